From an optimization exercise on the open Yosys and OpenROAD flow, aimed at small area; shortcuts taken in it are not production practice.
Only simulation tests tie the RTL to the original design; equivalence was not proved.
The runs stand in the order in which they began. Some may have run side by side, so a run need not build on the results above it, and the first need not be the original design.
Not every run is shown, and edits may drop behaviour that the tests do not exercise.
Power figures rest on the tool's default switching activity, not on a simulated workload.

--- flow/design.v ---
module ALU (
    input logic  [4:0]  alu_op,
    input logic  [31:0] SrcA,SrcB,
    output logic [31:0] ALUResult
);
 always_comb begin
    case(alu_op)
    5'b00000: ALUResult = SrcA + SrcB ;                              
    5'b00001: ALUResult = SrcA - SrcB ;                              
    5'b00010: ALUResult = SrcA << SrcB[4:0];                         
    5'b00011: ALUResult = ($signed(SrcA) < $signed(SrcB)) ? 1 : 0;   
    5'b00100: ALUResult = (SrcA < SrcB) ? 1 : 0;                     
    5'b00101: ALUResult = SrcA ^ SrcB;                               
    5'b00110: ALUResult = SrcA >> SrcB[4:0];                            
    5'b00111: ALUResult = $signed(SrcA) >>> SrcB[4:0];                       
    5'b01000: ALUResult = SrcA | SrcB;                               
    5'b01001: ALUResult = SrcA & SrcB;                               
    5'b01010: ALUResult = SrcB;                                       
    default:  ALUResult = SrcA + SrcB;
    endcase
  end
endmodule
module AddrPlus4 (
  input  logic [31:0] Addr_MW,
  output logic [31:0] AddrPlus4
);
  assign AddrPlus4 = Addr_MW + 32'd4;
endmodule
module BranchCond (
    input logic [2:0]  funct3,
    input logic [6:0]  instr_opcode,
    input logic [31:0] SrcAE,SrcBE,
    output logic br_taken
);
parameter [2:0] BEQ  = 3'b000;
parameter [2:0] BNE  = 3'b001;
parameter [2:0] BLT  = 3'b100;
parameter [2:0] BGE  = 3'b101;
parameter [2:0] BLTU = 3'b110;
parameter [2:0] BGEU = 3'b111;
logic [32:0] cmp_output;
logic [31:0] cmp_operand_1,cmp_operand_2;
logic        cmp_not_zero,cmp_neg,cmp_overflow;
assign cmp_operand_1 = SrcAE;
assign cmp_operand_2 = SrcBE;
assign cmp_output    = {1'b0, cmp_operand_1} - {1'b0, cmp_operand_2};
assign cmp_not_zero  = |cmp_output [31:0];
assign cmp_neg       = cmp_output [31];
assign cmp_overflow  = (cmp_neg & ~cmp_operand_1[31] & cmp_operand_2 [31] ) | ( ~cmp_neg & cmp_operand_1[31] & ~cmp_operand_2[31] );
always_comb begin
    case (instr_opcode)
        7'b1100011 :begin   
            case(funct3) 
                BEQ    : br_taken = ~cmp_not_zero;
                BNE    : br_taken = cmp_not_zero; 
                BLT    : br_taken = (cmp_neg ^ cmp_overflow);
                BLTU   : br_taken = cmp_output[32];
                BGE    : br_taken = ~( cmp_neg ^ cmp_overflow); 
                BGEU   : br_taken = ~cmp_output[32];
                default: br_taken = 1'b0;
            endcase
        end
        7'b1101111 , 7'b1100111: br_taken = 1'b1;  
        default   : br_taken = 1'b0;
    endcase
end
endmodule
module First_Register (
    input               clk ,rst,Stall,Flush,csr_Flush,is_mret,
    input  logic [31:0] Addr,Inst,
    output logic        is_mretF,
    output logic [31:0] AddrF,InstF
);
    always_ff @( posedge clk ) begin 
        if(rst) begin
            AddrF <= 32'b0;
            InstF <= 32'b0;
            is_mretF <= 1'b0;
        end
        else if(Stall) begin
            AddrF <= AddrF;
            InstF <= InstF;
            is_mretF <= is_mretF;
        end
        else if (Flush || csr_Flush) begin
            InstF <= 32'h00000013;
        end
        else begin
            AddrF <= Addr;
            InstF <= Inst;
            is_mretF <= is_mret;
        end
    end
endmodule
module Hazard_Controller (
input  logic        clk,rst,reg_wr,Stall_MW,csr_reg_rd,csr_reg_wr,is_mret,csr_kill,
input  logic [1:0]  wb_sel,
input  logic [31:0] InstF,
output logic        reg_wrMW,csr_reg_rdMW,csr_reg_wrMW,is_mretMW,valid_DM,
output logic [1:0]  wb_selMW,
output logic [2:0]  InstF_MW_funct3,
output logic [4:0]  InstF_MW_rs1,
output logic [6:0]  InstF_MW_opcode
);
always_ff @ ( posedge clk ) begin 
    if ( rst ) begin
        InstF_MW_funct3 <= 3'b0;
        InstF_MW_rs1    <= 5'b0;
        InstF_MW_opcode <= 7'b0;
        wb_selMW        <= 2'b0;
        reg_wrMW        <= 1'b0;  
        csr_reg_wrMW    <= 1'b0;
        csr_reg_rdMW    <= 1'b0;
        is_mretMW       <= 1'b0;
    end
     else if ( Stall_MW ) begin
        InstF_MW_funct3 <= InstF_MW_funct3;
        InstF_MW_rs1    <= InstF_MW_rs1;
        InstF_MW_opcode <= InstF_MW_opcode;
        wb_selMW        <= wb_selMW; 
        reg_wrMW        <= reg_wrMW;    
        csr_reg_wrMW    <= csr_reg_wrMW;
        csr_reg_rdMW    <= csr_reg_rdMW;  
        is_mretMW       <= is_mretMW;   
    end
    else if ( csr_kill ) begin    
        InstF_MW_funct3 <= 3'b0;
        InstF_MW_rs1    <= 5'b0;
        InstF_MW_opcode <= 7'b0;
        wb_selMW        <= 2'b0;
        reg_wrMW        <= 1'b0;
        csr_reg_wrMW    <= 1'b0;
        csr_reg_rdMW    <= 1'b0;
        is_mretMW       <= 1'b0;
    end
    else begin
        InstF_MW_funct3 <= InstF [14:12];
        InstF_MW_rs1    <= InstF [19:15];
        InstF_MW_opcode <= InstF [6:0];
        wb_selMW        <= wb_sel;
        reg_wrMW        <= reg_wr;
        csr_reg_wrMW    <= csr_reg_wr;
        csr_reg_rdMW    <= csr_reg_rd; 
        is_mretMW       <= is_mret;
    end
end
always_ff @(posedge clk) begin
    if ( rst )
        valid_DM <= 1'b0;
    else if ( Stall_MW )
        valid_DM <= 1'b1;
    else
        valid_DM <= 1'b0;
end
endmodule
module Hazard_Unit (
    input  logic       reg_wrMW,br_taken,valid,          
    input  logic [1:0] wb_selMW,                 
    input  logic [4:0] raddr1,raddr2,waddr_MW,  
    output logic       For_A, For_B,Stall,Stall_MW,Flush
);
  logic rs1_valid;
  logic rs2_valid;
  assign rs1_valid = |raddr1;
  assign rs2_valid = |raddr2;
  always_comb begin
    if (((raddr1 == waddr_MW) & (reg_wrMW)) & (rs1_valid)  & (valid==0)) begin
      For_A = 1'b0;
    end
    else begin
      For_A = 1'b1;
    end
  end
  always_comb begin
    if (((raddr2 == waddr_MW) & (reg_wrMW)) & (rs2_valid) & ( valid == 0) ) begin
      For_B = 1'b0;
    end
    else begin
      For_B = 1'b1;
    end
  end
  logic lwStall;
  assign  lwStall  = ( wb_selMW[1] & (( raddr1 == waddr_MW ) | ( raddr2 == waddr_MW )) & ( valid == 0) & (reg_wrMW));
  assign  Stall    = lwStall;
  assign  Stall_MW = lwStall;  
always_comb begin
  if (br_taken)
      Flush  = 1'b1;
  else Flush = 1'b0;
end
endmodule
module immediate_gen (
  input  logic [31:0] InstF,
  input  logic [2:0]  ImmSrcD,
  output logic [31:0] ImmExtD
);
logic [24:0] Imm;
assign Imm = InstF [31:7];
  always_comb begin
    casex(ImmSrcD)
    3'b000:   ImmExtD = {{20{Imm[24]}}, Imm[24:13]};
    3'b001:   ImmExtD = {{20{Imm[24]}}, Imm[24:18], Imm[4:0]};
    3'b010:   ImmExtD = {{20{Imm[24]}}, Imm[0],  Imm[23:18], Imm[4:1], 1'b0};
    3'b011:   ImmExtD = {{12{Imm[24]}}, Imm[12:5],  Imm[13], Imm[23:14], 1'b0};
    3'b100:   ImmExtD = {Imm[24:5],12'b000000000000};
    default: 	ImmExtD = 32'd0;  
    endcase
  end
endmodule
module Instruction_Fetch (
    input logic [31:0] InstF,
    output logic [4:0] raddr1,raddr2,waddr
);
always_comb begin
        raddr1 = InstF [19:15];
        raddr2 = InstF [24:20];
        waddr  = InstF [11:7];  
end
endmodule
module LoadStore_Unit (
    input  logic        Stall_MW,valid_DM,
    input  logic [2:0]  InstF_MW_funct3,
    input  logic [6:0]  InstF_MW_opcode,
    input  logic [31:0] data_rd,       
	input  logic [31:0] rdata2_MW,        
    input  logic [31:0] ALUResult_MW,    
    output logic        cs,wr,Stall_MW_DM,valid, 
    output logic [3:0]  mask,
    output logic [31:0] addr,data_wr,   
	output logic [31:0] rdata           
);
parameter Byte              = 3'b000; 
parameter HalfWord          = 3'b001;
parameter Word              = 3'b010;
parameter Byte_Unsigned     = 3'b100;
parameter HalfWord_Unsigned = 3'b101;
assign addr                 = ALUResult_MW;
assign Stall_MW_DM          = Stall_MW;
assign valid                = valid_DM;
always_comb begin
    wr = 1;
    cs = 1;
	case (InstF_MW_opcode)
	7'b0000011: begin 
		wr = 1;
	    cs = 0;   
	end
	7'b0100011: begin 
		wr = 0; 
	    cs = 0;   
	end
	endcase
end
logic [7:0]  rdata_byte;
logic [15:0] rdata_hword;
logic [31:0] rdata_word;
    always_comb begin
        rdata_byte  = '0;
        rdata_hword = '0;
        rdata_word  = '0;
        case(InstF_MW_opcode) 
            7'b0000011: begin  
                case (InstF_MW_funct3)
                    Byte , Byte_Unsigned: case( addr[1:0] )
                            2'b00 : rdata_byte = data_rd [7:0];
                            2'b01 : rdata_byte = data_rd [15:8];     
                            2'b10 : rdata_byte = data_rd [23:16];
                            2'b11 : rdata_byte = data_rd [31:24]; 
                        endcase     
                    HalfWord , HalfWord_Unsigned: case( addr[1] )
                            1'b0 : rdata_hword = data_rd [15:0];       
                            1'b1 : rdata_hword = data_rd [31:16];
                        endcase
                    Word: rdata_word = data_rd; 
                endcase
            end
        endcase
    end
 always_comb
   begin 
        case (InstF_MW_funct3)
            Byte              : rdata = {{24{rdata_byte[7]}},   rdata_byte}; 
            Byte_Unsigned     : rdata = {24'b0,                 rdata_byte};
            HalfWord          : rdata = {{16{rdata_hword[15]}}, rdata_hword}; 
            HalfWord_Unsigned : rdata = {16'b0,                 rdata_hword};
            Word              : rdata = {                       rdata_word};
            default           : rdata = '0;        
        endcase 
  end
always_comb begin
    data_wr = '0;
    mask    = '0;
    case (InstF_MW_opcode)
       7'b0100011 : begin  
            case (InstF_MW_funct3)
            	Byte :  begin
            		case (addr[1:0])
                    2'b00 : begin
                        data_wr[7:0] = rdata2_MW[7:0];
                        mask         = 4'b0001;
                    end 
                    2'b01: begin
                        data_wr [15:8] = rdata2_MW[7:0];
                        mask           = 4'b0010;
                    end
                    2'b10: begin
                       data_wr[23:16]  = rdata2_MW [7:0];
                        mask           = 4'b0100;
                    end
                    2'b11:begin
                        data_wr[31:24] = rdata2_MW[7:0];
                        mask           = 4'b1000;
                    end
                    default: begin
                    end
                    endcase
            	end
                HalfWord: begin
                    case(addr[1]) 
                        1'b0 : begin data_wr [15:0]  = rdata2_MW[15:0];
                        mask                         = 4'b0011;
						end
                        1'b1 : begin data_wr [31:16] = rdata2_MW [15:0];
                        mask                         = 4'b1100;
						end
                    endcase
                end
				Word: begin 
					data_wr = rdata2_MW;
					mask 	= 4'b1111;
				end 		
            endcase
       end 
    endcase
end
endmodule
module Mux_PC (
    input logic         PCsrc, csr_epc_taken,               
    input logic  [31:0] PCF,ALUResult, csr_evec,
    output logic [31:0] PC
);
logic [31:0] PCnew;
 always_comb 
 begin 
    case (PCsrc)
        1'b0 :   PCnew = PCF;
        1'b1 :   PCnew = {ALUResult[31:1], 1'b0}; 
    endcase
 end 
assign PC = (csr_epc_taken) ? csr_evec : PCnew;
endmodule
module MuxResult (
    input logic  [1:0]  wb_selMW,  
    input logic  [31:0] ALUResult_MW,rdata,AddrPlus4, csr_rdata,
    output logic [31:0] wdata
);
always_comb begin 
    case (wb_selMW)
       2'b00 : wdata = AddrPlus4;
       2'b01 : wdata = ALUResult_MW;
       2'b10 : wdata = rdata;
       2'b11 : wdata = csr_rdata;
    endcase
    end
endmodule
module PCPlus4 (
  input  logic [31:0] Addr,
  output logic [31:0] PCF
);
  assign PCF = Addr + 32'd4;
endmodule
module Register_file (
     input logic         clk,rst,reg_wrMW,
     input logic  [4:0]  raddr1,raddr2,waddr_MW,
     input logic  [31:0] wdata,
     output logic [31:0] rdata1,rdata2
);
    logic [31:0] register_file[31:0];
    always_comb begin
        rdata1 = (|raddr1) ? register_file[raddr1] : '0 ;
        rdata2 = (|raddr2) ? register_file[raddr2] : '0 ;
    end
  always_ff @(negedge clk) begin
    if (rst)
				for (int i = 0; i < 32; i++) register_file[i] <= '0;
    if (reg_wrMW && (|waddr_MW)) begin
        register_file[waddr_MW] <= wdata;
    end 
  end
endmodule
module Second_Register (
    input  logic         clk,rst,Stall_MW,  
    input  logic  [4:0]  waddr,
    input  logic  [31:0] AddrF,ALUResult,SrcBE, SrcAE, ImmExtD,
    output logic  [4:0]  waddr_MW,
    output logic  [31:0] Addr_MW,ALUResult_MW,rdata2_MW, SrcA_MW, ImmExt_MW
);
always_ff @( posedge clk ) begin
    if (rst) begin
        Addr_MW      <= 32'b0;
        ALUResult_MW <= 32'b0;
        rdata2_MW    <= 32'b0;
        waddr_MW     <= 5'b0;
        SrcA_MW      <= 32'b0;
        ImmExt_MW    <= 32'b0;
    end 
    else if (Stall_MW) begin
        Addr_MW      <= Addr_MW;
        ALUResult_MW <= ALUResult_MW;
        rdata2_MW    <= rdata2_MW;
        waddr_MW     <= waddr_MW; 
        SrcA_MW      <= SrcA_MW;  
        ImmExt_MW    <= ImmExt_MW;   
    end 
    else begin
        Addr_MW      <= AddrF;
        ALUResult_MW <= ALUResult;
        rdata2_MW    <= SrcBE;
        waddr_MW     <= waddr; 
        SrcA_MW      <= SrcAE; 
        ImmExt_MW    <= ImmExtD;
    end
end
endmodule
module controller (
    input  logic        br_taken,
    input  logic [31:0] InstF,
    output logic        PCsrc,reg_wr,sel_A,sel_B, csr_reg_wr, csr_reg_rd,is_mret,
    output logic [1:0]  wb_sel,
    output logic [2:0]  ImmSrcD,funct3,
    output logic [4:0]  alu_op,
    output logic [6:0]  instr_opcode
);
logic       Btype;
logic [6:0] funct7;
parameter [4:0] ADD  = 5'b00000;
parameter [4:0] SUB  = 5'b00001;
parameter [4:0] SLL  = 5'b00010;
parameter [4:0] SLT  = 5'b00011;
parameter [4:0] SLTU = 5'b00100;
parameter [4:0] XOR  = 5'b00101;
parameter [4:0] SRL  = 5'b00110;
parameter [4:0] SRA  = 5'b00111;
parameter [4:0] OR   = 5'b01000;
parameter [4:0] AND  = 5'b01001;
parameter [4:0] LUI  = 5'b01010;
assign instr_opcode = InstF[6:0];
assign funct7       = InstF[31:25];
assign funct3       = InstF[14:12];
always_comb
begin
       csr_reg_wr = 1'b0;
       csr_reg_rd = 1'b0;
       reg_wr     = 1'b0;
       sel_A      = 1'b1;
       sel_B      = 1'b0;
       wb_sel     = 2'b01;
       Btype      = 1'b0;
       ImmSrcD    = 3'b000;
       alu_op     = ADD;
    case(instr_opcode)
        7'b0110011:  
        begin 
            reg_wr   = 1'b1;
            sel_A    = 1'b1;
            sel_B    = 1'b0;
            wb_sel   = 2'b01;
            Btype    = 1'b0;
            ImmSrcD  = 3'b000;
            case (funct3)
                3'b000: begin
                    case (funct7) 
                        7'b0000000 : alu_op = ADD; 
                        7'b0100000 : alu_op = SUB; 
                    endcase
                    end
                3'b001: alu_op = SLL;
                3'b010: alu_op = SLT;
                3'b011: alu_op = SLTU;
                3'b100: alu_op = XOR;
                3'b101: begin
                    case (funct7)
                        7'b0000000 : alu_op = SRL;
                        7'b0100000 : alu_op = SRA; 
                    endcase          
                    end
                3'b110: alu_op = OR;
                3'b111: alu_op = AND;   
            endcase
            end
        7'b0010011: begin  
        reg_wr   = 1'b1;
        sel_A    = 1'b1;
        sel_B    = 1'b1;
        wb_sel   = 2'b01;
        Btype    = 1'b0;
        ImmSrcD  = 3'b000;
        case (funct3)
            3'b000: alu_op = ADD;
            3'b001: alu_op = SLL;
            3'b010: alu_op = SLT;
            3'b011: alu_op = SLTU;
            3'b100: alu_op = XOR;
            3'b101: begin
                    case (funct7)
                        7'b0000000: alu_op = SRL;
                        7'b0100000: alu_op = SRA; 
                    endcase
                    end
            3'b110: alu_op = OR;
            3'b111: alu_op = AND; 
        endcase
        end
        7'b0000011: begin  
            reg_wr  = 1'b1;
            sel_A   = 1'b1;
            sel_B   = 1'b1;
            wb_sel  = 2'b10;
            Btype   = 1'b0;
            ImmSrcD = 3'b000;
            alu_op  = ADD;
            end
        7'b0100011: begin  
            reg_wr  = 1'b0;
            sel_A   = 1'b1;
            sel_B   = 1'b1;
            wb_sel  = 2'b01;
            Btype   = 1'b0;
            ImmSrcD = 3'b001;
            alu_op  = ADD;
        end
        7'b0110111: begin  
            reg_wr  = 1'b1;
            sel_B   = 1'b1;
            sel_A   = 1'b1;
            wb_sel  = 2'b01;
            Btype    = 1'b0;
            ImmSrcD = 3'b100;
            alu_op  = LUI;
        end
        7'b0010111: begin  
            reg_wr  = 1'b1;
            sel_B   = 1'b1;
            sel_A   = 1'b0; 
            wb_sel  = 2'b01;
            Btype   = 1'b0;
            ImmSrcD = 3'b100;
            alu_op  = ADD;
        end
        7'b1100011: begin  
            Btype   = 1'b1;
            reg_wr  = 1'b0;
            sel_A   = 1'b0; 
            sel_B   = 1'b1; 
            wb_sel  = 2'b01;
            ImmSrcD = 3'b010;
            alu_op  = ADD;
        end
        7'b1101111: begin  
            Btype   = 1'b1;
            reg_wr  = 1'b1;
            sel_A   = 1'b0; 
            sel_B   = 1'b1; 
            wb_sel  = 2'b00;
            ImmSrcD = 3'b011;
            alu_op  = ADD;
            end
        7'b1100111: begin  
            Btype   = 1'b1;
            reg_wr  = 1'b1;
            sel_A   = 1'b1; 
            sel_B   = 1'b1; 
            wb_sel  = 2'b00;
            ImmSrcD = 3'b000;
            alu_op  = ADD;
        end
        7'b1110011: begin  
            if (funct3 != 3'b000) begin
                csr_reg_wr = 1'b1;
                csr_reg_rd = 1'b1;
                ImmSrcD    = 3'b000;
                wb_sel     = 2'b11;
                reg_wr     = 1'b1;
                Btype      = 1'b0;
            end
        end
        default: begin
        end
    endcase
    PCsrc = Btype && br_taken;
end
    always_comb begin
        is_mret = 1'b0;
        case ( InstF )
        32'h30200073: is_mret = 1'b1;  
        endcase
    end
endmodule
module csr (
    input  logic        clk,rst,csr_reg_wrpin,csr_reg_rdpin,csr_is_mret,interrupt,
    input  logic        csr_stall,csr_ex_sys,
    input  logic [2:0]  csr_funct3,
    input  logic [4:0]  csr_zimm,
    input  logic [31:0] csr_pc ,
    input  logic [31:0] csr_addr32,
    input  logic [31:0] csr_wdata,
    output logic        csr_epc_taken,csr_Flush,csr_kill,
    output logic [31:0] csr_rdata, csr_evec
    );
logic [11:0] csr_addr;
assign csr_addr = csr_addr32[11:0];
localparam logic [11:0] csr_addr_MIP     = 12'h344;
localparam logic [11:0] csr_addr_MIE     = 12'h304;
localparam logic [11:0] csr_addr_MSTATUS = 12'h300;
localparam logic [11:0] csr_addr_MCAUSE  = 12'h342;
localparam logic [11:0] csr_addr_MTVEC   = 12'h305;
localparam logic [11:0] csr_addr_MEPC    = 12'h341;
logic [31:0] csr_mip_ff;
logic [31:0] csr_mie_ff;
logic [31:0] csr_mstatus_ff;
logic [31:0] csr_mcause_ff;
logic [31:0] csr_mtvec_ff;
logic [31:0] csr_mepc_ff;
logic        mstatus_mie, mstatus_mpie, mie_mtie, mtvec_mode;
logic [31:2] mtvec_base, mepc_q;
logic [31:0] mcause_q;
logic csr_mip_wr_flag;
logic csr_mie_wr_flag;
logic csr_mstatus_wr_flag;
logic csr_mcause_wr_flag;
logic csr_mtvec_wr_flag;
logic csr_mepc_wr_flag;
logic csr_interrupt;
logic [31:0] csr_pre_evec;
logic [31:0] csr_wval, csr_new;
logic        csr_we;
always_comb begin
    csr_mip_ff     = '0;
    csr_mip_ff [7] = interrupt;
    csr_mie_ff     = '0;
    csr_mie_ff [7] = mie_mtie;
    csr_mstatus_ff = '0;
    csr_mstatus_ff [3] = mstatus_mie;
    csr_mstatus_ff [7] = mstatus_mpie;
    csr_mcause_ff  = mcause_q;
    csr_mtvec_ff   = {mtvec_base, 1'b0, mtvec_mode};
    csr_mepc_ff    = {mepc_q, 2'b00};
end
logic MTIP,MTIE,MIE;
assign MTIP = csr_mip_ff [7];
assign MTIE = csr_mie_ff [7];
assign MIE  = csr_mstatus_ff [3];
assign csr_interrupt = MTIP & MTIE & MIE & ~csr_stall & ~csr_ex_sys &
                       ~csr_reg_rdpin & ~csr_is_mret;
always_comb begin
    if ( csr_mtvec_ff[0] )
        csr_pre_evec = {csr_mtvec_ff[31:2], 2'b00} + 32'd28;    
    else
        csr_pre_evec = {csr_mtvec_ff[31:2], 2'b00};             
    csr_evec      = csr_is_mret ? csr_mepc_ff : csr_pre_evec;
    csr_epc_taken = csr_interrupt | csr_is_mret;
    csr_Flush     = csr_interrupt | csr_is_mret;
    csr_kill      = csr_is_mret;
end
always_comb begin
    csr_rdata = '0;
    if ( csr_reg_rdpin ) begin
        case (csr_addr)
            csr_addr_MIP     : csr_rdata = csr_mip_ff;
            csr_addr_MIE     : csr_rdata = csr_mie_ff;
            csr_addr_MSTATUS : csr_rdata = csr_mstatus_ff;
            csr_addr_MCAUSE  : csr_rdata = csr_mcause_ff;
            csr_addr_MTVEC   : csr_rdata = csr_mtvec_ff;
            csr_addr_MEPC    : csr_rdata = csr_mepc_ff;
            default          : csr_rdata = '0;
        endcase
    end
end
always_comb begin
    csr_wval = csr_funct3[2] ? {27'b0, csr_zimm} : csr_wdata;
    case (csr_funct3[1:0])
        2'b01:   csr_new = csr_wval;
        2'b10:   csr_new = csr_rdata | csr_wval;
        default: csr_new = csr_rdata & ~csr_wval;
    endcase
    csr_we = csr_reg_wrpin & ~csr_stall & ((csr_funct3[1:0] == 2'b01) | (|csr_zimm));
end
always_comb begin
    csr_mip_wr_flag      = 1'b0;
    csr_mie_wr_flag      = 1'b0;
    csr_mstatus_wr_flag  = 1'b0;
    csr_mcause_wr_flag   = 1'b0;
    csr_mtvec_wr_flag    = 1'b0;
    csr_mepc_wr_flag     = 1'b0;
    if ( csr_we ) begin
        case(csr_addr)
            csr_addr_MIP     : csr_mip_wr_flag     = 1'b1;
            csr_addr_MIE     : csr_mie_wr_flag     = 1'b1;
            csr_addr_MSTATUS : csr_mstatus_wr_flag = 1'b1;
            csr_addr_MCAUSE  : csr_mcause_wr_flag  = 1'b1;
            csr_addr_MTVEC   : csr_mtvec_wr_flag   = 1'b1;
            csr_addr_MEPC    : csr_mepc_wr_flag    = 1'b1;
            default          : ;
        endcase
    end
end
always_ff @( posedge clk) begin
    if( rst ) begin
        mie_mtie <= 1'b0 ;
    end
    else if ( csr_mie_wr_flag ) begin
        mie_mtie <= csr_new[7];
    end
end
always_ff @( posedge clk ) begin
    if( rst ) begin
        mstatus_mie  <= 1'b0;
        mstatus_mpie <= 1'b0;
    end
    else if ( csr_interrupt ) begin
        mstatus_mpie <= mstatus_mie;
        mstatus_mie  <= 1'b0;
    end
    else if ( csr_is_mret ) begin
        mstatus_mie  <= mstatus_mpie;
        mstatus_mpie <= 1'b1;
    end
    else if ( csr_mstatus_wr_flag ) begin
        mstatus_mie  <= csr_new[3];
        mstatus_mpie <= csr_new[7];
    end
end
always_ff @( posedge clk ) begin
    if( rst ) begin
        mcause_q <= 32'b0;
    end
    else if ( csr_interrupt ) begin
        mcause_q <= 32'h80000007;    
    end
    else if ( csr_mcause_wr_flag ) begin
        mcause_q <= csr_new;
    end
end
always_ff @( posedge clk ) begin
    if( rst ) begin
        mtvec_base <= 30'b0;
        mtvec_mode <= 1'b0;
    end
    else if ( csr_mtvec_wr_flag ) begin
        mtvec_base <= csr_new[31:2];
        mtvec_mode <= csr_new[0];
    end
end
always_ff @( posedge clk ) begin
    if( rst ) begin
        mepc_q <= 30'b0;
    end
    else if ( csr_interrupt ) begin
        mepc_q <= csr_pc[31:2];
    end
    else if ( csr_mepc_wr_flag ) begin
        mepc_q <= csr_new[31:2];
    end
end
endmodule
module forward_mux1(
  input  logic [31:0] rdata1, ALUResult_MW,
  input  logic For_A,
  output logic [31:0] SrcAE
);
always_comb begin
    case (For_A)
        1'b0 : SrcAE = ALUResult_MW;
        1'b1 : SrcAE = rdata1;
    default  : SrcAE = rdata1;
    endcase
end
endmodule
module forward_mux2(
  input  logic [31:0] rdata2, ALUResult_MW,
  input  logic For_B,
  output logic [31:0] SrcBE
);
always_comb begin
    case (For_B)
        1'b0 : SrcBE = ALUResult_MW;
        1'b1 : SrcBE = rdata2;
    default  : SrcBE = rdata2;
    endcase
end
endmodule
module mux_selA (
    input logic         sel_A,  
    input logic  [31:0] SrcAE,AddrF,
    output logic [31:0] SrcA
);
always_comb begin 
    case (sel_A)
       1'b0 : SrcA = AddrF;
       1'b1 : SrcA = SrcAE;
    endcase  
end
endmodule
module mux_selB (
    input logic         sel_B,  
    input logic  [31:0] ImmExtD,SrcBE,
    output logic [31:0] SrcB
);
always_comb begin 
    case (sel_B)
       1'b0 : SrcB = SrcBE;
       1'b1 : SrcB = ImmExtD;
    endcase
end
endmodule
module program_counter (
	input  logic 		clk,rst,Stall,
	input  logic [31:0] PC,
	output logic [31:0] Addr
);
	 always_ff @ (posedge clk) begin
	 	if (rst) 
	   		Addr <= 32'd0;
	 	else if( ~Stall )
			Addr <= PC;
	end	
endmodule
module TopLevel (
    input  logic        clk,rst,interrupt,
    output logic [31:0] imem_addr,
    input  logic [31:0] imem_rdata,
    output logic [31:0] dmem_addr,
    output logic [31:0] dmem_wdata,
    output logic [3:0]  dmem_wmask,
    output logic        dmem_we,
    input  logic [31:0] dmem_rdata);
    logic        PCsrc,reg_wr,sel_A,sel_B,cs,wr,br_taken,reg_wrMW,For_A,For_B,Stall,Flush,
                 Stall_MW,valid,valid_DM,Stall_MW_DM, csr_reg_wr, csr_reg_rd, csr_reg_wrMW, csr_reg_rdMW,is_mret,is_mretMW,csr_Flush,
                 csr_epc_taken,csr_kill,is_mretF;
    logic [1:0]  wb_sel,wb_selMW;
    logic [2:0]  ImmSrcD,funct3,InstF_MW_funct3;
    logic [3:0]  mask;
    logic [4:0]  raddr1,raddr2,waddr,alu_op,waddr_MW,InstF_MW_rs1;
    logic [6:0]  instr_opcode,InstF_MW_opcode;
    logic [31:0] Addr,PC,Inst,PCF,wdata,rdata1,SrcAE,rdata2,SrcBE,ImmExtD,SrcA,SrcB,ALUResult,
                 rdata,data_rd,addr,data_wr,AddrPlus4,AddrF,InstF,Addr_MW,ALUResult_MW,rdata2_MW, 
                 SrcA_MW, ImmExt_MW, csr_rdata, csr_evec, csr_pc;
Mux_PC MuxPC(
    .PCF(PCF),
    .ALUResult(ALUResult),
    .PCsrc(PCsrc),
    .PC(PC),
    .csr_epc_taken(csr_epc_taken),
    .csr_evec(csr_evec));
program_counter ProgCounter (
    .clk(clk),
    .rst(rst),
    .Stall(Stall),
    .PC(PC),
    .Addr(Addr));
assign imem_addr = Addr;
assign Inst      = imem_rdata;
Instruction_Fetch Fetch(
    .InstF(InstF),
    .raddr1(raddr1),
    .raddr2(raddr2),
    .waddr(waddr));
PCPlus4 PCplus4 (
    .Addr(Addr),
    .PCF(PCF));
Register_file RegsiterFile(
    .clk(clk),
    .rst(rst),
    .reg_wrMW(reg_wrMW),
    .raddr1(raddr1),
    .raddr2(raddr2),
    .waddr_MW(waddr_MW),
    .wdata(wdata),
    .rdata1(rdata1),
    .rdata2(rdata2));
ALU Alu(
    .alu_op(alu_op),
    .SrcA(SrcA),
    .SrcB(SrcB),
    .ALUResult(ALUResult));
controller Controller(
    .br_taken(br_taken),
    .InstF(InstF),
    .PCsrc(PCsrc),
    .reg_wr(reg_wr),
    .sel_A(sel_A),
    .sel_B(sel_B),
    .wb_sel(wb_sel),
    .ImmSrcD(ImmSrcD),
    .funct3(funct3),
    .alu_op(alu_op),
    .instr_opcode(instr_opcode),
    .csr_reg_wr(csr_reg_wr), 
    .csr_reg_rd(csr_reg_rd),
    .is_mret(is_mret));
LoadStore_Unit loadstore(
    .Stall_MW(Stall_MW),
    .valid_DM(valid_DM),
    .InstF_MW_funct3(InstF_MW_funct3),
    .InstF_MW_opcode(InstF_MW_opcode),
    .data_rd(data_rd),
    .rdata2_MW(rdata2_MW),
    .ALUResult_MW(ALUResult_MW),
    .cs(cs),
    .wr(wr),
    .Stall_MW_DM(Stall_MW_DM),
    .valid(valid),
    .mask(mask),
    .addr(addr),
    .data_wr(data_wr),
    .rdata(rdata));
assign dmem_addr  = addr;
assign dmem_wdata = data_wr;
assign dmem_wmask = mask;
assign dmem_we    = (~cs) & (~wr);
assign data_rd    = dmem_rdata;
immediate_gen Immediate(
    .InstF(InstF),
    .ImmSrcD(ImmSrcD),
    .ImmExtD(ImmExtD));
mux_selA MuxselA(
    .sel_A(sel_A),
    .SrcAE(SrcAE),
    .AddrF(AddrF),
    .SrcA(SrcA));
mux_selB MuxselB(
    .sel_B(sel_B),
    .ImmExtD(ImmExtD),
    .SrcBE(SrcBE),
    .SrcB(SrcB));
MuxResult Muxresult(
    .wb_selMW(wb_selMW),
    .ALUResult_MW(ALUResult_MW),
    .rdata(rdata),
    .AddrPlus4(AddrPlus4),
    .wdata(wdata),
    .csr_rdata(csr_rdata));
BranchCond Branchcond(
    .funct3(funct3),
    .instr_opcode(instr_opcode),
    .SrcAE(SrcAE),
    .SrcBE(SrcBE),
    .br_taken(br_taken));
AddrPlus4 addrplus4(
    .Addr_MW(Addr_MW),
    .AddrPlus4(AddrPlus4));
First_Register firs_register (
    .clk(clk),
    .rst(rst),
    .Stall(Stall),
    .Flush(Flush),
    .csr_Flush(csr_Flush),
    .is_mret(is_mret),
    .Addr(Addr),
    .Inst(Inst),
    .is_mretF(is_mretF),
    .AddrF(AddrF),
    .InstF(InstF));
Second_Register second_register(
    .clk(clk),
    .rst(rst),
    .Stall_MW(Stall_MW),
    .waddr(waddr),
    .AddrF(AddrF),
    .ALUResult(ALUResult),
    .SrcBE(SrcBE),
    .SrcAE(SrcAE),
    .ImmExtD(ImmExtD),
    .waddr_MW(waddr_MW),
    .Addr_MW(Addr_MW),
    .ALUResult_MW(ALUResult_MW),
    .rdata2_MW(rdata2_MW),
    .SrcA_MW(SrcA_MW),
    .ImmExt_MW(ImmExt_MW)
    );
forward_mux1 ForwardMux1(
    .rdata1(rdata1),
    .ALUResult_MW(ALUResult_MW),
    .For_A(For_A),
    .SrcAE(SrcAE));
forward_mux2 ForwardMux2(
    .rdata2(rdata2),
    .ALUResult_MW(ALUResult_MW),
    .For_B(For_B),
    .SrcBE(SrcBE));
Hazard_Unit hazardunit (
    .reg_wrMW(reg_wrMW),
    .br_taken(br_taken),
    .valid(valid),
    .wb_selMW(wb_selMW),
    .raddr1(raddr1),
    .raddr2(raddr2),
    .waddr_MW(waddr_MW),
    .For_A(For_A),
    .For_B(For_B),
    .Stall(Stall),
    .Stall_MW(Stall_MW),
    .Flush(Flush));
Hazard_Controller hazardcontroller(
    .clk(clk),
    .rst(rst),
    .reg_wr(reg_wr),
    .Stall_MW(Stall_MW),
    .csr_reg_rd(csr_reg_rd),
    .csr_reg_wr(csr_reg_wr),
    .is_mret(is_mret),
    .csr_kill(csr_kill),
    .valid_DM(valid_DM),
    .wb_sel(wb_sel),
    .InstF(InstF),
    .reg_wrMW(reg_wrMW),
    .csr_reg_rdMW(csr_reg_rdMW),
    .csr_reg_wrMW(csr_reg_wrMW),
    .is_mretMW(is_mretMW),
    .wb_selMW(wb_selMW),
    .InstF_MW_funct3(InstF_MW_funct3),
    .InstF_MW_rs1(InstF_MW_rs1),
    .InstF_MW_opcode(InstF_MW_opcode));
assign csr_pc = PCsrc ? {ALUResult[31:1], 1'b0} : Addr;
csr csr (
    .clk(clk), 
    .rst(rst), 
    .csr_reg_wrpin(csr_reg_wrMW), 
    .csr_reg_rdpin(csr_reg_rdMW), 
    .csr_is_mret(is_mretMW),
    .interrupt(interrupt),
    .csr_stall(Stall_MW),
    .csr_ex_sys(csr_reg_rd | is_mret),
    .csr_funct3(InstF_MW_funct3),
    .csr_zimm(InstF_MW_rs1),
    .csr_pc(csr_pc),
    .csr_addr32(ImmExt_MW), 
    .csr_wdata(SrcA_MW), 
    .csr_epc_taken(csr_epc_taken),
    .csr_Flush(csr_Flush),
    .csr_kill(csr_kill),
    .csr_rdata(csr_rdata), 
    .csr_evec(csr_evec));
endmodule
--- flow/run.sh ---
#!/bin/bash
# synth_recipe.tcl (not shown) runs the flow's synth.tcl, then flattens the netlist and writes it again
# the make line also repeats each setting of config.mk as NAME=value (left out here)
make -C /OpenROAD-flow-scripts/flow DESIGN_CONFIG=/design/flow/config.mk WORK_HOME=/design/flow/orfs CLKGATE_MAP_FILE= SYNTH_SCRIPT=/design/flow/synth_recipe.tcl finish
--- flow/config.mk ---
export PLATFORM = sky130hd
export DESIGN_NAME = TopLevel
export DESIGN_NICKNAME = TopLevel
export VERILOG_FILES = /design/flow/design.v
export SDC_FILE = /design/flow/constraint.sdc
export NUM_CORES = 8
export LEC_CHECK = 0
export CAP_MARGIN = 20
export CORE_MARGIN = 2
export CORE_UTILIZATION = 40
export SLEW_MARGIN = 20
--- flow/constraint.sdc ---
create_clock -name core_clock -period 20.0 [get_ports {clk}]
set_input_delay 4.0000 -clock core_clock [delete_from_list [all_inputs] [get_ports {clk}]]
set_output_delay 4.0000 -clock core_clock [all_outputs]
set_load 0.01 [all_outputs]
==> results.yml, run 1 <==
synthesis:
  synth_cell_types: 107
  synth_top_area_share_pct: 36.9
  ys_warn_count: 19
  synth_top_cell_by_area: "edfxtp_1"
  synth_area_sq_mm: 0.0832
  synthCells: 7942
  ys_async_sr_fraction_pct: 0
  synth_area_leaders: "edfxtp_1 37%, mux4_2 13%, dfxtp_1 8.5%, nor2_1 6.9%, mux2i_1 5.0%"
  avgSynthCellArea_sq_um: 10.5
  synth-edff-count: 1024
  seq_area_frac_synth_pct: 45.5
  ys.flop_type: "edfxtp_1"
  synth_seq_cells: 1379
timing:
  slew_violations: 0
  whs_ns: 0.453
  hold_viol: 0
  tightest_slew_ns: 1.32
  rsz0062_at_grt: "false"
  relSlewSlack_pct: 12.0
  setup_viol: 0
  final.setup_skew_ns: 0.0798
  tns_ns: 0
cells_and_area:
  final_common_cell: "nor2_1"
  fin_nets: 9051
  final_layout_size_suffix_gt1_share_pct: 13.5
  design_area_sq_mm: 0.0970
  final_cell_count_no_fill: 11667
  fill_cells: 19294
  synthToLayoutAreaGrowth_pct: 16.6
  mostFrequentLayoutCells: "1523 x nor2_1, 1188 x inv_1, 1024 x edfxtp_1"
power_and_ir_drop:
  total_power_w: 0.00934
  pwr-share-comb_pct: 23.8
  p_sw_share_pct: 37.7
  seq_power_share_pct: 35.4
  p_leak_nw: 37.2
  netSwitchingPower_w: 0.00352
  p_int_w: 0.00582
  clkPwrFrac_pct: 40.7
  ir_drop_uv: 94.0
  p_per_area_mw_per_mm2: 96.3
floorplan:
  initial_utilization_pct: 40.2
  boundaryPins: 168
  die-area_sq_mm: 0.212
  row_count: 167
  coreArea_sq_mm: 0.207
  chipWidth_um: 460
  die_y_um: 460
placement:
  dp_cells: 10364
  dp_hpwl_mm: 268
  placed_area_sq_mm: 0.0880
  globalplace.congestion: 1.05
  port_buffers: 166
setup_path:
  worstReg2RegEnd: "csr.mepc_q[6]$_SDFFE_PP0P_"
  crit_type: "flop to flop"
  crit_path_end_kind: "flop"
  crit_start: "RegsiterFile.register_file[31][6]$_SDFFCE_NN0P_"
  cp_data_arrival_time_ns: 19.90
  cp_num_buf_inv: 1
  worst-path-stages: 31
  cpMaxStageDelayCell: "mux2i_1"
  critPathTopFamily: "simple AND/OR/NAND/NOR gates"
  r2r-start: "RegsiterFile.register_file[31][6]$_SDFFCE_NN0P_"
  crit_end: "csr.mepc_q[6]$_SDFFE_PP0P_"
  rr_worst_depth: 31
  regToRegSetupSlack_ns: 0.82
  crit_fanout: 31
  worstPathRequired_ns: 20.73
  slowest_delay_ns: 0.86
  worstSetupStartpointType: "flop"
grt:
  first_global_vias: 75880
  grt_max_degree: 147
  grt.overflow.total: 0
  grt_pass1_wl_mm: 566
  antenna_found_initial: 14
  track_usage_pct: 37.8
cts:
  clockBufferDepth: 3
  post_cts_resized: 0
  path_clk_slew_ns: 0.06
  numCtsBuffers: 158
  cts_hold_buf: 0
  cts_max_level: 4
  clk_latency_ns: 0.84
  cts_tree: "yes"
  cts_sinks: 1379
  clockRootBuffer: "clkbuf_16"
  postCtsSetupRepairBufs: 0
route:
  num_vias: 77463
  ant_nets: 0
  drt-initial-drc-count: 12450
  vias_per_cell: 6.64
  drt_wl_total_mm: 410
  drc: 0
  detail_route.wl_per_cell_um: 35.2
  drt-pass1-iter-count: 8
min_path:
  hp-class: "flop to flop"
run_status:
  outcome: "finished clean"
job:
  drv_cap: 0
## registers in the layout, summed over array words and instances, names as in the netlist, 2 cells and up
register and count:
second_register.Addr_MW 31, RegsiterFile.register_file 1024, second_register.rdata2_MW 32, hazardcontroller.InstF_MW_opcode 7, csr.mepc_q 30, hazardcontroller.wb_selMW 2, hazardcontroller.InstF_MW_rs1 5, second_register.ImmExt_MW 12
second_register.ALUResult_MW 32, ProgCounter.Addr 31, second_register.waddr_MW 5, csr.mcause_q 32, hazardcontroller.InstF_MW_funct3 3, firs_register.InstF 32, second_register.SrcA_MW 32, csr.mtvec_base 30
firs_register.AddrF 31
## cells by family after synthesis
group                      count (synthesis)  synth area share, %
DFF                                     1379                 45.5
other                                      1              0.00451
muxes                                    926                 18.3
xor gates and xnor gates                 122                 1.28
and+or+nand+nor                         2766                 14.2
buffers and inverters                    876                 4.49
AOI/OAI and AO/OA                       1733                 14.1
adders and majority gates                139                 2.13
## power by group through the flow
stage               registers (W)  logic, W  clock network [W]
finish                    0.00331   0.00223            0.00380
global route              0.00331   0.00226            0.00409
CTS                       0.00331   0.00213            0.00383
detailed placement        0.00335   0.00212           0.000303
global placement          0.00334   0.00213           0.000303
floorplan                 0.00330   0.00119           0.000303
## routing by layer
layer / GRT usage [%] / wire length (um) / share of wire, % / vias to the layer above
li1: - / - / - / 31558
met1: 45.7 / 142000 / 35 / 37984
met2: 56.8 / 180000 / 44 / 6374
met3: 11.3 / 52400 / 13 / 1537
met4: 28.8 / 35500 / 8.6 / 10
met5: 0 / 71 / 0.017 / -
## cell type report
| type | instances | area, sq um | area share, % |
|---|---|---|---|
| Multi-Input combinational cell | 5719 | 42500 | 43.8 |
| Sequential cell | 1379 | 37900 | 39.1 |
| Clock inverter | 1122 | 4850 | 5.00 |
| Tap cell | 2704 | 3380 | 3.49 |
| Inverter | 135 | 508 | 0.524 |
| Clock buffer | 175 | 4120 | 4.25 |
| Antenna cell | 5 | 12.5 | 0.0129 |
| Timing Repair Buffer | 428 | 3720 | 3.83 |
## per-stage QoR
step / worst slack, ns / utilization (%)
floorplan: 3.24 / -
global placement: 1.18 / 42.5
detailed placement: 1.11 / 42.5
CTS: 1.12 / 46.9
global route: 0.476 / 46.9
finish: 0.825 / 46.9
## cells in the mapped netlist (29+ instances only)
master	n
nor2_1	1531
edfxtp_1	1024
nand2_1	626
clkbuf_1	543
a21oi_1	496
mux4_2	470
mux2i_1	412
dfxtp_1	355
o21ai_0	201
a22oi_1	158
a211oi_1	143
ha_1	135
inv_1	129
nand3_1	124
nor3_1	103
a31oi_1	92
buf_2	89
o22ai_1	86
xnor2_1	77
o211ai_1	70
and2_1	63
nand2b_1	56
o221ai_1	55
a22o_1	51
buf_1	46
xor2_1	45
mux2_2	44
nand4_1	38
a21o_1	37
a222oi_1	37
a221o_1	34
or3_1	33
buf_4	32
and3_1	30
buf_6	29
## worst min path at each step
stage                                                                start  slack [ns]                                                to  cells after the start
after CTS                 hazardcontroller.InstF_MW_opcode[1]$_SDFFE_PP0N_        0.45  hazardcontroller.InstF_MW_opcode[1]$_SDFFE_PP0N_                      2
final                     hazardcontroller.InstF_MW_opcode[1]$_SDFFE_PP0N_        0.45  hazardcontroller.InstF_MW_opcode[1]$_SDFFE_PP0N_                      2
after global routing               second_register.Addr_MW[1]$_SDFFE_PP0N_        0.47           second_register.Addr_MW[1]$_SDFFE_PP0N_                      2
after global placement    hazardcontroller.InstF_MW_opcode[1]$_SDFFE_PP0N_        0.43  hazardcontroller.InstF_MW_opcode[1]$_SDFFE_PP0N_                      2
after detailed placement  hazardcontroller.InstF_MW_opcode[6]$_SDFFE_PP0N_        0.45  hazardcontroller.InstF_MW_opcode[6]$_SDFFE_PP0N_                      2
after floorplan           hazardcontroller.InstF_MW_opcode[0]$_SDFFE_PP0N_        0.43  hazardcontroller.InstF_MW_opcode[0]$_SDFFE_PP0N_                      2
## worst min-delay path: stages (launching register included)
cell and delay (ns):
dfxtp_1 0.30, nand2_1 0.05, a21oi_1 0.05
==> run 2: changes to the inputs <==
==> flow/design.v (replaced) <==
module TopLevel (
    input  logic        clk, rst, interrupt,
    output logic [31:0] imem_addr,
    input  logic [31:0] imem_rdata,
    output logic [31:0] dmem_addr,
    output logic [31:0] dmem_wdata,
    output logic [3:0]  dmem_wmask,
    output logic        dmem_we,
    input  logic [31:0] dmem_rdata);
  localparam logic [2:0] INIT = 3'd0, EX0 = 3'd1, EX1 = 3'd2,
                         TR0 = 3'd3, TR1 = 3'd4, TR2 = 3'd5;
  localparam int E_MTVEC = 32, E_MEPC = 33, E_MCAUSE = 34;
  logic [2:0]  ph;         
  logic [2:0]  st;
  logic [29:0] pc;
  logic [31:0] a;          
  logic [31:0] t;          
  logic        mie_q, mpie_q, mtie_q;
  logic        carry_q, z_q, aux_q;
  logic [3:0]  prev_q;
  wire ex0  = st == EX0;
  wire ex1  = st == EX1;
  wire tr0  = st == TR0;
  wire tr1  = st == TR1;
  wire tr2  = st == TR2;
  wire init = st == INIT;
  wire ph0  = ph == 3'd0;
  wire ph7  = ph == 3'd7;
  wire [31:0] ir  = imem_rdata;
  wire [4:0]  opc = ir[6:2];
  wire [2:0]  f3  = ir[14:12];
  wire [4:0]  rd  = ir[11:7];
  wire [4:0]  rs1 = ir[19:15];
  wire [4:0]  rs2 = ir[24:20];
  wire is_load  = opc == 5'b00000;
  wire is_opimm = opc == 5'b00100;
  wire is_auipc = opc == 5'b00101;
  wire is_store = opc == 5'b01000;
  wire is_op    = opc == 5'b01100;
  wire is_lui   = opc == 5'b01101;
  wire is_br    = opc == 5'b11000;
  wire is_jalr  = opc == 5'b11001;
  wire is_jal   = opc == 5'b11011;
  wire is_sys   = opc == 5'b11100;
  wire is_csr   = is_sys & (f3 != 3'b000);
  wire is_mret  = is_sys & (f3 == 3'b000) & ir[29];
  wire is_alu   = is_op | is_opimm;
  wire is_shift = is_alu & (f3[1:0] == 2'b01);
  wire is_slt   = is_alu & (f3[2:1] == 2'b01);
  wire is_logic = is_alu & f3[2] & (f3[1:0] != 2'b01);
  wire is_sub   = is_op & ir[30] & (f3 == 3'b000);
  wire [11:0] csra = ir[31:20];
  wire c_mstatus = csra == 12'h300;
  wire c_mie     = csra == 12'h304;
  wire c_mip     = csra == 12'h344;
  wire c_mtvec   = csra == 12'h305;
  wire c_mepc    = csra == 12'h341;
  wire c_mcause  = csra == 12'h342;
  wire csr_wr    = is_csr & ((f3[1:0] == 2'b01) | (rs1 != 5'd0));
  logic [31:0] imm;
  always_comb begin
    if (is_store)                imm = {{20{ir[31]}}, ir[31:25], ir[11:7]};
    else if (is_br)              imm = {{19{ir[31]}}, ir[31], ir[7], ir[30:25], ir[11:8], 1'b0};
    else if (is_lui | is_auipc)  imm = {ir[31:12], 12'b0};
    else if (is_jal)             imm = {{11{ir[31]}}, ir[31], ir[19:12], ir[20], ir[30:21], 1'b0};
    else                         imm = {{20{ir[31]}}, ir[31:20]};
  end
  wire [3:0] immnib = imm[{ph, 2'b00} +: 4];
  wire [31:0] pcw = {pc, 2'b00};
  wire [3:0] pcnib = pcw[{ph, 2'b00} +: 4];
  logic [5:0]  ra2;
  logic [34:0] wen;
  logic [3:0]  wdat;
  logic [139:0] onib;       
  assign onib[3:0] = 4'd0;
  genvar e;
  for (e = 1; e <= 34; e++) begin : g_rf
    logic [31:0] r;
    always_ff @(posedge clk) r <= {wen[e] ? wdat : r[3:0], r[31:4]};
    assign onib[4*e +: 4] = r[3:0];
  end
  always_comb begin
    ra2 = {1'b0, rs2};
    if (tr2) ra2 = 6'd32;
    else if (is_mret) ra2 = 6'd33;
    else if (is_csr) begin
      ra2 = 6'd0;
      if (c_mtvec)  ra2 = 6'd32;
      if (c_mepc)   ra2 = 6'd33;
      if (c_mcause) ra2 = 6'd34;
    end
  end
  wire [3:0] p1 = onib[{rs1, 2'b00} +: 4];
  wire [3:0] p2 = onib[{ra2, 2'b00} +: 4];
  logic [3:0] csyn;
  always_comb begin
    csyn = 4'd0;
    if (is_csr) begin
      if (c_mstatus & ph == 3'd0) csyn = {mie_q, 3'b0};
      if (c_mstatus & ph == 3'd1) csyn = {mpie_q, 3'b0};
      if (c_mie     & ph == 3'd1) csyn = {mtie_q, 3'b0};
      if (c_mip     & ph == 3'd1) csyn = {interrupt, 3'b0};
    end
  end
  wire [3:0] p2x = p2 | csyn;
  logic [3:0] xo, yo;
  logic       sub;
  always_comb begin
    xo = 4'd0;
    yo = immnib;
    sub = 1'b0;
    case (st)
      EX0: begin
        if (is_alu | is_load | is_store | is_jalr | is_br) xo = p1;
        if (is_auipc | is_jal) xo = pcw[{ph, 2'b00} +: 4];
        if (is_shift) xo = 4'd0;
        if (is_csr) xo = f3[2] ? ((ph == 3'd0) ? rs1[3:0] : (ph == 3'd1) ? {3'b0, rs1[4]} : 4'd0) : p1;
        if (is_op | is_br | is_csr | is_mret) yo = p2x;
        sub = is_sub | is_slt | is_br;
      end
      EX1: begin
        if (is_jal | is_jalr | is_br) xo = pcnib;
        if (is_jal | is_jalr) yo = (ph == 3'd0) ? 4'd4 : 4'd0;
        if (is_slt) yo = (ph == 3'd0) ? {3'b0, aux_q} : 4'd0;
      end
      TR0: begin xo = pcnib; yo = 4'd0; end
      TR1: begin yo = (ph == 3'd0) ? 4'h7 : (ph == 3'd7) ? 4'h8 : 4'h0; end
      TR2: begin
        yo = p2;
        xo = (ph == 3'd0) ? {p2[0], p2[0], 2'b00} : (ph == 3'd1) ? {3'b0, aux_q} : 4'd0;
      end
      default: ;
    endcase
  end
  wire [3:0] yv  = yo ^ {4{sub}};
  wire       cin = ph0 ? sub : carry_q;
  wire [4:0] sum5 = {1'b0, xo} + {1'b0, yv} + {4'd0, cin};
  wire [3:0] sum = sum5[3:0];
  wire       cout = sum5[4];
  logic [3:0] lut;
  always_comb begin
    if (is_csr) lut = (f3[1:0] == 2'b01) ? 4'b1100 : (f3[1:0] == 2'b10) ? 4'b1110 : 4'b0010;
    else        lut = (f3[1:0] == 2'b00) ? 4'b0110 : (f3[1:0] == 2'b10) ? 4'b1110 : 4'b1000;
  end
  logic [3:0] lres;
  always_comb for (int i = 0; i < 4; i++) lres[i] = lut[{xo[i], yo[i]}];
  wire use_logic = ex0 & (is_logic | is_csr);
  wire [3:0] res = use_logic ? lres : sum;
  wire uns   = is_br ? f3[1] : f3[0];
  wire lt    = uns ? ~cout : ((xo[3] ^ yo[3]) ? xo[3] : sum[3]);
  wire eq    = z_q & (sum == 4'd0);
  wire taken = f3[2] ? (lt ^ f3[0]) : (eq ^ f3[0]);
  wire [4:0] shamt = is_csr ? 5'd0 : a[4:0];
  wire [2:0] q = shamt[4:2];
  wire [1:0] r = shamt[1:0];
  wire left = is_csr | ~f3[2];
  logic [3:0] depth;
  always_comb begin
    if (left) depth = (q == 3'd0) ? 4'd8 : {1'b0, q};
    else      depth = {1'b0, 3'd7 - q};
  end
  logic [3:0] tap;
  always_comb begin
    case (depth)
      4'd0: tap = p1;
      4'd1: tap = t[31:28];
      4'd2: tap = t[27:24];
      4'd3: tap = t[23:20];
      4'd4: tap = t[19:16];
      4'd5: tap = t[15:12];
      4'd6: tap = t[11:8];
      4'd7: tap = t[7:4];
      default: tap = t[3:0];
    endcase
  end
  wire [3:0] phq = {1'b0, ph} + {1'b0, q};
  logic [3:0] tapv;
  always_comb begin
    if (left) tapv = (ex1 & (ph >= q)) ? tap : 4'd0;
    else      tapv = (ex0 | (phq <= 4'd6)) ? tap : {4{aux_q}};
  end
  wire [2:0] shr = left ? (3'd4 - {1'b0, r}) : {1'b0, r};
  wire [7:0] win = {tapv, prev_q} >> shr;
  wire [3:0] shout = win[3:0];
  wire [1:0] off = a[1:0];
  wire [2:0] lidx = ph + {off, 1'b0};
  wire [3:0] lraw = dmem_rdata[{lidx, 2'b00} +: 4];
  wire lsgn = ~f3[2] & ((f3[1:0] == 2'b00) ? dmem_rdata[{off, 3'b111}] : dmem_rdata[{off[1], 4'b1111}]);
  wire lfill = ((f3[1:0] == 2'b00) & (ph >= 3'd2)) | ((f3[1:0] == 2'b01) & (ph >= 3'd4));
  wire [3:0] ldnib = lfill ? {4{lsgn}} : lraw;
  wire single = ~(is_load | is_jal | is_jalr | is_shift | is_slt | is_csr |
                  (is_store & (off != 2'd0)) | (is_br & taken));
  wire done = ph7 & ((ex0 & single) | ex1 | tr2);
  wire jump = (ex1 & (is_jal | is_jalr | is_br)) | (ex0 & is_mret) | tr2;
  wire irq  = interrupt & mie_q & mtie_q;
  wire a_we = (ex0 & (is_load | is_store | is_jal | is_jalr | is_shift | is_mret)) |
              (ex1 & is_br) | tr2;
  wire [31:0] a_eff = {(a_we & ph7) ? res : a[31:28], a[27:0]};
  wire gwe = (ex0 & ((is_alu & ~is_shift & ~is_slt) | is_lui | is_auipc)) |
             (ex1 & (is_jal | is_jalr | is_slt | is_shift | is_load | is_csr));
  wire cwe = ex0 & csr_wr;
  always_comb begin
    wdat = res;
    if (ex1 & is_load) wdat = ldnib;
    if (ex1 & (is_shift | is_csr)) wdat = shout;
    if (ph0 & cwe & c_mtvec) wdat[1] = 1'b0;
    if (ph0 & cwe & c_mepc)  wdat[1:0] = 2'b00;
    if (init) wdat = 4'd0;
  end
  always_comb begin
    wen = '0;
    for (int i = 1; i < 32; i++) wen[i] = gwe & (rd == i);
    wen[E_MTVEC]  = init | (cwe & c_mtvec);
    wen[E_MEPC]   = init | (cwe & c_mepc) | tr0;
    wen[E_MCAUSE] = init | (cwe & c_mcause) | tr1;
  end
  assign imem_addr = pcw;
  assign dmem_addr = a_eff;
  assign dmem_wdata = {(is_store | is_csr) ? p2x : p1, t[31:4]};
  assign dmem_we = is_store & (ph == {~off, 1'b1}) & ((ex0 & (off == 2'd0)) | (ex1 & (off != 2'd0)));
  always_comb begin
    case (f3[1:0])
      2'b00:   dmem_wmask = 4'b0001 << off;
      2'b01:   dmem_wmask = off[1] ? 4'b1100 : 4'b0011;
      default: dmem_wmask = 4'b1111;
    endcase
  end
  always_ff @(posedge clk) begin
    t <= {(is_store | is_csr) ? p2x : p1, t[31:4]};
    carry_q <= cout;
    z_q <= (ph0 | z_q) & (sum == 4'd0);
    prev_q <= tapv;
    if (a_we) a[{ph, 2'b00} +: 4] <= res;
    if (tr2 & ph0) aux_q <= p2[0];
    else if (ex0 & ph7) aux_q <= is_slt ? lt : (p1[3] & ir[30]);
  end
  always_ff @(posedge clk) begin
    if (rst) begin
      ph <= 3'd0;
      st <= INIT;
      pc <= 30'd0;
      mie_q <= 1'b0;
      mpie_q <= 1'b0;
      mtie_q <= 1'b0;
    end else begin
      ph <= ph + 3'd1;
      if (done) pc <= jump ? a_eff[31:2] : pc + 30'd1;
      if (ph7) begin
        case (st)
          INIT: st <= irq ? TR0 : EX0;
          EX0:  st <= single ? (irq ? TR0 : EX0) : EX1;
          EX1:  st <= irq ? TR0 : EX0;
          TR0:  st <= TR1;
          TR1:  st <= TR2;
          default: st <= EX0;
        endcase
      end
      if (cwe & c_mstatus & (ph == 3'd0)) mie_q <= res[3];
      if (cwe & c_mstatus & (ph == 3'd1)) mpie_q <= res[3];
      if (cwe & c_mie & (ph == 3'd1)) mtie_q <= res[3];
      if (ex0 & is_mret & ph7) begin
        mie_q <= mpie_q;
        mpie_q <= 1'b1;
      end
      if (tr0 & ph0) begin
        mpie_q <= mie_q;
        mie_q <= 1'b0;
      end
    end
  end
endmodule
==> run 2 against run 1 <==
  * Still clean
  * Core utilization up 0.49 points
  * Clock-buffer cell count shrank 26
  * Critical path depth fell by 14
  * Combinational power down 91%
  * Total power fell by 49%
  * Setup slack improved by 3.7 ns
  * First-iteration DRC count decreased by 83%
  * Non-clock buffer count is 234 lower
  * Clock skew decreased by 0.031 ns
  * Critical path type is now input port to output pin
  * Critical endpoint is now dmem_addr[30]
==> results.yml, run 2 <==
synthesis:
  synth_area_sq_mm: 0.0355
  avgSynthCellArea_sq_um: 12.1
  ys.flop_type: "dfxtp_1"
  yosys-top-cells-count: "1165 x dfxtp_1, 345 x nand2_1, 179 x o21ai_0"
  synth_top_cell_by_area: "dfxtp_1"
  synth_top_area_share_pct: 65.8
  synthCells: 2926
  synth_cell_types: 94
  ys_async_sr_fraction_pct: 0
  ys_warn_count: 1
  synth_area_leaders: "dfxtp_1 66%, nand2_1 3.7%, mux4_2 3.0%, edfxtp_1 2.8%, o21ai_0 2.5%"
  synth-edff-count: 33
  seq_area_frac_synth_pct: 68.6
  yosysMostFrequentCell: "dfxtp_1"
  synth_seq_cells: 1198
power_and_ir_drop:
  clkPwrFrac_pct: 45.9
  netSwitchingPower_w: 0.00103
  p_per_area_mw_per_mm2: 115
  seq_power_share_pct: 50.1
  p_int_w: 0.00378
  p_sw_share_pct: 21.5
  pwr-share-comb_pct: 4.0
  p_leak_nw: 15.7
  ir_drop_uv: 101
cts:
  clk_latency_ns: 0.70
  clockRootBuffer: "clkbuf_16"
  cts_sinks: 1198
  clockBufferDepth: 3
  cts_tree: "yes"
  cts_hold_buf: 0
  post_cts_resized: 0
  postCtsSetupRepairBufs: 0
  cts_max_level: 3
  numCtsBuffers: 111
  path_clk_slew_ns: 0.06
setup_path:
  cp_data_arrival_time_ns: 11.48
  worstSetupStartpointType: "input port"
  crit_type: "input port to output pin"
  crit_path_end_kind: "output pin"
  worstPathRequired_ns: 16.00
  crit_fanout: 22
route:
  drt_wl_total_mm: 95.9
  num_vias: 22685
  detail_route.wl_per_cell_um: 22.3
  highest_layer: "met5"
  vias_per_cell: 5.27
  drt-initial-drc-count: 2060
  wl_met2_mm: 41.7
  dr_wl_met3_mm: 6.61
  drc: 0
  met1_length_mm: 44.9
  drt-pass1-iter-count: 5
  ant_nets: 0
placement:
  globalplace.congestion: 0.926
  port_buffers: 163
  pre_cts_slack_ns: 4.62
  dp_hpwl_mm: 66.0
  dp_cells: 4095
timing:
  tns_ns: 0
  final.setup_skew_ns: 0.0485
  slew_violations: 0
  max_freq_mhz: 64.6
  whs_ns: 0.296
  relSlewSlack_pct: 24.3
  finalCriticalPeriod_ns: 15.48
  rsz0062_at_grt: "false"
  hold_viol: 0
  setup_viol: 0
  tightest_slew_ns: 1.12
  layout_setup_ws_ns: 4.52
  finalCritPeriodShare_pct: 77.4
grt:
  grt_pass1_wl_mm: 141
  track_usage_pct: 20.7
  grt.overflow.total: 0
  first_global_vias: 22044
  antenna_found_initial: 4
  grt_max_degree: 71
floorplan:
  initial_utilization_pct: 40.2
  boundaryPins: 168
  die_y_um: 302
  chipWidth_um: 302
  row_count: 109
  coreArea_sq_mm: 0.0881
  die-area_sq_mm: 0.0910
run_status:
  outcome: "finished clean"
min_path:
  hp-class: "flop to flop"
cells_and_area:
  fin_nets: 3138
  max_flop_register: "g_rf.r"
  largest_reg_flops: 1088
  final_layout_size_suffix_gt1_share_pct: 10.5
  mostFrequentLayoutCells: "1164 x dfxtp_1, 345 x nand2_1, 177 x o21ai_0"
  synthToLayoutAreaGrowth_pct: 17.8
  final_common_cell: "dfxtp_1"
  final_cell_count_no_fill: 4301
  reg_top3: "g_rf.r: 1088 flops, a: 32 flops, t: 32 flops"
  utilization_pct: 47.4
job:
  drv_cap: 0
## run 2: cell types whose count changed in the layout (fill, tap and decap cells not counted), moves of 72 or more
cell,change
nand2_1,-218
buf_4,-225
edfxtp_1,-991
inv_1,-1158
ha_1,-110
a21oi_1,-401
xnor2_1,-72
mux4_2,-422
nor2_1,-1424
dfxtp_1,+822
a22oi_1,-144
mux2i_1,-340
a211oi_1,-131
## run 2: worst paths after layout
kind,start,slack (ns),end,cells after the start
setup / recovery,imem_rdata[2],4.52,dmem_addr[30],17
hold / removal,g_rf[33].r[9]$_DFF_P_,0.30,g_rf[33].r[5]$_DFF_P_,0
setup reg to reg,ph[0]$_SDFF_PP0_,10.95,pc[29]$_SDFFE_PP0P_,23
hold reg to reg,g_rf[33].r[9]$_DFF_P_,0.30,g_rf[33].r[5]$_DFF_P_,0
## run 2: worst max-delay path, stage by stage
cell and delay, ns:
clkdlybuf4s50_1 0.79, nand4bb_1 0.72, or3_1 0.68, or4_1 0.73, nand2_2 0.57, mux2i_1 0.29
a211oi_1 0.10, or4_1 0.57, a41oi_1 0.41, nor2_1 0.13, xor2_1 0.18, fa_1 0.47
fa_1 0.42, xor2_1 0.23, nor2_1 0.09, o21ai_0 0.43, clkdlybuf4s50_1 0.66
## run 2: cell type report
cell class	instances	area [sq um]
fillers	7881	46300
well taps	1165	1460
flip-flops and latches	1198	24300
inverters	34	128
clock buffers	149	3140
multi-input cells	1504	10100
diodes	1	2.50
clock inverters	56	801
repair buffers	194	1850
## run 2: per-layer routing
layer | global-route usage (%) | vias up
li1 | - | 10507
met1 | 29.6 | 11093
met2 | 31.8 | 903
met3 | 3.81 | 176
met4 | 6.67 | 6
met5 | 0 | -
## run 2: logic make-up after synthesis
family                     after synthesis  synth area share (%)
buffers and inverters                  225                  3.27
xor gates and xnor gates                11                 0.272
and+or+nand+nor                        730                  9.74
AOI/OAI and AO/OA                      588                  11.2
other                                    1                0.0106
muxes                                  144                  5.85
adders and majority gates               29                  1.08
DFF                                   1198                  68.6
## run 2: metrics by stage
stage                     cell area, sq um  power (W)
final                                41800    0.00481
after global routing                 41800    0.00496
after CTS                            41800    0.00486
after detailed placement             37800    0.00265
after global placement               37800    0.00265
after floorplan                      35500    0.00258
## run 2: power by group through the flow
stage | clock network [W] | registers (W) | logic, W
floorplan | 0 | 0.00246 | 0.000117
global placement | 0 | 0.00246 | 0.000190
detailed placement | 0 | 0.00246 | 0.000191
CTS | 0.00225 | 0.00241 | 0.000192
global route | 0.00235 | 0.00241 | 0.000206
finish | 0.00221 | 0.00241 | 0.000194
==> run 3: changes to the inputs <==
--- a/flow/config.mk
+++ b/flow/config.mk
@@ -9,3 +9,4 @@
 export CORE_MARGIN = 2
 export CORE_UTILIZATION = 40
+export CTS_BUF_LIST = sky130_fd_sc_hd__clkbuf_2 sky130_fd_sc_hd__clkbuf_4 sky130_fd_sc_hd__clkbuf_8
 export SLEW_MARGIN = 20
==> run 3 against run 2 <==
  * Still clean on timing, DRC and antenna
  * Design area is 0.28% higher
  * Total power is 1.0% lower
  * Routed wire length is 0.52% higher
  * Maximum frequency is 0.24% higher
  * Sequential power hardly changed
  * Synthesized area stayed put
  * Critical endpoint unchanged
==> results.yml, run 3 <==
timing:
  tightest_slew_ns: 1.12
  max_freq_mhz: 64.8
  hold_viol: 0
  final.setup_skew_ns: 0.0428
  finalCritPeriodShare_pct: 77.2
  setup_viol: 0
  relSlewSlack_pct: 24.5
  rsz0062_at_grt: "false"
  slew_violations: 0
  finalCriticalPeriod_ns: 15.44
  tns_ns: 0
floorplan:
  row_count: 109
  die_y_um: 302
  coreArea_sq_mm: 0.0881
  initial_utilization_pct: 40.2
  boundaryPins: 168
  die-area_sq_mm: 0.0910
  chipWidth_um: 302
synthesis:
  synth-edff-count: 33
  yosys.area_share.adder_pct: 1.08
  synth_xor_area_share_pct: 0.272
  yosys-top-cells-count: "1165 x dfxtp_1, 345 x nand2_1, 179 x o21ai_0"
  synth_area_sq_mm: 0.0355
  synth_cell_types: 94
  ys_async_sr_fraction_pct: 0
  yosysMostFrequentCell: "dfxtp_1"
  synth_seq_cells: 1198
  synth_top_area_share_pct: 65.8
  synthSimpleGateAreaFrac_pct: 9.74
  synth-compound-area-share_pct: 11.2
  synthCells: 2926
  synth_top_family_by_area: "compound AO/OA/AOI/OAI gates"
  synth_area_leaders: "dfxtp_1 66%, nand2_1 3.7%, mux4_2 3.0%, edfxtp_1 2.8%, o21ai_0 2.5%"
  avgSynthCellArea_sq_um: 12.1
  ys.flop_type: "dfxtp_1"
  synth_top_cell_by_area: "dfxtp_1"
  muxShareOfSynthArea_pct: 5.85
  ys_warn_count: 1
  seq_area_frac_synth_pct: 68.6
setup_path:
  crit_chain: "clkdlybuf4s50_1, nand4bb_1, or3_1, or4_1, nand2_2, mux2i_1, a211oi_1, or4_1, a41oi_1, nor2_1, xor2_1, fa_1, fa_1, xor2_1, nor2_1, o21ai_0, clkdlybuf4s50_1"
  worstReg2RegEnd: "pc[29]$_SDFFE_PP0P_"
  crit_type: "input port to output pin"
  worstPathRequired_ns: 16.00
  regToRegSetupSlack_ns: 10.98
  r2r-start: "ph[0]$_SDFF_PP0_"
  crit_fanout: 22
  worstSetupStartpointType: "input port"
  critPathTopFamily: "simple AND/OR/NAND/NOR gates"
  cp_num_buf_inv: 2
  crit_path_end_kind: "output pin"
  cpMaxStageDelayCell: "clkdlybuf4s50_1"
  cp_data_arrival_time_ns: 11.44
  slowest_delay_ns: 0.78
  rr_worst_depth: 23
power_and_ir_drop:
  pwr-share-comb_pct: 4.1
  p_per_area_mw_per_mm2: 114
  clkPwrFrac_pct: 45.3
  seq_power_share_pct: 50.6
  p_leak_nw: 16.0
  p_int_w: 0.00370
  netSwitchingPower_w: 0.00107
  ir_drop_uv: 85.0
  p_sw_share_pct: 22.4
placement:
  globalplace.congestion: 0.926
  dp_hpwl_mm: 66.0
  port_buffers: 163
  placed_area_sq_mm: 0.0378
route:
  drt-initial-drc-count: 1891
  drt-pass1-iter-count: 7
  drt_wl_total_mm: 96.4
  detail_route.wl_per_cell_um: 21.8
  num_vias: 22977
  drc: 0
  ant_nets: 0
  vias_per_cell: 5.20
cts:
  cts_hold_buf: 0
  clockRootBuffer: "clkbuf_8"
  clockBufferDepth: 3
  cts_tree: "yes"
  clk_latency_ns: 0.85
  postCtsSetupRepairBufs: 0
  cts_sinks: 1198
  numCtsBuffers: 177
  cts_max_level: 4
  post_cts_resized: 0
  path_clk_slew_ns: 0.07
cells_and_area:
  mostFrequentLayoutCells: "1164 x dfxtp_1, 345 x nand2_1, 214 x clkbuf_8"
  max_flop_register: "g_rf.r"
  fill_cells: 7920
  largest_reg_flops: 1088
  reg_top3: "g_rf.r: 1088 flops, a: 32 flops, t: 32 flops"
  design_area_sq_mm: 0.0419
  utilization_pct: 47.5
  final_layout_size_suffix_gt1_share_pct: 14.2
  fin_nets: 3204
  final_common_cell: "dfxtp_1"
  synthToLayoutAreaGrowth_pct: 18.1
min_path:
  hp-class: "flop to flop"
  min_to: "g_rf[10].r[26]$_DFF_P_"
  hold_start: "g_rf[10].r[30]$_DFF_P_"
  whs_path_depth: 0
job:
  drv_cap: 0
grt:
  grt.overflow.total: 0
  antenna_found_initial: 6
  grt_pass1_wl_mm: 143
  track_usage_pct: 21.0
  first_global_vias: 22702
  grt_max_degree: 71
run_status:
  outcome: "finished clean"
run 3: cell counts after synthesis:
No cell type changed its count.
run 3: worst max-delay path by stage:
stage / start / depth (start not counted) / endpoint / slack [ns]
6_report: imem_rdata[2] / 17 / dmem_addr[30] / 4.56
5_1_grt: imem_rdata[2] / 17 / dmem_addr[30] / 4.27
4_1_cts: imem_rdata[2] / 17 / dmem_addr[30] / 4.62
3_5_place_dp: imem_rdata[2] / 17 / dmem_addr[30] / 4.62
3_3_place_gp: imem_rdata[2] / 17 / dmem_addr[30] / 4.69
2_1_floorplan: imem_rdata[12] / 20 / dmem_addr[29] / 7.25
run 3: logic make-up after synthesis:
logic type | count (synthesis)
flip-flops | 1198
AND/OR/NAND/NOR | 730
AO/OA/AOI/OAI | 588
buffers and inverters | 225
multiplexers | 144
adder cells (fa/ha/maj) | 29
XOR/XNOR | 11
other | 1
run 3: through the flow:
step	instances	setup slack (ns)	total power (W)	hold WS [ns]
floorplan	2927	7.25	0.00258	0.310
global placement	4095	4.69	0.00265	0.310
detailed placement	4095	4.62	0.00265	0.312
CTS	4417	4.62	0.00481	0.291
global route	4418	4.27	0.00493	0.291
finish	4420	4.56	0.00476	0.298
run 3: cell type report:
class	count	area (sq um)	share of cell area, %
inverter	34	128	0.305
tap	1165	1460	3.48
clock buffer	276	3410	8.15
sequential	1198	24300	58.1
clock inverter	46	642	1.53
timing repair buffer	194	1850	4.43
antenna	3	7.51	0.0179
multi-input combinational	1504	10100	24.0
run 3: power by group through the flow:
stage          combinational, W  sequential, W  clock [W]
2_1_floorplan          0.000117        0.00246          0
3_3_place_gp           0.000190        0.00246          0
5_1_grt                0.000206        0.00241    0.00231
3_5_place_dp           0.000191        0.00246          0
4_1_cts                0.000192        0.00241    0.00221
6_report               0.000194        0.00241    0.00216
run 3: metal layers:
layer  up-vias  track usage [%]  share of wire [%]
li1      10694                -                  -
met1     11151             29.5                 47
met2       948             31.8                 43
met3       178             4.40                7.2
met4         6             8.13                2.8
met5         -                0              0.036
==> run 4: changes to the inputs <==
--- a/flow/config.mk
+++ b/flow/config.mk
@@ -9,4 +9,4 @@
 export CORE_MARGIN = 2
 export CORE_UTILIZATION = 40
-export CTS_BUF_LIST = sky130_fd_sc_hd__clkbuf_2 sky130_fd_sc_hd__clkbuf_4 sky130_fd_sc_hd__clkbuf_8
+export CTS_BUF_LIST = sky130_fd_sc_hd__clkbuf_4
 export SLEW_MARGIN = 20
==> run 4 against run 3 <==
  * Register-to-register slack improved by 0.29 ns
  * Clock skew rose by 0.056 ns
  * Maximum frequency decreased by 0.39%
  * Non-clock buffer count increased by 1
  * Synthesized cell count unchanged
  * Total power shrank 5.4%
  * Synthesized area did not move
==> results.yml, run 4 <==
floorplan:
  initial_utilization_pct: 40.2
  die-area_sq_mm: 0.0910
  boundaryPins: 168
  die_y_um: 302
  chipWidth_um: 302
  row_count: 109
  coreArea_sq_mm: 0.0881
cells_and_area:
  mostFrequentLayoutCells: "1164 x dfxtp_1, 416 x clkbuf_4, 345 x nand2_1"
  synthToLayoutAreaGrowth_pct: 16.7
  final_layout_size_suffix_gt1_share_pct: 16.9
  max_flop_register: "g_rf.r"
  final_common_cell: "dfxtp_1"
  fin_nets: 3333
  utilization_pct: 47.0
  final_cell_count_no_fill: 4589
  reg_top3: "g_rf.r: 1088 flops, a: 32 flops, t: 32 flops"
  largest_reg_flops: 1088
timing:
  slew_violations: 0
  final.setup_skew_ns: 0.0985
  hold_viol: 0
  setup_viol: 0
  max_freq_mhz: 64.5
  finalCritPeriodShare_pct: 77.5
  finalCriticalPeriod_ns: 15.50
  tightest_slew_ns: 1.11
  whs_ns: 0.241
  tns_ns: 0
  relSlewSlack_pct: 25.3
  rsz0062_at_grt: "false"
power_and_ir_drop:
  p_per_area_mw_per_mm2: 109
  total_power_w: 0.00451
  ir_drop_uv: 80.9
  p_leak_nw: 15.9
setup_path:
  regToRegSetupSlack_ns: 11.27
  rr_worst_depth: 24
  crit_path_end_kind: "output pin"
  cp_data_arrival_time_ns: 11.50
  worstReg2RegEnd: "pc[24]$_SDFFE_PP0P_"
  r2r-start: "ph[0]$_SDFF_PP0_"
  crit_fanout: 22
  crit_type: "input port to output pin"
  worstSetupStartpointType: "input port"
  worstPathRequired_ns: 16.00
synthesis:
  synthCells: 2926
  synth_cell_types: 94
  synth_area_sq_mm: 0.0355
  synth-edff-count: 33
  synth_top_family_by_area: "compound AO/OA/AOI/OAI gates"
  synthSimpleGateAreaFrac_pct: 9.74
  muxShareOfSynthArea_pct: 5.85
  ys.flop_type: "dfxtp_1"
  synth_xor_area_share_pct: 0.272
  seq_area_frac_synth_pct: 68.6
  ys_warn_count: 1
  yosysMostFrequentCell: "dfxtp_1"
  synth_top_area_share_pct: 65.8
  yosys-top-cells-count: "1165 x dfxtp_1, 345 x nand2_1, 179 x o21ai_0"
  ys_async_sr_fraction_pct: 0
  synth-compound-area-share_pct: 11.2
  synth_area_leaders: "dfxtp_1 66%, nand2_1 3.7%, mux4_2 3.0%, edfxtp_1 2.8%, o21ai_0 2.5%"
  avgSynthCellArea_sq_um: 12.1
  synth_top_cell_by_area: "dfxtp_1"
  synth_seq_cells: 1198
  yosys.area_share.adder_pct: 1.08
route:
  met1_length_mm: 44.4
  wl_met2_mm: 42.3
  highest_layer: "met5"
  drt-initial-drc-count: 2017
  drt_wl_total_mm: 97.2
  dr_wl_met3_mm: 7.78
  detail_route.wl_per_cell_um: 21.2
  ant_nets: 0
  drc: 0
  vias_per_cell: 5.17
  num_vias: 23709
  drt-pass1-iter-count: 6
min_path:
  hold_start: "g_rf[22].r[17]$_DFF_P_"
  min_to: "g_rf[22].r[13]$_DFF_P_"
  whs_path_depth: 0
  hp-class: "flop to flop"
cts:
  cts_sinks: 1198
  postCtsSetupRepairBufs: 0
  cts_hold_buf: 0
  path_clk_slew_ns: 0.06
  clockRootBuffer: "clkbuf_4"
  cts_max_level: 5
  clk_latency_ns: 1.12
  clockBufferDepth: 4
  numCtsBuffers: 305
  post_cts_resized: 0
  cts_tree: "yes"
job:
  drv_cap: 0
placement:
  globalplace.congestion: 0.926
  port_buffers: 163
  dp_cells: 4095
  dp_hpwl_mm: 66.0
grt:
  first_global_vias: 23709
  grt_max_degree: 71
  antenna_found_initial: 8
  track_usage_pct: 21.2
  grt.overflow.total: 0
  grt_pass1_wl_mm: 145
run_status:
  outcome: "finished clean"
==> run 4: cell type report <==
class                           instances  area, sq um
Fill cell                            8109        46700
Sequential cell                      1198        24300
Multi-Input combinational cell       1504        10100
Clock buffer                          416         3120
Timing Repair Buffer                  195         1880
Tap cell                             1165         1460
Clock inverter                         74          405
Inverter                               34          128
Antenna cell                            3         7.51
==> run 4: how the worst max path moves through the flow <==
stage                         startpoint             to  slack (ns)  cells after the start
after floorplan           imem_rdata[12]  dmem_addr[29]        7.25                     20
after global placement     imem_rdata[2]  dmem_addr[30]        4.69                     17
after detailed placement   imem_rdata[2]  dmem_addr[30]        4.62                     17
after CTS                  imem_rdata[2]  dmem_addr[30]        4.62                     17
after global routing       imem_rdata[2]  dmem_addr[30]        4.26                     18
final                      imem_rdata[2]  dmem_addr[30]        4.50                     17
==> run 4: layer usage <==
layer	vias to the layer above	track usage, %
met4	8	8.25
met1	11463	29.2
li1	11074	-
met3	186	5.97
met2	978	31.7
met5	-	0
==> run 4: cells by family after synthesis <==
logic type	after synthesis
multiplexers	144
AO/OA/AOI/OAI	588
flip-flops	1198
XOR/XNOR	11
other	1
adder cells (fa/ha/maj)	29
buffers and inverters	225
AND/OR/NAND/NOR	730
==> run 4: worst max-delay path, cell delays in order <==
cell	delay, ns
clkdlybuf4s50_1	0.80
nand4bb_1	0.72
or3_1	0.67
or4_1	0.72
nand2_2	0.57
mux2i_1	0.29
a211oi_1	0.10
or4_1	0.57
a41oi_1	0.42
nor2_1	0.13
xor2_1	0.18
fa_1	0.47
fa_1	0.42
xor2_1	0.23
nor2_1	0.09
o21ai_0	0.44
clkdlybuf4s50_1	0.66
==> run 4: stage by stage <==
stage	cell area (sq um)	worst slack [ns]
floorplan	35500	7.25
finish	41400	4.50
CTS	41300	4.62
global placement	37800	4.69
global route	41400	4.26
detailed placement	37800	4.62
==> run 4: where the power goes <==
group	total (W)	switching [W]	internal (W)
clock network	0.00190	0.000896	0.00101
registers	0.00241	0.00000543	0.00240
logic	0.000194	0.000125	0.0000687
total	0.00451	0.00103	0.00348
==> run 5: changes to the inputs <==
--- a/flow/config.mk
+++ b/flow/config.mk
@@ -8,5 +8,7 @@
 export CAP_MARGIN = 20
 export CORE_MARGIN = 2
-export CORE_UTILIZATION = 40
+export CORE_UTILIZATION = 60
 export CTS_BUF_LIST = sky130_fd_sc_hd__clkbuf_4
+export CTS_CLUSTER_DIAMETER = 40
+export CTS_CLUSTER_SIZE = 10
 export SLEW_MARGIN = 20
==> run 5 against run 4 <==
  * Sequential power hardly changed
  * Clock-buffer cell count down 264
  * Total power down 17%
  * Sequential cell count unchanged
  * Clock skew shrank 0.030 ns
  * Sequential share of layout area grew 3.8 points
  * Core utilization increased by 19 points
  * Setup slack worse by 0.093 ns
  * Clock power shrank about 40%
  * Die area shrank 33%
  * Non-clock buffer count increased by 3
  * Critical path depth increased by 1
==> results.yml, run 5 <==
run_status:
  outcome: "finished clean"
setup_path:
  cp_data_arrival_time_ns: 11.60
  slowest_delay_ns: 0.96
  crit_start: "imem_rdata[6]"
  crit_type: "input port to output pin"
  crit_chain: "clkdlybuf4s50_1, nand4bb_1, or3_1, or4_1, nand2_2, mux2_2, a221oi_1, o2111ai_1, a41oi_1, nor2_1, xor2_1, fa_1, fa_1, xor2_1, nor2_1, buf_4, o21ai_0, clkdlybuf4s50_1"
  regToRegSetupSlack_ns: 11.70
  worstSetupStartpointType: "input port"
  r2r-start: "st[2]$_SDFFE_PP0P_"
  cpMaxStageDelayCell: "clkdlybuf4s50_1"
  crit_fanout: 21
  crit_path_end_kind: "output pin"
  worstPathRequired_ns: 16.00
route:
  vias_per_cell: 5.82
  drt-initial-drc-count: 2437
  num_vias: 22668
  drc: 0
  detail_route.wl_per_cell_um: 23.3
  drt_wl_total_mm: 90.8
  drt-pass1-iter-count: 8
  ant_nets: 0
synthesis:
  ys_warn_count: 1
  yosysMostFrequentCell: "dfxtp_1"
  synth_seq_cells: 1198
  synthCells: 2926
  avgSynthCellArea_sq_um: 12.1
  synth_area_sq_mm: 0.0355
  synth_area_leaders: "dfxtp_1 66%, nand2_1 3.7%, mux4_2 3.0%, edfxtp_1 2.8%, o21ai_0 2.5%"
  ys_async_sr_fraction_pct: 0
  yosys-top-cells-count: "1165 x dfxtp_1, 345 x nand2_1, 179 x o21ai_0"
  synth_cell_types: 94
  seq_area_frac_synth_pct: 68.6
  synth-edff-count: 33
  synth_top_cell_by_area: "dfxtp_1"
  synth_top_area_share_pct: 65.8
  ys.flop_type: "dfxtp_1"
timing:
  slew_violations: 0
  tightest_slew_ns: 1.15
  rsz0062_at_grt: "false"
  layout_setup_ws_ns: 4.40
  whs_ns: 0.299
  final.setup_skew_ns: 0.0688
  finalCriticalPeriod_ns: 15.60
  setup_viol: 0
  tns_ns: 0
  relSlewSlack_pct: 23.3
  hold_viol: 0
  max_freq_mhz: 64.1
  finalCritPeriodShare_pct: 78.0
floorplan:
  initial_utilization_pct: 60.4
  boundaryPins: 168
  chipWidth_um: 247
  die_y_um: 247
  die-area_sq_mm: 0.0611
  coreArea_sq_mm: 0.0587
  row_count: 89
cells_and_area:
  fin_nets: 3178
  max_flop_register: "g_rf.r"
  largest_reg_flops: 1088
  final_common_cell: "dfxtp_1"
  mostFrequentLayoutCells: "1164 x dfxtp_1, 345 x nand2_1, 177 x o21ai_0"
  final_cell_count_no_fill: 3896
  design_area_sq_mm: 0.0388
  synthToLayoutAreaGrowth_pct: 9.52
  final_layout_size_suffix_gt1_share_pct: 10.5
  reg_top3: "g_rf.r: 1088 flops, a: 32 flops, t: 32 flops"
power_and_ir_drop:
  p_per_area_mw_per_mm2: 96.4
  p_leak_nw: 14.6
  ir_drop_uv: 85.2
cts:
  cts_max_level: 4
  path_clk_slew_ns: 0.10
  cts_hold_buf: 0
  post_cts_resized: 0
  cts_sinks: 1198
  cts_tree: "yes"
  numCtsBuffers: 147
  clockBufferDepth: 3
  postCtsSetupRepairBufs: 0
  clk_latency_ns: 1.03
  clockRootBuffer: "clkbuf_4"
job:
  drv_cap: 0
grt:
  track_usage_pct: 29.9
  grt_max_degree: 71
  grt_pass1_wl_mm: 135
  first_global_vias: 22060
  antenna_found_initial: 11
  grt.overflow.total: 0
placement:
  pre_cts_slack_ns: 4.62
  placed_area_sq_mm: 0.0373
  globalplace.congestion: 0.959
  port_buffers: 163
  dp_hpwl_mm: 64.1
  dp_cells: 3706
min_path:
  hp-class: "flop to flop"
  hold_start: "g_rf[22].r[19]$_DFF_P_"
run 5: cell counts after synthesis:
Identical to the previous run, type by type.
run 5: kinds of logic (layout without fill, tap and decap cells):
group	count (synthesis)	after routing	synth area share, %
and+or+nand+nor	730	730	9.74
adders and majority gates	29	29	1.08
buffers and inverters	225	416	3.27
AOI/OAI and AO/OA	588	588	11.2
muxes	144	144	5.85
DFF	1198	1198	68.6
xor gates and xnor gates	11	11	0.272
other	1	7	0.0106
run 5: cell type report:
class | count | area (sq um)
Clock inverter | 32 | 297
Tap cell | 773 | 967
Multi-Input combinational cell | 1504 | 10100
Antenna cell | 5 | 12.5
Inverter | 34 | 128
Timing Repair Buffer | 198 | 1900
Clock buffer | 152 | 1140
Sequential cell | 1198 | 24300
Fill cell | 4350 | 19800
run 5: final timing paths:
kind,cells after the start,end
min,0,g_rf[22].r[15]$_DFF_P_
max reg2reg,21,pc[29]$_SDFFE_PP0P_
min reg2reg,0,g_rf[22].r[15]$_DFF_P_
max,18,dmem_addr[30]
run 5: metal layers:
layer | up-vias | GRT usage [%] | wire length [um]
li1 | 10575 | - | -
met1 | 10839 | 41.2 | 39800
met2 | 1032 | 45.5 | 40400
met3 | 208 | 7.31 | 7220
met4 | 14 | 12.0 | 3220
met5 | - | 0 | 92
run 5: per-stage QoR:
step,util (%),power (W)
after floorplan,-,0.00258
after global placement,63.6,0.00265
after detailed placement,63.6,0.00265
after CTS,66.1,0.00378
after global routing,66.2,0.00389
final,66.2,0.00375
run 5: worst max-delay path, delay by kind of cell:
kind / cells / cell delay [ns]
simple gates: 6 / 2.65
fa+ha+maj: 2 / 0.90
xor+xnor: 2 / 0.40
buf+inv: 3 / 1.79
mux: 1 / 0.41
compound gates: 4 / 1.42
run 5: power by group:
group          internal, W  switching [W]
clock             0.000409       0.000735
sequential         0.00240     0.00000504
combinational    0.0000699       0.000124
==> run 6: changes to the inputs <==
--- a/flow/config.mk
+++ b/flow/config.mk
@@ -8,7 +8,7 @@
 export CAP_MARGIN = 20
 export CORE_MARGIN = 2
-export CORE_UTILIZATION = 60
-export CTS_BUF_LIST = sky130_fd_sc_hd__clkbuf_4
-export CTS_CLUSTER_DIAMETER = 40
-export CTS_CLUSTER_SIZE = 10
+export CORE_UTILIZATION = 40
+export CTS_BUF_LIST = sky130_fd_sc_hd__clkbuf_8
+export CTS_CLUSTER_DIAMETER = 50
+export CTS_CLUSTER_SIZE = 16
 export SLEW_MARGIN = 20
==> run 6 against run 5 <==
  * Largest cell class unchanged
  * Synthesized area unchanged
  * Critical endpoint unchanged
  * Global-route usage down 9.5 points
  * Total power rose by 5.4%
  * Critical path depth decreased by 1
  * Final cell count is 8.9% higher
  * Synthesized cell count did not move
  * Routed wire length grew 4.2%
  * Register-to-register slack got worse by 0.77 ns
  * Core utilization shrank 21 points
  * Maximum frequency increased by 0.67%
  * Sequential cell count is the same
  * Worst hold slack got worse by 0.0015 ns
==> results.yml, run 6 <==
synthesis:
  ys_async_sr_fraction_pct: 0
  synth_seq_cells: 1198
  yosysMostFrequentCell: "dfxtp_1"
  synth_top_area_share_pct: 65.8
  avgSynthCellArea_sq_um: 12.1
  seq_area_frac_synth_pct: 68.6
  ys_warn_count: 1
  synth-edff-count: 33
  synth_top_cell_by_area: "dfxtp_1"
  synth_area_leaders: "dfxtp_1 66%, nand2_1 3.7%, mux4_2 3.0%, edfxtp_1 2.8%, o21ai_0 2.5%"
  ys.flop_type: "dfxtp_1"
  synthCells: 2926
  synth_area_sq_mm: 0.0355
  synth_cell_types: 94
  yosys-top-cells-count: "1165 x dfxtp_1, 345 x nand2_1, 179 x o21ai_0"
route:
  drt_wl_total_mm: 94.6
  drc: 0
  ant_nets: 0
  num_vias: 22459
  vias_per_cell: 5.29
  drt-pass1-iter-count: 6
  drt-initial-drc-count: 2058
  detail_route.wl_per_cell_um: 22.3
cts:
  post_cts_resized: 0
  postCtsSetupRepairBufs: 0
  cts_max_level: 3
  numCtsBuffers: 101
  cts_hold_buf: 0
  path_clk_slew_ns: 0.09
  cts_sinks: 1198
  clockRootBuffer: "clkbuf_8"
  clk_latency_ns: 0.75
  cts_tree: "yes"
  clockBufferDepth: 3
floorplan:
  row_count: 109
  die_y_um: 302
  coreArea_sq_mm: 0.0881
  die-area_sq_mm: 0.0910
  chipWidth_um: 302
  initial_utilization_pct: 40.2
  boundaryPins: 168
power_and_ir_drop:
  ir_drop_uv: 66.2
  p_leak_nw: 14.8
  total_power_w: 0.00395
  p_per_area_mw_per_mm2: 99.4
grt:
  antenna_found_initial: 6
  track_usage_pct: 20.4
  first_global_vias: 21818
  grt.overflow.total: 0
  grt_max_degree: 71
  grt_pass1_wl_mm: 140
min_path:
  whs_path_depth: 0
  hp-class: "flop to flop"
cells_and_area:
  mostFrequentLayoutCells: "1164 x dfxtp_1, 345 x nand2_1, 177 x o21ai_0"
  reg_top3: "g_rf.r: 1088 flops, a: 32 flops, t: 32 flops"
  final_common_cell: "dfxtp_1"
  final_layout_size_suffix_gt1_share_pct: 9.23
  max_flop_register: "g_rf.r"
  fin_nets: 3128
  fill_cells: 8119
  synthToLayoutAreaGrowth_pct: 12.0
  largest_reg_flops: 1088
setup_path:
  rr_worst_depth: 23
  cp_data_arrival_time_ns: 11.49
  worstPathRequired_ns: 16.00
  crit_type: "input port to output pin"
  worstSetupStartpointType: "input port"
  crit_fanout: 22
  regToRegSetupSlack_ns: 10.93
  crit_path_end_kind: "output pin"
placement:
  dp_hpwl_mm: 66.0
  globalplace.congestion: 0.926
  port_buffers: 163
timing:
  tns_ns: 0
  final.setup_skew_ns: 0.0533
  rsz0062_at_grt: "false"
  setup_viol: 0
  max_freq_mhz: 64.6
  finalCriticalPeriod_ns: 15.49
  hold_viol: 0
  relSlewSlack_pct: 25.8
  slew_violations: 0
  finalCritPeriodShare_pct: 77.5
  tightest_slew_ns: 1.10
run_status:
  outcome: "finished clean"
job:
  drv_cap: 0
## run 6: cell types whose count changed in the layout (fill, tap and decap cells not counted), moves of 2 or more
cell,change
clkinvlp_4,-3
inv_6,+2
inv_1,+4
clkinv_2,+10
inv_2,-3
clkinv_4,-3
diode_2,-4
clkbuf_4,-152
buf_4,-3
clkinv_1,-5
bufinv_16,+3
clkinv_8,+3
inv_8,+3
clkbuf_8,+103
## run 6: kinds of logic after synthesis
logic type	synth area share (%)
AO/OA/AOI/OAI	11.2
XOR/XNOR	0.272
adder cells (fa/ha/maj)	1.08
buffers and inverters	3.27
flip-flops	68.6
multiplexers	5.85
other	0.0106
AND/OR/NAND/NOR	9.74
## run 6: worst paths after layout
| check | end | start |
|---|---|---|
| worst max register to register | pc[24]$_SDFFE_PP0P_ | ph[0]$_SDFF_PP0_ |
| worst max-delay path | dmem_addr[30] | imem_rdata[2] |
| worst min register to register | g_rf[3].r[21]$_DFF_P_ | g_rf[3].r[25]$_DFF_P_ |
| worst min-delay path | g_rf[3].r[21]$_DFF_P_ | g_rf[3].r[25]$_DFF_P_ |
## run 6: per-stage QoR
step	setup WS (ns)	std cells	hold WS [ns]	utilization, %	area (sq um)
2_1_floorplan	7.25	2927	0.310	-	35500
3_3_place_gp	4.69	4095	0.310	42.9	37800
3_5_place_dp	4.62	4095	0.312	42.9	37800
4_1_cts	4.63	4242	0.287	45.1	39700
5_1_grt	4.21	4243	0.304	45.1	39700
6_report	4.51	4243	0.297	45.1	39700
## run 6: cell type report
class / count / area [sq um] / area share [%]
Antenna cell: 1 / 2.50 / 0.00630
Clock buffer: 103 / 1420 / 3.57
Clock inverter: 44 / 489 / 1.23
Inverter: 34 / 128 / 0.321
Multi-Input combinational cell: 1504 / 10100 / 25.3
Sequential cell: 1198 / 24300 / 61.2
Tap cell: 1165 / 1460 / 3.67
Timing Repair Buffer: 194 / 1850 / 4.67
## run 6: worst max-delay path, stage by stage
cell and delay, ns:
clkdlybuf4s50_1 0.79, nand4bb_1 0.71, or3_1 0.67, or4_1 0.73, nand2_2 0.55, mux2i_1 0.30, a211oi_1 0.10, or4_1 0.57
a41oi_1 0.45, nor2_1 0.13, xor2_1 0.18, fa_1 0.47, fa_1 0.42, xor2_1 0.23, nor2_1 0.09, o21ai_0 0.44
clkdlybuf4s50_1 0.65
## run 6: metal layers
layer  share of wire [%]  track usage, %  wire length (um)  vias up
met3                 6.7            3.57              6360      175
li1                    -               -                 -    10442
met2                  43            31.3             40800      881
met5               0.044               0                42        -
met4                 3.0            6.40              2810        8
met1                  47            29.5             44600    10953
## run 6: power by group
| part | switching (W) | internal, W | leakage [nW] |
|---|---|---|---|
| sequential | 0.00000549 | 0.00240 | 9.68 |
| combinational | 0.000126 | 0.0000686 | 4.12 |
| clock | 0.000777 | 0.000571 | 0.988 |
| total | 0.000908 | 0.00304 | 14.8 |
==> run 7: changes to the inputs <==
==> flow/design.v (replaced) <==
module TopLevel (
    input  logic        clk, rst, interrupt,
    output logic [31:0] imem_addr,
    input  logic [31:0] imem_rdata,
    output logic [31:0] dmem_addr,
    output logic [31:0] dmem_wdata,
    output logic [3:0]  dmem_wmask,
    output logic        dmem_we,
    input  logic [31:0] dmem_rdata);
  localparam logic [2:0] INIT = 3'd0, S0 = 3'd1, S1 = 3'd2, S2 = 3'd3,
                         T0 = 3'd4, T1 = 3'd5, T2 = 3'd6;
  logic [2:0]  ph;         
  logic [2:0]  st;
  logic [29:0] pc;
  logic [31:0] a;          
  logic [31:0] t;          
  logic        mie_q, mpie_q, mtie_q;
  logic        carry_q, z_q, aux_q;
  logic [3:0]  prev_q;
  wire s0   = st == S0;
  wire s1   = st == S1;
  wire s2   = st == S2;
  wire t0   = st == T0;
  wire t1   = st == T1;
  wire t2   = st == T2;
  wire init = st == INIT;
  wire trap = t0 | t1 | t2;
  wire ph0  = ph == 3'd0;
  wire ph7  = ph == 3'd7;
  wire [31:0] ir  = imem_rdata;
  wire [4:0]  opc = ir[6:2];
  wire [2:0]  f3  = ir[14:12];
  wire [4:0]  rd  = ir[11:7];
  wire [4:0]  rs1 = ir[19:15];
  wire [4:0]  rs2 = ir[24:20];
  wire is_load  = opc == 5'b00000;
  wire is_opimm = opc == 5'b00100;
  wire is_auipc = opc == 5'b00101;
  wire is_store = opc == 5'b01000;
  wire is_op    = opc == 5'b01100;
  wire is_lui   = opc == 5'b01101;
  wire is_br    = opc == 5'b11000;
  wire is_jalr  = opc == 5'b11001;
  wire is_jal   = opc == 5'b11011;
  wire is_sys   = opc == 5'b11100;
  wire is_csr   = is_sys & (f3 != 3'b000);
  wire is_mret  = is_sys & (f3 == 3'b000) & ir[29];
  wire is_alu   = is_op | is_opimm;
  wire is_shift = is_alu & (f3[1:0] == 2'b01);
  wire is_slt   = is_alu & (f3[2:1] == 2'b01);
  wire is_logic = is_alu & f3[2] & (f3[1:0] != 2'b01);
  wire is_sub   = is_op & ir[30] & (f3 == 3'b000);
  wire csr_imm  = is_csr & f3[2];
  wire csr_reg  = is_csr & ~f3[2];
  wire len3 = (is_op & (is_shift | is_slt)) | csr_reg;
  wire len2 = is_jal | is_jalr | is_br | is_load | is_store | is_mret |
              (is_opimm & (is_shift | is_slt)) | (is_op & ~is_shift & ~is_slt) | csr_imm;
  wire last = (s0 & ~len2 & ~len3) | (s1 & ~len3) | s2 | t2;
  wire [11:0] csra = ir[31:20];
  wire c_mstatus = csra == 12'h300;
  wire c_mie     = csra == 12'h304;
  wire c_mip     = csra == 12'h344;
  wire c_mtvec   = csra == 12'h305;
  wire c_mepc    = csra == 12'h341;
  wire c_mcause  = csra == 12'h342;
  wire csr_wr    = (f3[1:0] == 2'b01) | (rs1 != 5'd0);
  wire cstep     = (csr_imm & s0) | (csr_reg & s1);    
  wire cwe       = cstep & csr_wr;
  wire sh_pre = is_shift & ((is_opimm & s0) | (is_op & s1));
  wire sh_wr  = is_shift & ((is_opimm & s1) | (is_op & s2));
  logic [5:0]   pa;
  logic [34:0]  wen;
  logic [3:0]   wdat;
  logic [139:0] onib;       
  assign onib[3:0] = 4'd0;
  genvar e;
  for (e = 1; e <= 34; e++) begin : g_rf
    logic [31:0] r;
    always_ff @(posedge clk) r <= {wen[e] ? wdat : r[3:0], r[31:4]};
    assign onib[4*e +: 4] = r[3:0];
  end
  always_comb begin
    pa = {1'b0, rs1};
    if (trap) pa = 6'd32;
    else if (is_mret) pa = 6'd33;
    else if (cstep) begin
      pa = 6'd0;
      if (c_mtvec)  pa = 6'd32;
      if (c_mepc)   pa = 6'd33;
      if (c_mcause) pa = 6'd34;
    end
    else if (((is_br | is_op) & s0) | (is_store & s1)) pa = {1'b0, rs2};
  end
  wire [3:0] p = onib[{pa, 2'b00} +: 4];
  logic [3:0] csyn;
  always_comb begin
    csyn = 4'd0;
    if (cstep) begin
      if (c_mstatus & ph == 3'd0) csyn = {mie_q, 3'b0};
      if (c_mstatus & ph == 3'd1) csyn = {mpie_q, 3'b0};
      if (c_mie     & ph == 3'd1) csyn = {mtie_q, 3'b0};
      if (c_mip     & ph == 3'd1) csyn = {interrupt, 3'b0};
    end
  end
  wire [3:0] pb = p | csyn;
  logic [31:0] imm;
  always_comb begin
    if (t1)                      imm = {27'd0, aux_q, aux_q, aux_q, 2'b00};
    else if (t2)                 imm = 32'h80000007;
    else if (t0)                 imm = 32'd0;
    else if (~s0)                imm = (is_jal | is_jalr) ? 32'd4 : {31'd0, aux_q};
    else if (is_store)           imm = {{20{ir[31]}}, ir[31:25], ir[11:7]};
    else if (is_br)              imm = {{19{ir[31]}}, ir[31], ir[7], ir[30:25], ir[11:8], 1'b0};
    else if (is_lui | is_auipc)  imm = {ir[31:12], 12'b0};
    else if (is_jal)             imm = {{11{ir[31]}}, ir[31], ir[19:12], ir[20], ir[30:21], 1'b0};
    else if (is_csr)             imm = {27'd0, rs1};
    else if (is_op | is_mret)     imm = 32'd0;
    else                         imm = {{20{ir[31]}}, ir[31:20]};
  end
  wire [3:0] immnib = imm[{ph, 2'b00} +: 4];
  wire [31:0] pcw = {pc, 2'b00};
  wire [3:0] pcnib = pcw[{ph, 2'b00} +: 4];
  wire xsel_pc = (s0 & (is_auipc | is_jal | is_br)) | (s1 & (is_jal | is_jalr)) | t0;
  wire xsel_p  = (s0 & (is_jalr | is_load | is_store | (is_opimm & ~is_shift) | csr_imm | is_mret | is_op)) |
                 (s1 & (is_br | is_op | csr_reg)) | t1;
  wire ysel_t  = (s1 & (is_op | is_br | is_csr)) | (s2 & csr_reg);
  wire [3:0] xo = xsel_pc ? pcnib : xsel_p ? pb : 4'd0;
  wire [3:0] yo = ysel_t ? t[3:0] : immnib;
  wire sub = (s0 & is_opimm & is_slt) | (s1 & (is_br | (is_op & (is_slt | is_sub))));
  wire [3:0] yv  = yo ^ {4{sub}};
  wire       cin = ph0 ? sub : carry_q;
  wire [4:0] sum5 = {1'b0, xo} + {1'b0, yv} + {4'd0, cin};
  wire [3:0] sum = sum5[3:0];
  wire       cout = sum5[4];
  logic [3:0] lut;
  always_comb begin
    if (is_csr) lut = (f3[1:0] == 2'b01) ? 4'b1010 : (f3[1:0] == 2'b10) ? 4'b1110 : 4'b0100;
    else        lut = (f3[1:0] == 2'b00) ? 4'b0110 : (f3[1:0] == 2'b10) ? 4'b1110 : 4'b1000;
  end
  logic [3:0] lres;
  always_comb for (int i = 0; i < 4; i++) lres[i] = lut[{xo[i], yo[i]}];
  wire use_logic = (s0 & is_opimm & is_logic) | (s1 & is_op & is_logic) | cstep;
  wire [3:0] res = use_logic ? lres : sum;
  wire uns   = is_br ? f3[1] : f3[0];
  wire lt    = uns ? ~cout : ((xo[3] ^ yo[3]) ? xo[3] : sum[3]);
  wire eq    = z_q & (sum == 4'd0);
  wire taken = f3[2] ? (lt ^ f3[0]) : (eq ^ f3[0]);
  wire [2:0] q = a[4:2];
  wire [1:0] r = a[1:0];
  wire left = ~f3[2];
  wire [2:0] depth = left ? q : 3'd7 - q;
  logic [3:0] tap;
  always_comb begin
    case (depth)
      3'd0: tap = pb;
      3'd1: tap = t[31:28];
      3'd2: tap = t[27:24];
      3'd3: tap = t[23:20];
      3'd4: tap = t[19:16];
      3'd5: tap = t[15:12];
      3'd6: tap = t[11:8];
      default: tap = t[7:4];
    endcase
  end
  wire [3:0] phq = {1'b0, ph} + {1'b0, q};
  logic [3:0] tapv;
  always_comb begin
    if (left) tapv = (sh_wr & (ph >= q)) ? tap : 4'd0;
    else      tapv = (sh_pre | (phq <= 4'd6)) ? tap : {4{aux_q}};
  end
  wire [2:0] shr = left ? (3'd4 - {1'b0, r}) : {1'b0, r};
  wire [7:0] win = {tapv, prev_q} >> shr;
  wire [3:0] shout = win[3:0];
  wire [1:0] off = a[1:0];
  wire [2:0] lidx = ph + {off, 1'b0};
  wire [3:0] lraw = dmem_rdata[{lidx, 2'b00} +: 4];
  wire lsgn = ~f3[2] & ((f3[1:0] == 2'b00) ? dmem_rdata[{off, 3'b111}] : dmem_rdata[{off[1], 4'b1111}]);
  wire lfill = ((f3[1:0] == 2'b00) & (ph >= 3'd2)) | ((f3[1:0] == 2'b01) & (ph >= 3'd4));
  wire [3:0] ldnib = lfill ? {4{lsgn}} : lraw;
  wire done = ph7 & last;
  wire jump = (s1 & (is_jal | is_jalr | (is_br & taken) | is_mret)) | t2;
  wire irq  = interrupt & mie_q & mtie_q;
  logic [29:0] pc_base, pc_next;
  logic [30:0] pc_c;
  always_comb begin
    pc_base = jump ? a[31:2] : pc;
    pc_c[0] = ~jump;
    for (int i = 0; i < 30; i++) begin
      pc_next[i] = pc_base[i] ^ pc_c[i];
      pc_c[i+1] = pc_base[i] & pc_c[i];
    end
  end
  wire a_we = (s0 & (is_load | is_store | is_jal | is_jalr | is_br | is_shift | is_mret)) | t1;
  wire gwe = (s0 & (is_lui | is_auipc | (is_opimm & ~is_shift & ~is_slt))) |
             (s1 & (is_jal | is_jalr | (is_opimm & (is_shift | is_slt)) |
                    (is_op & ~is_shift & ~is_slt) | is_load | csr_imm)) |
             (s2 & len3);
  always_comb begin
    wdat = res;
    if (s1 & is_load) wdat = ldnib;
    if (sh_wr) wdat = shout;
    if (ph0 & cwe & c_mtvec) wdat[1] = 1'b0;
    if (ph0 & cwe & c_mepc)  wdat[1:0] = 2'b00;
    if (init) wdat = 4'd0;
  end
  always_comb begin
    wen = '0;
    for (int i = 1; i < 32; i++) wen[i] = gwe & (rd == i);
    wen[32] = init | (cwe & c_mtvec);
    wen[33] = init | (cwe & c_mepc) | t0;
    wen[34] = init | (cwe & c_mcause) | t2;
  end
  assign imem_addr = pcw;
  assign dmem_addr = a;
  assign dmem_wdata = {pb, t[31:4]};
  assign dmem_we = is_store & s1 & (ph == {~off, 1'b1});
  always_comb begin
    case (f3[1:0])
      2'b00:   dmem_wmask = 4'b0001 << off;
      2'b01:   dmem_wmask = off[1] ? 4'b1100 : 4'b0011;
      default: dmem_wmask = 4'b1111;
    endcase
  end
  always_ff @(posedge clk) begin
    t <= {pb, t[31:4]};
    carry_q <= cout;
    z_q <= (ph0 | z_q) & (sum == 4'd0);
    prev_q <= tapv;
    for (int j = 0; j < 8; j++) if (a_we && ph == j) a[4*j +: 4] <= res;
    if (t0 & ph0) aux_q <= p[0];
    else if (ph7 & ((s0 & is_opimm & is_slt) | (s1 & is_op & is_slt))) aux_q <= lt;
    else if (ph7 & sh_pre) aux_q <= pb[3] & ir[30];
  end
  always_ff @(posedge clk) begin
    if (rst) begin
      ph <= 3'd0;
      st <= INIT;
      pc <= 30'd0;
      mie_q <= 1'b0;
      mpie_q <= 1'b0;
      mtie_q <= 1'b0;
    end else begin
      ph <= ph + 3'd1;
      if (done) pc <= pc_next;
      if (ph7) begin
        case (st)
          INIT:    st <= irq ? T0 : S0;
          S0:      st <= last ? (irq ? T0 : S0) : S1;
          S1:      st <= last ? (irq ? T0 : S0) : S2;
          S2:      st <= irq ? T0 : S0;
          T0:      st <= T1;
          T1:      st <= T2;
          default: st <= S0;
        endcase
      end
      if (cwe & c_mstatus & (ph == 3'd0)) mie_q <= res[3];
      if (cwe & c_mstatus & (ph == 3'd1)) mpie_q <= res[3];
      if (cwe & c_mie & (ph == 3'd1)) mtie_q <= res[3];
      if (s1 & is_mret & ph7) begin
        mie_q <= mpie_q;
        mpie_q <= 1'b1;
      end
      if (t0 & ph0) begin
        mpie_q <= mie_q;
        mie_q <= 1'b0;
      end
    end
  end
endmodule
--- a/flow/config.mk
+++ b/flow/config.mk
@@ -8,7 +8,7 @@
 export CAP_MARGIN = 20
 export CORE_MARGIN = 2
-export CORE_UTILIZATION = 40
+export CORE_UTILIZATION = 60
 export CTS_BUF_LIST = sky130_fd_sc_hd__clkbuf_8
 export CTS_CLUSTER_DIAMETER = 50
-export CTS_CLUSTER_SIZE = 16
+export CTS_CLUSTER_SIZE = 20
 export SLEW_MARGIN = 20
==> run 7 against run 6 <==
  * Global-route usage up 6.1 points
  * Worst hold slack worse by 0.013 ns
  * Core utilization grew 23 points
  * Critical path type is now input port to flop
  * Design area decreased by 5.4%
  * Final cell count is 18% lower
  * Non-clock buffer count decreased by 1
  * Critical path depth increased by 40
  * Die area down 36%
  * Critical endpoint is now pc[29]$_SDFFE_PP0P_
  * Clock-buffer cell count fell by 11
==> results.yml, run 7 <==
run_status:
  outcome: "finished clean"
setup_path:
  cp_num_buf_inv: 5
  path_common_cell: "ha_1"
  crit_fanout: 16
  cpMaxStageDelayCell: "o31a_1"
  crit_type: "input port to flop"
  worstPathRequired_ns: 20.53
  slowest_delay_ns: 0.69
  cp_data_arrival_time_ns: 18.37
  worstSetupStartpointType: "input port"
  critPathTopFamily: "adder cells"
  crit_path_end_kind: "flop"
synthesis:
  synth_cell_types: 95
  avgSynthCellArea_sq_um: 13.3
  yosysMostFrequentCell: "dfxtp_1"
  ys.flop_type: "dfxtp_1"
  seq_area_frac_synth_pct: 72.1
  ys_async_sr_fraction_pct: 0
  synth_top_cell_by_area: "dfxtp_1"
  yosys-top-cells-count: "1165 x dfxtp_1, 187 x nand2_1, 158 x mux2_2"
  synth_seq_cells: 1198
  synth-edff-count: 33
  synth_area_leaders: "dfxtp_1 69%, mux2_2 5.3%, edfxtp_1 2.9%, nand2_1 2.1%, ha_1 1.9%"
  synth_area_sq_mm: 0.0337
  synthCells: 2538
  ys_warn_count: 1
  synth_top_area_share_pct: 69.2
timing:
  setup_viol: 0
  tns_ns: 0
  tightest_slew_ns: 1.14
  finalCritPeriodShare_pct: 89.2
  finalCriticalPeriod_ns: 17.84
  hold_viol: 0
  max_freq_mhz: 56.1
  rsz0062_at_grt: "false"
  final.setup_skew_ns: 0.0804
  relSlewSlack_pct: 24.1
  slew_violations: 0
cells_and_area:
  reg_top3: "g_rf.r: 1088 flops, a: 32 flops, t: 32 flops"
  max_flop_register: "g_rf.r"
  utilization_pct: 67.9
  final_layout_size_suffix_gt1_share_pct: 13.3
  mostFrequentLayoutCells: "1164 x dfxtp_1, 186 x nand2_1, 163 x clkdlybuf4s50_1"
  largest_reg_flops: 1088
  synthToLayoutAreaGrowth_pct: 11.5
  design_area_sq_mm: 0.0376
  fin_nets: 2813
  fill_cells: 4007
  final_common_cell: "dfxtp_1"
cts:
  clk_latency_ns: 0.73
  cts_sinks: 1198
  clockRootBuffer: "clkbuf_8"
  cts_hold_buf: 0
  numCtsBuffers: 84
  path_clk_slew_ns: 0.10
  post_cts_resized: 0
  cts_max_level: 3
  cts_tree: "yes"
  clockBufferDepth: 3
  postCtsSetupRepairBufs: 0
route:
  drt_wl_total_mm: 77.5
  drc: 0
  ant_nets: 0
  vias_per_cell: 5.53
  drt-initial-drc-count: 1389
  drt-pass1-iter-count: 5
  detail_route.wl_per_cell_um: 22.2
  num_vias: 19286
floorplan:
  die-area_sq_mm: 0.0581
  chipWidth_um: 241
  initial_utilization_pct: 61.0
  coreArea_sq_mm: 0.0553
  die_y_um: 241
  boundaryPins: 168
  row_count: 86
grt:
  grt.overflow.total: 0
  antenna_found_initial: 2
  grt_pass1_wl_mm: 115
  first_global_vias: 18843
  grt_max_degree: 41
  track_usage_pct: 26.5
power_and_ir_drop:
  p_per_area_mw_per_mm2: 102
  ir_drop_uv: 120
  p_leak_nw: 14.8
min_path:
  hp-class: "flop to flop"
placement:
  globalplace.congestion: 0.959
  dp_hpwl_mm: 54.8
  port_buffers: 163
  placed_area_sq_mm: 0.0358
job:
  drv_cap: 0
==> run 7: changes by cell type in the layout (fill, tap and decap cells not counted), moves of 11 or more <==
| cell | before | now |
|---|---|---|
| a22o_1 | 26 | 5 |
| a32o_1 | 13 | 0 |
| clkbuf_8 | 103 | 92 |
| ha_1 | 25 | 51 |
| mux2_2 | 23 | 158 |
| mux2i_1 | 72 | 47 |
| mux4_2 | 48 | 21 |
| nand2_1 | 345 | 186 |
| nand3_1 | 71 | 57 |
| nor3_1 | 46 | 29 |
| nor4_1 | 17 | 4 |
| o21ai_0 | 177 | 55 |
| o311ai_0 | 21 | 1 |
| o31ai_1 | 71 | 5 |
==> run 7: final timing paths <==
check / startpoint / endpoint / slack [ns] / cells past startpoint
worst max-delay path: imem_rdata[12] / pc[29]$_SDFFE_PP0P_ / 2.16 / 57
worst min-delay path: g_rf[30].r[14]$_DFF_P_ / g_rf[30].r[10]$_DFF_P_ / 0.28 / 0
worst max register to register: st[2]$_SDFFE_PP0N_ / pc[29]$_SDFFE_PP0P_ / 6.08 / 54
worst min register to register: g_rf[30].r[14]$_DFF_P_ / g_rf[30].r[10]$_DFF_P_ / 0.28 / 0
==> run 7: metrics by stage <==
| stage | instances | hold slack, ns | power [W] | setup slack [ns] |
|---|---|---|---|---|
| after detailed placement | 3354 | 0.312 | 0.00263 | 1.64 |
| after global routing | 3485 | 0.283 | 0.00396 | 1.41 |
| after floorplan | 2539 | 0.310 | 0.00256 | 4.93 |
| after global placement | 3354 | 0.310 | 0.00263 | 1.81 |
| after CTS | 3484 | 0.279 | 0.00386 | 2.35 |
| final | 3487 | 0.284 | 0.00384 | 2.16 |
==> run 7: layout make-up <==
class	instances	area, sq um	share of cell area (%)
Sequential cell	1198	24300	64.7
Tap cell	748	936	2.49
Multi-Input combinational cell	1179	8600	22.9
Clock buffer	92	1270	3.37
Timing Repair Buffer	193	1860	4.94
Inverter	36	135	0.360
Clock inverter	38	462	1.23
Antenna cell	3	7.51	0.0200
==> run 7: worst reg2reg max path: cells and delay by family (launching register included) <==
family                   cells  cell delay, ns
adder cells (fa/ha/maj)     29            5.63
AO/OA/AOI/OAI               13            3.57
multiplexers                 3            0.74
XOR/XNOR                     1            0.16
buffers and inverters        2            0.45
AND/OR/NAND/NOR              6            2.20
flip-flops                   1            0.96
==> run 7: cells by family (layout without fill, tap and decap cells) <==
group	count (synthesis)	count (layout)	synth area share, %
compound gates	361	361	7.30
xor+xnor	14	14	0.364
fa+ha+maj	54	54	2.07
buf+inv	162	359	2.43
flops	1198	1198	72.1
mux	234	234	8.34
other cells	1	5	0.0111
simple gates	514	514	7.37
==> run 7: where the power goes <==
group | internal, W | switching (W) | total [W]
sequential | 0.00241 | 0.00000977 | 0.00242
combinational | 0.0000644 | 0.0000995 | 0.000164
clock | 0.000492 | 0.000766 | 0.00126
==> run 7: metal layers <==
layer | routed length [um] | up-vias | global-route usage (%)
met3 | 4760 | 169 | 4.27
met4 | 2550 | 0 | 8.89
met1 | 35100 | 9374 | 36.9
met5 | 0 | - | 0
li1 | - | 9028 | -
met2 | 35100 | 715 | 42.6
==> run 8: changes to the inputs <==
--- a/flow/config.mk
+++ b/flow/config.mk
@@ -9,6 +9,6 @@
 export CORE_MARGIN = 2
 export CORE_UTILIZATION = 60
-export CTS_BUF_LIST = sky130_fd_sc_hd__clkbuf_8
-export CTS_CLUSTER_DIAMETER = 50
-export CTS_CLUSTER_SIZE = 20
+export CTS_BUF_LIST = sky130_fd_sc_hd__clkbuf_4
+export CTS_CLUSTER_DIAMETER = 40
+export CTS_CLUSTER_SIZE = 8
 export SLEW_MARGIN = 20
==> run 8 against run 7 <==
  * Total power barely moved
  * Final cell count up 2.5%
  * Combinational power barely moved
  * Via count up 2.6%
  * Routed wire length increased by 0.50%
  * Die area did not move
  * Global-route usage rose by 0.43 points
  * Setup slack improved by 0.40 ns
  * Critical path type unchanged
  * Critical endpoint unchanged
  * Largest cell class unchanged
  * Largest power group unchanged
==> results.yml, run 8 <==
cts:
  cts_sinks: 1198
  cts_tree: "yes"
  clockBufferDepth: 3
  clockRootBuffer: "clkbuf_4"
  cts_max_level: 4
  numCtsBuffers: 177
  cts_hold_buf: 0
  postCtsSetupRepairBufs: 0
  clk_latency_ns: 1.01
  path_clk_slew_ns: 0.10
  post_cts_resized: 0
synthesis:
  synth_top_area_share_pct: 69.2
  synth_area_leaders: "dfxtp_1 69%, mux2_2 5.3%, edfxtp_1 2.9%, nand2_1 2.1%, ha_1 1.9%"
  seq_area_frac_synth_pct: 72.1
  synth_top_cell_by_area: "dfxtp_1"
  synth-edff-count: 33
  synth_seq_cells: 1198
  yosys-top-cells-count: "1165 x dfxtp_1, 187 x nand2_1, 158 x mux2_2"
  synth_area_sq_mm: 0.0337
  synthCells: 2538
  synth_cell_types: 95
  yosysMostFrequentCell: "dfxtp_1"
  ys_warn_count: 1
  ys_async_sr_fraction_pct: 0
  ys.flop_type: "dfxtp_1"
  avgSynthCellArea_sq_um: 13.3
cells_and_area:
  final_common_cell: "dfxtp_1"
  multiInputGateArea_sq_mm: 0.00860
  regArea_sq_mm: 0.0243
  fin_nets: 2906
  largest_reg_flops: 1088
  final_layout_size_suffix_gt1_share_pct: 15.8
  final_cell_count_no_fill: 3573
  design_area_sq_mm: 0.0376
  synthToLayoutAreaGrowth_pct: 11.5
  reg_top3: "g_rf.r: 1088 flops, a: 32 flops, t: 32 flops"
  fill_cells: 4055
  mostFrequentLayoutCells: "1164 x dfxtp_1, 186 x nand2_1, 182 x clkbuf_4"
  max_flop_register: "g_rf.r"
route:
  vias_per_cell: 5.54
  drc: 0
  detail_route.wl_per_cell_um: 21.8
  drt-initial-drc-count: 1366
  num_vias: 19792
  drt_wl_total_mm: 77.9
  drt-pass1-iter-count: 6
  ant_nets: 0
floorplan:
  die-area_sq_mm: 0.0581
  initial_utilization_pct: 61.0
  boundaryPins: 168
  coreArea_sq_mm: 0.0553
  chipWidth_um: 241
  row_count: 86
  die_y_um: 241
grt:
  grt_pass1_wl_mm: 116
  first_global_vias: 19630
  met3_usage_pct: 5.90
  track_usage_pct: 27.0
  grtUsageMet1_pct: 36.3
  busiest_layer: "met2"
  grt_max_degree: 41
  grt.overflow.total: 0
  antenna_found_initial: 3
  met2_usage_pct: 42.7
timing:
  finalCriticalPeriod_ns: 17.44
  whs_ns: 0.283
  rsz0062_at_grt: "false"
  finalCritPeriodShare_pct: 87.2
  max_freq_mhz: 57.3
  tightest_slew_ns: 1.08
  tns_ns: 0
  setup_viol: 0
  relSlewSlack_pct: 28.3
  slew_violations: 0
  hold_viol: 0
  final.setup_skew_ns: 0.0648
setup_path:
  cp_data_arrival_time_ns: 18.32
  crit_fanout: 16
  slowest_delay_ns: 0.70
  path_common_cell: "ha_1"
  crit_type: "input port to flop"
  crit_path_end_kind: "flop"
  worstSetupStartpointType: "input port"
  cpMaxStageDelayCell: "o31a_1"
  worstPathRequired_ns: 20.88
job:
  drv_cap: 0
power_and_ir_drop:
  ir_drop_uv: 88.5
  p_int_w: 0.00297
  netSwitchingPower_w: 0.000865
  p_leak_nw: 14.9
  p_sw_share_pct: 22.5
  seq_power_share_pct: 62.9
  p_per_area_mw_per_mm2: 102
  clkPwrFrac_pct: 32.8
  pwr-share-comb_pct: 4.3
placement:
  placed_area_sq_mm: 0.0358
  dp_cells: 3354
  port_buffers: 163
  dp_hpwl_mm: 54.8
  globalplace.congestion: 0.959
run_status:
  outcome: "finished clean"
min_path:
  hp-class: "flop to flop"
[run 8: cell types whose count changed in the layout (fill, tap and decap cells not counted), moves of 3 or more]
cell	before	now
inv_16	3	0
inv_6	2	5
clkbuf_8	92	0
inv_8	6	2
clkinv_8	4	1
clkinv_1	3	9
inv_1	36	33
clkbuf_4	0	182
clkinvlp_4	8	4
[run 8: worst paths after layout]
kind / from / endpoint / slack (ns) / cells past startpoint
max reg2reg: st[2]$_SDFFE_PP0N_ / pc[29]$_SDFFE_PP0P_ / 6.14 / 54
max: imem_rdata[12] / pc[29]$_SDFFE_PP0P_ / 2.56 / 57
min reg2reg: g_rf[2].r[27]$_DFF_P_ / g_rf[2].r[23]$_DFF_P_ / 0.28 / 0
min: g_rf[2].r[27]$_DFF_P_ / g_rf[2].r[23]$_DFF_P_ / 0.28 / 0
[run 8: cell families (layout without fill, tap and decap cells)]
family / after synthesis / after routing / synth area share, %
XOR/XNOR: 14 / 14 / 0.364
AND/OR/NAND/NOR: 514 / 514 / 7.37
AO/OA/AOI/OAI: 361 / 361 / 7.30
buffers and inverters: 162 / 443 / 2.43
other: 1 / 7 / 0.0111
adder cells (fa/ha/maj): 54 / 54 / 2.07
multiplexers: 234 / 234 / 8.34
flip-flops: 1198 / 1198 / 72.1
[run 8: metrics by stage]
stage / util (%) / setup WS (ns) / total power, W
final: 68.0 / 2.56 / 0.00384
after global routing: 67.9 / 1.78 / 0.00399
after CTS: 67.9 / 2.76 / 0.00387
after detailed placement: 64.8 / 1.64 / 0.00263
after global placement: 64.8 / 1.81 / 0.00263
after floorplan: - / 4.93 / 0.00256
[run 8: layer usage]
layer  up-vias  wire [um]
li1       9271          -
met1      9602      34400
met2       766      35600
met3       153       5500
met4         0       2410
met5         -          0
[run 8: worst max-delay path, delay by kind of cell]
| family | cells | cell delay [ns] |
|---|---|---|
| AOI/OAI and AO/OA | 11 | 3.25 |
| xor gates and xnor gates | 1 | 0.16 |
| adders and majority gates | 30 | 6.09 |
| buffers and inverters | 4 | 1.20 |
| muxes | 3 | 0.96 |
| and+or+nand+nor | 8 | 2.59 |
[run 8: power by group through the flow]
stage | sequential (W) | combinational, W | clock, W
after global routing | 0.00242 | 0.000173 | 0.00140
after detailed placement | 0.00247 | 0.000161 | 0
after global placement | 0.00247 | 0.000160 | 0
final | 0.00241 | 0.000164 | 0.00126
after CTS | 0.00241 | 0.000162 | 0.00130
after floorplan | 0.00247 | 0.0000956 | 0
[run 8: area by class of cell]
cell class,count,share of cell area (%)
inverter,36,0.360
clock buffer,182,3.64
timing repair buffer,193,4.94
sequential,1198,64.7
antenna,5,0.0333
multi-input combinational,1179,22.9
tap,748,2.49
clock inverter,32,0.959
==> run 9: changes to the inputs <==
==> flow/flow/run.sh (new file) <==
#!/bin/bash
# The standard layout, with the smallest buffer on every port.
set -euo pipefail
bash standard.sh BUFFER_PORTS_ARGS="-buffer_cell sky130_fd_sc_hd__buf_1" finish > standard.log 2>&1
==> flow/standard.sh (new file) <==
#!/bin/bash
# synth_recipe.tcl (not shown) runs the flow's synth.tcl, then flattens the netlist and writes it again
# the make line also repeats each setting of config.mk as NAME=value (left out here)
make -C /OpenROAD-flow-scripts/flow DESIGN_CONFIG=/design/flow/config.mk WORK_HOME=/design/flow/orfs CLKGATE_MAP_FILE= SYNTH_SCRIPT=/design/flow/synth_recipe.tcl "${@:-finish}"
removed: flow/run.sh
==> run 9 against run 8 <==
  * Still clean on timing, DRC and antenna
  * Worst hold slack improved by 0.0024 ns
  * Sequential power about the same
  * Synthesized area unchanged
  * First-iteration DRC count decreased by 0.15%
  * Sequential share of layout area increased by 1.8 points
  * Clock-buffer cell count is 2 higher
  * Setup slack improved by 0.67 ns
  * Total power shrank 0.98%
  * Global-route usage shrank 0.32 points
  * Maximum frequency rose by 4.0%
  * Clock power hardly changed
  * Core utilization shrank 1.9 points
==> results.yml, run 9 <==
grt:
  grt_pass1_wl_mm: 114
  track_usage_pct: 26.7
  antenna_found_initial: 7
  first_global_vias: 19360
  grt_max_degree: 41
  grt.overflow.total: 0
synthesis:
  synth_top_cell_by_area: "dfxtp_1"
  ys.flop_type: "dfxtp_1"
  avgSynthCellArea_sq_um: 13.3
  synth_area_leaders: "dfxtp_1 69%, mux2_2 5.3%, edfxtp_1 2.9%, nand2_1 2.1%, ha_1 1.9%"
  yosysMostFrequentCell: "dfxtp_1"
  ys_warn_count: 1
  seq_area_frac_synth_pct: 72.1
  synth_seq_cells: 1198
  synth-edff-count: 33
  synth_cell_types: 95
  yosys-top-cells-count: "1165 x dfxtp_1, 187 x nand2_1, 158 x mux2_2"
  ys_async_sr_fraction_pct: 0
  synth_top_area_share_pct: 69.2
  synthCells: 2538
  synth_area_sq_mm: 0.0337
cts:
  cts_hold_buf: 0
  clk_latency_ns: 1.05
  cts_max_level: 4
  post_cts_resized: 0
  path_clk_slew_ns: 0.09
  cts_tree: "yes"
  clockRootBuffer: "clkbuf_4"
  postCtsSetupRepairBufs: 0
  clockBufferDepth: 3
  numCtsBuffers: 175
  cts_sinks: 1198
route:
  ant_nets: 0
  drt-initial-drc-count: 1364
  num_vias: 19591
  detail_route.wl_per_cell_um: 21.3
  drt_wl_total_mm: 76.2
  drc: 0
  vias_per_cell: 5.48
  drt-pass1-iter-count: 6
setup_path:
  cpMaxStageDelayCell: "a311oi_1"
  crit_fanout: 33
  worstSetupStartpointType: "input port"
  crit_path_end_kind: "flop"
  rr_worst_depth: 53
  worstPathRequired_ns: 20.91
  crit_type: "input port to flop"
  path_common_cell: "ha_1"
  slowest_delay_ns: 0.76
  cp_data_arrival_time_ns: 17.68
cells_and_area:
  final_common_cell: "dfxtp_1"
  reg_top3: "g_rf.r: 1088 flops, a: 32 flops, t: 32 flops"
  fill_cells: 4191
  final_layout_size_suffix_gt1_share_pct: 15.8
  fin_nets: 2906
  synthToLayoutAreaGrowth_pct: 8.45
  multiInputGateArea_sq_mm: 0.00860
  mostFrequentLayoutCells: "1164 x dfxtp_1, 187 x nand2_1, 184 x clkbuf_4"
  regArea_sq_mm: 0.0243
  max_flop_register: "g_rf.r"
  largest_reg_flops: 1088
floorplan:
  die_y_um: 241
  row_count: 86
  chipWidth_um: 241
  coreArea_sq_mm: 0.0553
  initial_utilization_pct: 61.0
  boundaryPins: 168
  die-area_sq_mm: 0.0581
timing:
  setup_viol: 0
  finalCritPeriodShare_pct: 83.8
  rsz0062_at_grt: "false"
  tightest_slew_ns: 1.01
  slew_violations: 0
  hold_viol: 0
  finalCriticalPeriod_ns: 16.77
  tns_ns: 0
  whs_ns: 0.285
  max_freq_mhz: 59.6
  relSlewSlack_pct: 30.7
  layout_setup_ws_ns: 3.23
  final.setup_skew_ns: 0.0848
power_and_ir_drop:
  clkPwrFrac_pct: 32.7
  p_leak_nw: 14.5
  netSwitchingPower_w: 0.000856
  ir_drop_uv: 108
  seq_power_share_pct: 63.6
  pwr-share-comb_pct: 3.7
  p_sw_share_pct: 22.5
  p_int_w: 0.00294
  p_per_area_mw_per_mm2: 104
placement:
  pre_cts_slack_ns: 2.32
  dp_hpwl_mm: 53.2
  port_buffers: 163
  globalplace.congestion: 0.929
min_path:
  whs_path_depth: 0
  hp-class: "flop to flop"
run_status:
  outcome: "finished clean"
job:
  drv_cap: 0
-- run 9: final timing paths --
check	from	to	slack (ns)
setup / recovery	imem_rdata[12]	pc[29]$_SDFFE_PP0P_	3.23
hold / removal	g_rf[4].r[22]$_DFF_P_	g_rf[4].r[18]$_DFF_P_	0.29
setup reg to reg	st[0]$_SDFFE_PP0N_	pc[29]$_SDFFE_PP0P_	6.52
hold reg to reg	g_rf[4].r[22]$_DFF_P_	g_rf[4].r[18]$_DFF_P_	0.29
-- run 9: power groups by stage --
stage	registers, W	clock network [W]	logic, W
after floorplan	0.00247	0	0.0000956
after global placement	0.00247	0	0.000138
after CTS	0.00241	0.00129	0.000140
after detailed placement	0.00247	0	0.000139
final	0.00241	0.00124	0.000142
after global routing	0.00242	0.00139	0.000152
-- run 9: cells by family (layout without fill, tap and decap cells) --
| kind of cell | Yosys count | count (layout) | synth area share, % |
|---|---|---|---|
| flip-flops | 1198 | 1198 | 72.1 |
| AND/OR/NAND/NOR | 514 | 514 | 7.37 |
| AO/OA/AOI/OAI | 361 | 361 | 7.30 |
| multiplexers | 234 | 234 | 8.34 |
| buffers and inverters | 162 | 443 | 2.43 |
| adder cells (fa/ha/maj) | 54 | 54 | 2.07 |
| XOR/XNOR | 14 | 14 | 0.364 |
| other | 1 | 11 | 0.0111 |
-- run 9: layer usage --
metal  global-route usage [%]  vias up  share of wire (%)
li1                         -     9287                  -
met1                     35.8     9372                 45
met4                     12.4        4                3.9
met3                     6.42      183                6.7
met2                     41.0      745                 45
met5                        0        -              0.034
-- run 9: cell type report --
type | count | area share, %
inverter | 36 | 0.370
timing repair buffer | 195 | 2.33
clock inverter | 28 | 0.862
antenna | 9 | 0.0616
clock buffer | 184 | 3.78
tap | 748 | 2.56
multi-input combinational | 1179 | 23.5
sequential | 1198 | 66.5
-- run 9: critical path: cells and delay by family --
family                     cells  cell delay (ns)
and+or+nand+nor                8             3.12
adders and majority gates     29             5.85
xor gates and xnor gates       1             0.15
buffers and inverters          5             1.32
muxes                          2             0.56
AOI/OAI and AO/OA             10             2.64
-- run 9: stage by stage --
step	total power, W	utilization [%]	instance area (sq um)	std cells
final	0.00380	66.1	36600	3577
after global routing	0.00396	66.1	36600	3573
after CTS	0.00384	66.1	36500	3568
after detailed placement	0.00261	63.0	34800	3356
after global placement	0.00261	63.0	34800	3356
after floorplan	0.00256	-	33700	2539
==> run 10: changes to the inputs <==
--- a/flow/design.v
+++ b/flow/design.v
@@ -212,5 +212,5 @@
   end
   assign imem_addr = pcw;
-  assign dmem_addr = a;
+  assign dmem_addr = {a[31:2], 2'b00};
   assign dmem_wdata = {pb, t[31:4]};
   assign dmem_we = is_store & s1 & (ph == {~off, 1'b1});
==> flow/flow/run.sh (replaced) <==
#!/bin/bash
# The standard layout, with two changes:
#  - after the standard synthesis, its combinational logic is mapped again by
#    ABC for area; flip-flops keep their instances, names and cell types;
#  - every port gets the smallest buffer.
# Each tool's output goes to a log file of its own in this folder.
set -euo pipefail
RES="$PWD/orfs/results/$FLOW_PLATFORM/TopLevel/base"
BP="BUFFER_PORTS_ARGS=-buffer_cell sky130_fd_sc_hd__buf_1"
YOSYS="${FLOW_HOME}/../tools/install/yosys/bin/yosys"
command -v yosys >/dev/null 2>&1 && YOSYS="$(command -v yosys)"
LIB="${FLOW_HOME}/platforms/${FLOW_PLATFORM}/lib/sky130_fd_sc_hd__tt_025C_1v80.lib"

# standard synthesis
bash standard.sh "$BP" "$RES/1_2_yosys.v" > standard_synth.log 2>&1
cp "$RES/1_2_yosys.v" "$RES/1_2_yosys_std.v"

# area remap of the combinational cells
DU=""
for c in $(cat flow/dont_use.txt); do DU="$DU -dont_use $c"; done
cat > remap.ys <<EOT
read_liberty -ignore_miss_func $LIB
delete sky130_fd_sc_hd__*df* sky130_fd_sc_hd__*dl* sky130_fd_sc_hd__conb_*
write_verilog -noattr remap_models.v
design -reset
read_liberty -lib $LIB
read_verilog -sv $RES/1_2_yosys_std.v
hierarchy -top $FLOW_TOP
techmap -map remap_models.v
techmap
rename -hide w:*.*
opt -fast -purge
abc -liberty $LIB $DU -script $PWD/flow/area.abc
opt_clean -purge
hilomap -singleton -hicell sky130_fd_sc_hd__conb_1 HI -locell sky130_fd_sc_hd__conb_1 LO
rename -hide w:*.*
splitnets
opt_clean -purge
insbuf -buf sky130_fd_sc_hd__buf_4 A X
check -assert
stat -liberty $LIB
write_verilog -noattr -nohex -nodec $RES/1_2_yosys.v
EOT
"$YOSYS" -s remap.ys > remap.log 2>&1

# the rest of the standard flow
bash standard.sh "$BP" finish > standard.log 2>&1
==> flow/flow/area.abc (new file) <==
strash
dch -f
map -a
topo
==> flow/flow/dont_use.txt (new file) <==
sky130_fd_sc_hd__probe_p_8
sky130_fd_sc_hd__probec_p_8
sky130_fd_sc_hd__lpflow_bleeder_1
sky130_fd_sc_hd__lpflow_clkbufkapwr_1
sky130_fd_sc_hd__lpflow_clkbufkapwr_16
sky130_fd_sc_hd__lpflow_clkbufkapwr_2
sky130_fd_sc_hd__lpflow_clkbufkapwr_4
sky130_fd_sc_hd__lpflow_clkbufkapwr_8
sky130_fd_sc_hd__lpflow_clkinvkapwr_1
sky130_fd_sc_hd__lpflow_clkinvkapwr_16
sky130_fd_sc_hd__lpflow_clkinvkapwr_2
sky130_fd_sc_hd__lpflow_clkinvkapwr_4
sky130_fd_sc_hd__lpflow_clkinvkapwr_8
sky130_fd_sc_hd__lpflow_decapkapwr_12
sky130_fd_sc_hd__lpflow_decapkapwr_3
sky130_fd_sc_hd__lpflow_decapkapwr_4
sky130_fd_sc_hd__lpflow_decapkapwr_6
sky130_fd_sc_hd__lpflow_decapkapwr_8
sky130_fd_sc_hd__lpflow_inputiso0n_1
sky130_fd_sc_hd__lpflow_inputiso0p_1
sky130_fd_sc_hd__lpflow_inputiso1n_1
sky130_fd_sc_hd__lpflow_inputiso1p_1
sky130_fd_sc_hd__lpflow_inputisolatch_1
sky130_fd_sc_hd__lpflow_isobufsrc_1
sky130_fd_sc_hd__lpflow_isobufsrc_16
sky130_fd_sc_hd__lpflow_isobufsrc_2
sky130_fd_sc_hd__lpflow_isobufsrc_4
sky130_fd_sc_hd__lpflow_isobufsrc_8
sky130_fd_sc_hd__lpflow_isobufsrckapwr_16
sky130_fd_sc_hd__lpflow_lsbuf_lh_hl_isowell_tap_1
sky130_fd_sc_hd__lpflow_lsbuf_lh_hl_isowell_tap_2
sky130_fd_sc_hd__lpflow_lsbuf_lh_hl_isowell_tap_4
sky130_fd_sc_hd__lpflow_lsbuf_lh_isowell_4
sky130_fd_sc_hd__lpflow_lsbuf_lh_isowell_tap_1
sky130_fd_sc_hd__lpflow_lsbuf_lh_isowell_tap_2
sky130_fd_sc_hd__lpflow_lsbuf_lh_isowell_tap_4
==> run 10 against run 9 <==
  * Synthesized area fell by 4.8%
  * Register-to-register slack better by 0.06 ns
  * Routed wire length increased by 2.5%
  * Sequential cell count is the same
  * Critical path depth rose by 20
  * Die area fell by 4.7%
  * Setup slack got worse by 0.36 ns
  * Clock power is essentially flat
  * Via count increased by 7.2%
  * Sequential power is essentially flat
  * Largest cell class unchanged
  * Largest power group unchanged
==> results.yml, run 10 <==
cells_and_area:
  final_common_cell: "dfxtp_1"
  fill_cells: 4044
  largest_reg_flops: 1088
  reg_top3: "g_rf.r: 1088 flops, a: 32 flops, t: 32 flops"
  max_flop_register: "g_rf.r"
  final_layout_size_suffix_gt1_share_pct: 8.05
  mostFrequentLayoutCells: "1165 x dfxtp_1, 341 x nand2_1, 244 x o21ai_0"
  synthToLayoutAreaGrowth_pct: 9.13
  fin_nets: 3159
  design_area_sq_mm: 0.0350
grt:
  met3_usage_pct: 5.95
  grt_max_degree: 46
  antenna_found_initial: 6
  grt_pass1_wl_mm: 117
  grt.overflow.total: 0
  first_global_vias: 19970
  busiest_layer: "met2"
  track_usage_pct: 28.1
  met2_usage_pct: 41.4
  grtUsageMet1_pct: 40.8
job:
  drv_cap: 0
placement:
  placed_area_sq_mm: 0.0333
  dp_hpwl_mm: 55.4
  port_buffers: 161
  globalplace.congestion: 0.963
cts:
  clk_latency_ns: 1.02
  numCtsBuffers: 176
  cts_tree: "yes"
  post_cts_resized: 0
  postCtsSetupRepairBufs: 0
  cts_sinks: 1198
  path_clk_slew_ns: 0.09
  cts_max_level: 4
  clockRootBuffer: "clkbuf_4"
  cts_hold_buf: 0
  clockBufferDepth: 3
floorplan:
  boundaryPins: 168
  initial_utilization_pct: 60.8
  die-area_sq_mm: 0.0554
  coreArea_sq_mm: 0.0528
  die_y_um: 235
  row_count: 84
  chipWidth_um: 235
power_and_ir_drop:
  p_per_area_mw_per_mm2: 109
  p_leak_nw: 13.2
  p_int_w: 0.00293
  seq_power_share_pct: 63.5
  pwr-share-comb_pct: 3.6
  netSwitchingPower_w: 0.000873
  p_sw_share_pct: 22.9
  ir_drop_uv: 83.1
  clkPwrFrac_pct: 32.9
  total_power_w: 0.00381
min_path:
  min_to: "g_rf[34].r[14]$_DFF_P_"
  hp-class: "flop to flop"
  hold_start: "g_rf[34].r[18]$_DFF_P_"
  whs_path_depth: 0
route:
  drt-initial-drc-count: 2148
  drt_wl_total_mm: 78.1
  detail_route.wl_per_cell_um: 20.4
  ant_nets: 0
  drt-pass1-iter-count: 6
  drc: 0
  num_vias: 21008
  vias_per_cell: 5.50
setup_path:
  slowest_delay_ns: 0.82
  critPathTopFamily: "simple AND/OR/NAND/NOR gates"
  crit_fanout: 45
  r2r-start: "st[0]$_SDFFE_PP0N_"
  worstReg2RegEnd: "pc[29]$_SDFFE_PP0P_"
  worstSetupStartpointType: "input port"
  path_common_cell: "nor2_1"
  crit_type: "input port to flop"
  cp_data_arrival_time_ns: 18.03
  worstPathRequired_ns: 20.91
  cpMaxStageDelayCell: "clkinv_1"
  regToRegSetupSlack_ns: 6.58
  rr_worst_depth: 73
  cp_num_buf_inv: 20
  crit_path_end_kind: "flop"
timing:
  tightest_slew_ns: 1.24
  relSlewSlack_pct: 16.7
  slew_violations: 0
  final.setup_skew_ns: 0.0684
  max_freq_mhz: 58.4
  setup_viol: 0
  finalCriticalPeriod_ns: 17.13
  tns_ns: 0
  rsz0062_at_grt: "false"
  finalCritPeriodShare_pct: 85.6
  hold_viol: 0
synthesis:
  synth_area_sq_mm: 0.0321
  ys_warn_count: 1
  avgSynthCellArea_sq_um: 11.5
  synthCells: 2787
run_status:
  outcome: "finished clean"
==> run 10: cell types whose count changed in the layout (fill, tap and decap cells not counted), sizes merged, moves of 27 or more <==
cell,delta
a21oi,+29
o21ai,+182
mux2,-164
nand2,+154
clkinv,+211
ha,-51
inv,-31
mux2i,-44
nor2,+133
o22ai,+27
==> run 10: worst max-delay path by stage <==
stage	start	end	slack [ns]	cells after the start
final	imem_rdata[2]	pc[29]$_SDFFE_PP0P_	2.87	75
after global routing	imem_rdata[5]	pc[29]$_SDFFE_PP0P_	1.36	75
after CTS	imem_rdata[2]	pc[29]$_SDFFE_PP0P_	3.29	75
after detailed placement	imem_rdata[5]	pc[29]$_SDFFE_PP0P_	2.18	74
after global placement	imem_rdata[5]	pc[29]$_SDFFE_PP0P_	2.58	74
after floorplan	imem_rdata[2]	pc[29]$_SDFFE_PP0P_	4.87	74
==> run 10: final cells by class <==
class	instances	area [sq um]	share of cell area [%]
well taps	688	861	2.46
multi-input cells	1320	6550	18.7
clock inverters	32	335	0.957
flip-flops and latches	1198	24300	69.4
diodes	6	15.0	0.0429
repair buffers	186	790	2.25
clock buffers	183	1370	3.92
inverters	210	788	2.25
==> run 10: routing by layer <==
layer / vias up / routed length, um / part of all wire (%)
li1: 9930 / - / -
met4: 2 / 2090 / 2.7
met3: 160 / 5740 / 7.3
met2: 929 / 33800 / 43
met1: 9987 / 36500 / 47
met5: - / 11 / 0.014
==> run 10: through the flow <==
step	hold WS [ns]	util [%]	worst slack (ns)	std cells
after floorplan	0.310	-	4.87	2790
after global placement	0.309	63.1	2.58	3601
after detailed placement	0.312	63.1	2.18	3601
after CTS	0.297	66.3	3.29	3816
after global routing	0.301	66.4	1.36	3822
final	0.311	66.4	2.87	3823
==> run 10: power by group through the flow <==
stage | Clock, W | Combinational, W | Sequential [W]
floorplan | 0 | 0.0000797 | 0.00247
global placement | 0 | 0.000133 | 0.00247
detailed placement | 0 | 0.000133 | 0.00248
CTS | 0.00129 | 0.000134 | 0.00242
global route | 0.00138 | 0.000146 | 0.00242
finish | 0.00125 | 0.000137 | 0.00242
==> run 11: changes to the inputs <==
--- a/flow/config.mk
+++ b/flow/config.mk
@@ -9,6 +9,6 @@
 export CORE_MARGIN = 2
 export CORE_UTILIZATION = 60
-export CTS_BUF_LIST = sky130_fd_sc_hd__clkbuf_4
-export CTS_CLUSTER_DIAMETER = 40
-export CTS_CLUSTER_SIZE = 8
+export CTS_BUF_LIST = sky130_fd_sc_hd__clkbuf_16
+export CTS_CLUSTER_DIAMETER = 60
+export CTS_CLUSTER_SIZE = 30
 export SLEW_MARGIN = 20
==> run 11 against run 10 <==
  * Still clean on timing, DRC and antenna
  * Design area about the same
  * Die area unchanged
  * Non-clock buffer count did not move
  * Final cell count shrank 3.7%
  * Routed wire length grew 1.4%
  * Synthesized cell count did not move
  * Via count down 2.9%
  * First-iteration DRC count barely moved
  * Largest power group unchanged
==> results.yml, run 11 <==
cts:
  cts_hold_buf: 0
  clockBufferDepth: 3
  clk_latency_ns: 0.66
  postCtsSetupRepairBufs: 0
  clockRootBuffer: "clkbuf_16"
  cts_tree: "yes"
  post_cts_resized: 0
  path_clk_slew_ns: 0.11
  cts_max_level: 2
  cts_sinks: 1198
  numCtsBuffers: 55
timing:
  max_freq_mhz: 56.9
  tns_ns: 0
  slew_violations: 0
  final.setup_skew_ns: 0.0487
  relSlewSlack_pct: 9.01
  layout_setup_ws_ns: 2.43
  finalCritPeriodShare_pct: 87.9
  finalCriticalPeriod_ns: 17.57
  setup_viol: 0
  hold_viol: 0
  tightest_slew_ns: 1.35
  rsz0062_at_grt: "false"
route:
  drt-pass1-iter-count: 7
  num_vias: 20406
  drt_wl_total_mm: 79.2
  drt-initial-drc-count: 2150
  detail_route.wl_per_cell_um: 21.5
  ant_nets: 0
  drc: 0
  vias_per_cell: 5.54
cells_and_area:
  regArea_sq_mm: 0.0243
  final_common_cell: "dfxtp_1"
  fill_cells: 3952
  final_cell_count_no_fill: 3682
  max_flop_register: "g_rf.r"
  fin_nets: 3038
  utilization_pct: 66.3
  multiInputGateArea_sq_mm: 0.00655
  mostFrequentLayoutCells: "1165 x dfxtp_1, 341 x nand2_1, 244 x o21ai_0"
  largest_reg_flops: 1088
  reg_top3: "g_rf.r: 1088 flops, a: 32 flops, t: 32 flops"
  synthToLayoutAreaGrowth_pct: 9.07
  final_layout_size_suffix_gt1_share_pct: 3.71
placement:
  dp_hpwl_mm: 55.4
  pre_cts_slack_ns: 2.18
  dp_cells: 3601
  port_buffers: 161
  globalplace.congestion: 0.963
grt:
  antenna_found_initial: 4
  grt_pass1_wl_mm: 118
  grt.overflow.total: 0
  grt_max_degree: 46
  track_usage_pct: 28.2
  first_global_vias: 19145
min_path:
  hp-class: "flop to flop"
  hold_start: "g_rf[29].r[19]$_DFF_P_"
  whs_path_depth: 0
  min_to: "g_rf[29].r[15]$_DFF_P_"
setup_path:
  path_common_cell: "nor2_1"
  worstPathRequired_ns: 20.51
  critPathTopFamily: "simple AND/OR/NAND/NOR gates"
  crit_fanout: 45
  worstReg2RegEnd: "pc[29]$_SDFFE_PP0P_"
  r2r-start: "st[0]$_SDFFE_PP0N_"
  cpMaxStageDelayCell: "nor2_1"
  rr_worst_depth: 73
  slowest_delay_ns: 0.83
  crit_type: "input port to flop"
  crit_path_end_kind: "flop"
  cp_data_arrival_time_ns: 18.08
  cp_num_buf_inv: 20
  regToRegSetupSlack_ns: 6.47
  worstSetupStartpointType: "input port"
power_and_ir_drop:
  pwr-share-comb_pct: 3.6
  clkPwrFrac_pct: 33.6
  ir_drop_uv: 103
  p_leak_nw: 13.0
  netSwitchingPower_w: 0.000859
  p_sw_share_pct: 22.3
  p_per_area_mw_per_mm2: 110
  seq_power_share_pct: 62.8
  p_int_w: 0.00299
floorplan:
  row_count: 84
  coreArea_sq_mm: 0.0528
  boundaryPins: 168
  die-area_sq_mm: 0.0554
  chipWidth_um: 235
  initial_utilization_pct: 60.8
  die_y_um: 235
synthesis:
  synthCells: 2787
  avgSynthCellArea_sq_um: 11.5
  synth_area_sq_mm: 0.0321
  ys_warn_count: 1
run_status:
  outcome: "finished clean"
job:
  drv_cap: 0
-- run 11: changes by cell type in the layout (fill, tap and decap cells not counted), sizes merged --
| cell | delta |
|---|---|
| clkbuf | -126 |
| inv | +4 |
| clkinv | -12 |
| clkinvlp | -2 |
| diode | -2 |
| bufinv | -3 |
-- run 11: layout make-up --
class,instances,share of cell area (%)
Antenna cell,4,0.0286
Clock buffer,57,4.07
Clock inverter,19,0.772
Inverter,210,2.25
Multi-Input combinational cell,1320,18.7
Sequential cell,1198,69.5
Tap cell,688,2.46
Timing Repair Buffer,186,2.26
-- run 11: metrics by stage --
step / area (sq um) / hold slack [ns] / power (W)
6_report: 35000 / 0.298 / 0.00385
5_1_grt: 35000 / 0.295 / 0.00396
4_1_cts: 35000 / 0.296 / 0.00386
3_5_place_dp: 33300 / 0.312 / 0.00261
3_3_place_gp: 33300 / 0.309 / 0.00261
2_1_floorplan: 32100 / 0.310 / 0.00255
-- run 11: worst reg2reg max path, delay by kind of cell, from the launching register on --
family / cells / cell delay [ns]
and+or+nand+nor: 42 / 7.04
buffers and inverters: 20 / 3.83
AOI/OAI and AO/OA: 11 / 1.91
DFF: 1 / 0.62
-- run 11: routing by layer --
layer / track usage [%] / vias up / part of all wire [%]
met4: 7.99 / 2 / 2.5
met2: 43.1 / 819 / 44
li1: - / 9629 / -
met5: 0 / - / 0.019
met1: 42.0 / 9827 / 47
met3: 4.20 / 129 / 7.0
-- run 11: how the worst max path moves through the flow --
| stage | from | endpoint | cells after the start |
|---|---|---|---|
| 2_1_floorplan | imem_rdata[2] | pc[29]$_SDFFE_PP0P_ | 74 |
| 3_3_place_gp | imem_rdata[5] | pc[29]$_SDFFE_PP0P_ | 74 |
| 3_5_place_dp | imem_rdata[5] | pc[29]$_SDFFE_PP0P_ | 74 |
| 4_1_cts | imem_rdata[2] | pc[29]$_SDFFE_PP0P_ | 75 |
| 5_1_grt | imem_rdata[5] | pc[29]$_SDFFE_PP0P_ | 75 |
| 6_report | imem_rdata[5] | pc[29]$_SDFFE_PP0P_ | 74 |
-- run 11: power by group through the flow --
stage	Combinational (W)	Sequential, W	Clock (W)
global placement	0.000133	0.00247	0
global route	0.000146	0.00242	0.00139
CTS	0.000134	0.00242	0.00131
detailed placement	0.000133	0.00248	0
finish	0.000137	0.00242	0.00130
floorplan	0.0000797	0.00247	0
==> run 12: changes to the inputs <==
--- a/flow/config.mk
+++ b/flow/config.mk
@@ -9,6 +9,6 @@
 export CORE_MARGIN = 2
 export CORE_UTILIZATION = 60
-export CTS_BUF_LIST = sky130_fd_sc_hd__clkbuf_16
-export CTS_CLUSTER_DIAMETER = 60
-export CTS_CLUSTER_SIZE = 30
+export CTS_BUF_LIST = sky130_fd_sc_hd__clkbuf_8
+export CTS_CLUSTER_DIAMETER = 40
+export CTS_CLUSTER_SIZE = 20
 export SLEW_MARGIN = 20
==> run 12 against run 11 <==
  * Clock-buffer cell count is 56 higher
  * Still clean
  * Largest power group unchanged
  * Synthesized cell count stayed put
  * Combinational power hardly changed
  * Critical path type unchanged
  * Highest routed layer unchanged
  * Clock power is 24% higher
  * Total power is 8.1% higher
  * Largest cell class unchanged
  * Sequential cell count stayed put
  * Sequential share of layout area is 1.7 points lower
  * Maximum frequency is 1.0% higher
  * Design area is 2.6% higher
  * Register-to-register slack better by 0.06 ns
==> results.yml, run 12 <==
run_status:
  outcome: "finished clean"
cts:
  clockRootBuffer: "clkbuf_8"
  cts_max_level: 3
  numCtsBuffers: 107
  cts_sinks: 1198
  cts_tree: "yes"
  clk_latency_ns: 0.75
  path_clk_slew_ns: 0.10
  postCtsSetupRepairBufs: 0
  clockBufferDepth: 3
  cts_hold_buf: 0
  post_cts_resized: 0
placement:
  dp_hpwl_mm: 55.4
  pre_cts_slack_ns: 2.18
  globalplace.congestion: 0.963
  placed_area_sq_mm: 0.0333
  port_buffers: 161
synthesis:
  synth_area_sq_mm: 0.0321
  ys_warn_count: 1
  synthCells: 2787
  avgSynthCellArea_sq_um: 11.5
cells_and_area:
  synthToLayoutAreaGrowth_pct: 11.9
  fin_nets: 3090
  utilization_pct: 68.0
  max_flop_register: "g_rf.r"
  design_area_sq_mm: 0.0359
  final_common_cell: "dfxtp_1"
  fill_cells: 3887
  reg_top3: "g_rf.r: 1088 flops, a: 32 flops, t: 32 flops"
  final_layout_size_suffix_gt1_share_pct: 7.51
  largest_reg_flops: 1088
  mostFrequentLayoutCells: "1165 x dfxtp_1, 341 x nand2_1, 244 x o21ai_0"
setup_path:
  crit_type: "input port to flop"
  path_common_cell: "nor2_1"
  worstPathRequired_ns: 20.64
  crit_path_end_kind: "flop"
  r2r-start: "st[0]$_SDFFE_PP0N_"
  cpMaxStageDelayCell: "nor2_1"
  critPathTopFamily: "simple AND/OR/NAND/NOR gates"
  worstReg2RegEnd: "pc[29]$_SDFFE_PP0P_"
  regToRegSetupSlack_ns: 6.53
  slowest_delay_ns: 0.79
  crit_fanout: 45
  worstSetupStartpointType: "input port"
  rr_worst_depth: 69
  cp_num_buf_inv: 20
  cp_data_arrival_time_ns: 18.04
timing:
  final.setup_skew_ns: 0.0554
  hold_viol: 0
  max_freq_mhz: 57.5
  layout_setup_ws_ns: 2.60
  tns_ns: 0
  finalCriticalPeriod_ns: 17.40
  rsz0062_at_grt: "false"
  slew_violations: 0
  whs_ns: 0.299
  finalCritPeriodShare_pct: 87.0
  setup_viol: 0
  tightest_slew_ns: 1.26
  relSlewSlack_pct: 15.5
route:
  num_vias: 20687
  ant_nets: 0
  drc: 0
  drt-pass1-iter-count: 6
  detail_route.wl_per_cell_um: 20.7
  drt_wl_total_mm: 78.7
  vias_per_cell: 5.43
  drt-initial-drc-count: 2204
floorplan:
  initial_utilization_pct: 60.8
  chipWidth_um: 235
  row_count: 84
  coreArea_sq_mm: 0.0528
  die_y_um: 235
  boundaryPins: 168
  die-area_sq_mm: 0.0554
grt:
  track_usage_pct: 28.1
  antenna_found_initial: 4
  grt_pass1_wl_mm: 117
  grt_max_degree: 46
  first_global_vias: 19645
  grt.overflow.total: 0
min_path:
  hold_start: "g_rf[1].r[9]$_DFF_P_"
  whs_path_depth: 0
  hp-class: "flop to flop"
  min_to: "g_rf[1].r[5]$_DFF_P_"
power_and_ir_drop:
  p_per_area_mw_per_mm2: 116
  p_leak_nw: 13.5
  ir_drop_uv: 125
job:
  drv_cap: 0
[run 12: worst max path at each step]
| stage | start | to | slack [ns] | cells past startpoint |
|---|---|---|---|---|
| final | imem_rdata[5] | pc[29]$_SDFFE_PP0P_ | 2.60 | 74 |
| after global routing | imem_rdata[5] | pc[29]$_SDFFE_PP0P_ | 1.11 | 75 |
| after CTS | imem_rdata[5] | pc[29]$_SDFFE_PP0P_ | 2.96 | 74 |
| after detailed placement | imem_rdata[5] | pc[29]$_SDFFE_PP0P_ | 2.18 | 74 |
| after global placement | imem_rdata[5] | pc[29]$_SDFFE_PP0P_ | 2.58 | 74 |
| after floorplan | imem_rdata[2] | pc[29]$_SDFFE_PP0P_ | 4.87 | 74 |
[run 12: routing by layer]
layer	global-route usage [%]	wire length, um	vias up
met2	42.2	34300	818
li1	-	-	9801
met1	41.7	36900	9933
met5	0	15	-
met3	5.41	5680	133
met4	8.40	1760	2
[run 12: through the flow]
stage	cells	total power, W
after floorplan	2790	0.00255
after global placement	3601	0.00261
after detailed placement	3601	0.00261
after CTS	3803	0.00419
after global routing	3807	0.00429
final	3807	0.00416
[run 12: where the power goes]
group          switching [W]  leakage [nW]  total [W]  internal, W
registers          0.0000113          9.69    0.00242      0.00241
logic               0.000103          2.48   0.000137    0.0000342
clock network       0.000889          1.33    0.00161     0.000717
total                0.00100          13.5    0.00416      0.00316
[run 12: final cells by class]
| type | instances | area, sq um | share of cell area, % |
|---|---|---|---|
| well taps | 688 | 861 | 2.40 |
| diodes | 3 | 7.51 | 0.0209 |
| flip-flops and latches | 1198 | 24300 | 67.7 |
| clock inverters | 89 | 1040 | 2.89 |
| clock buffers | 113 | 1560 | 4.33 |
| inverters | 210 | 788 | 2.20 |
| repair buffers | 186 | 790 | 2.20 |
| multi-input cells | 1320 | 6550 | 18.2 |
==> run 13: changes to the inputs <==
--- a/flow/flow/run.sh
+++ b/flow/flow/run.sh
@@ -45,3 +45,4 @@
 
 # the rest of the standard flow
-bash standard.sh "$BP" finish > standard.log 2>&1
+CTS="CTS_ARGS=-sink_clustering_enable -repair_clock_nets -sink_clustering_size 30 -sink_clustering_max_diameter 60 -buf_list sky130_fd_sc_hd__clkbuf_16 -tree_buf sky130_fd_sc_hd__clkbuf_4 -dont_use_dummy_load"
+bash standard.sh "$BP" "$CTS" finish > standard.log 2>&1
--- a/flow/config.mk
+++ b/flow/config.mk
@@ -9,6 +9,6 @@
 export CORE_MARGIN = 2
 export CORE_UTILIZATION = 60
-export CTS_BUF_LIST = sky130_fd_sc_hd__clkbuf_8
+export CTS_BUF_LIST = sky130_fd_sc_hd__clkbuf_4
 export CTS_CLUSTER_DIAMETER = 40
-export CTS_CLUSTER_SIZE = 20
+export CTS_CLUSTER_SIZE = 8
 export SLEW_MARGIN = 20
==> run 13 against run 12 <==
  * Routed wire length about the same
  * Sequential cell count unchanged
  * Highest routed layer is now met4
  * Global-route usage decreased by 0.19 points
  * Critical path type unchanged
  * Still clean
==> results.yml, run 13 <==
route:
  drt-initial-drc-count: 2223
  drc: 0
  detail_route.wl_per_cell_um: 21.5
  vias_per_cell: 5.55
  drt-pass1-iter-count: 6
  ant_nets: 0
  num_vias: 20309
  drt_wl_total_mm: 78.6
grt:
  grtUsageMet1_pct: 41.5
  first_global_vias: 19118
  grt_pass1_wl_mm: 117
  met2_usage_pct: 42.6
  antenna_found_initial: 4
  track_usage_pct: 27.9
  grt_max_degree: 46
  grt.overflow.total: 0
  met3_usage_pct: 4.24
  busiest_layer: "met2"
job:
  drv_cap: 0
timing:
  tightest_slew_ns: 1.21
  relSlewSlack_pct: 18.1
  tns_ns: 0
  rsz0062_at_grt: "false"
  finalCritPeriodShare_pct: 87.9
  finalCriticalPeriod_ns: 17.57
  hold_viol: 0
  final.setup_skew_ns: 0.0942
  slew_violations: 0
  max_freq_mhz: 56.9
  setup_viol: 0
setup_path:
  r2r-start: "st[0]$_SDFFE_PP0N_"
  crit_fanout: 45
  slowest_delay_ns: 0.79
  path_common_cell: "nor2_1"
  worstSetupStartpointType: "input port"
  crit_path_end_kind: "flop"
  cp_data_arrival_time_ns: 18.05
  worstPathRequired_ns: 20.48
  cpMaxStageDelayCell: "nor2_1"
  crit_start: "imem_rdata[2]"
  crit_type: "input port to flop"
cells_and_area:
  final_common_cell: "dfxtp_1"
  reg_top3: "g_rf.r: 1088 flops, a: 32 flops, t: 32 flops"
  design_area_sq_mm: 0.0347
  final_layout_size_suffix_gt1_share_pct: 3.20
  max_flop_register: "g_rf.r"
  largest_reg_flops: 1088
  regArea_sq_mm: 0.0243
  utilization_pct: 65.7
  final_cell_count_no_fill: 3662
  mostFrequentLayoutCells: "1165 x dfxtp_1, 341 x nand2_1, 244 x o21ai_0"
  multiInputGateArea_sq_mm: 0.00655
  fill_cells: 3991
  fin_nets: 3038
  synthToLayoutAreaGrowth_pct: 8.08
cts:
  postCtsSetupRepairBufs: 0
  cts_max_level: 2
  clockBufferDepth: 3
  clockRootBuffer: "clkbuf_16"
  numCtsBuffers: 55
  post_cts_resized: 0
  clk_latency_ns: 0.65
  cts_sinks: 1198
  cts_hold_buf: 0
  cts_tree: "yes"
  path_clk_slew_ns: 0.10
placement:
  placed_area_sq_mm: 0.0333
  dp_hpwl_mm: 55.4
  globalplace.congestion: 0.963
  dp_cells: 3601
  port_buffers: 161
synthesis:
  synthCells: 2787
  avgSynthCellArea_sq_um: 11.5
  synth_area_sq_mm: 0.0321
  ys_warn_count: 1
floorplan:
  coreArea_sq_mm: 0.0528
  die_y_um: 235
  chipWidth_um: 235
  row_count: 84
  initial_utilization_pct: 60.8
  die-area_sq_mm: 0.0554
  boundaryPins: 168
run_status:
  outcome: "finished clean"
power_and_ir_drop:
  p_per_area_mw_per_mm2: 107
  pwr-share-comb_pct: 3.7
  ir_drop_uv: 104
  p_int_w: 0.00293
  clkPwrFrac_pct: 31.3
  p_sw_share_pct: 21.2
  netSwitchingPower_w: 0.000789
  p_leak_nw: 12.8
  seq_power_share_pct: 65.0
min_path:
  hp-class: "flop to flop"
  hold_start: "g_rf[29].r[19]$_DFF_P_"
## run 13: cell type report
class                      count  share of cell area (%)
sequential                  1198                    70.1
multi-input combinational   1320                    18.9
clock buffer                  55                    3.97
tap                          688                    2.48
timing repair buffer         186                    2.28
inverter                     210                    2.27
antenna                        5                  0.0361
## run 13: worst paths after layout
check	slack, ns	end	cells past startpoint
worst max-delay path	2.43	pc[29]$_SDFFE_PP0P_	75
worst min-delay path	0.26	g_rf[29].r[15]$_DFF_P_	0
worst max register to register	6.58	pc[29]$_SDFFE_PP0P_	73
worst min register to register	0.26	g_rf[29].r[15]$_DFF_P_	0
## run 13: worst max-delay path: cells and delay by family
| family | cells | cell delay [ns] |
|---|---|---|
| buf+inv | 20 | 4.00 |
| compound gates | 11 | 1.91 |
| simple gates | 44 | 8.11 |
## run 13: metrics by stage
stage / power, W / worst slack (ns) / hold WS [ns]
finish: 0.00372 / 2.43 / 0.263
CTS: 0.00374 / 2.76 / 0.256
detailed placement: 0.00261 / 2.18 / 0.312
floorplan: 0.00255 / 4.87 / 0.310
global route: 0.00383 / 0.899 / 0.248
global placement: 0.00261 / 2.58 / 0.309
## run 13: per-layer routing
layer,up-vias,part of all wire (%)
li1,9613,-
met1,9733,47
met2,823,44
met3,140,7.1
met4,0,2.6
met5,-,0
## run 13: power groups by stage
stage	logic, W	registers (W)	clock network, W
floorplan	0.0000797	0.00247	0
global placement	0.000133	0.00247	0
detailed placement	0.000133	0.00248	0
CTS	0.000134	0.00242	0.00118
global route	0.000146	0.00242	0.00126
finish	0.000137	0.00242	0.00117
==> run 14: changes to the inputs <==
--- a/flow/flow/run.sh
+++ b/flow/flow/run.sh
@@ -45,4 +45,4 @@
 
 # the rest of the standard flow
-CTS="CTS_ARGS=-sink_clustering_enable -repair_clock_nets -sink_clustering_size 30 -sink_clustering_max_diameter 60 -buf_list sky130_fd_sc_hd__clkbuf_16 -tree_buf sky130_fd_sc_hd__clkbuf_4 -dont_use_dummy_load"
+CTS="CTS_ARGS=-sink_clustering_enable -repair_clock_nets -sink_clustering_size 36 -sink_clustering_max_diameter 60 -buf_list sky130_fd_sc_hd__clkbuf_16 -tree_buf sky130_fd_sc_hd__clkbuf_4 -root_buf sky130_fd_sc_hd__clkbuf_4 -dont_use_dummy_load"
 bash standard.sh "$BP" "$CTS" finish > standard.log 2>&1
==> run 14 against run 13 <==
  * Sequential share of layout area rose by 0.43 points
  * Setup slack improved by 0.29 ns
  * Die area unchanged
  * Core utilization is 0.40 points lower
  * Critical endpoint unchanged
  * Register-to-register slack got worse by 0.12 ns
  * Combinational power hardly changed
  * Clock power fell by 9%
  * Sequential power about the same
==> results.yml, run 14 <==
power_and_ir_drop:
  netSwitchingPower_w: 0.000773
  p_int_w: 0.00285
  p_leak_nw: 12.7
  seq_power_share_pct: 66.8
  pwr-share-comb_pct: 3.8
  ir_drop_uv: 104
  clkPwrFrac_pct: 29.4
  p_per_area_mw_per_mm2: 105
  p_sw_share_pct: 21.3
floorplan:
  row_count: 84
  die-area_sq_mm: 0.0554
  boundaryPins: 168
  chipWidth_um: 235
  initial_utilization_pct: 60.8
  coreArea_sq_mm: 0.0528
  die_y_um: 235
grt:
  first_global_vias: 18985
  grt_pass1_wl_mm: 116
  track_usage_pct: 27.6
  grt.overflow.total: 0
  grt_max_degree: 46
  antenna_found_initial: 5
setup_path:
  worstPathRequired_ns: 20.76
  r2r-start: "st[0]$_SDFFE_PP0N_"
  path_common_cell: "nor2_1"
  rr_worst_depth: 73
  regToRegSetupSlack_ns: 6.46
  worstSetupStartpointType: "input port"
  cp_data_arrival_time_ns: 18.04
  slowest_delay_ns: 0.79
  cpMaxStageDelayCell: "nor2_1"
  crit_end: "pc[29]$_SDFFE_PP0P_"
  worstReg2RegEnd: "pc[29]$_SDFFE_PP0P_"
  crit_start: "imem_rdata[2]"
  crit_type: "input port to flop"
  crit_path_end_kind: "flop"
  crit_fanout: 45
cts:
  clockRootBuffer: "clkbuf_4"
  post_cts_resized: 0
  cts_sinks: 1198
  cts_max_level: 2
  cts_hold_buf: 0
  cts_tree: "yes"
  clockBufferDepth: 3
  numCtsBuffers: 50
  postCtsSetupRepairBufs: 0
  clk_latency_ns: 1.03
  path_clk_slew_ns: 0.12
timing:
  hold_viol: 0
  tightest_slew_ns: 1.21
  layout_setup_ws_ns: 2.72
  whs_ns: 0.213
  max_freq_mhz: 57.9
  finalCriticalPeriod_ns: 17.28
  relSlewSlack_pct: 18.3
  finalCritPeriodShare_pct: 86.4
  rsz0062_at_grt: "false"
  final.setup_skew_ns: 0.191
  slew_violations: 0
  tns_ns: 0
  setup_viol: 0
min_path:
  hold_start: "g_rf[29].r[23]$_DFF_P_"
  hp-class: "flop to flop"
placement:
  port_buffers: 161
  dp_hpwl_mm: 55.4
  globalplace.congestion: 0.963
  dp_cells: 3601
  pre_cts_slack_ns: 2.18
  placed_area_sq_mm: 0.0333
route:
  drc: 0
  num_vias: 20323
  ant_nets: 0
  drt-pass1-iter-count: 6
  detail_route.wl_per_cell_um: 21.3
  drt-initial-drc-count: 2192
  drt_wl_total_mm: 77.8
  vias_per_cell: 5.56
cells_and_area:
  max_flop_register: "g_rf.r"
  largest_reg_flops: 1088
  fin_nets: 3033
  final_cell_count_no_fill: 3657
  mostFrequentLayoutCells: "1165 x dfxtp_1, 341 x nand2_1, 244 x o21ai_0"
  final_layout_size_suffix_gt1_share_pct: 3.04
  fill_cells: 4026
  final_common_cell: "dfxtp_1"
  reg_top3: "g_rf.r: 1088 flops, a: 32 flops, t: 32 flops"
  design_area_sq_mm: 0.0345
  synthToLayoutAreaGrowth_pct: 7.42
run_status:
  outcome: "finished clean"
synthesis:
  avgSynthCellArea_sq_um: 11.5
  ys_warn_count: 1
  synth_area_sq_mm: 0.0321
  synthCells: 2787
job:
  drv_cap: 0
## run 14: layout make-up
type	instances	area (sq um)	area share [%]
multi-input cells	1320	6550	19.0
inverters	210	788	2.29
repair buffers	186	790	2.29
clock buffers	50	1160	3.38
flip-flops and latches	1198	24300	70.5
well taps	688	861	2.50
diodes	5	12.5	0.0363
## run 14: through the flow
| stage | total power, W | utilization, % |
|---|---|---|
| global placement | 0.00261 | 63.1 |
| finish | 0.00362 | 65.3 |
| detailed placement | 0.00261 | 63.1 |
| CTS | 0.00364 | 65.3 |
| floorplan | 0.00255 | - |
| global route | 0.00373 | 65.3 |
## run 14: how the worst min path moves through the flow
stage / end / slack (ns) / depth (start not counted)
2_1_floorplan: g_rf[10].r[0]$_DFF_P_ / 0.31 / 0
3_3_place_gp: g_rf[12].r[8]$_DFF_P_ / 0.31 / 0
3_5_place_dp: g_rf[12].r[0]$_DFF_P_ / 0.31 / 0
4_1_cts: g_rf[27].r[7]$_DFF_P_ / 0.19 / 0
5_1_grt: g_rf[26].r[15]$_DFF_P_ / 0.20 / 0
6_report: g_rf[29].r[19]$_DFF_P_ / 0.21 / 0
## run 14: critical path, delay by kind of cell
family,cells,cell delay (ns)
buffers and inverters,20,4.04
and+or+nand+nor,44,8.07
AOI/OAI and AO/OA,11,1.91
## run 14: power groups by stage
| stage | logic [W] | registers [W] | clock network (W) |
|---|---|---|---|
| after floorplan | 0.0000797 | 0.00247 | 0 |
| after global placement | 0.000133 | 0.00247 | 0 |
| after detailed placement | 0.000133 | 0.00248 | 0 |
| after CTS | 0.000134 | 0.00242 | 0.00108 |
| after global routing | 0.000146 | 0.00242 | 0.00116 |
| final | 0.000137 | 0.00242 | 0.00106 |
## run 14: metal layers
metal	vias up	part of all wire, %	track usage, %
met2	807	44	41.6
met4	0	2.5	8.15
met3	122	6.9	4.01
met1	9802	47	41.4
li1	9592	-	-
met5	-	0	0
==> run 15: changes to the inputs <==
--- a/flow/flow/run.sh
+++ b/flow/flow/run.sh
@@ -45,4 +45,4 @@
 
 # the rest of the standard flow
-CTS="CTS_ARGS=-sink_clustering_enable -repair_clock_nets -sink_clustering_size 36 -sink_clustering_max_diameter 60 -buf_list sky130_fd_sc_hd__clkbuf_16 -tree_buf sky130_fd_sc_hd__clkbuf_4 -root_buf sky130_fd_sc_hd__clkbuf_4 -dont_use_dummy_load"
+CTS="CTS_ARGS=-sink_clustering_enable -repair_clock_nets -sink_clustering_size 18 -sink_clustering_max_diameter 40 -buf_list sky130_fd_sc_hd__clkbuf_8 -dont_use_dummy_load"
 bash standard.sh "$BP" "$CTS" finish > standard.log 2>&1
==> run 15 against run 14 <==
  * Highest routed layer is now met5
  * Maximum frequency shrank 1.5%
  * Routed wire length shrank 0.85%
  * Final cell count grew 1.6%
  * Register-to-register slack gained 0.02 ns
  * Combinational power is essentially flat
==> results.yml, run 15 <==
floorplan:
  boundaryPins: 168
  die_y_um: 235
  coreArea_sq_mm: 0.0528
  initial_utilization_pct: 60.8
  die-area_sq_mm: 0.0554
  chipWidth_um: 235
  row_count: 84
setup_path:
  slowest_delay_ns: 0.80
  cpMaxStageDelayCell: "nor2_1"
  cp_data_arrival_time_ns: 18.09
  worstPathRequired_ns: 20.55
  crit_type: "input port to flop"
  worstSetupStartpointType: "input port"
  crit_start: "imem_rdata[5]"
  path_common_cell: "nor2_1"
  crit_fanout: 45
  crit_path_end_kind: "flop"
  r2r-start: "st[0]$_SDFFE_PP0N_"
power_and_ir_drop:
  p_per_area_mw_per_mm2: 107
  ir_drop_uv: 90.3
  p_leak_nw: 12.9
cells_and_area:
  largest_reg_flops: 1088
  mostFrequentLayoutCells: "1165 x dfxtp_1, 341 x nand2_1, 244 x o21ai_0"
  reg_top3: "g_rf.r: 1088 flops, a: 32 flops, t: 32 flops"
  utilization_pct: 65.9
  regArea_sq_mm: 0.0243
  fill_cells: 4033
  final_common_cell: "dfxtp_1"
  final_layout_size_suffix_gt1_share_pct: 4.87
  multiInputGateArea_sq_mm: 0.00655
  design_area_sq_mm: 0.0348
  max_flop_register: "g_rf.r"
  fin_nets: 3090
  synthToLayoutAreaGrowth_pct: 8.38
cts:
  clk_latency_ns: 0.74
  numCtsBuffers: 107
  clockBufferDepth: 3
  path_clk_slew_ns: 0.09
  cts_sinks: 1198
  postCtsSetupRepairBufs: 0
  post_cts_resized: 0
  cts_hold_buf: 0
  cts_max_level: 3
  cts_tree: "yes"
  clockRootBuffer: "clkbuf_8"
timing:
  layout_setup_ws_ns: 2.46
  setup_viol: 0
  tns_ns: 0
  tightest_slew_ns: 1.26
  relSlewSlack_pct: 14.7
  rsz0062_at_grt: "false"
  finalCriticalPeriod_ns: 17.54
  final.setup_skew_ns: 0.117
  max_freq_mhz: 57.0
  slew_violations: 0
  whs_ns: 0.266
  hold_viol: 0
  finalCritPeriodShare_pct: 87.7
route:
  drt_wl_total_mm: 77.1
  ant_nets: 0
  detail_route.wl_per_cell_um: 20.8
  vias_per_cell: 5.50
  num_vias: 20417
  drc: 0
  drt-pass1-iter-count: 5
  drt-initial-drc-count: 2041
grt:
  track_usage_pct: 27.6
  antenna_found_initial: 5
  grt_pass1_wl_mm: 115
  grt_max_degree: 46
  first_global_vias: 19238
  grt.overflow.total: 0
job:
  drv_cap: 0
placement:
  placed_area_sq_mm: 0.0333
  globalplace.congestion: 0.963
  dp_hpwl_mm: 55.4
  pre_cts_slack_ns: 2.18
  port_buffers: 161
min_path:
  hold_start: "g_rf[34].r[12]$_DFF_P_"
  hp-class: "flop to flop"
synthesis:
  synthCells: 2787
  ys_warn_count: 1
  synth_area_sq_mm: 0.0321
  avgSynthCellArea_sq_um: 11.5
run_status:
  outcome: "finished clean"
## run 15: final cells by class
cell class                      count  share of cell area [%]
Sequential cell                  1198                    69.9
Multi-Input combinational cell   1320                    18.8
Clock buffer                      107                    4.23
Tap cell                          688                    2.47
Timing Repair Buffer              186                    2.27
Inverter                          210                    2.27
Antenna cell                        5                  0.0360
## run 15: path summary, 6_finish.rpt
path              cells after the start  slack, ns                     to
setup / recovery                     74       2.46    pc[29]$_SDFFE_PP0P_
hold / removal                        0       0.27  g_rf[34].r[8]$_DFF_P_
setup reg to reg                     73       6.48    pc[29]$_SDFFE_PP0P_
hold reg to reg                       0       0.27  g_rf[34].r[8]$_DFF_P_
## run 15: worst max-delay path: cells and delay by family
family	cells	cell delay (ns)
and+or+nand+nor	43	8.01
buffers and inverters	20	4.13
AOI/OAI and AO/OA	11	1.91
## run 15: stage by stage
step / power (W) / cells
detailed placement: 0.00261 / 3601
finish: 0.00372 / 3714
floorplan: 0.00255 / 2790
CTS: 0.00374 / 3708
global route: 0.00384 / 3712
global placement: 0.00261 / 3601
## run 15: routing by layer
metal,track usage [%],routed length [um]
met1,40.8,36500
met2,41.0,33100
met3,5.50,5520
met4,8.94,2000
met5,0,11
## run 15: where the power goes
group	leakage [nW]	switching [W]	internal (W)	total, W
clock	0.769	0.000687	0.000474	0.00116
combinational	2.48	0.000102	0.0000342	0.000137
sequential	9.69	0.0000114	0.00241	0.00242
==> run 16: changes to the inputs <==
--- a/flow/flow/run.sh
+++ b/flow/flow/run.sh
@@ -45,4 +45,4 @@
 
 # the rest of the standard flow
-CTS="CTS_ARGS=-sink_clustering_enable -repair_clock_nets -sink_clustering_size 18 -sink_clustering_max_diameter 40 -buf_list sky130_fd_sc_hd__clkbuf_8 -dont_use_dummy_load"
+CTS="CTS_ARGS=-sink_clustering_enable -repair_clock_nets -sink_clustering_size 32 -sink_clustering_max_diameter 50 -buf_list sky130_fd_sc_hd__clkbuf_16 -root_buf sky130_fd_sc_hd__clkbuf_4 -dont_use_dummy_load"
 bash standard.sh "$BP" "$CTS" finish > standard.log 2>&1
==> run 16 against run 15 <==
  * First-iteration DRC count rose by 21%
  * Maximum frequency grew 0.89%
  * Worst hold slack got worse by 0.022 ns
  * Combinational power hardly changed
  * Total power up 1.6%
  * Die area did not move
  * Critical endpoint unchanged
  * Largest cell class unchanged
  * Largest power group unchanged
==> results.yml, run 16 <==
setup_path:
  worstPathRequired_ns: 20.73
  cpMaxStageDelayCell: "nor2_1"
  slowest_delay_ns: 0.81
  worst-path-stages: 74
  cp_num_buf_inv: 20
  crit_type: "input port to flop"
  cp_data_arrival_time_ns: 18.11
  path_common_cell: "nor2_1"
  crit_path_end_kind: "flop"
  crit_fanout: 45
  rr_worst_depth: 73
  worstSetupStartpointType: "input port"
  critPathTopFamily: "simple AND/OR/NAND/NOR gates"
timing:
  finalCriticalPeriod_ns: 17.38
  slew_violations: 0
  whs_ns: 0.244
  relSlewSlack_pct: 10.9
  hold_viol: 0
  tns_ns: 0
  tightest_slew_ns: 1.32
  finalCritPeriodShare_pct: 86.9
  rsz0062_at_grt: "false"
  max_freq_mhz: 57.5
  final.setup_skew_ns: 0.159
  layout_setup_ws_ns: 2.62
  setup_viol: 0
grt:
  track_usage_pct: 28.2
  antenna_found_initial: 5
  grt_pass1_wl_mm: 117
  grt_max_degree: 46
  grt.overflow.total: 0
  first_global_vias: 19312
cts:
  path_clk_slew_ns: 0.11
  clockBufferDepth: 3
  cts_tree: "yes"
  numCtsBuffers: 67
  clockRootBuffer: "clkbuf_4"
  post_cts_resized: 0
  clk_latency_ns: 0.97
  cts_max_level: 3
  postCtsSetupRepairBufs: 0
  cts_hold_buf: 0
  cts_sinks: 1198
min_path:
  whs_path_depth: 0
  hp-class: "flop to flop"
route:
  drt-initial-drc-count: 2463
  num_vias: 20472
  detail_route.wl_per_cell_um: 21.5
  drt_wl_total_mm: 78.9
  vias_per_cell: 5.57
  drt-pass1-iter-count: 6
  ant_nets: 0
  drc: 0
floorplan:
  boundaryPins: 168
  coreArea_sq_mm: 0.0528
  die_y_um: 235
  row_count: 84
  initial_utilization_pct: 60.8
  chipWidth_um: 235
  die-area_sq_mm: 0.0554
power_and_ir_drop:
  ir_drop_uv: 116
  p_per_area_mw_per_mm2: 108
  p_leak_nw: 12.9
  total_power_w: 0.00378
cells_and_area:
  synthToLayoutAreaGrowth_pct: 8.52
  fill_cells: 3967
  final_common_cell: "dfxtp_1"
  fin_nets: 3050
  reg_top3: "g_rf.r: 1088 flops, a: 32 flops, t: 32 flops"
  mostFrequentLayoutCells: "1165 x dfxtp_1, 341 x nand2_1, 244 x o21ai_0"
  final_layout_size_suffix_gt1_share_pct: 3.59
  largest_reg_flops: 1088
  max_flop_register: "g_rf.r"
synthesis:
  synthCells: 2787
  avgSynthCellArea_sq_um: 11.5
  ys_warn_count: 1
  synth_area_sq_mm: 0.0321
placement:
  pre_cts_slack_ns: 2.18
  port_buffers: 161
  dp_hpwl_mm: 55.4
  globalplace.congestion: 0.963
job:
  drv_cap: 0
run_status:
  outcome: "finished clean"
==> run 16: path summary, 6_finish.rpt <==
| kind | slack (ns) | to | start |
|---|---|---|---|
| setup / recovery | 2.62 | pc[29]$_SDFFE_PP0P_ | imem_rdata[5] |
| hold / removal | 0.24 | g_rf[17].r[21]$_DFF_P_ | g_rf[17].r[25]$_DFF_P_ |
| setup reg to reg | 6.40 | pc[29]$_SDFFE_PP0P_ | st[0]$_SDFFE_PP0N_ |
| hold reg to reg | 0.24 | g_rf[17].r[21]$_DFF_P_ | g_rf[17].r[25]$_DFF_P_ |
==> run 16: stage by stage <==
stage,instance area [sq um],utilization [%],std cells
after floorplan,32100,-,2790
after global placement,33300,63.1,3601
after detailed placement,33300,63.1,3601
after CTS,34800,66.0,3668
after global routing,34800,66.0,3673
final,34800,66.0,3673
==> run 16: final cells by class <==
| type | instances | area (sq um) | share of cell area (%) |
|---|---|---|---|
| sequential | 1198 | 24300 | 69.8 |
| multi-input combinational | 1320 | 6550 | 18.8 |
| clock buffer | 67 | 1520 | 4.36 |
| tap | 688 | 861 | 2.47 |
| timing repair buffer | 186 | 790 | 2.27 |
| inverter | 210 | 788 | 2.26 |
| antenna | 4 | 10.0 | 0.0287 |
==> run 16: power by group <==
part           internal [W]  switching, W  leakage, nW
Clock              0.000526      0.000693        0.756
Combinational     0.0000343      0.000102         2.48
Sequential          0.00241     0.0000115         9.69
==> run 16: per-layer routing <==
metal | up-vias | wire length, um | track usage (%)
met3 | 170 | 5650 | 4.60
met5 | - | 13 | 0
met2 | 838 | 34400 | 42.6
met1 | 9839 | 36700 | 41.6
li1 | 9623 | - | -
met4 | 2 | 2180 | 9.38
==> run 17: changes to the inputs <==
--- a/flow/flow/run.sh
+++ b/flow/flow/run.sh
@@ -45,4 +45,4 @@
 
 # the rest of the standard flow
-CTS="CTS_ARGS=-sink_clustering_enable -repair_clock_nets -sink_clustering_size 32 -sink_clustering_max_diameter 50 -buf_list sky130_fd_sc_hd__clkbuf_16 -root_buf sky130_fd_sc_hd__clkbuf_4 -dont_use_dummy_load"
+CTS="CTS_ARGS=-sink_clustering_enable -repair_clock_nets -sink_clustering_size 30 -sink_clustering_max_diameter 60 -buf_list sky130_fd_sc_hd__clkbuf_16 -dont_use_dummy_load"
 bash standard.sh "$BP" "$CTS" finish > standard.log 2>&1
==> flow/flow/area.abc (replaced) <==
strash
dc2
dch -f
amap
strash
dc2
dch -f
amap
topo
==> run 17 against run 16 <==
  * Highest routed layer is now met4
  * Total power decreased by 2.4%
  * Global-route usage decreased by 0.48 points
  * Sequential power about the same
==> results.yml, run 17 <==
setup_path:
  cpMaxStageDelayCell: "nor3_1"
  worstPathRequired_ns: 20.43
  crit_type: "input port to flop"
  crit_fanout: 8
  worstReg2RegEnd: "pc[29]$_SDFFE_PP0P_"
  path_common_cell: "or2_0"
  regToRegSetupSlack_ns: 4.78
  critPathTopFamily: "simple AND/OR/NAND/NOR gates"
  rr_worst_depth: 57
  cp_data_arrival_time_ns: 18.92
  r2r-start: "st[0]$_SDFFE_PP0N_"
  slowest_delay_ns: 0.59
  worstSetupStartpointType: "input port"
  crit_path_end_kind: "flop"
  cp_num_buf_inv: 10
placement:
  pre_cts_slack_ns: 1.21
  globalplace.congestion: 0.965
  dp_hpwl_mm: 53.6
  placed_area_sq_mm: 0.0330
  dp_cells: 3422
  port_buffers: 161
synthesis:
  synthCells: 2575
  avgSynthCellArea_sq_um: 12.3
  synth_area_sq_mm: 0.0316
  ys_warn_count: 1
cells_and_area:
  largest_reg_flops: 1088
  max_flop_register: "g_rf.r"
  final_layout_size_suffix_gt1_share_pct: 4.09
  reg_top3: "g_rf.r: 1088 flops, a: 32 flops, t: 32 flops"
  synthToLayoutAreaGrowth_pct: 8.81
  mostFrequentLayoutCells: "1165 x dfxtp_1, 235 x nor2_1, 215 x clkinv_1"
  design_area_sq_mm: 0.0343
  final_common_cell: "dfxtp_1"
  fin_nets: 2856
  final_cell_count_no_fill: 3477
grt:
  grt.overflow.total: 0
  grt_pass1_wl_mm: 112
  antenna_found_initial: 0
  grt_max_degree: 32
  first_global_vias: 18548
  track_usage_pct: 27.7
floorplan:
  die_y_um: 233
  die-area_sq_mm: 0.0545
  chipWidth_um: 233
  coreArea_sq_mm: 0.0522
  initial_utilization_pct: 60.4
  boundaryPins: 168
  row_count: 84
timing:
  finalCriticalPeriod_ns: 18.49
  setup_viol: 0
  max_freq_mhz: 54.1
  slew_violations: 0
  rsz0062_at_grt: "false"
  tns_ns: 0
  hold_viol: 0
  finalCritPeriodShare_pct: 92.4
  tightest_slew_ns: 1.17
  layout_setup_ws_ns: 1.51
  final.setup_skew_ns: 0.139
  relSlewSlack_pct: 21.7
cts:
  cts_tree: "yes"
  post_cts_resized: 0
  clockRootBuffer: "clkbuf_16"
  cts_hold_buf: 0
  clockBufferDepth: 3
  postCtsSetupRepairBufs: 0
  clk_latency_ns: 0.66
  path_clk_slew_ns: 0.10
  cts_sinks: 1198
  cts_max_level: 2
  numCtsBuffers: 53
power_and_ir_drop:
  total_power_w: 0.00369
  p_per_area_mw_per_mm2: 107
  p_leak_nw: 12.7
  ir_drop_uv: 104
route:
  num_vias: 19321
  drc: 0
  drt-pass1-iter-count: 7
  ant_nets: 0
  detail_route.wl_per_cell_um: 21.9
  drt_wl_total_mm: 76.2
  drt-initial-drc-count: 1744
  vias_per_cell: 5.56
min_path:
  min_to: "g_rf[32].r[8]$_DFF_P_"
  whs_path_depth: 0
  hold_start: "g_rf[32].r[12]$_DFF_P_"
  hp-class: "flop to flop"
job:
  drv_cap: 0
run_status:
  outcome: "finished clean"
==> run 17: layer usage <==
layer,GRT usage [%],wire (um),vias to the layer above
li1,-,-,9166
met1,38.4,33700,9222
met2,44.6,34600,777
met3,3.54,5120,156
met4,10.4,2780,0
met5,0,0,-
==> run 17: metrics by stage <==
stage	util, %	hold WS [ns]
6_report	65.7	0.244
5_1_grt	65.7	0.251
4_1_cts	65.7	0.243
3_5_place_dp	63.2	0.312
3_3_place_gp	63.2	0.310
2_1_floorplan	-	0.310
==> run 17: power by group <==
| part | switching, W | internal (W) |
|---|---|---|
| sequential | 0.0000100 | 0.00241 |
| combinational | 0.0000913 | 0.0000350 |
| clock | 0.000668 | 0.000473 |
| total | 0.000769 | 0.00292 |
==> run 17: worst max path at each step <==
stage | startpoint | end | slack, ns | cells after the start
5_1_grt | imem_rdata[5] | pc[29]$_SDFFE_PP0P_ | 0.25 | 58
2_1_floorplan | imem_rdata[5] | pc[29]$_SDFFE_PP0P_ | 0.57 | 57
6_report | imem_rdata[5] | pc[29]$_SDFFE_PP0P_ | 1.51 | 63
3_5_place_dp | imem_rdata[5] | pc[29]$_SDFFE_PP0P_ | 1.21 | 58
4_1_cts | imem_rdata[5] | pc[29]$_SDFFE_PP0P_ | 1.71 | 58
3_3_place_gp | imem_rdata[5] | pc[29]$_SDFFE_PP0P_ | 1.44 | 58
==> run 17: layout make-up <==
| cell class | instances | area [sq um] |
|---|---|---|
| diodes | 2 | 5.00 |
| clock buffers | 53 | 1330 |
| fillers | 3827 | 17900 |
| inverters | 215 | 807 |
| multi-input cells | 1103 | 6000 |
| flip-flops and latches | 1198 | 24300 |
| well taps | 688 | 861 |
| repair buffers | 218 | 1030 |
==> run 18: changes to the inputs <==
--- a/flow/config.mk
+++ b/flow/config.mk
@@ -9,6 +9,4 @@
 export CORE_MARGIN = 2
 export CORE_UTILIZATION = 60
-export CTS_BUF_LIST = sky130_fd_sc_hd__clkbuf_4
-export CTS_CLUSTER_DIAMETER = 40
-export CTS_CLUSTER_SIZE = 8
+export GPL_TIMING_DRIVEN = 0
 export SLEW_MARGIN = 20
==> run 18 against run 17 <==
  * Total power is 0.70% higher
  * Synthesized area is the same
  * Sequential power barely moved
  * Maximum frequency shrank 2.9%
  * Design area grew 1.6%
  * Synthesized cell count unchanged
  * Worst hold slack gained 0.049 ns
  * Clock power hardly changed
  * Clock-buffer cell count increased by 1
  * Combinational power up 12%
  * Routed wire length is 1.2% lower
  * Global-route usage decreased by 0.38 points
==> results.yml, run 18 <==
run_status:
  outcome: "finished clean"
power_and_ir_drop:
  p_per_area_mw_per_mm2: 106
  total_power_w: 0.00371
  ir_drop_uv: 105
  p_leak_nw: 13.0
cts:
  clk_latency_ns: 0.65
  numCtsBuffers: 54
  cts_tree: "yes"
  cts_max_level: 2
  clockBufferDepth: 3
  path_clk_slew_ns: 0.10
  cts_sinks: 1198
  clockRootBuffer: "clkbuf_16"
floorplan:
  chipWidth_um: 233
  die_y_um: 233
  initial_utilization_pct: 60.4
  row_count: 84
  die-area_sq_mm: 0.0545
  coreArea_sq_mm: 0.0522
  boundaryPins: 168
cells_and_area:
  fill_cells: 3766
  fin_nets: 2881
  synthToLayoutAreaGrowth_pct: 10.6
  largest_reg_flops: 1088
  final_layout_size_suffix_gt1_share_pct: 6.26
  reg_top3: "g_rf.r: 1088 flops, a: 32 flops, t: 32 flops"
  max_flop_register: "g_rf.r"
  design_area_sq_mm: 0.0349
  final_cell_count_no_fill: 3501
  mostFrequentLayoutCells: "1165 x dfxtp_1, 228 x nor2_1, 208 x clkinv_1"
  final_common_cell: "dfxtp_1"
timing:
  whs_ns: 0.293
  max_freq_mhz: 52.5
  slew_violations: 0
  finalCritPeriodShare_pct: 95.2
  tns_ns: 0
  relSlewSlack_pct: 22.5
  finalCriticalPeriod_ns: 19.04
  hold_viol: 0
  setup_viol: 0
  final.setup_skew_ns: 0.119
  tightest_slew_ns: 1.16
setup_path:
  cp_data_arrival_time_ns: 19.47
  worstPathRequired_ns: 20.43
  slowest_delay_ns: 0.54
  worstSetupStartpointType: "input port"
  crit_path_end_kind: "flop"
  path_common_cell: "or2_0"
  crit_fanout: 37
  cpMaxStageDelayCell: "nor4_2"
  crit_type: "input port to flop"
grt:
  met2_usage_pct: 44.0
  grt_max_degree: 38
  grtUsageMet1_pct: 37.4
  grt.overflow.total: 0
  first_global_vias: 18517
  busiest_layer: "met2"
  met3_usage_pct: 4.83
  antenna_found_initial: 1
  grt_pass1_wl_mm: 111
  track_usage_pct: 27.3
placement:
  placed_area_sq_mm: 0.0333
  globalplace.congestion: 0.959
  dp_cells: 3434
  port_buffers: 161
  dp_hpwl_mm: 53.1
route:
  num_vias: 19451
  drt_wl_total_mm: 75.3
  drt-pass1-iter-count: 7
  vias_per_cell: 5.56
  ant_nets: 0
  drt-initial-drc-count: 1873
  drc: 0
  detail_route.wl_per_cell_um: 21.5
synthesis:
  synth_area_sq_mm: 0.0316
  ys_warn_count: 1
  synthCells: 2575
  avgSynthCellArea_sq_um: 12.3
job:
  drv_cap: 0
min_path:
  hp-class: "flop to flop"
## run 18: worst max-delay path, delay by kind of cell
kind | cells | cell delay, ns
AOI/OAI and AO/OA | 15 | 3.16
buffers and inverters | 10 | 2.48
and+or+nand+nor | 37 | 9.70
## run 18: layer usage
metal | vias to the layer above | part of all wire (%) | wire [um]
li1 | 9210 | - | -
met1 | 9307 | 45 | 33600
met2 | 764 | 46 | 34300
met3 | 168 | 6.6 | 4990
met4 | 2 | 3.2 | 2390
met5 | - | 0.015 | 11
## run 18: path summary, 6_finish.rpt
check,to,cells after the start,slack [ns],startpoint
setup reg to reg,pc[29]$_SDFFE_PP0P_,61,3.93,st[1]$_SDFFE_PP0N_
hold reg to reg,g_rf[34].r[15]$_DFF_P_,0,0.29,g_rf[34].r[19]$_DFF_P_
hold / removal,g_rf[34].r[15]$_DFF_P_,0,0.29,g_rf[34].r[19]$_DFF_P_
setup / recovery,pc[29]$_SDFFE_PP0P_,62,0.96,imem_rdata[5]
## run 18: layout make-up
type                            count  area, sq um  share of cell area [%]
Antenna cell                        1         2.50                 0.00717
Buffer                             62          465                    1.33
Clock buffer                       54         1350                    3.87
Inverter                          215          835                    2.39
Multi-Input combinational cell   1103         6220                    17.8
Sequential cell                  1198        24300                    69.7
Tap cell                          688          861                    2.47
Timing Repair Buffer              180          845                    2.42
## run 18: what timing repair did
item | in CTS | in global routing
hold buffers | 0 | 0
pin swaps | 1 | 6
endpoints found under the setup margin | 14 | 6
resized for setup | 28 | 15
hold endpoints to repair | 0 | 0
setup buffers | 1 | 10
## run 18: through the flow
stage                     utilization, %  setup WS [ns]
after detailed placement            63.7          -3.66
final                               66.8          0.959
after floorplan                        -          0.571
after global placement              63.3          -8.56
after global routing                66.8       -0.00542
after CTS                           66.5          0.212
## run 18: power breakdown
part / switching, W / leakage (nW) / total, W / internal (W)
clock network: 0.000670 / 0.665 / 0.00115 / 0.000482
logic: 0.0000966 / 2.61 / 0.000141 / 0.0000441
registers: 0.0000115 / 9.70 / 0.00242 / 0.00241
==> run 19: changes to the inputs <==
--- a/flow/config.mk
+++ b/flow/config.mk
@@ -9,4 +9,4 @@
 export CORE_MARGIN = 2
 export CORE_UTILIZATION = 60
-export GPL_TIMING_DRIVEN = 0
+export PLACE_DENSITY = 0.75
 export SLEW_MARGIN = 20
==> run 19 against run 18 <==
  * Clock power is essentially flat
  * Clock-buffer cell count grew 1
  * Global-route usage grew 1.1 points
  * Die area is the same
  * First-iteration DRC count shrank 5.6%
  * Sequential cell count is the same
  * Critical path type unchanged
  * Critical endpoint unchanged
  * Largest cell class unchanged
  * Highest routed layer unchanged
==> results.yml, run 19 <==
cts:
  cts_hold_buf: 0
  numCtsBuffers: 55
  clk_latency_ns: 0.66
  clockBufferDepth: 3
  cts_tree: "yes"
  cts_sinks: 1198
  postCtsSetupRepairBufs: 0
  post_cts_resized: 0
  clockRootBuffer: "clkbuf_16"
  cts_max_level: 2
  path_clk_slew_ns: 0.10
timing:
  finalCriticalPeriod_ns: 18.48
  relSlewSlack_pct: 25.0
  tns_ns: 0
  finalCritPeriodShare_pct: 92.4
  max_freq_mhz: 54.1
  setup_viol: 0
  slew_violations: 0
  hold_viol: 0
  tightest_slew_ns: 1.13
  final.setup_skew_ns: 0.117
  layout_setup_ws_ns: 1.52
  rsz0062_at_grt: "false"
grt:
  antenna_found_initial: 2
  track_usage_pct: 28.4
  first_global_vias: 18860
  grt_max_degree: 32
  grt_pass1_wl_mm: 114
  grt.overflow.total: 0
placement:
  globalplace.congestion: 0.943
  pre_cts_slack_ns: 1.44
  port_buffers: 161
  dp_cells: 3425
  dp_hpwl_mm: 55.6
setup_path:
  crit_path_end_kind: "flop"
  worstSetupStartpointType: "input port"
  slowest_delay_ns: 0.55
  path_common_cell: "or2_0"
  cp_data_arrival_time_ns: 18.93
  worstPathRequired_ns: 20.44
  crit_fanout: 8
  crit_type: "input port to flop"
  cpMaxStageDelayCell: "o21ai_0"
power_and_ir_drop:
  p_per_area_mw_per_mm2: 108
  ir_drop_uv: 105
  p_leak_nw: 12.8
  total_power_w: 0.00371
synthesis:
  synthCells: 2575
  avgSynthCellArea_sq_um: 12.3
  synth_area_sq_mm: 0.0316
  ys_warn_count: 1
floorplan:
  coreArea_sq_mm: 0.0522
  die-area_sq_mm: 0.0545
  chipWidth_um: 233
  row_count: 84
  initial_utilization_pct: 60.4
  boundaryPins: 168
  die_y_um: 233
cells_and_area:
  final_cell_count_no_fill: 3484
  final_layout_size_suffix_gt1_share_pct: 4.33
  synthToLayoutAreaGrowth_pct: 9.09
  utilization_pct: 65.9
  final_common_cell: "dfxtp_1"
  mostFrequentLayoutCells: "1165 x dfxtp_1, 235 x nor2_1, 215 x clkinv_1"
  fill_cells: 3830
  reg_top3: "g_rf.r: 1088 flops, a: 32 flops, t: 32 flops"
  max_flop_register: "g_rf.r"
  largest_reg_flops: 1088
  fin_nets: 2861
route:
  ant_nets: 0
  num_vias: 19613
  drt-initial-drc-count: 1768
  drt-pass1-iter-count: 8
  drc: 0
  detail_route.wl_per_cell_um: 22.3
  vias_per_cell: 5.63
  drt_wl_total_mm: 77.7
min_path:
  hp-class: "flop to flop"
run_status:
  outcome: "finished clean"
job:
  drv_cap: 0
## run 19: path summary, 6_finish.rpt
check	startpoint	endpoint	slack, ns	cells past startpoint
setup reg to reg	st[0]$_SDFFE_PP0N_	pc[29]$_SDFFE_PP0P_	4.52	59
setup / recovery	imem_rdata[5]	pc[29]$_SDFFE_PP0P_	1.52	60
hold / removal	g_rf[34].r[24]$_DFF_P_	g_rf[34].r[20]$_DFF_P_	0.28	0
hold reg to reg	g_rf[34].r[24]$_DFF_P_	g_rf[34].r[20]$_DFF_P_	0.28	0
## run 19: area by class of cell
class                   count  area [sq um]  area share [%]
flip-flops and latches   1198         24300            70.6
multi-input cells        1103          6010            17.5
clock buffers              55          1380            4.00
diodes                      4          10.0          0.0291
inverters                 215           807            2.34
repair buffers            221          1050            3.06
well taps                 688           861            2.50
## run 19: report_power, final
group	switching (W)	internal [W]	total, W
logic	0.0000959	0.0000362	0.000132
registers	0.0000101	0.00241	0.00242
clock network	0.000669	0.000490	0.00116
total	0.000775	0.00293	0.00371
## run 19: critical path: cells and delay by family
kind | cells | cell delay [ns]
AOI/OAI and AO/OA | 14 | 3.38
buffers and inverters | 10 | 2.46
and+or+nand+nor | 36 | 9.01
## run 19: per-stage QoR
stage               hold WS [ns]  cell area, sq um
floorplan                  0.310             31600
global placement           0.310             33000
detailed placement         0.312             33000
CTS                        0.282             34400
global route               0.281             34400
finish                     0.276             34400
## run 19: metal layers
metal  share of wire, %  up-vias  global-route usage, %
met4                3.9        2                   11.0
met3                7.4      201                   4.63
met2                 45      881                   45.0
li1                   -     9169                      -
met1                 44     9360                   39.2
met5              0.012        -                      0
==> run 20: changes to the inputs <==
--- a/flow/config.mk
+++ b/flow/config.mk
@@ -8,5 +8,5 @@
 export CAP_MARGIN = 20
 export CORE_MARGIN = 2
-export CORE_UTILIZATION = 60
-export PLACE_DENSITY = 0.75
+export CORE_UTILIZATION = 70
+export PLACE_DENSITY = 0.8
 export SLEW_MARGIN = 20
==> run 20 against run 19 <==
  * Sequential cell count stayed put
  * Register-to-register slack worse by 0.95 ns
  * Sequential share of layout area is 0.59 points higher
  * Core utilization is 11 points higher
  * Synthesized area stayed put
  * First-iteration DRC count is 110% higher
  * Design area is 0.83% lower
  * Critical path depth is 1 higher
  * Critical path type unchanged
  * Sequential power hardly changed
  * Still clean on timing, DRC and antenna
==> results.yml, run 20 <==
timing:
  finalCritPeriodShare_pct: 95.7
  final.setup_skew_ns: 0.129
  max_freq_mhz: 52.3
  setup_viol: 0
  finalCriticalPeriod_ns: 19.14
  relSlewSlack_pct: 25.6
  hold_viol: 0
  tns_ns: 0
  slew_violations: 0
  tightest_slew_ns: 1.12
setup_path:
  worstSetupStartpointType: "input port"
  cp_data_arrival_time_ns: 19.57
  crit_fanout: 11
  cpMaxStageDelayCell: "nor4_1"
  critPathTopFamily: "simple AND/OR/NAND/NOR gates"
  crit_type: "input port to flop"
  cp_num_buf_inv: 11
  path_common_cell: "or2_0"
  worstPathRequired_ns: 20.43
  slowest_delay_ns: 0.51
  crit_path_end_kind: "flop"
synthesis:
  ys_warn_count: 1
  synthCells: 2575
  synth_area_sq_mm: 0.0316
  avgSynthCellArea_sq_um: 12.3
power_and_ir_drop:
  clkPwrFrac_pct: 31.2
  total_power_w: 0.00371
  netSwitchingPower_w: 0.000811
  seq_power_share_pct: 65.1
  p_leak_nw: 12.7
  p_int_w: 0.00290
  pwr-share-comb_pct: 3.7
  p_sw_share_pct: 21.8
  p_per_area_mw_per_mm2: 109
  ir_drop_uv: 132
route:
  ant_nets: 0
  drt_wl_total_mm: 92.5
  drt-initial-drc-count: 3666
  dr_wl_met3_mm: 10.0
  wl_met2_mm: 41.3
  drc: 0
  vias_per_cell: 6.37
  detail_route.wl_per_cell_um: 27.5
  drt-pass1-iter-count: 13
  met1_length_mm: 34.7
  num_vias: 21433
  highest_layer: "met5"
cts:
  cts_hold_buf: 0
  cts_tree: "yes"
  clockRootBuffer: "clkbuf_16"
  postCtsSetupRepairBufs: 0
  cts_sinks: 1198
  post_cts_resized: 0
  numCtsBuffers: 51
  clk_latency_ns: 0.67
  cts_max_level: 2
  path_clk_slew_ns: 0.10
  clockBufferDepth: 3
cells_and_area:
  final_cell_count_no_fill: 3367
  max_flop_register: "g_rf.r"
  reg_top3: "g_rf.r: 1088 flops, a: 32 flops, t: 32 flops"
  largest_reg_flops: 1088
  final_layout_size_suffix_gt1_share_pct: 3.93
  synthToLayoutAreaGrowth_pct: 8.18
  final_common_cell: "dfxtp_1"
  mostFrequentLayoutCells: "1165 x dfxtp_1, 233 x nor2_1, 215 x clkinv_1"
  fin_nets: 2841
  design_area_sq_mm: 0.0341
placement:
  dp_cells: 3312
  port_buffers: 161
  globalplace.congestion: 0.997
  placed_area_sq_mm: 0.0328
  dp_hpwl_mm: 58.5
grt:
  grt_max_degree: 32
  grt_pass1_wl_mm: 136
  track_usage_pct: 39.3
  antenna_found_initial: 6
  first_global_vias: 21007
  grt.overflow.total: 0
run_status:
  outcome: "finished clean"
min_path:
  hp-class: "flop to flop"
floorplan:
  die_y_um: 216
  die-area_sq_mm: 0.0468
  chipWidth_um: 216
  initial_utilization_pct: 71.2
  coreArea_sq_mm: 0.0443
  boundaryPins: 168
  row_count: 77
job:
  drv_cap: 0
run 20: final timing paths:
| kind | startpoint | to | depth (start not counted) | slack [ns] |
|---|---|---|---|---|
| worst max register to register | st[0]$_SDFFE_PP0N_ | pc[29]$_SDFFE_PP0P_ | 60 | 3.57 |
| worst min register to register | g_rf[12].r[5]$_DFF_P_ | g_rf[12].r[1]$_DFF_P_ | 0 | 0.24 |
| worst max-delay path | imem_rdata[5] | pc[29]$_SDFFE_PP0P_ | 61 | 0.86 |
| worst min-delay path | g_rf[12].r[5]$_DFF_P_ | g_rf[12].r[1]$_DFF_P_ | 0 | 0.24 |
run 20: area by class of cell:
class | instances | area (sq um)
flip-flops and latches | 1198 | 24300
fillers | 2398 | 10200
multi-input cells | 1103 | 6050
clock buffers | 51 | 1280
repair buffers | 205 | 951
inverters | 215 | 807
well taps | 592 | 741
diodes | 3 | 7.51
run 20: power by group through the flow:
| stage | combinational [W] | sequential [W] | clock [W] |
|---|---|---|---|
| CTS | 0.000127 | 0.00242 | 0.00114 |
| floorplan | 0.0000728 | 0.00247 | 0 |
| global placement | 0.000121 | 0.00247 | 0 |
| finish | 0.000137 | 0.00242 | 0.00116 |
| global route | 0.000142 | 0.00242 | 0.00122 |
| detailed placement | 0.000124 | 0.00247 | 0 |
run 20: worst reg2reg max path: cells and delay by family (launching register included):
kind	cells	cell delay (ns)
AO/OA/AOI/OAI	13	2.91
flip-flops	1	0.51
AND/OR/NAND/NOR	37	10.13
buffers and inverters	10	2.64
run 20: through the flow:
stage          setup WS [ns]  util (%)  hold slack (ns)
4_1_cts                0.531      76.9            0.238
3_3_place_gp           0.817      74.0            0.310
5_1_grt              -0.0535      77.0            0.231
2_1_floorplan          0.571         -            0.310
3_5_place_dp           0.188      74.0            0.312
6_report               0.861      77.0            0.244
run 20: layer usage:
metal,global-route usage [%],up-vias
li1,-,9120
met1,50.6,10085
met2,61.8,1745
met3,9.61,477
met4,21.3,6
met5,0.313,-
==> run 21: changes to the inputs <==
--- a/flow/config.mk
+++ b/flow/config.mk
@@ -6,7 +6,6 @@
 export NUM_CORES = 8
 export LEC_CHECK = 0
-export CAP_MARGIN = 20
+export CAP_MARGIN = 5
 export CORE_MARGIN = 2
-export CORE_UTILIZATION = 70
-export PLACE_DENSITY = 0.8
-export SLEW_MARGIN = 20
+export CORE_UTILIZATION = 60
+export SLEW_MARGIN = 5
==> run 21 against run 20 <==
  * Still clean
  * Sequential cell count is the same
  * Core utilization shrank 11 points
  * Via count shrank 9.9%
  * Die area grew 16%
  * Total power shrank 0.73%
  * Maximum frequency grew 3.5%
  * Routed wire length shrank 18%
  * Sequential share of layout area shrank 0.42 points
  * Register-to-register slack gained 1.2 ns
==> results.yml, run 21 <==
setup_path:
  path_common_cell: "or2_0"
  worstSetupStartpointType: "input port"
  cp_num_buf_inv: 10
  critPathTopFamily: "simple AND/OR/NAND/NOR gates"
  crit_type: "input port to flop"
  crit_path_end_kind: "flop"
  cpMaxStageDelayCell: "nor3_1"
  worstPathRequired_ns: 20.43
  slowest_delay_ns: 0.59
  crit_fanout: 8
  cp_data_arrival_time_ns: 18.92
grt:
  first_global_vias: 18548
  grt_max_degree: 32
  antenna_found_initial: 0
  grt.overflow.total: 0
  grt_pass1_wl_mm: 112
  track_usage_pct: 27.7
floorplan:
  chipWidth_um: 233
  coreArea_sq_mm: 0.0522
  boundaryPins: 168
  row_count: 84
  initial_utilization_pct: 60.4
  die-area_sq_mm: 0.0545
  die_y_um: 233
route:
  drt-pass1-iter-count: 7
  num_vias: 19321
  ant_nets: 0
  drt-initial-drc-count: 1744
  drc: 0
  vias_per_cell: 5.56
  detail_route.wl_per_cell_um: 21.9
  drt_wl_total_mm: 76.2
synthesis:
  synthCells: 2575
  avgSynthCellArea_sq_um: 12.3
  synth_area_sq_mm: 0.0316
  ys_warn_count: 1
cts:
  cts_sinks: 1198
  cts_hold_buf: 0
  postCtsSetupRepairBufs: 0
  post_cts_resized: 0
  clk_latency_ns: 0.66
  cts_tree: "yes"
  path_clk_slew_ns: 0.10
  clockRootBuffer: "clkbuf_16"
  cts_max_level: 2
  numCtsBuffers: 53
  clockBufferDepth: 3
timing:
  setup_viol: 0
  slew_violations: 0
  finalCritPeriodShare_pct: 92.4
  tightest_slew_ns: 1.17
  final.setup_skew_ns: 0.139
  tns_ns: 0
  rsz0062_at_grt: "false"
  whs_ns: 0.244
  max_freq_mhz: 54.1
  relSlewSlack_pct: 21.7
  finalCriticalPeriod_ns: 18.49
  hold_viol: 0
  layout_setup_ws_ns: 1.51
placement:
  dp_hpwl_mm: 53.6
  globalplace.congestion: 0.965
  port_buffers: 161
  pre_cts_slack_ns: 1.21
power_and_ir_drop:
  p_leak_nw: 12.7
  ir_drop_uv: 104
  p_per_area_mw_per_mm2: 107
cells_and_area:
  fill_cells: 3827
  reg_top3: "g_rf.r: 1088 flops, a: 32 flops, t: 32 flops"
  max_flop_register: "g_rf.r"
  synthToLayoutAreaGrowth_pct: 8.81
  final_common_cell: "dfxtp_1"
  mostFrequentLayoutCells: "1165 x dfxtp_1, 235 x nor2_1, 215 x clkinv_1"
  largest_reg_flops: 1088
  final_layout_size_suffix_gt1_share_pct: 4.09
  multiInputGateArea_sq_mm: 0.00600
  fin_nets: 2856
  regArea_sq_mm: 0.0243
run_status:
  outcome: "finished clean"
job:
  drv_cap: 0
min_path:
  hp-class: "flop to flop"
run 21: worst register-to-register path, delay by kind of cell (launching register included):
family	cells	cell delay, ns
AO/OA/AOI/OAI	14	4.04
buffers and inverters	8	1.86
flip-flops	1	0.47
AND/OR/NAND/NOR	35	8.65
run 21: metal layers:
layer  global-route usage, %  part of all wire [%]
met5                       0                     0
met4                    10.4                   3.6
met3                    3.54                   6.7
met2                    44.6                    45
met1                    38.4                    44
run 21: stage by stage:
step                      cell area (sq um)  power, W  instances  utilization (%)
after floorplan                       31600   0.00254       2578                -
after global placement                33000   0.00260       3422             63.2
after detailed placement              33000   0.00260       3422             63.2
after CTS                             34300   0.00370       3475             65.7
after global routing                  34300   0.00379       3475             65.7
final                                 34300   0.00369       3477             65.7
run 21: report_power, final:
part	internal (W)	leakage [nW]	switching, W
Clock	0.000473	0.653	0.000668
Combinational	0.0000350	2.37	0.0000913
Sequential	0.00241	9.70	0.0000100
run 21: layout make-up:
cell class / instances / area share [%]
Multi-Input combinational cell: 1103 / 17.5
Antenna cell: 2 / 0.0146
Timing Repair Buffer: 218 / 3.01
Tap cell: 688 / 2.51
Clock buffer: 53 / 3.86
Sequential cell: 1198 / 70.8
Inverter: 215 / 2.35
run 21: worst paths after layout:
path | from | to | slack, ns | cells after the start
max | imem_rdata[5] | pc[29]$_SDFFE_PP0P_ | 1.51 | 63
min reg2reg | g_rf[32].r[12]$_DFF_P_ | g_rf[32].r[8]$_DFF_P_ | 0.24 | 0
max reg2reg | st[0]$_SDFFE_PP0N_ | pc[29]$_SDFFE_PP0P_ | 4.78 | 57
min | g_rf[32].r[12]$_DFF_P_ | g_rf[32].r[8]$_DFF_P_ | 0.24 | 0
==> run 22: changes to the inputs <==
--- a/flow/flow/run.sh
+++ b/flow/flow/run.sh
@@ -45,4 +45,4 @@
 
 # the rest of the standard flow
-CTS="CTS_ARGS=-sink_clustering_enable -repair_clock_nets -sink_clustering_size 30 -sink_clustering_max_diameter 60 -buf_list sky130_fd_sc_hd__clkbuf_16 -dont_use_dummy_load"
+CTS="CTS_ARGS=-sink_clustering_enable -repair_clock_nets -sink_clustering_size 24 -sink_clustering_max_diameter 50 -buf_list {sky130_fd_sc_hd__clkbuf_4 sky130_fd_sc_hd__clkbuf_8 sky130_fd_sc_hd__clkbuf_16} -dont_use_dummy_load"
 bash standard.sh "$BP" "$CTS" finish > standard.log 2>&1
--- a/flow/config.mk
+++ b/flow/config.mk
@@ -6,6 +6,9 @@
 export NUM_CORES = 8
 export LEC_CHECK = 0
-export CAP_MARGIN = 5
+export CAP_MARGIN = 20
 export CORE_MARGIN = 2
 export CORE_UTILIZATION = 60
-export SLEW_MARGIN = 5
+export CTS_BUF_LIST = sky130_fd_sc_hd__clkbuf_4
+export CTS_CLUSTER_DIAMETER = 40
+export CTS_CLUSTER_SIZE = 8
+export SLEW_MARGIN = 20
==> run 22 against run 21 <==
  * First-iteration DRC count down 3.3%
  * Routed wire length up 0.87%
  * Core utilization up 1.0 points
  * Total power up 6.0%
  * Final cell count up 0.58%
  * Combinational power about the same
  * Critical path depth down 2
  * Die area unchanged
  * Critical endpoint unchanged
  * Synthesized cell count unchanged
  * Setup slack worse by 0.13 ns
  * Clock skew down 0.030 ns
==> results.yml, run 22 <==
floorplan:
  boundaryPins: 168
  die-area_sq_mm: 0.0545
  row_count: 84
  initial_utilization_pct: 60.4
  chipWidth_um: 233
  die_y_um: 233
  coreArea_sq_mm: 0.0522
setup_path:
  regToRegSetupSlack_ns: 4.64
  worstSetupStartpointType: "input port"
  crit_end: "pc[29]$_SDFFE_PP0P_"
  rr_worst_depth: 60
  r2r-start: "st[0]$_SDFFE_PP0N_"
  critPathTopFamily: "simple AND/OR/NAND/NOR gates"
  crit_fanout: 14
  crit_path_end_kind: "flop"
  crit_type: "input port to flop"
  cp_data_arrival_time_ns: 19.01
  slowest_delay_ns: 0.65
  crit_start: "imem_rdata[5]"
  worst-path-stages: 61
  cp_num_buf_inv: 9
  worstReg2RegEnd: "pc[29]$_SDFFE_PP0P_"
  worstPathRequired_ns: 20.39
  cpMaxStageDelayCell: "o21ai_0"
  path_common_cell: "or2_0"
timing:
  relSlewSlack_pct: 24.4
  rsz0062_at_grt: "false"
  whs_ns: 0.286
  setup_viol: 0
  finalCriticalPeriod_ns: 18.62
  finalCritPeriodShare_pct: 93.1
  max_freq_mhz: 53.7
  tightest_slew_ns: 1.13
  tns_ns: 0
  slew_violations: 0
  hold_viol: 0
  final.setup_skew_ns: 0.109
cells_and_area:
  synthToLayoutAreaGrowth_pct: 10.5
  final_layout_size_suffix_gt1_share_pct: 4.81
  fin_nets: 2877
  reg_top3: "g_rf.r: 1088 flops, a: 32 flops, t: 32 flops"
  largest_reg_flops: 1088
  max_flop_register: "g_rf.r"
  design_area_sq_mm: 0.0349
  mostFrequentLayoutCells: "1165 x dfxtp_1, 235 x nor2_1, 215 x clkinv_1"
  final_common_cell: "dfxtp_1"
  fill_cells: 3711
route:
  num_vias: 19531
  drt-pass1-iter-count: 8
  vias_per_cell: 5.59
  detail_route.wl_per_cell_um: 22.0
  drt-initial-drc-count: 1686
  drc: 0
  ant_nets: 0
  drt_wl_total_mm: 76.8
cts:
  clockBufferDepth: 3
  path_clk_slew_ns: 0.07
  cts_hold_buf: 0
  cts_tree: "yes"
  post_cts_resized: 0
  numCtsBuffers: 74
  postCtsSetupRepairBufs: 0
  clk_latency_ns: 0.63
  cts_sinks: 1198
  cts_max_level: 3
  clockRootBuffer: "clkbuf_16"
placement:
  placed_area_sq_mm: 0.0330
  port_buffers: 161
  globalplace.congestion: 0.965
  dp_hpwl_mm: 53.6
grt:
  first_global_vias: 18887
  antenna_found_initial: 0
  grt_pass1_wl_mm: 113
  met3_usage_pct: 4.25
  grt_max_degree: 32
  grt.overflow.total: 0
  busiest_layer: "met2"
  grtUsageMet1_pct: 38.4
  met2_usage_pct: 44.9
  track_usage_pct: 28.0
synthesis:
  avgSynthCellArea_sq_um: 12.3
  synthCells: 2575
  ys_warn_count: 1
  synth_area_sq_mm: 0.0316
job:
  drv_cap: 0
power_and_ir_drop:
  ir_drop_uv: 94.4
  p_per_area_mw_per_mm2: 112
  p_leak_nw: 13.0
min_path:
  hp-class: "flop to flop"
run_status:
  outcome: "finished clean"
## run 22: cell type report
| class | instances | area [sq um] | share of cell area, % |
|---|---|---|---|
| diodes | 1 | 2.50 | 0.00718 |
| clock buffers | 74 | 1850 | 5.31 |
| multi-input cells | 1103 | 6000 | 17.2 |
| well taps | 688 | 861 | 2.47 |
| inverters | 215 | 807 | 2.31 |
| repair buffers | 218 | 1030 | 2.96 |
| flip-flops and latches | 1198 | 24300 | 69.7 |
## run 22: where the power goes
part / internal (W) / leakage, nW / total, W / switching (W)
registers: 0.00241 / 9.70 / 0.00242 / 0.0000102
logic: 0.0000349 / 2.37 / 0.000126 / 0.0000914
clock network: 0.000656 / 0.912 / 0.00136 / 0.000706
## run 22: worst min path at each step
| stage | start | to | depth (start not counted) |
|---|---|---|---|
| after floorplan | g_rf[10].r[4]$_DFF_P_ | g_rf[10].r[0]$_DFF_P_ | 0 |
| after global placement | g_rf[7].r[17]$_DFF_P_ | g_rf[7].r[13]$_DFF_P_ | 0 |
| after detailed placement | g_rf[20].r[29]$_DFF_P_ | g_rf[20].r[25]$_DFF_P_ | 0 |
| after CTS | g_rf[5].r[15]$_DFF_P_ | g_rf[5].r[11]$_DFF_P_ | 0 |
| after global routing | g_rf[5].r[15]$_DFF_P_ | g_rf[5].r[11]$_DFF_P_ | 0 |
| final | g_rf[5].r[15]$_DFF_P_ | g_rf[5].r[11]$_DFF_P_ | 0 |
## run 22: through the flow
stage	worst slack [ns]	instances	power [W]	utilization (%)
6_report	1.38	3497	0.00391	66.8
5_1_grt	0.201	3496	0.00402	66.7
4_1_cts	1.66	3496	0.00392	66.7
3_5_place_dp	1.21	3422	0.00260	63.2
3_3_place_gp	1.44	3422	0.00260	63.2
2_1_floorplan	0.571	2578	0.00254	-
## run 22: worst reg2reg max path: cells and delay by family (launching register included)
family	cells	cell delay [ns]
AND/OR/NAND/NOR	38	9.52
AO/OA/AOI/OAI	14	3.38
flip-flops	1	0.46
buffers and inverters	8	1.74
## run 22: routing by layer
layer  vias to the layer above  part of all wire (%)
met5                         -                     0
met4                         0                   3.6
met3                       183                   6.8
met2                       803                    45
met1                      9340                    44
li1                       9205                     -
==> run 23: changes to the inputs <==
--- a/flow/flow/run.sh
+++ b/flow/flow/run.sh
@@ -45,4 +45,4 @@
 
 # the rest of the standard flow
-CTS="CTS_ARGS=-sink_clustering_enable -repair_clock_nets -sink_clustering_size 24 -sink_clustering_max_diameter 50 -buf_list {sky130_fd_sc_hd__clkbuf_4 sky130_fd_sc_hd__clkbuf_8 sky130_fd_sc_hd__clkbuf_16} -dont_use_dummy_load"
+CTS="CTS_ARGS=-sink_clustering_enable -repair_clock_nets -sink_clustering_size 28 -sink_clustering_max_diameter 75 -buf_list sky130_fd_sc_hd__clkbuf_16 -dont_use_dummy_load"
 bash standard.sh "$BP" "$CTS" finish > standard.log 2>&1
==> run 23 against run 22 <==
  * Final cell count shrank 0.60%
  * Global-route usage shrank 0.30 points
  * Combinational power is essentially flat
  * First-iteration DRC count grew 7.8%
==> results.yml, run 23 <==
run_status:
  outcome: "finished clean"
power_and_ir_drop:
  p_leak_nw: 12.7
  clkPwrFrac_pct: 31.0
  total_power_w: 0.00369
  p_per_area_mw_per_mm2: 107
  p_int_w: 0.00292
  ir_drop_uv: 147
  pwr-share-comb_pct: 3.4
  seq_power_share_pct: 65.6
  netSwitchingPower_w: 0.000773
  p_sw_share_pct: 20.9
synthesis:
  synthCells: 2575
  synth_area_sq_mm: 0.0316
  ys_warn_count: 1
  avgSynthCellArea_sq_um: 12.3
cells_and_area:
  final_cell_count_no_fill: 3476
  utilization_pct: 65.7
  fill_cells: 3814
  synthToLayoutAreaGrowth_pct: 8.80
  largest_reg_flops: 1088
  final_layout_size_suffix_gt1_share_pct: 4.09
  final_common_cell: "dfxtp_1"
  reg_top3: "g_rf.r: 1088 flops, a: 32 flops, t: 32 flops"
  fin_nets: 2856
  max_flop_register: "g_rf.r"
  mostFrequentLayoutCells: "1165 x dfxtp_1, 235 x nor2_1, 215 x clkinv_1"
cts:
  clockRootBuffer: "clkbuf_16"
  cts_sinks: 1198
  clockBufferDepth: 3
  cts_hold_buf: 0
  postCtsSetupRepairBufs: 0
  path_clk_slew_ns: 0.10
  clk_latency_ns: 0.65
  post_cts_resized: 0
  numCtsBuffers: 53
  cts_max_level: 2
  cts_tree: "yes"
placement:
  globalplace.congestion: 0.965
  port_buffers: 161
  dp_cells: 3422
  dp_hpwl_mm: 53.6
setup_path:
  worstReg2RegEnd: "pc[29]$_SDFFE_PP0P_"
  rr_worst_depth: 57
  cp_data_arrival_time_ns: 18.90
  slowest_delay_ns: 0.66
  worstSetupStartpointType: "input port"
  worstPathRequired_ns: 20.45
  crit_type: "input port to flop"
  crit_fanout: 14
  r2r-start: "st[2]$_SDFFE_PP0N_"
  regToRegSetupSlack_ns: 4.78
  path_common_cell: "or2_0"
  cpMaxStageDelayCell: "nor2_1"
  crit_path_end_kind: "flop"
timing:
  relSlewSlack_pct: 21.6
  rsz0062_at_grt: "false"
  slew_violations: 0
  tns_ns: 0
  whs_ns: 0.272
  final.setup_skew_ns: 0.120
  max_freq_mhz: 54.2
  setup_viol: 0
  hold_viol: 0
  finalCritPeriodShare_pct: 92.2
  tightest_slew_ns: 1.18
  finalCriticalPeriod_ns: 18.44
route:
  drt-pass1-iter-count: 6
  num_vias: 19438
  detail_route.wl_per_cell_um: 22.0
  drt_wl_total_mm: 76.4
  drt-initial-drc-count: 1818
  ant_nets: 0
  vias_per_cell: 5.59
  drc: 0
min_path:
  hp-class: "flop to flop"
  hold_start: "g_rf[2].r[20]$_DFF_P_"
  whs_path_depth: 0
  min_to: "g_rf[2].r[16]$_DFF_P_"
grt:
  grt_pass1_wl_mm: 112
  antenna_found_initial: 0
  grt_max_degree: 32
  track_usage_pct: 27.7
  first_global_vias: 18684
  grt.overflow.total: 0
floorplan:
  die-area_sq_mm: 0.0545
  die_y_um: 233
  chipWidth_um: 233
  row_count: 84
  initial_utilization_pct: 60.4
  coreArea_sq_mm: 0.0522
  boundaryPins: 168
job:
  drv_cap: 0
-- run 23: worst max path at each step --
stage	cells past startpoint	to	start	slack, ns
5_1_grt	58	pc[29]$_SDFFE_PP0P_	imem_rdata[5]	0.29
3_5_place_dp	58	pc[29]$_SDFFE_PP0P_	imem_rdata[5]	1.21
3_3_place_gp	58	pc[29]$_SDFFE_PP0P_	imem_rdata[5]	1.44
4_1_cts	58	pc[29]$_SDFFE_PP0P_	imem_rdata[5]	1.74
6_report	61	pc[29]$_SDFFE_PP0P_	imem_rdata[5]	1.56
2_1_floorplan	57	pc[29]$_SDFFE_PP0P_	imem_rdata[5]	0.57
-- run 23: per-stage QoR --
| stage | area [sq um] | worst slack [ns] |
|---|---|---|
| floorplan | 31600 | 0.571 |
| global placement | 33000 | 1.44 |
| detailed placement | 33000 | 1.21 |
| CTS | 34300 | 1.74 |
| global route | 34300 | 0.285 |
| finish | 34300 | 1.56 |
-- run 23: worst max-delay path, delay by kind of cell --
family | cells | cell delay [ns]
buffers and inverters | 9 | 1.95
AND/OR/NAND/NOR | 37 | 9.40
AO/OA/AOI/OAI | 15 | 3.53
-- run 23: layer usage --
layer  vias up  wire [um]  global-route usage, %
met3       160       5120                   3.72
met4         0       2790                   10.7
met2       767      34500                   44.1
li1       9166          -                      -
met1      9345      34000                   38.8
met5         -          0                      0
-- run 23: power by group through the flow --
stage / clock network [W] / registers (W) / logic, W
final: 0.00114 / 0.00242 / 0.000126
after global routing: 0.00124 / 0.00242 / 0.000135
after CTS: 0.00116 / 0.00242 / 0.000124
after detailed placement: 0 / 0.00247 / 0.000124
after global placement: 0 / 0.00247 / 0.000123
after floorplan: 0 / 0.00247 / 0.0000728
-- run 23: final cells by class --
cell class / count / area [sq um] / area share [%]
Tap cell: 688 / 861 / 2.51
Clock buffer: 53 / 1330 / 3.86
Sequential cell: 1198 / 24300 / 70.8
Inverter: 215 / 807 / 2.35
Multi-Input combinational cell: 1103 / 6000 / 17.5
Antenna cell: 1 / 2.50 / 0.00729
Timing Repair Buffer: 218 / 1030 / 3.01

[afterwards: timing with drivers on the ports]
In the flow no input, the clock included, has a driving cell. The finished layouts below were timed again as built, in two steps. Step 1 (the two cells are an assumption about what drives the block):
set clk [get_ports {clk}]
set_driving_cell -lib_cell sky130_fd_sc_hd__clkbuf_16 $clk
set_driving_cell -lib_cell sky130_fd_sc_hd__buf_2 [delete_from_list [all_inputs] $clk]
Step 2, shift: input delay + t, output delay - t, t = (earliest + latest rising clock arrival at the registers) / 2. This alone moves slack from input paths to output paths. Slacks: ideal / step 1 / step 2; pairs: ideal / step 1.
run | t (ns) | setup WS [ns] | cell pins on the clock port's net
run 2 | 0.733 | 4.520 / 4.488 / 4.488 | 1
run 3 | 0.891 | 4.557 / 4.519 / 4.519 | 1
run 4 | 1.128 | 4.497 / 4.464 / 4.464 | 1
run 5 | 1.055 | 4.404 / 4.309 / 4.309 | 1
run 6 | 0.776 | 4.509 / 4.475 / 4.475 | 1
run 7 | 0.748 | 2.164 / 2.148 / 1.400 | 1
run 8 | 1.028 | 2.560 / 2.545 / 1.516 | 1
run 9 | 1.066 | 3.233 / 3.219 / 2.153 | 1
run 10 | 1.041 | 2.871 / 2.845 / 1.804 | 1
run 11 | 0.691 | 2.430 / 2.398 / 1.708 | 1
run 12 | 0.780 | 2.603 / 2.561 / 1.781 | 1
run 13 | 0.660 | 2.430 / 2.405 / 1.745 | 1
run 14 | 0.990 | 2.724 / 2.700 / 1.710 | 1
run 15 | 0.741 | 2.465 / 2.419 / 1.679 | 1
run 16 | 0.952 | 2.620 / 2.579 / 1.628 | 1
run 17 | 0.651 | 1.512 / 1.469 / 0.818 | 1
run 18 | 0.649 | 0.959 / 0.985 / 0.336 | 1
run 19 | 0.661 | 1.517 / 1.484 / 0.822 | 1
run 20 | 0.662 | 0.861 / 0.859 / 0.197 | 1
run 21 | 0.651 | 1.512 / 1.469 / 0.818 | 1
run 22 | 0.638 | 1.380 / 1.348 / 0.709 | 1
run 23 | 0.652 | 1.557 / 1.521 / 0.869 | 1
After both steps setup and hold are still met in every run listed. The setup slack of run 9, which loses most, moves by -0.014 ns with the drivers and by -1.080 ns with both steps.
